What follows belongs to an exercise in optimizing a design on an open flow for small area and a short achievable clock period; a production flow would make more cautious choices.
Where RTL was checked, it was by simulation tests only, not by an equivalence proof against the original.
Order is by start time. A run may have started before the one above it ended, and the first run may already hold edits.
The series may have gaps, and a smaller design here may also do less where the tests do not look.
No functional check of the RTL was part of runs 2 to 7, 9, 10, 12 to 16, 18, 19, 22 and 24 to 27.
Power and IR drop assume default switching activity.

[flow/config.mk]
export PLATFORM = sky130hd
export DESIGN_NAME = alu_top
export DESIGN_NICKNAME = alu_top
export VERILOG_FILES = /design/flow/design.v
export SDC_FILE = /design/flow/constraint.sdc
export NUM_CORES = 4
export LEC_CHECK = 0
export CAP_MARGIN = 20
export CORE_MARGIN = 2
export CORE_UTILIZATION = 40
export SLEW_MARGIN = 20
[flow/constraint.sdc]
create_clock -name core_clock -period 6.0 [get_ports {clk}]
set_input_delay 1.2000 -clock core_clock [delete_from_list [all_inputs] [get_ports {clk}]]
set_output_delay 1.2000 -clock core_clock [all_outputs]
set_load 0.01 [all_outputs]
[flow/run.sh]
#!/bin/bash
# synth_recipe.tcl (not shown) runs the flow's synth.tcl, then flattens the netlist and writes it again
# the make line also repeats each setting of config.mk as NAME=value (left out here)
make -C /OpenROAD-flow-scripts/flow DESIGN_CONFIG=/design/flow/config.mk WORK_HOME=/design/flow/orfs CLKGATE_MAP_FILE= SYNTH_SCRIPT=/design/flow/synth_recipe.tcl finish
[flow/design.v]
module alu(instruction,regA,regB,result,flags);
input[31:0] instruction,regA,regB;
output[31:0] result;
output[2:0] flags;
reg[2:0] flags;
reg[5:0] opcode,funct;
reg[31:0] rd,rs,rt;
reg[31:0] imm;
reg[5:0] shamt;
always @(*)
begin
    opcode=instruction[31:26];
    funct=instruction[5:0];
    flags=3'b000;
    rd=32'b0;
    imm=32'b0;
    if(instruction[25:21]=={5'b0})
    begin
        rs=regA;
        rt=regB;
    end
    else
    begin
        rs=regB;
        rt=regA;
    end
    shamt=instruction[10:6];
    case(opcode)
    6'b000000:
    begin
        case(funct)
        6'b100000: 
        begin
            rd=rs+rt;
            if(!rs[31]&&!rt[31]&&rd[31]||rs[31]&&rt[31]&&!rd[31])
                flags[0]=1;
            else
                flags[0]=0;
        end
        6'b100001: 
        begin
            rd=rs+rt;
        end
        6'b100010: 
        begin
            rd=rs-rt;
            if(!rs[31]&&rt[31]&&rd[31]||rs[31]&&!rt[31]&&!rd[31])
                flags[0]=1;
            else
                flags[0]=0;
        end
        6'b100011: 
        begin
            rd=rs-rt;
        end
        6'b100100: 
        begin
            rd=rs&rt;
        end
        6'b100111: 
        begin
            rd=~(rs|rt);
        end
        6'b100101: 
        begin
            rd=rs|rt;
        end
        6'b100110: 
        begin
            rd=rs^rt;
        end
        6'b101010: 
        begin
            rd=rs-rt;
            flags[1]=rd[31];
        end
        6'b101011: 
        begin
            rd=rs-rt;
            flags[1]=(rs<rt);
        end
        6'b000000: 
        begin
            rd=rt<<shamt;
        end
        6'b000100: 
        begin
            rd=rt<<rs;
        end
        6'b000010: 
        begin
            rd=rt>>shamt;
        end
        6'b000110: 
        begin
            rd=rt>>rs;
        end
        6'b000011: 
        begin
            rd=rt>>>shamt;
        end
        6'b000111: 
        begin
            rd=rt>>>rs;
        end
        endcase
    end
    6'b001000: 
    begin
        imm=$signed(instruction[15:0]);
        rd=rs+imm;
        if(!rs[31]&&rd[31]||rs[31]&&!rd[31])
            flags[0]=1;
        else
            flags[0]=0;
    end
    6'b001001: 
    begin
        imm=instruction[15:0];
        rd=rs+imm;
    end
    6'b001100: 
    begin
        imm=instruction[15:0];
        rd=rs&imm;
    end
    6'b000100: 
    begin
        rd=rs-rt;
        if(rd=={32'b0})
            flags[2]=1;
        else
            flags[2]=0;
    end
    6'b000101: 
    begin
        rd=rs-rt;
        if(rd=={32'b0})
            flags[2]=1;
        else
            flags[2]=0;
    end
    6'b001101: 
    begin
        imm=instruction[15:0];
        rd=rs|imm;
    end
    6'b001110: 
    begin
        imm=instruction[15:0];
        rd=rs^imm;
    end
    6'b001010: 
    begin
        imm=$signed(instruction[15:0]);
        rd=rs-imm;
        flags[1]=rd[31];
    end
    6'b001011: 
    begin
        imm=instruction[15:0];
        rd=rs-imm;
        flags[1]=(rs<imm);
    end
    6'b100011: 
    begin
        imm=$signed(instruction[15:0]);
        rd=rs+imm;
    end
    6'b101011: 
    begin
        imm=$signed(instruction[15:0]);
        rd=rs+imm;
    end
    endcase
end
assign result=rd[31:0];
endmodule
module alu_top(clk, instruction, regA, regB, result, flags);
input clk;
input [31:0] instruction, regA, regB;
output [31:0] result;
output [2:0] flags;
reg [31:0] instruction_q, regA_q, regB_q;
reg [31:0] result_q;
reg [2:0] flags_q;
wire [31:0] result_d;
wire [2:0] flags_d;
alu u_alu(.instruction(instruction_q), .regA(regA_q), .regB(regB_q),
          .result(result_d), .flags(flags_d));
always @(posedge clk) begin
    instruction_q <= instruction;
    regA_q <= regA;
    regB_q <= regB;
    result_q <= result_d;
    flags_q <= flags_d;
end
assign result = result_q;
assign flags = flags_q;
endmodule
==> results of run 1 <==
[final timing paths]
kind / slack, ns / start / end / cells after the start
max: 0.43 / instruction_q[25]$_DFF_P_ / result_q[30]$_DFF_P_ / 18
min reg2reg: 0.70 / instruction_q[26]$_DFF_P_ / flags_q[0]$_DFF_P_ / 2
max reg2reg: 0.43 / instruction_q[25]$_DFF_P_ / result_q[30]$_DFF_P_ / 18
min: 0.70 / instruction_q[26]$_DFF_P_ / flags_q[0]$_DFF_P_ / 2
[power breakdown]
group / internal (uW) / switching [uW] / leakage [uW]
registers: 890 / 93.6 / 0.00106
logic: 685 / 1320 / 0.00785
clock network: 704 / 386 / 0.000294
total: 2280 / 1800 / 0.00920
[metal layers]
layer / track usage / up-vias
met4: 0.221 / 6
met5: 0 / -
met2: 0.617 / 1967
met3: 0.125 / 341
met1: 0.532 / 12300
li1: - / 11400
[final cells by class]
cell class	instances	area [um2]	area share
antenna	2	5.00	0.000215
clock inverter	10	163	0.00700
clock buffer	22	454	0.0195
timing repair buffer	255	2240	0.0964
multi-input combinational	2544	16500	0.708
sequential	126	2530	0.109
inverter	150	563	0.0242
tap	672	841	0.0362
[through the flow]
stage	setup slack [ns]	cell area, um2	hold WS (ns)	std cells	utilization
2_1_floorplan	0.669	20400	0.594	3027	-
3_3_place_gp	0.692	22600	0.663	3747	0.451
3_5_place_dp	0.601	22600	0.671	3747	0.451
4_1_cts	0.589	23200	0.683	3779	0.463
5_1_grt	0.153	23200	0.744	3779	0.463
6_report	0.434	23300	0.703	3781	0.463
[cell usage after synthesis (9+ instances only)]
master / number
and3_1: 18
a31oi_1: 50
or2_2: 12
dfxtp_1: 126
buf_4: 12
nor3b_1: 15
mux2_2: 30
a21o_1: 41
o221ai_1: 26
o21ai_0: 221
o32ai_1: 9
a31o_2: 9
buf_1: 18
xnor2_1: 65
inv_1: 150
a21oi_1: 291
nand4_1: 36
a211o_1: 9
nand2_1: 289
a211oi_1: 64
nor2_1: 331
a22oi_1: 24
a221o_1: 13
o31ai_1: 31
o22ai_1: 52
nor2b_1: 37
o21bai_1: 14
or3_1: 20
buf_2: 43
nand3_1: 75
and2_1: 16
nand2b_1: 21
nor4_1: 39
a2111oi_0: 20
xor2_1: 19
mux2i_1: 125
clkbuf_1: 127
ha_1: 131
o21a_1: 21
nor3_1: 129
o211ai_1: 62
o2111ai_1: 10
o21ai_1: 16
a221oi_1: 26
[state kept, by name, summed over array words and instances (netlist names)]
signal / count
flags_q: 3
regA_q: 32
result_q: 32
instruction_q: 27
regB_q: 32
[worst max-delay path, stage by stage (launching register included)]
cell and delay, ns:
dfxtp_1 0.33, nor3_4 0.47, nand3_1 0.39, nand2_1 0.29
ha_1 0.27, inv_1 0.08, fa_1 0.44, o21ba_2 0.23
or2_0 0.21, a21oi_1 0.29, o211ai_1 0.25, a2bb2oi_1 0.35
a211oi_1 0.20, o41ai_1 0.65, a2111oi_0 0.22, a41oi_1 0.27
nor2_1 0.10, a2111oi_2 0.23, o31ai_1 0.14
[kinds of logic after synthesis]
logic type                 share of synthesized area
AOI/OAI and AO/OA                              0.361
buffers and inverters                         0.0733
muxes                                         0.0792
xor gates and xnor gates                      0.0361
DFF                                            0.124
adders and majority gates                     0.0835
and+or+nand+nor                                0.243
==> flow_summary.json, run 1 <==
{
  "status": "complete, no violations",
  "fin_tns_setup_ns": 0,
  "path_clk_slew_ns": 0.06,
  "slew_headroom": 0.188,
  "dieArea_um2": 52700,
  "clock_path_buffers": 2,
  "worstMarginPinSlew_ns": 1.19,
  "layout_common_cells": "329 x nor2_1, 288 x a21oi_1, 288 x nand2_1",
  "synth.area.top_cells": "dfxtp_1 12%, ha_1 8.1%, a21oi_1 7.2%, mux2i_1 6.1%, nor2_1 6.1%",
  "drc": 0,
  "die_w_um": 230,
  "final-setup-viol-count": 0,
  "final_common_cell": "nor2_1",
  "wl_met2_um": 47200,
  "num_rows": 82,
  "start_kind": "flop",
  "root_buffer": "clkbuf_16",
  "max_freq_mhz": 180,
  "grt_pass1_vias": 24000,
  "drt_wl_total_um": 113000,
  "top_layer_used": "met5",
  "cts_setup_buffers": 0,
  "wl_met1_um": 44600,
  "power.density_nw_per_um2": 175,
  "slew_viol_final": 0,
  "avgSynthCellArea_um2": 6.73,
  "fin_crit_ns": 5.57,
  "grt.overflow.total": 0,
  "period_share": 0.928,
  "synth_top_flop_cell": "dfxtp_1",
  "core_area_um2": 50200,
  "grt_pass1_wl_um": 163000,
  "cts_buffers": 17,
  "area_growth_pct": 14.2,
  "cp-end-kind": "flop",
  "rsz0062_at_grt": "no",
  "drt-wirelength-per-cell_um": 29.9,
  "yosysSeqAreaShare": 0.124,
  "synth_edf_count": 0,
  "grt_max_degree": 78,
  "vias_per_cell": 6.89,
  "drt_pass1_iterations": 6,
  "hpwlAfterDp_um": 88700,
  "ant_nets": 0,
  "critPathRequiredTime_ns": 6.32,
  "clk_latency_ns": 0.45,
  "finalHoldViolCount": 0,
  "hold_class": "flop to flop",
  "num_io_pins": 132,
  "drt-initial-drc-count": 3855,
  "ctsHoldBuffers": 0,
  "synth_area_leader_cell": "dfxtp_1",
  "synth.distinct_cells": 100,
  "grtUsageTotal": 0.414,
  "crit_fanout": 11,
  "p_leak_uw": 0.00920,
  "drv_cap": 0,
  "cts-resized-gates": 0,
  "synthCells": 3027,
  "initial_core_util": 0.406,
  "yosysTopAreaCellShare": 0.124,
  "fillers": 5173,
  "synthArstFlopShare": 0,
  "cts.sinks": 126,
  "crit_type": "flop to flop",
  "vias": 26000,
  "syn_area_um2": 20400,
  "synth-seq-cells": 126,
  "cts_tree": "built",
  "p_total_uw": 4070,
  "arrival_ns": 5.89,
  "wl_met3_um": 14200,
  "drive_above_1_share": 0.0863,
  "place.gp.congestion": 1.13,
  "antenna_found_initial": 5,
  "fin_skew_ns": 0.0134,
  "htreeDepth": 4,
  "port_buffers": 126,
  "die_h_um": 230,
  "fin_nets": 3325,
  "synth_warnings": 2,
  "ir_drop_mv": 0.250
}
==> run 2: changes to the inputs <==
==> flow/design.v (replaced) <==
module alu_pre(instruction, regA, regB, a, b, cin, sel, fctl, f2);
input  [31:0] instruction, regA, regB;
output [31:0] a, b;        
output        cin;         
output [6:0]  sel;         
output [3:0]  fctl;        
output        f2;          
wire [5:0] op = instruction[31:26];
wire [5:0] fn = instruction[5:0];
wire       rsz = (instruction[25:21] == 5'b0);
wire [31:0] rs = rsz ? regA : regB;
wire [31:0] rt = rsz ? regB : regA;
wire r = (op == 6'b000000);
wire r_add  = r & (fn == 6'b100000);
wire r_addu = r & (fn == 6'b100001);
wire r_sub  = r & (fn == 6'b100010);
wire r_subu = r & (fn == 6'b100011);
wire r_and  = r & (fn == 6'b100100);
wire r_or   = r & (fn == 6'b100101);
wire r_xor  = r & (fn == 6'b100110);
wire r_nor  = r & (fn == 6'b100111);
wire r_slt  = r & (fn == 6'b101010);
wire r_sltu = r & (fn == 6'b101011);
wire r_sll  = r & (fn == 6'b000000);
wire r_srl  = r & (fn == 6'b000010 || fn == 6'b000011);
wire r_sllv = r & (fn == 6'b000100);
wire r_srlv = r & (fn == 6'b000110 || fn == 6'b000111);
wire i_addi  = (op == 6'b001000);
wire i_addiu = (op == 6'b001001);
wire i_andi  = (op == 6'b001100);
wire i_ori   = (op == 6'b001101);
wire i_xori  = (op == 6'b001110);
wire i_beq   = (op == 6'b000100) | (op == 6'b000101);
wire i_slti  = (op == 6'b001010);
wire i_sltiu = (op == 6'b001011);
wire i_mem   = (op == 6'b100011) | (op == 6'b101011);
wire big = |rs[31:5];
wire shconst = r_sll | r_srl;
wire sub = r_sub | r_subu | r_slt | r_sltu | i_beq | i_slti | i_sltiu;
wire add = r_add | r_addu | i_addi | i_addiu | i_mem;
wire simm = i_addi | i_slti | i_mem;
wire zimm = i_addiu | i_andi | i_ori | i_xori | i_sltiu;
wire [31:0] imm = {{16{simm & instruction[15]}}, instruction[15:0]};
wire [31:0] bb = (simm | zimm) ? imm : rt;
assign a   = {rs[31:5], shconst ? instruction[10:6] : rs[4:0]};
assign b   = sub ? ~bb : bb;
assign cin = sub;
assign sel = {add | sub, r_and | i_andi, r_or | i_ori, r_xor | i_xori, r_nor,
              r_sll | (r_sllv & ~big), r_srl | (r_srlv & ~big)};
assign fctl = {r_add | r_sub, i_addi, r_slt | i_slti, r_sltu | i_sltiu};
assign f2 = i_beq & (regA == regB);
endmodule
module alu(a, b, cin, sel, fctl, f2, result, flags);
input  [31:0] a, b;
input         cin;
input  [6:0]  sel;
input  [3:0]  fctl;
input         f2;
output [31:0] result;
output [2:0]  flags;
wire [32:0] sum = {1'b0, a} + {1'b0, b} + {32'b0, cin};
wire [4:0]  amt = a[4:0];
wire [31:0] shl = b << amt;
wire [31:0] shr = b >> amt;
assign result = ({32{sel[6]}} & sum[31:0])
              | ({32{sel[5]}} & (a & b))
              | ({32{sel[4]}} & (a | b))
              | ({32{sel[3]}} & (a ^ b))
              | ({32{sel[2]}} & ~(a | b))
              | ({32{sel[1]}} & shl)
              | ({32{sel[0]}} & shr);
wire ovf = (sum[31] ^ a[31]) & (fctl[2] | (fctl[3] & ~(a[31] ^ b[31])));
assign flags = {f2, (fctl[1] & sum[31]) | (fctl[0] & ~sum[32]), ovf};
endmodule
module alu_top(clk, instruction, regA, regB, result, flags);
input clk;
input [31:0] instruction, regA, regB;
output [31:0] result;
output [2:0] flags;
wire [31:0] a_d, b_d;
wire        cin_d, f2_d;
wire [6:0]  sel_d;
wire [3:0]  fctl_d;
reg  [31:0] a_q, b_q;
reg         cin_q, f2_q;
reg  [6:0]  sel_q;
reg  [3:0]  fctl_q;
reg  [31:0] result_q;
reg  [2:0]  flags_q;
wire [31:0] result_d;
wire [2:0]  flags_d;
alu_pre u_pre(.instruction(instruction), .regA(regA), .regB(regB),
              .a(a_d), .b(b_d), .cin(cin_d), .sel(sel_d), .fctl(fctl_d),
              .f2(f2_d));
alu u_alu(.a(a_q), .b(b_q), .cin(cin_q), .sel(sel_q), .fctl(fctl_q),
          .f2(f2_q), .result(result_d), .flags(flags_d));
always @(posedge clk) begin
    a_q <= a_d;
    b_q <= b_d;
    cin_q <= cin_d;
    sel_q <= sel_d;
    fctl_q <= fctl_d;
    f2_q <= f2_d;
    result_q <= result_d;
    flags_q <= flags_d;
end
assign result = result_q;
assign flags = flags_q;
endmodule
==> run 2 against run 1 <==
Still clean on timing, DRC and antenna; non-clock buffer count is 111 lower; cell count is 52% lower; hold slack worse by 0.37 ns; clock-buffer cell count is 13 lower; combinational power is 42% lower; sequential share of layout area is 7.4 points higher; register-to-register slack better by 1.7 ns; maximum frequency is 44% higher; critical path type unchanged; critical endpoint unchanged.
==> flow_summary.json, run 2 <==
{
  "status": "complete, no violations",
  "die_h_um": 166,
  "fin_nets": 1620,
  "drive_above_1_share": 0.0575,
  "rsz0062_at_grt": "no",
  "cts-resized-gates": 0,
  "max_freq_mhz": 259,
  "critPathRequiredTime_ns": 6.25,
  "num_io_pins": 132,
  "grtUsageTotal": 0.289,
  "synth_area_leader_cell": "dfxtp_1",
  "grt_pass1_vias": 10200,
  "synth_commonest_cells": "233 x nand2_1, 112 x dfxtp_1, 110 x o21ai_0, 104 x mux2i_1, 93 x a21oi_1",
  "grt_pass1_wl_um": 61900,
  "antenna_found_initial": 1,
  "cp-end-kind": "flop",
  "drv_cap": 0,
  "crit_fanout": 17,
  "arrival_ns": 4.12,
  "placement.cell_area_um2": 11900,
  "cts_setup_buffers": 0,
  "synth-seq-cells": 112,
  "avgSynthCellArea_um2": 7.52,
  "r2r-start": "a_q[4]$_DFF_P_",
  "vias": 10900,
  "period_share": 0.645,
  "synth_adder_area_share": 0.0810,
  "drc": 0,
  "die_w_um": 166,
  "yosysMostFrequentCell": "nand2_1",
  "place.gp.congestion": 1.02,
  "fin_crit_ns": 3.87,
  "synth_top_flop_cell": "dfxtp_1",
  "final-setup-viol-count": 0,
  "critPathLaunch": "a_q[4]$_DFF_P_",
  "synthArstFlopShare": 0,
  "grt.overflow.total": 0,
  "cts.sinks": 112,
  "fin_hold_ws_ns": 0.334,
  "grt_max_degree": 60,
  "worstMarginPinSlew_ns": 1.01,
  "path_clk_slew_ns": 0.09,
  "largestRegisters": "a_q (32), b_q (32), result_q (32)",
  "area_growth_pct": 16.4,
  "yosysTopAreaCellShare": 0.213,
  "root_buffer": "clkbuf_16",
  "slew_viol_final": 0,
  "synth.area.mux_share": 0.148,
  "yosys.area_share.simple": 0.171,
  "fin_area_um2": 12300,
  "synth_top_family_by_area": "compound AO/OA/AOI/OAI gates",
  "reg2reg_depth": 12,
  "drt-initial-drc-count": 1149,
  "cts_buffers": 9,
  "htreeDepth": 3,
  "regArea_um2": 2240,
  "syn_area_um2": 10500,
  "clk_latency_ns": 0.38,
  "initial_core_util": 0.405,
  "synth.distinct_cells": 65,
  "ant_nets": 0,
  "vias_per_cell": 6.04,
  "start_kind": "flop",
  "p_total_uw": 2700,
  "synth_xor_area_frac": 0.0723,
  "hold_class": "flop to flop",
  "synth_warnings": 1,
  "drt-wirelength-per-cell_um": 22.7,
  "multi_input_area_um2": 7580,
  "power.density_nw_per_um2": 221,
  "port_buffers": 126,
  "clock_path_buffers": 2,
  "yosysSeqAreaShare": 0.213,
  "crit_type": "flop to flop",
  "min-delay-start": "f2_q$_DFF_P_",
  "finalHoldViolCount": 0,
  "synth.area.top_cells": "dfxtp_1 21%, mux2i_1 9.9%, nand2_1 8.3%, ha_1 7.7%, o21ai_0 5.2%",
  "fin_tns_setup_ns": 0,
  "synthCells": 1400,
  "slew_headroom": 0.324,
  "ir_drop_mv": 0.140,
  "drt_wl_total_um": 40900,
  "core_area_um2": 26000,
  "worst_hold_path.num_cells": 0,
  "synth-compound-area-share": 0.247,
  "dieArea_um2": 27600,
  "hpwlAfterDp_um": 32100,
  "final_common_cell": "nand2_1",
  "ctsHoldBuffers": 0,
  "fin_skew_ns": 0.0214,
  "cts_tree": "built",
  "synth_edf_count": 0,
  "drt_pass1_iterations": 7,
  "layout_common_cells": "232 x nand2_1, 126 x clkdlybuf4s50_1, 111 x dfxtp_1",
  "fillers": 2616,
  "num_rows": 59,
  "p_leak_uw": 0.00530
}
[run 2: layer usage]
metal / wire length, um / GRT usage / vias up
met3: 3640 / 0.0527 / 91
li1: - / - / 5114
met2: 17700 / 0.440 / 592
met4: 1630 / 0.114 / 0
met5: 0 / 0 / -
met1: 17900 / 0.405 / 5065
[run 2: worst paths after layout]
check,end,slack (ns)
setup reg to reg,result_q[30]$_DFF_P_,2.13
hold / removal,flags_q[2]$_DFF_P_,0.33
setup / recovery,result_q[30]$_DFF_P_,2.13
hold reg to reg,flags_q[2]$_DFF_P_,0.33
[run 2: layout make-up]
class | count | share of cell area
Timing Repair Buffer | 144 | 0.114
Antenna cell | 1 | 0.000204
Tap cell | 335 | 0.0342
Sequential cell | 112 | 0.183
Multi-Input combinational cell | 1109 | 0.618
Clock buffer | 9 | 0.0184
Inverter | 80 | 0.0245
Clock inverter | 7 | 0.00776
[run 2: per-stage QoR]
stage                     std cells   util  worst slack, ns
after detailed placement       1780  0.459             1.86
final                          1797  0.472             2.13
after CTS                      1796  0.472             2.23
after global routing           1796  0.472             1.93
after global placement         1780  0.459             1.87
after floorplan                1400      -             2.69
[run 2: power by group]
part / internal, uW / switching [uW] / leakage (uW)
sequential: 810 / 76.2 / 0.000930
clock: 305 / 344 / 0.000151
combinational: 465 / 705 / 0.00422
total: 1580 / 1120 / 0.00530
[run 2: worst max-delay path: stages (launching register included)]
cell,delay (ns)
dfxtp_1,0.31
buf_4,0.25
inv_1,0.34
ha_1,0.52
a21o_1,0.15
a21oi_1,0.08
a211oi_1,0.43
o22ai_2,0.24
o21a_1,0.31
o211ai_1,0.38
a21oi_1,0.18
xnor2_1,0.19
a221o_1,0.35
[run 2: kinds of logic (layout without fill, tap and decap cells)]
kind of cell               after synthesis  in the layout
other                                    0              1
muxes                                  139            139
and+or+nand+nor                        418            418
adders and majority gates               67             67
AOI/OAI and AO/OA                      398            398
DFF                                    112            112
buffers and inverters                  179            240
xor gates and xnor gates                87             87
==> run 3: changes to the inputs <==
==> flow/design.v (replaced) <==
module alu_pre(instruction, regA, regB, p, g, cin, sl, sr, amt, fctl, f2);
input  [31:0] instruction, regA, regB;
output [31:0] p;           
output [31:0] g;           
output        cin;         
output        sl, sr;      
output [2:0]  amt;         
output [3:0]  fctl;        
output        f2;          
wire [5:0] op = instruction[31:26];
wire [5:0] fn = instruction[5:0];
wire       rsz = (instruction[25:21] == 5'b0);
wire [31:0] rs = rsz ? regA : regB;
wire [31:0] rt = rsz ? regB : regA;
wire r = (op == 6'b000000);
wire r_add  = r & (fn == 6'b100000);
wire r_addu = r & (fn == 6'b100001);
wire r_sub  = r & (fn == 6'b100010);
wire r_subu = r & (fn == 6'b100011);
wire r_and  = r & (fn == 6'b100100);
wire r_or   = r & (fn == 6'b100101);
wire r_xor  = r & (fn == 6'b100110);
wire r_nor  = r & (fn == 6'b100111);
wire r_slt  = r & (fn == 6'b101010);
wire r_sltu = r & (fn == 6'b101011);
wire r_sll  = r & (fn == 6'b000000);
wire r_srl  = r & (fn == 6'b000010 || fn == 6'b000011);
wire r_sllv = r & (fn == 6'b000100);
wire r_srlv = r & (fn == 6'b000110 || fn == 6'b000111);
wire i_addi  = (op == 6'b001000);
wire i_addiu = (op == 6'b001001);
wire i_andi  = (op == 6'b001100);
wire i_ori   = (op == 6'b001101);
wire i_xori  = (op == 6'b001110);
wire i_beq   = (op == 6'b000100) | (op == 6'b000101);
wire i_slti  = (op == 6'b001010);
wire i_sltiu = (op == 6'b001011);
wire i_mem   = (op == 6'b100011) | (op == 6'b101011);
wire sub   = r_sub | r_subu | r_slt | r_sltu | i_beq | i_slti | i_sltiu;
wire add   = r_add | r_addu | i_addi | i_addiu | i_mem;
wire simm  = i_addi | i_slti | i_mem;
wire uimm  = i_addiu | i_andi | i_ori | i_xori | i_sltiu;
wire l_and = r_and | i_andi;
wire l_or  = r_or | i_ori;
wire l_xor = r_xor | i_xori;
wire shl   = r_sll | r_sllv;
wire shr   = r_srl | r_srlv;
wire shc   = r_sll | r_srl;
wire big   = (r_sllv | r_srlv) & (|rs[31:5]);
wire [31:0] imm = {{16{simm & instruction[15]}}, instruction[15:0]};
wire [31:0] b  = (simm | uimm) ? imm : rt;
wire [31:0] bs = sub ? ~b : b;
wire [31:0] rtr;
genvar i;
generate for (i = 0; i < 32; i = i + 1) begin : rev
    assign rtr[i] = rt[31-i];
end endgenerate
wire [4:0]  sa = shc ? instruction[10:6] : rs[4:0];
wire [31:0] x0 = shr ? rtr : rt;
wire [31:0] x1 = sa[4] ? {x0[15:0], 16'b0} : x0;
wire [31:0] x2 = sa[3] ? {x1[23:0], 8'b0} : x1;
wire [31:0] arith_p = rs ^ bs;
wire [31:0] arith_g = rs & bs;
wire [31:0] logic_r = ({32{l_and}} & (rs & b)) | ({32{l_or}} & (rs | b))
                    | ({32{l_xor}} & (rs ^ b)) | ({32{r_nor}} & ~(rs | b));
wire        sh = (shl | shr) & ~big;
assign p = ({32{add | sub}} & arith_p) | logic_r | ({32{sh}} & x2);
assign g = {32{add | sub}} & arith_g;
assign cin = sub;
assign sl = shl;
assign sr = shr;
assign amt = sa[2:0];
assign fctl = {((r_add | r_sub) & ~arith_p[31]) | i_addi,
               i_addi ? instruction[15] : rs[31],
               r_slt | i_slti, r_sltu | i_sltiu};
assign f2 = i_beq & (regA == regB);
endmodule
module alu(p, g, cin, sl, sr, amt, fctl, f2, result, flags);
input  [31:0] p, g;
input         cin, sl, sr;
input  [2:0]  amt;
input  [3:0]  fctl;
input         f2;
output [31:0] result;
output [2:0]  flags;
wire [31:0] gg [0:5];
wire [31:0] pp [0:5];
assign gg[0] = {g[31:1], g[0] | (p[0] & cin)};
assign pp[0] = p;
genvar i, l;
generate for (l = 0; l < 5; l = l + 1) begin : lvl
    for (i = 0; i < 32; i = i + 1) begin : bt
        if (i >= (1 << l)) begin : m
            assign gg[l+1][i] = gg[l][i] | (pp[l][i] & gg[l][i - (1 << l)]);
            assign pp[l+1][i] = pp[l][i] & pp[l][i - (1 << l)];
        end else begin : k
            assign gg[l+1][i] = gg[l][i];
            assign pp[l+1][i] = pp[l][i];
        end
    end
end endgenerate
wire [32:0] c = {gg[5], cin};            
wire [31:0] sum = p ^ c[31:0];
wire [31:0] y0 = amt[2] ? {p[27:0], 4'b0} : p;
wire [31:0] y1 = amt[1] ? {y0[29:0], 2'b0} : y0;
wire [31:0] y  = amt[0] ? {y1[30:0], 1'b0} : y1;
wire [31:0] yr;
generate for (i = 0; i < 32; i = i + 1) begin : rev
    assign yr[i] = y[31-i];
end endgenerate
assign result = sl ? y : sr ? yr : sum;
assign flags = {f2, (fctl[1] & sum[31]) | (fctl[0] & ~c[32]),
                fctl[3] & (c[31] ^ fctl[2])};
endmodule
module alu_top(clk, instruction, regA, regB, result, flags);
input clk;
input [31:0] instruction, regA, regB;
output [31:0] result;
output [2:0] flags;
wire [31:0] p_d, g_d;
wire        cin_d, sl_d, sr_d, f2_d;
wire [2:0]  amt_d;
wire [3:0]  fctl_d;
reg  [31:0] p_q, g_q;
reg         cin_q, sl_q, sr_q, f2_q;
reg  [2:0]  amt_q;
reg  [3:0]  fctl_q;
reg  [31:0] result_q;
reg  [2:0]  flags_q;
wire [31:0] result_d;
wire [2:0]  flags_d;
alu_pre u_pre(.instruction(instruction), .regA(regA), .regB(regB),
              .p(p_d), .g(g_d), .cin(cin_d), .sl(sl_d), .sr(sr_d),
              .amt(amt_d), .fctl(fctl_d), .f2(f2_d));
alu u_alu(.p(p_q), .g(g_q), .cin(cin_q), .sl(sl_q), .sr(sr_q), .amt(amt_q),
          .fctl(fctl_q), .f2(f2_q), .result(result_d), .flags(flags_d));
always @(posedge clk) begin
    p_q <= p_d;
    g_q <= g_d;
    cin_q <= cin_d;
    sl_q <= sl_d;
    sr_q <= sr_d;
    amt_q <= amt_d;
    fctl_q <= fctl_d;
    f2_q <= f2_d;
    result_q <= result_d;
    flags_q <= flags_d;
end
assign result = result_q;
assign flags = flags_q;
endmodule
--- a/flow/config.mk
+++ b/flow/config.mk
@@ -10,2 +10,3 @@
 export CORE_UTILIZATION = 40
+export SETUP_SLACK_MARGIN = 2.8
 export SLEW_MARGIN = 20
==> run 3 against run 2 <==
Clock skew is 0.0094 ns lower; non-clock buffer count is 69 higher; register-to-register slack better by 0.79 ns; critical endpoint is now p_q[31]$_DFF_P_; die area is 8.1% higher; setup slack better by 0.36 ns.
==> flow_summary.json, run 3 <==
{
  "status": "complete, no violations",
  "dieArea_um2": 29900,
  "p_leak_uw": 0.00640,
  "top_usage_layer": "met2",
  "synth_area_leader_cell": "dfxtp_1",
  "fillers": 2620,
  "avgSynthCellArea_um2": 7.55,
  "cts_buffers": 9,
  "period_share": 0.584,
  "arrival_ns": 3.74,
  "root_buffer": "clkbuf_16",
  "num_io_pins": 132,
  "vias_per_cell": 6.17,
  "p_total_uw": 2460,
  "multi_input_area_um2": 9340,
  "worstMarginPinSlew_ns": 1.00,
  "cp-end-kind": "flop",
  "fin_skew_ns": 0.0120,
  "cts_tree": "built",
  "fin_crit_ns": 3.50,
  "synth_edf_count": 0,
  "synthCells": 1511,
  "use_met1": 0.375,
  "slew_headroom": 0.333,
  "fin_tns_setup_ns": 0,
  "regArea_um2": 2200,
  "drt-wirelength-per-cell_um": 22.8,
  "final_common_cell": "nand2_1",
  "synth_commonest_cells": "250 x nand2_1, 111 x mux2i_1, 110 x dfxtp_1, 98 x ha_1, 91 x clkbuf_1",
  "synth_warnings": 2,
  "area_growth_pct": 32.2,
  "drive_above_1_share": 0.170,
  "layout_common_cells": "245 x nand2_1, 109 x dfxtp_1, 107 x clkdlybuf4s50_1",
  "critPathRequiredTime_ns": 6.23,
  "yosysMostFrequentCell": "nand2_1",
  "syn_area_um2": 11400,
  "port_buffers": 126,
  "met3_usage": 0.0416,
  "grt_pass1_vias": 11600,
  "clk_latency_ns": 0.36,
  "synth_top_flop_cell": "dfxtp_1",
  "path_clk_slew_ns": 0.08,
  "synth.area.top_cells": "dfxtp_1 19%, ha_1 11%, mux2i_1 9.7%, nand2_1 8.2%, xor2_1 5.2%",
  "htreeDepth": 3,
  "fin_nets": 1821,
  "start_kind": "input pin",
  "drt_pass1_iterations": 7,
  "synth.distinct_cells": 64,
  "drt-initial-drc-count": 1569,
  "place.gp.congestion": 0.954,
  "die_w_um": 173,
  "synth-seq-cells": 110,
  "grt_max_degree": 65,
  "vias": 12400,
  "drt_wl_total_um": 45800,
  "die_h_um": 173,
  "crit_type": "input pin to flop",
  "ir_drop_mv": 0.131,
  "grt.overflow.total": 0,
  "initial_core_util": 0.408,
  "grt_pass1_wl_um": 68100,
  "synthArstFlopShare": 0,
  "use_met2": 0.481,
  "num_rows": 61,
  "drv_cap": 0,
  "slew_viol_final": 0,
  "rsz0062_at_grt": "yes",
  "grtUsageTotal": 0.291,
  "ant_nets": 0,
  "antenna_cells": 0,
  "finalHoldViolCount": 0,
  "final-setup-viol-count": 0,
  "yosysSeqAreaShare": 0.193,
  "max_freq_mhz": 285,
  "clock_path_buffers": 2,
  "core_area_um2": 27900,
  "yosysTopAreaCellShare": 0.193,
  "hpwlAfterDp_um": 31500,
  "hold_class": "flop to flop",
  "cts.sinks": 110,
  "power.density_nw_per_um2": 163,
  "drc": 0,
  "largestRegisters": "g_q (32), p_q (32), result_q (32)",
  "antenna_found_initial": 0,
  "crit_fanout": 32
}
run 3: logic make-up (layout without fill, tap and decap cells):
logic type | Yosys count | after routing | synth area share
AO/OA/AOI/OAI | 333 | 335 | 0.194
flip-flops | 110 | 110 | 0.193
XOR/XNOR | 84 | 84 | 0.0645
adder cells (fa/ha/maj) | 98 | 98 | 0.108
AND/OR/NAND/NOR | 529 | 532 | 0.212
buffers and inverters | 199 | 314 | 0.0697
multiplexers | 158 | 158 | 0.160
run 3: final cells by class:
class,instances,area share
Sequential cell,110,0.146
Clock inverter,5,0.00340
Tap cell,378,0.0314
Timing Repair Buffer,213,0.160
Clock buffer,11,0.0161
Multi-Input combinational cell,1207,0.620
Inverter,85,0.0229
run 3: where the power goes:
group          leakage (uW)  total [uW]  internal [uW]  switching [uW]
combinational       0.00535         943            441             502
sequential         0.000907         910            802             108
clock              0.000144         605            303             302
total               0.00640        2460           1550             912
run 3: critical path, cell delays in order:
cell,delay (ns)
dlygate4sd2_1,0.51
nor4b_4,0.11
a22o_4,0.30
buf_4,0.14
buf_6,0.12
a211o_4,0.36
buf_12,0.20
a222oi_1,0.34
nand2_1,0.16
a221o_1,0.29
run 3: layer usage:
layer | share of wire | vias to the layer above
li1 | - | 5643
met1 | 0.39 | 5886
met2 | 0.46 | 702
met3 | 0.091 | 161
met4 | 0.051 | 0
met5 | 0 | -
run 3: path summary, 6_finish.rpt:
kind	from	endpoint	slack, ns	depth (start not counted)
worst max-delay path	instruction[2]	p_q[31]$_DFF_P_	2.50	10
worst min-delay path	f2_q$_DFF_P_	flags_q[2]$_DFF_P_	0.34	0
worst max register to register	p_q[8]$_DFF_P_	flags_q[1]$_DFF_P_	2.92	8
worst min register to register	f2_q$_DFF_P_	flags_q[2]$_DFF_P_	0.34	0
run 3: per-stage QoR:
stage	instance area (um2)	hold slack (ns)	cells	util	setup slack [ns]
2_1_floorplan	11600	0.310	1511	-	2.43
5_1_grt	15100	0.355	2009	0.540	2.45
3_5_place_dp	12900	0.322	1917	0.461	1.29
3_3_place_gp	12900	0.316	1917	0.461	1.32
4_1_cts	14500	0.341	1981	0.518	2.56
6_report	15100	0.336	2009	0.540	2.50
run 3: timing repair:
| item | CTS | global route |
|---|---|---|
| gates cloned | 11 | 2 |
| buffers inserted | 37 | 26 |
| pin swaps | 30 | 49 |
| setup endpoints to repair | 81 | 69 |
| resized for setup | 168 | 71 |
| hold buffers | 0 | 0 |
==> run 4: changes to the inputs <==
--- a/flow/config.mk
+++ b/flow/config.mk
@@ -10,3 +10,3 @@
 export CORE_UTILIZATION = 40
-export SETUP_SLACK_MARGIN = 2.8
+export SETUP_SLACK_MARGIN = 3.5
 export SLEW_MARGIN = 20
==> run 4 against run 3 <==
Register-to-register slack improved by 0.39 ns; still clean on timing, DRC and antenna; sequential power increased by 0.7%; critical path type unchanged; clock skew increased by 0.0020 ns.
==> flow_summary.json, run 4 <==
{
  "port_buffers": 126,
  "status": "complete, no violations",
  "worstMarginPinSlew_ns": 0.762,
  "synthCells": 1511,
  "path_clk_slew_ns": 0.08,
  "cp-end-kind": "flop",
  "ir_drop_mv": 0.135,
  "critPathLaunch": "instruction[29]",
  "grt_pass1_wl_um": 69900,
  "final-setup-viol-count": 0,
  "final_common_cell": "nand2_1",
  "yosysTopAreaCellShare": 0.193,
  "num_io_pins": 132,
  "area_growth_pct": 35.4,
  "die_h_um": 173,
  "dieArea_um2": 29900,
  "synth_commonest_cells": "250 x nand2_1, 111 x mux2i_1, 110 x dfxtp_1, 98 x ha_1, 91 x clkbuf_1",
  "crit_family": "simple AND/OR/NAND/NOR gates",
  "synth_warnings": 2,
  "yosysMostFrequentCell": "nand2_1",
  "yosysSeqAreaShare": 0.193,
  "p_leak_uw": 0.00659,
  "crit_buf_inv": 3,
  "initial_core_util": 0.408,
  "rsz0062_at_grt": "yes",
  "drt_pass1_iterations": 6,
  "vias_per_cell": 6.11,
  "max_freq_mhz": 286,
  "htreeDepth": 3,
  "power.density_nw_per_um2": 161,
  "fin_crit_ns": 3.50,
  "place.gp.congestion": 0.966,
  "synthArstFlopShare": 0,
  "synth_edf_count": 0,
  "slew_headroom": 0.492,
  "synth_area_leader_cell": "dfxtp_1",
  "hpwlAfterDp_um": 31900,
  "crit_fanout": 6,
  "period_share": 0.583,
  "fin_skew_ns": 0.0140,
  "ant_nets": 0,
  "clock_path_buffers": 2,
  "cts_buffers": 9,
  "drt-wirelength-per-cell_um": 23.1,
  "crit_type": "input pin to flop",
  "grt_max_degree": 49,
  "drv_cap": 0,
  "grt_pass1_vias": 11700,
  "cts_tree": "built",
  "root_buffer": "clkbuf_16",
  "die_w_um": 173,
  "core_area_um2": 27900,
  "utilization": 0.553,
  "fillers": 2589,
  "arrival_ns": 3.76,
  "fin_tns_setup_ns": 0,
  "layout_common_cells": "238 x nand2_1, 97 x mux2i_1, 92 x dfxtp_1, 92 x clkdlybuf4s50_1, 81 x inv_1",
  "drive_above_1_share": 0.227,
  "grtUsageTotal": 0.298,
  "syn_area_um2": 11400,
  "vias": 12400,
  "largestRegisters": "g_q (32), p_q (32), result_q (32)",
  "antenna_cells": 0,
  "antenna_found_initial": 0,
  "start_kind": "input pin",
  "cts.sinks": 110,
  "synth.area.top_cells": "dfxtp_1 19%, ha_1 11%, mux2i_1 9.7%, nand2_1 8.2%, xor2_1 5.2%",
  "crit_slowest_cell": "or4_4",
  "path_cells": "buf_8 -> or4_4 -> or3_4 -> or3_4 -> mux2i_4 -> buf_12 -> buf_12 -> mux2i_2 -> nand2_1 -> nand4_1",
  "clk_latency_ns": 0.36,
  "fin_nets": 1847,
  "max_stage_delay_ns": 0.56,
  "drc": 0,
  "synth-seq-cells": 110,
  "hold_class": "flop to flop",
  "drt-initial-drc-count": 1610,
  "finalHoldViolCount": 0,
  "critPathRequiredTime_ns": 6.26,
  "grt.overflow.total": 0,
  "r2r-start": "p_q[0]$_DFF_P_",
  "avgSynthCellArea_um2": 7.55,
  "drt_wl_total_um": 46900,
  "slew_viol_final": 0,
  "min-delay-start": "f2_q$_DFF_P_",
  "num_rows": 61,
  "synth.distinct_cells": 64,
  "synth_top_flop_cell": "dfxtp_1"
}
## run 4: cell types whose count changed in the layout (fill, tap and decap cells not counted), moves of 8 or more
cell / change
buf_4: +20
mux2_4: -10
ha_1: -22
dfxtp_1: -17
buf_6: +12
xor2_1: +9
xor2_2: -10
mux2_2: +10
ha_2: +20
dfxtp_2: +8
dlygate4sd2_1: +10
dfxtp_4: +9
clkdlybuf4s50_1: -15
## run 4: kinds of logic (layout without fill, tap and decap cells)
kind of cell | after synthesis | in the layout | synth area share
AOI/OAI and AO/OA | 333 | 334 | 0.194
xor gates and xnor gates | 84 | 84 | 0.0645
adders and majority gates | 98 | 98 | 0.108
buffers and inverters | 199 | 340 | 0.0697
DFF | 110 | 110 | 0.193
muxes | 158 | 158 | 0.160
and+or+nand+nor | 529 | 533 | 0.212
## run 4: through the flow
step                      instances  area (um2)  worst slack (ns)  total power, uW  hold WS (ns)
after floorplan                1511       11700              2.43             1390         0.310
after global placement         1920       13000              1.35             1730         0.315
after detailed placement       1920       13000              1.29             1740         0.319
after CTS                      2004       14700              2.53             2430         0.337
after global routing           2035       15400              2.49             2610         0.339
final                          2035       15400              2.50             2480         0.332
## run 4: final timing paths
kind / end / depth (start not counted) / slack, ns
setup / recovery: p_q[29]$_DFF_P_ / 10 / 2.50
hold reg to reg: flags_q[2]$_DFF_P_ / 0 / 0.33
setup reg to reg: result_q[20]$_DFF_P_ / 12 / 3.31
hold / removal: flags_q[2]$_DFF_P_ / 0 / 0.33
## run 4: report_power, final
part	internal (uW)	leakage, uW	switching [uW]
clock network	301	0.000142	297
registers	805	0.000915	111
logic	455	0.00554	515
total	1560	0.00659	924
## run 4: layer usage
layer / share of wire / track usage
met5: 0 / 0
met4: 0.050 / 0.118
met3: 0.090 / 0.0420
met2: 0.46 / 0.500
met1: 0.40 / 0.387
## run 4: what timing repair did
action	in CTS	in global routing
resized for setup	213	108
setup buffers	59	27
endpoints found under the setup margin	96	90
hold buffers	0	0
cloned	9	4
pin swaps	40	49
## run 4: worst reg2reg max path, delay by kind of cell (launching register included)
kind / cells / cell delay [ns]
flops: 1 / 0.36
buf+inv: 1 / 0.16
simple gates: 3 / 0.67
fa+ha+maj: 2 / 0.31
compound gates: 6 / 1.10
## run 4: area by class of cell
class | instances | area (um2) | area share
clock buffers | 10 | 239 | 0.0155
flip-flops and latches | 110 | 2250 | 0.145
well taps | 378 | 473 | 0.0306
clock inverters | 6 | 50.0 | 0.00324
repair buffers | 238 | 2510 | 0.163
inverters | 85 | 333 | 0.0215
repair inverters | 1 | 8.76 | 0.000567
multi-input cells | 1207 | 9580 | 0.620
==> run 5: changes to the inputs <==
--- a/flow/design.v
+++ b/flow/design.v
@@ -1,2 +1,2 @@
-module alu_pre(instruction, regA, regB, p, g, cin, sl, sr, amt, fctl, f2);
+module alu_pre(instruction, regA, regB, p, g, cin, sl, sr, fctl, beq);
 input  [31:0] instruction, regA, regB;
@@ -6,5 +6,4 @@
 output        sl, sr;      
-output [2:0]  amt;         
 output [3:0]  fctl;        
-output        f2;          
+output        beq;         
 wire [5:0] op = instruction[31:26];
@@ -12,4 +11,2 @@
 wire       rsz = (instruction[25:21] == 5'b0);
-wire [31:0] rs = rsz ? regA : regB;
-wire [31:0] rt = rsz ? regB : regA;
 wire r = (op == 6'b000000);
@@ -41,3 +38,2 @@
 wire simm  = i_addi | i_slti | i_mem;
-wire uimm  = i_addiu | i_andi | i_ori | i_xori | i_sltiu;
 wire l_and = r_and | i_andi;
@@ -48,22 +44,28 @@
 wire shc   = r_sll | r_srl;
-wire big   = (r_sllv | r_srlv) & (|rs[31:5]);
 wire [31:0] imm = {{16{simm & instruction[15]}}, instruction[15:0]};
-wire [31:0] b  = (simm | uimm) ? imm : rt;
-wire [31:0] bs = sub ? ~b : b;
-wire [31:0] rtr;
+wire        rr = r | i_beq;                     
+wire [31:0] u = (rr | rsz) ? regA : regB;
+wire [31:0] v = rr ? regB : imm;
+wire [4:0] rs_lo = rsz ? regA[4:0] : regB[4:0];
+wire       big   = rsz ? (|regA[31:5]) : (|regB[31:5]);
+wire [4:0] sa    = shc ? instruction[10:6] : rs_lo;
+wire       shz   = (r_sllv | r_srlv) & big;       
+wire [3:0] fp = ({4{add}}   & 4'b0110) | ({4{sub}}   & 4'b1001)
+              | ({4{l_and}} & 4'b1000) | ({4{l_or}}  & 4'b1110)
+              | ({4{l_xor}} & 4'b0110) | ({4{r_nor}} & 4'b0001)
+              | ({4{(shl | shr) & ~shz}} & 4'b1010);
+wire [3:0] fg = ({4{add}} & 4'b1000) | ({4{sub}} & 4'b0100);
+wire       sw = rr & ~rsz;
+wire [3:0] tp = sw ? {fp[3], fp[1], fp[2], fp[0]} : fp;
+wire [3:0] tg = sw ? {fg[3], fg[1], fg[2], fg[0]} : fg;
+wire [4:0] ra = shl ? sa : (5'd0 - sa);           
 genvar i;
-generate for (i = 0; i < 32; i = i + 1) begin : rev
-    assign rtr[i] = rt[31-i];
+generate for (i = 0; i < 32; i = i + 1) begin : bt
+    assign p[i] = tp[{u[i], v[i]}];
+    if (i < 5) begin : a
+        assign g[i] = (shl | shr) ? ra[i] : tg[{u[i], v[i]}];
+    end else begin : n
+        assign g[i] = tg[{u[i], v[i]}];
+    end
 end endgenerate
-wire [4:0]  sa = shc ? instruction[10:6] : rs[4:0];
-wire [31:0] x0 = shr ? rtr : rt;
-wire [31:0] x1 = sa[4] ? {x0[15:0], 16'b0} : x0;
-wire [31:0] x2 = sa[3] ? {x1[23:0], 8'b0} : x1;
-wire [31:0] arith_p = rs ^ bs;
-wire [31:0] arith_g = rs & bs;
-wire [31:0] logic_r = ({32{l_and}} & (rs & b)) | ({32{l_or}} & (rs | b))
-                    | ({32{l_xor}} & (rs ^ b)) | ({32{r_nor}} & ~(rs | b));
-wire        sh = (shl | shr) & ~big;
-assign p = ({32{add | sub}} & arith_p) | logic_r | ({32{sh}} & x2);
-assign g = {32{add | sub}} & arith_g;
 assign cin = sub;
@@ -71,14 +73,12 @@
 assign sr = shr;
-assign amt = sa[2:0];
-assign fctl = {((r_add | r_sub) & ~arith_p[31]) | i_addi,
-               i_addi ? instruction[15] : rs[31],
+assign fctl = {((r_add | r_sub) & ~p[31]) | i_addi,
+               i_addi ? instruction[15] : (rsz ? regA[31] : regB[31]),
                r_slt | i_slti, r_sltu | i_sltiu};
-assign f2 = i_beq & (regA == regB);
+assign beq = i_beq;
 endmodule
-module alu(p, g, cin, sl, sr, amt, fctl, f2, result, flags);
+module alu(p, g, cin, sl, sr, fctl, beq, result, flags);
 input  [31:0] p, g;
 input         cin, sl, sr;
-input  [2:0]  amt;
 input  [3:0]  fctl;
-input         f2;
+input         beq;
 output [31:0] result;
@@ -103,11 +103,15 @@
 wire [31:0] sum = p ^ c[31:0];
-wire [31:0] y0 = amt[2] ? {p[27:0], 4'b0} : p;
-wire [31:0] y1 = amt[1] ? {y0[29:0], 2'b0} : y0;
-wire [31:0] y  = amt[0] ? {y1[30:0], 1'b0} : y1;
-wire [31:0] yr;
-generate for (i = 0; i < 32; i = i + 1) begin : rev
-    assign yr[i] = y[31-i];
+wire [4:0]  ra = g[4:0];
+wire [31:0] y0 = ra[4] ? {p[15:0], p[31:16]} : p;
+wire [31:0] y1 = ra[3] ? {y0[23:0], y0[31:24]} : y0;
+wire [31:0] y2 = ra[2] ? {y1[27:0], y1[31:28]} : y1;
+wire [31:0] y3 = ra[1] ? {y2[29:0], y2[31:30]} : y2;
+wire [31:0] y  = ra[0] ? {y3[30:0], y3[31]} : y3;
+wire        rz = (ra == 5'd0);
+wire [31:0] keep;
+generate for (i = 0; i < 32; i = i + 1) begin : mk
+    assign keep[i] = sl ? (i >= ra) : (sr & ((i < ra) | rz));
 end endgenerate
-assign result = sl ? y : sr ? yr : sum;
-assign flags = {f2, (fctl[1] & sum[31]) | (fctl[0] & ~c[32]),
+assign result = (sl | sr) ? (y & keep) : sum;
+assign flags = {beq & pp[5][31], (fctl[1] & sum[31]) | (fctl[0] & ~c[32]),
                 fctl[3] & (c[31] ^ fctl[2])};
@@ -120,8 +124,6 @@
 wire [31:0] p_d, g_d;
-wire        cin_d, sl_d, sr_d, f2_d;
-wire [2:0]  amt_d;
+wire        cin_d, sl_d, sr_d, beq_d;
 wire [3:0]  fctl_d;
 reg  [31:0] p_q, g_q;
-reg         cin_q, sl_q, sr_q, f2_q;
-reg  [2:0]  amt_q;
+reg         cin_q, sl_q, sr_q, beq_q;
 reg  [3:0]  fctl_q;
@@ -133,5 +135,5 @@
               .p(p_d), .g(g_d), .cin(cin_d), .sl(sl_d), .sr(sr_d),
-              .amt(amt_d), .fctl(fctl_d), .f2(f2_d));
-alu u_alu(.p(p_q), .g(g_q), .cin(cin_q), .sl(sl_q), .sr(sr_q), .amt(amt_q),
-          .fctl(fctl_q), .f2(f2_q), .result(result_d), .flags(flags_d));
+              .fctl(fctl_d), .beq(beq_d));
+alu u_alu(.p(p_q), .g(g_q), .cin(cin_q), .sl(sl_q), .sr(sr_q),
+          .fctl(fctl_q), .beq(beq_q), .result(result_d), .flags(flags_d));
 always @(posedge clk) begin
@@ -142,5 +144,4 @@
     sr_q <= sr_d;
-    amt_q <= amt_d;
     fctl_q <= fctl_d;
-    f2_q <= f2_d;
+    beq_q <= beq_d;
     result_q <= result_d;
--- a/flow/config.mk
+++ b/flow/config.mk
@@ -10,3 +10,2 @@
 export CORE_UTILIZATION = 40
-export SETUP_SLACK_MARGIN = 3.5
 export SLEW_MARGIN = 20
==> run 5 against run 4 <==
Still clean; maximum frequency is 17% lower; utilization is 7.4 points lower; register-to-register slack lost 0.74 ns; sequential share of layout area grew 4.4 points; non-clock buffer count fell by 94; setup slack worse by 0.70 ns; routed wire length down 32%; first-iteration DRC count decreased by 55%; largest power group is now sequential cells.
==> flow_summary.json, run 5 <==
{
  "synth.distinct_cells": 75,
  "synth_commonest_cells": "184 x mux2i_1, 134 x nand2_1, 107 x dfxtp_1, 79 x clkbuf_1, 77 x nor2_1",
  "path_clk_slew_ns": 0.07,
  "synth_edf_count": 0,
  "vias": 9514,
  "power.density_nw_per_um2": 169,
  "drive_above_1_share": 0.0852,
  "fillers": 2353,
  "period_share": 0.700,
  "crit_type": "input pin to flop",
  "syn_area_um2": 9670,
  "die_w_um": 160,
  "antenna_cells": 0,
  "drt_wl_total_um": 32100,
  "cts_tree": "built",
  "num_io_pins": 132,
  "antenna_found_initial": 0,
  "synthCells": 1215,
  "utilization": 0.479,
  "crit_fanout": 49,
  "fin_tns_setup_ns": 0,
  "layout_common_cells": "184 x mux2i_1, 132 x nand2_1, 126 x clkdlybuf4s50_1",
  "worstMarginPinSlew_ns": 1.21,
  "slew_headroom": 0.190,
  "arrival_ns": 4.46,
  "status": "complete, no violations",
  "cts_buffers": 9,
  "dieArea_um2": 25400,
  "cts.sinks": 107,
  "placement.cell_area_um2": 11000,
  "hpwlAfterDp_um": 24300,
  "clock_path_buffers": 2,
  "synthArstFlopShare": 0,
  "ctsHoldBuffers": 0,
  "critPathRequiredTime_ns": 6.26,
  "grt_pass1_wl_um": 49800,
  "num_rows": 56,
  "use_met2": 0.383,
  "synth-seq-cells": 107,
  "root_buffer": "clkbuf_16",
  "area_growth_pct": 16.8,
  "largestRegisters": "g_q (32), p_q (32), result_q (32)",
  "rsz0062_at_grt": "no",
  "hold_class": "flop to flop",
  "synth_area_leader_cell": "dfxtp_1",
  "p_leak_uw": 0.00440,
  "fin_crit_ns": 4.20,
  "drt-initial-drc-count": 721,
  "finalHoldViolCount": 0,
  "die_h_um": 160,
  "r2r_slack_ns": 2.57,
  "yosysSeqAreaShare": 0.221,
  "synth_warnings": 2,
  "ir_drop_mv": 0.105,
  "ant_nets": 0,
  "fin_nets": 1363,
  "drt-wirelength-per-cell_um": 20.2,
  "core_area_um2": 23600,
  "reg2reg_depth": 12,
  "use_met1": 0.342,
  "port_buffers": 126,
  "yosysMostFrequentCell": "mux2i_1",
  "avgSynthCellArea_um2": 7.96,
  "htreeDepth": 3,
  "max_freq_mhz": 238,
  "vias_per_cell": 6.00,
  "yosysTopAreaCellShare": 0.221,
  "fin_skew_ns": 0.0145,
  "cp-end-kind": "flop",
  "drt_pass1_iterations": 5,
  "synth.area.top_cells": "dfxtp_1 22%, mux2i_1 19%, mux4_2 6.5%, nand2_1 5.2%, o21ai_0 3.1%",
  "clk_latency_ns": 0.36,
  "grt.overflow.total": 0,
  "grt_pass1_vias": 8793,
  "start_kind": "input pin",
  "drc": 0,
  "grtUsageTotal": 0.244,
  "met3_usage": 0.0422,
  "drv_cap": 0,
  "cts_setup_buffers": 0,
  "synth_top_flop_cell": "dfxtp_1",
  "final-setup-viol-count": 0,
  "initial_core_util": 0.410,
  "top_usage_layer": "met2",
  "cts-resized-gates": 0,
  "fin_area_um2": 11300,
  "final_common_cell": "mux2i_1",
  "slew_viol_final": 0,
  "grt_max_degree": 52,
  "place.gp.congestion": 0.942,
  "worst_hold_path.num_cells": 1
}
run 5: changes by cell type in the layout (fill, tap and decap cells not counted), moves of 31 or more:
cell / before / now
a222oi_1: 31 / 0
buf_4: 69 / 18
clkdlybuf4s50_1: 92 / 126
ha_1: 76 / 3
inv_1: 81 / 32
mux2i_1: 97 / 184
nand2_1: 238 / 132
nor3_1: 12 / 43
o21ai_1: 4 / 43
xor2_1: 66 / 19
run 5: metal layers:
metal | share of wire | vias up
met5 | 0 | -
met3 | 0.062 | 49
met1 | 0.46 | 4497
li1 | - | 4624
met4 | 0.027 | 0
met2 | 0.45 | 344
run 5: logic make-up after synthesis:
logic type,Yosys count,synth area share
simple gates,373,0.184
flops,107,0.221
xor+xnor,37,0.0335
buf+inv,140,0.0590
fa+ha+maj,3,0.00388
compound gates,329,0.226
mux,226,0.272
run 5: cell type report:
cell class	instances	area (um2)	area share
Inverter	33	124	0.0110
Timing Repair Buffer	144	1400	0.124
Sequential cell	107	2150	0.190
Clock buffer	10	229	0.0203
Clock inverter	5	37.5	0.00332
Multi-Input combinational cell	968	6970	0.617
Tap cell	319	399	0.0353
run 5: per-stage QoR:
step	total power, uW	setup WS (ns)	std cells	hold slack [ns]
floorplan	1130	2.63	1215	0.406
global placement	1340	1.46	1571	0.515
detailed placement	1350	1.45	1571	0.514
CTS	1910	1.82	1586	0.525
global route	1990	1.59	1586	0.547
finish	1910	1.80	1586	0.519
run 5: worst paths after layout:
path / startpoint / end
max: instruction[28] / p_q[19]$_DFF_P_
min: fctl_q[3]$_DFF_P_ / flags_q[0]$_DFF_P_
max reg2reg: g_q[0]$_DFF_P_ / result_q[24]$_DFF_P_
min reg2reg: fctl_q[3]$_DFF_P_ / flags_q[0]$_DFF_P_
run 5: power breakdown:
group	total, uW	switching (uW)	internal (uW)
clock	565	282	283
sequential	818	63.1	755
combinational	523	275	249
run 5: worst max-delay path: stages:
cell and delay (ns):
clkdlybuf4s50_1 0.55, nand2b_1 0.27, nand2_2 0.11, buf_4 0.53, nor2_1 0.32, o31ai_4 0.73
buf_4 0.37, mux2i_1 0.10, mux2i_1 0.27
==> run 6: changes to the inputs <==
--- a/flow/config.mk
+++ b/flow/config.mk
@@ -10,2 +10,3 @@
 export CORE_UTILIZATION = 40
+export SETUP_SLACK_MARGIN = 3.6
 export SLEW_MARGIN = 20
==> run 6 against run 5 <==
Still clean; clock skew down 0.00089 ns; sequential power about the same; flip-flop and latch count unchanged; maximum frequency up 29%; largest power group unchanged.
==> flow_summary.json, run 6 <==
{
  "finalHoldViolCount": 0,
  "synthCells": 1215,
  "slew_headroom": 0.409,
  "met3_usage": 0.0287,
  "synth.distinct_cells": 75,
  "grt_pass1_vias": 10200,
  "yosysMostFrequentCell": "mux2i_1",
  "num_rows": 56,
  "arrival_ns": 3.54,
  "antenna_cells": 0,
  "clk_latency_ns": 0.37,
  "synth_edf_count": 0,
  "vias_per_cell": 6.35,
  "synthArstFlopShare": 0,
  "fin_crit_ns": 3.25,
  "drc": 0,
  "cts.sinks": 107,
  "hold_class": "flop to flop",
  "power.density_nw_per_um2": 147,
  "yosysSeqAreaShare": 0.221,
  "drive_above_1_share": 0.348,
  "dieArea_um2": 25400,
  "grt_pass1_wl_um": 58800,
  "final_common_cell": "mux2i_1",
  "drt_pass1_iterations": 7,
  "drt_wl_total_um": 41900,
  "p_leak_uw": 0.00605,
  "cp-end-kind": "flop",
  "num_io_pins": 132,
  "use_met2": 0.476,
  "placement.cell_area_um2": 11500,
  "worstMarginPinSlew_ns": 0.886,
  "area_growth_pct": 55.7,
  "period_share": 0.541,
  "top_usage_layer": "met2",
  "antenna_found_initial": 0,
  "ir_drop_mv": 0.122,
  "root_buffer": "clkbuf_16",
  "ctsHoldBuffers": 0,
  "fin_nets": 1524,
  "htreeDepth": 3,
  "clock_path_buffers": 2,
  "core_area_um2": 23600,
  "synth_top_flop_cell": "dfxtp_1",
  "die_w_um": 160,
  "start_kind": "input pin",
  "syn_area_um2": 9670,
  "yosysTopAreaCellShare": 0.221,
  "crit_fanout": 7,
  "cts_tree": "built",
  "critPathRequiredTime_ns": 6.29,
  "avgSynthCellArea_um2": 7.96,
  "final-setup-viol-count": 0,
  "path_clk_slew_ns": 0.08,
  "synth.area.top_cells": "dfxtp_1 22%, mux2i_1 19%, mux4_2 6.5%, nand2_1 5.2%, o21ai_0 3.1%",
  "slew_viol_final": 0,
  "place.gp.congestion": 0.905,
  "ant_nets": 0,
  "fin_skew_ns": 0.0136,
  "drv_cap": 0,
  "grt.overflow.total": 0,
  "initial_core_util": 0.410,
  "grtUsageTotal": 0.292,
  "max_freq_mhz": 308,
  "crit_type": "input pin to flop",
  "port_buffers": 126,
  "drt-initial-drc-count": 1257,
  "hpwlAfterDp_um": 24200,
  "layout_common_cells": "135 x mux2i_1, 128 x nand2_1, 100 x buf_4",
  "synth_commonest_cells": "184 x mux2i_1, 134 x nand2_1, 107 x dfxtp_1, 79 x clkbuf_1, 77 x nor2_1",
  "synth_warnings": 2,
  "fin_tns_setup_ns": 0,
  "synth_area_leader_cell": "dfxtp_1",
  "vias": 11100,
  "synth-seq-cells": 107,
  "largestRegisters": "g_q (32), p_q (32), result_q (32)",
  "cts_buffers": 9,
  "fin_area_um2": 15100,
  "drt-wirelength-per-cell_um": 24.0,
  "die_h_um": 160,
  "rsz0062_at_grt": "yes",
  "use_met1": 0.392,
  "grt_max_degree": 52,
  "status": "complete, no violations"
}
-- run 6: cells by family (layout without fill, tap and decap cells) --
family / Yosys count / count (layout) / synth area share
buffers and inverters: 140 / 351 / 0.0590
adder cells (fa/ha/maj): 3 / 3 / 0.00388
AND/OR/NAND/NOR: 373 / 376 / 0.184
multiplexers: 226 / 226 / 0.272
XOR/XNOR: 37 / 37 / 0.0335
flip-flops: 107 / 107 / 0.221
AO/OA/AOI/OAI: 329 / 329 / 0.226
-- run 6: final cells by class --
type                    instances  area, um2
fillers                      1862       8550
flip-flops and latches        107       2180
repair inverters                1       7.51
clock inverters                 6       77.6
well taps                     319        399
repair buffers                301       3380
inverters                      33        130
clock buffers                  10        239
multi-input cells             971       8650
-- run 6: routing by layer --
metal	wire [um]	vias up
met5	0	-
met4	2150	0
met3	3390	153
met2	19700	711
met1	16700	5259
li1	-	4970
-- run 6: through the flow --
step,total power [uW],instances,hold slack [ns],setup WS (ns),utilization
6_report,2220,1748,0.488,2.75,0.638
5_1_grt,2290,1748,0.504,2.71,0.638
4_1_cts,2120,1700,0.490,3.05,0.595
3_5_place_dp,1380,1570,0.472,1.43,0.485
3_3_place_gp,1370,1570,0.455,1.47,0.485
2_1_floorplan,1160,1215,0.406,2.69,-
-- run 6: path summary, 6_finish.rpt --
kind | start | end | slack, ns | cells past startpoint
worst max-delay path | regA[6] | p_q[27]$_DFF_P_ | 2.75 | 12
worst min-delay path | fctl_q[3]$_DFF_P_ | flags_q[0]$_DFF_P_ | 0.49 | 1
worst min register to register | fctl_q[3]$_DFF_P_ | flags_q[0]$_DFF_P_ | 0.49 | 1
worst max register to register | p_q[0]$_DFF_P_ | result_q[30]$_DFF_P_ | 3.20 | 12
-- run 6: what timing repair did --
item / in CTS / in global routing
pin swaps: 82 / 63
setup buffers: 98 / 42
setup endpoints to repair: 137 / 103
gates resized for setup: 400 / 114
gates cloned: 16 / 6
-- run 6: power by group --
part,internal (uW),switching (uW)
logic,356,388
clock network,345,308
registers,755,64.4
total,1460,760
-- run 6: worst max-delay path, stage by stage --
cell and delay [ns]:
dlygate4sd2_1 0.28, nor4_2 0.27, nand4_1 0.24, nor3_4 0.34, a211oi_4 0.09, o31ai_4 0.32, buf_12 0.16, buf_12 0.11
buf_12 0.12, buf_12 0.11, mux2i_1 0.07, mux2i_1 0.21
==> run 7: changes to the inputs <==
==> flow/flow/run.sh (new file) <==
#!/bin/bash
# Standard ORFS layout, with plain buffers on the ports instead of the
# delay-cell buffers buffer_ports picks by default.
set -euo pipefail
bash standard.sh 'BUFFER_PORTS_ARGS=-buffer_cell sky130_fd_sc_hd__buf_2' finish > standard.log 2>&1
==> flow/standard.sh (new file) <==
#!/bin/bash
# synth_recipe.tcl (not shown) runs the flow's synth.tcl, then flattens the netlist and writes it again
# the make line also repeats each setting of config.mk as NAME=value (left out here)
make -C /OpenROAD-flow-scripts/flow DESIGN_CONFIG=/design/flow/config.mk WORK_HOME=/design/flow/orfs CLKGATE_MAP_FILE= SYNTH_SCRIPT=/design/flow/synth_recipe.tcl "${@:-finish}"
--- a/flow/config.mk
+++ b/flow/config.mk
@@ -10,3 +10,2 @@
 export CORE_UTILIZATION = 40
-export SETUP_SLACK_MARGIN = 3.6
 export SLEW_MARGIN = 20
removed: flow/run.sh
==> run 7 against run 6 <==
Final area shrank 29%; area after synthesis stayed put; first-iteration DRC count fell by 34%; routed wire length down 24%; sequential power fell by 0.5%; power decreased by 12%; critical path type unchanged; largest cell class unchanged; highest routed layer unchanged.
==> flow_summary.json, run 7 <==
{
  "p_int_uw": 1290,
  "fin_nets": 1361,
  "grt_pass1_vias": 8737,
  "rsz0062_at_grt": "no",
  "cts_buffers": 9,
  "synth_edf_count": 0,
  "synth_top_family_by_area": "multiplexers",
  "ctsHoldBuffers": 0,
  "slew_viol_final": 0,
  "drt_pass1_iterations": 5,
  "path_cells": "buf_2 -> or3_1 -> nor3b_2 -> a21oi_1 -> o21a_1 -> buf_4 -> nand2_1 -> mux2i_1 -> a211oi_2 -> o41ai_1",
  "synth_adder_area_share": 0.00388,
  "clock_power_share": 0.338,
  "yosysSeqAreaShare": 0.221,
  "drt-wirelength-per-cell_um": 20.0,
  "grtUsageTotal": 0.243,
  "status": "complete, no violations",
  "path_clk_slew_ns": 0.08,
  "drt-initial-drc-count": 833,
  "yosysTopAreaCellShare": 0.221,
  "drt_wl_total_um": 31700,
  "fin_skew_ns": 0.0183,
  "avgSynthCellArea_um2": 7.96,
  "crit_fanout": 39,
  "start_kind": "input pin",
  "num_rows": 56,
  "synthCells": 1215,
  "p_switching_uw": 654,
  "power_frac_seq": 0.420,
  "place.gp.congestion": 0.938,
  "htreeDepth": 3,
  "arrival_ns": 4.18,
  "synth_commonest_cells": "184 x mux2i_1, 134 x nand2_1, 107 x dfxtp_1, 79 x clkbuf_1, 77 x nor2_1",
  "synth_area_leader_cell": "dfxtp_1",
  "period_share": 0.652,
  "p_leak_uw": 0.00448,
  "synth-compound-area-share": 0.226,
  "slew_headroom": 0.258,
  "fin_hold_ws_ns": 0.511,
  "synth_warnings": 2,
  "final_common_cell": "mux2i_1",
  "max_stage_delay_ns": 0.80,
  "yosys.area_share.simple": 0.184,
  "cts.sinks": 107,
  "drc": 0,
  "synthArstFlopShare": 0,
  "drive_above_1_share": 0.186,
  "grt.overflow.total": 0,
  "clk_latency_ns": 0.38,
  "ant_nets": 0,
  "fin_crit_ns": 3.91,
  "layout_common_cells": "184 x mux2i_1, 132 x nand2_1, 126 x buf_2",
  "max_freq_mhz": 256,
  "cts_setup_buffers": 0,
  "syn_area_um2": 9670,
  "swShare": 0.336,
  "crit_type": "input pin to flop",
  "vias": 9651,
  "finalHoldViolCount": 0,
  "fin_area_um2": 10700,
  "synth.area.top_cells": "dfxtp_1 22%, mux2i_1 19%, mux4_2 6.5%, nand2_1 5.2%, o21ai_0 3.1%",
  "critPathRequiredTime_ns": 6.26,
  "initial_core_util": 0.410,
  "drv_cap": 0,
  "crit_buf_inv": 2,
  "synth_top_flop_cell": "dfxtp_1",
  "final-setup-viol-count": 0,
  "hpwlAfterDp_um": 24000,
  "placement.cell_area_um2": 10400,
  "crit_family": "simple AND/OR/NAND/NOR gates",
  "synth-seq-cells": 107,
  "core_area_um2": 23600,
  "antenna_cells": 0,
  "clock_path_buffers": 2,
  "fin_tns_setup_ns": 0,
  "largestRegisters": "g_q (32), p_q (32), result_q (32)",
  "grt_pass1_wl_um": 49500,
  "cts_tree": "built",
  "ir_drop_mv": 0.112,
  "area_growth_pct": 10.9,
  "die_w_um": 160,
  "synth_xor_area_frac": 0.0335,
  "crit_slowest_cell": "nand2_1",
  "vias_per_cell": 6.09,
  "power.density_nw_per_um2": 181,
  "synth.distinct_cells": 75,
  "port_buffers": 126,
  "cts-resized-gates": 0,
  "root_buffer": "clkbuf_16",
  "worstMarginPinSlew_ns": 1.11,
  "comb_power_share": 0.242,
  "dieArea_um2": 25400,
  "antenna_found_initial": 0,
  "die_h_um": 160,
  "synth.area.mux_share": 0.272,
  "yosysMostFrequentCell": "mux2i_1",
  "hold_class": "flop to flop",
  "num_io_pins": 132,
  "grt_max_degree": 52,
  "cp-end-kind": "flop"
}
run 7: worst reg2reg max path: stages (launching register included):
cell      delay, ns
dfxtp_2        0.32
buf_4          0.45
nor2_1         0.16
inv_1          0.09
ha_1           0.15
o21ai_1        0.10
a22oi_1        0.37
a211oi_2       0.19
o22ai_1        0.33
nor2_1         0.14
a311oi_1       0.65
mux2_2         0.41
nand3_1        0.08
run 7: path summary, 6_finish.rpt:
kind                                         from              endpoint  slack, ns  depth (start not counted)
worst max-delay path              instruction[28]     fctl_q[3]$_DFF_P_       2.09                         10
worst min-delay path            fctl_q[3]$_DFF_P_    flags_q[0]$_DFF_P_       0.51                          1
worst min register to register  fctl_q[3]$_DFF_P_    flags_q[0]$_DFF_P_       0.51                          1
worst max register to register     g_q[0]$_DFF_P_  result_q[24]$_DFF_P_       2.54                         12
run 7: layer usage:
layer | global-route usage | wire length (um) | up-vias
met2 | 0.376 | 14100 | 423
met1 | 0.348 | 14600 | 4573
met5 | 0 | 0 | -
li1 | - | - | 4601
met4 | 0.0810 | 886 | 0
met3 | 0.0294 | 2060 | 54
run 7: cell families (layout without fill, tap and decap cells):
kind of cell             Yosys count  after routing
flip-flops                       107            107
adder cells (fa/ha/maj)            3              3
multiplexers                     226            226
AO/OA/AOI/OAI                    329            329
buffers and inverters            140            191
AND/OR/NAND/NOR                  373            373
XOR/XNOR                          37             37
run 7: stage by stage:
| step | worst slack (ns) | utilization | cells | total power (uW) |
|---|---|---|---|---|
| floorplan | 2.63 | - | 1215 | 1130 |
| global placement | 1.75 | 0.440 | 1569 | 1290 |
| detailed placement | 1.72 | 0.440 | 1569 | 1300 |
| CTS | 2.12 | 0.454 | 1585 | 1950 |
| global route | 1.86 | 0.454 | 1585 | 2030 |
| finish | 2.09 | 0.454 | 1585 | 1950 |
run 7: power by group through the flow:
stage	registers (uW)	clock network, uW	logic [uW]
after global placement	831	0	459
final	816	658	471
after global routing	823	693	514
after detailed placement	832	0	464
after CTS	815	673	466
after floorplan	800	0	330
run 7: cell type report:
| class | instances | area, um2 |
|---|---|---|
| fillers | 2394 | 12900 |
| multi-input cells | 968 | 6980 |
| flip-flops and latches | 107 | 2150 |
| repair buffers | 142 | 751 |
| well taps | 319 | 399 |
| clock buffers | 9 | 225 |
| inverters | 33 | 124 |
| clock inverters | 7 | 103 |
==> run 8: changes to the inputs <==
--- a/flow/design.v
+++ b/flow/design.v
@@ -1,2 +1,2 @@
-module alu_pre(instruction, regA, regB, p, g, cin, sl, sr, fctl, beq);
+module alu_pre(instruction, regA, regB, p, g, cin, sh, sl, sr, fctl, beq);
 input  [31:0] instruction, regA, regB;
@@ -5,2 +5,3 @@
 output        cin;         
+output        sh;          
 output        sl, sr;      
@@ -55,3 +56,3 @@
               | ({4{l_xor}} & 4'b0110) | ({4{r_nor}} & 4'b0001)
-              | ({4{(shl | shr) & ~shz}} & 4'b1010);
+              | ({4{shl | shr}} & 4'b1010);
 wire [3:0] fg = ({4{add}} & 4'b1000) | ({4{sub}} & 4'b0100);
@@ -64,4 +65,4 @@
     assign p[i] = tp[{u[i], v[i]}];
-    if (i < 5) begin : a
-        assign g[i] = (shl | shr) ? ra[i] : tg[{u[i], v[i]}];
+    if (i >= 27) begin : a
+        assign g[i] = (shl | shr) ? ra[i-27] : tg[{u[i], v[i]}];
     end else begin : n
@@ -71,4 +72,5 @@
 assign cin = sub;
-assign sl = shl;
-assign sr = shr;
+assign sh = shl | shr;
+assign sl = shl & ~shz;
+assign sr = shr & ~shz;
 assign fctl = {((r_add | r_sub) & ~p[31]) | i_addi,
@@ -78,5 +80,5 @@
 endmodule
-module alu(p, g, cin, sl, sr, fctl, beq, result, flags);
+module alu(p, g, cin, sh, sl, sr, fctl, beq, result, flags);
 input  [31:0] p, g;
-input         cin, sl, sr;
+input         cin, sh, sl, sr;
 input  [3:0]  fctl;
@@ -103,3 +105,3 @@
 wire [31:0] sum = p ^ c[31:0];
-wire [4:0]  ra = g[4:0];
+wire [4:0]  ra = g[31:27];
 wire [31:0] y0 = ra[4] ? {p[15:0], p[31:16]} : p;
@@ -114,3 +116,3 @@
 end endgenerate
-assign result = (sl | sr) ? (y & keep) : sum;
+assign result = sh ? (y & keep) : sum;
 assign flags = {beq & pp[5][31], (fctl[1] & sum[31]) | (fctl[0] & ~c[32]),
@@ -124,6 +126,6 @@
 wire [31:0] p_d, g_d;
-wire        cin_d, sl_d, sr_d, beq_d;
+wire        cin_d, sh_d, sl_d, sr_d, beq_d;
 wire [3:0]  fctl_d;
 reg  [31:0] p_q, g_q;
-reg         cin_q, sl_q, sr_q, beq_q;
+reg         cin_q, sh_q, sl_q, sr_q, beq_q;
 reg  [3:0]  fctl_q;
@@ -134,5 +136,5 @@
 alu_pre u_pre(.instruction(instruction), .regA(regA), .regB(regB),
-              .p(p_d), .g(g_d), .cin(cin_d), .sl(sl_d), .sr(sr_d),
+              .p(p_d), .g(g_d), .cin(cin_d), .sh(sh_d), .sl(sl_d), .sr(sr_d),
               .fctl(fctl_d), .beq(beq_d));
-alu u_alu(.p(p_q), .g(g_q), .cin(cin_q), .sl(sl_q), .sr(sr_q),
+alu u_alu(.p(p_q), .g(g_q), .cin(cin_q), .sh(sh_q), .sl(sl_q), .sr(sr_q),
           .fctl(fctl_q), .beq(beq_q), .result(result_d), .flags(flags_d));
@@ -142,2 +144,3 @@
     cin_q <= cin_d;
+    sh_q <= sh_d;
     sl_q <= sl_d;
==> run 8 against run 7 <==
Largest cell class unchanged; first-iteration DRC count up 35%; maximum frequency down 3.3%; utilization down 0.60 points; register-to-register slack better by 0.02 ns; sequential power up 3.1%; clock skew down 0.0072 ns.
==> flow_summary.json, run 8 <==
{
  "instances_no_fill": 1608,
  "num_io_pins": 132,
  "synth.distinct_cells": 80,
  "drt-wirelength-per-cell_um": 20.4,
  "status": "complete, no violations",
  "place.gp.congestion": 0.905,
  "synthCells": 1237,
  "initial_core_util": 0.407,
  "dieArea_um2": 26000,
  "fin_area_um2": 10900,
  "r2r-start": "p_q[0]$_DFF_P_",
  "grt_pass1_wl_um": 50700,
  "vias": 9818,
  "yosysSeqAreaShare": 0.219,
  "slew_viol_final": 0,
  "critPathLaunch": "instruction[27]",
  "cp-end-kind": "flop",
  "num_rows": 57,
  "rsz0062_at_grt": "no",
  "synth-seq-cells": 108,
  "crit_slowest_cell": "or2_1",
  "path_clk_slew_ns": 0.08,
  "top_layer_used": "met4",
  "period_share": 0.675,
  "power.density_nw_per_um2": 181,
  "fillers": 2480,
  "max_freq_mhz": 247,
  "synth_commonest_cells": "126 x mux2i_1, 124 x nand2_1, 117 x o21ai_0, 108 x dfxtp_1, 88 x a21oi_1",
  "crit_type": "input pin to flop",
  "drc": 0,
  "avgSynthCellArea_um2": 7.98,
  "dp_cells": 1592,
  "synth_edf_count": 0,
  "antenna_found_initial": 0,
  "root_buffer": "clkbuf_16",
  "grt_pass1_vias": 8924,
  "clk_latency_ns": 0.36,
  "vias_per_cell": 6.11,
  "die_w_um": 161,
  "crit_fanout": 41,
  "grt.overflow.total": 0,
  "regArea_um2": 2170,
  "crit_family": "simple AND/OR/NAND/NOR gates",
  "yosysTopAreaCellShare": 0.219,
  "synth.area.top_cells": "dfxtp_1 22%, mux2i_1 13%, mux4_2 6.8%, o21ai_0 5.9%, nand2_1 4.7%",
  "min-delay-start": "fctl_q[1]$_DFF_P_",
  "synth_area_leader_cell": "dfxtp_1",
  "utilization": 0.448,
  "cts_setup_buffers": 0,
  "cts_tree": "built",
  "start_kind": "input pin",
  "wl_met1_um": 15200,
  "die_h_um": 161,
  "worstMarginPinSlew_ns": 1.18,
  "arrival_ns": 4.29,
  "r2r_slack_ns": 2.56,
  "multi_input_area_um2": 7110,
  "area_growth_pct": 10.1,
  "syn_area_um2": 9870,
  "finalWorstSetupSlack_ns": 1.95,
  "hpwlAfterDp_um": 24900,
  "largestRegisters": "g_q (32), p_q (32), result_q (32)",
  "port_buffers": 126,
  "finalHoldViolCount": 0,
  "critPathRequiredTime_ns": 6.24,
  "drt-initial-drc-count": 1121,
  "drive_above_1_share": 0.200,
  "ant_nets": 0,
  "p_leak_uw": 0.00428,
  "cts-resized-gates": 0,
  "wl_met3_um": 2340,
  "htreeDepth": 3,
  "dp_slack_ns": 1.58,
  "cts.sinks": 108,
  "synth_warnings": 2,
  "core_area_um2": 24200,
  "fin_nets": 1379,
  "synthArstFlopShare": 0,
  "synth_top_flop_cell": "dfxtp_1",
  "hold_class": "flop to flop",
  "grt_max_degree": 55,
  "drt_pass1_iterations": 6,
  "yosysMostFrequentCell": "mux2i_1",
  "path_cells": "buf_2 -> or3_4 -> nor4_4 -> or2_1 -> o21ai_4 -> buf_4 -> o21ai_2 -> buf_4 -> mux2i_1 -> mux2i_1 -> o21ai_1",
  "fin_crit_ns": 4.05,
  "max_stage_delay_ns": 0.61,
  "drt_wl_total_um": 32800,
  "cts_buffers": 9,
  "final-setup-viol-count": 0,
  "ir_drop_mv": 0.144,
  "fin_tns_setup_ns": 0,
  "wl_met2_um": 14400,
  "clock_path_buffers": 2,
  "fin_skew_ns": 0.0111,
  "crit_buf_inv": 3,
  "antenna_cells": 0,
  "grtUsageTotal": 0.247,
  "ctsHoldBuffers": 0,
  "placement.cell_area_um2": 10600,
  "drv_cap": 0,
  "slew_headroom": 0.191,
  "layout_common_cells": "126 x mux2i_1, 126 x buf_2, 124 x nand2_1"
}
## run 8: cell count changes in the layout (fill, tap and decap cells not counted), moves of 15 or more
cell	previous run	this run
a21oi_1	56	88
mux2i_1	184	126
mux2i_4	0	15
nand2b_1	16	34
nor3_1	43	19
o211ai_1	19	37
o21ai_0	60	116
o21ai_1	43	24
## run 8: cell families (layout without fill, tap and decap cells)
| kind of cell | count (synthesis) | after routing | synth area share |
|---|---|---|---|
| XOR/XNOR | 33 | 33 | 0.0293 |
| buffers and inverters | 149 | 196 | 0.0640 |
| flip-flops | 108 | 108 | 0.219 |
| AO/OA/AOI/OAI | 415 | 415 | 0.264 |
| adder cells (fa/ha/maj) | 3 | 3 | 0.00380 |
| AND/OR/NAND/NOR | 349 | 349 | 0.179 |
| multiplexers | 180 | 180 | 0.241 |
## run 8: metrics by stage
| stage | total power, uW | hold slack, ns |
|---|---|---|
| after global routing | 2060 | 0.493 |
| after detailed placement | 1380 | 0.455 |
| after floorplan | 1190 | 0.425 |
| final | 1970 | 0.466 |
| after CTS | 1980 | 0.469 |
| after global placement | 1380 | 0.451 |
## run 8: final timing paths
kind	endpoint	cells after the start
setup / recovery	fctl_q[3]$_DFF_P_	11
hold / removal	flags_q[1]$_DFF_P_	2
setup reg to reg	flags_q[1]$_DFF_P_	12
hold reg to reg	flags_q[1]$_DFF_P_	2
## run 8: layout make-up
cell class / count / share of cell area
clock buffer: 9 / 0.0207
clock inverter: 7 / 0.00656
inverter: 38 / 0.0131
multi-input combinational: 980 / 0.654
sequential: 108 / 0.199
tap: 324 / 0.0373
timing repair buffer: 142 / 0.0691
## run 8: worst reg2reg max path: stages (launching register included)
cell      delay [ns]
dfxtp_1         0.39
ha_1            0.23
or2_2           0.29
ha_1            0.18
nor2_1          0.16
o21ai_1         0.14
a221o_1         0.41
a221o_1         0.44
a31oi_1         0.20
o21ai_0         0.28
a221oi_1        0.42
o211ai_1        0.12
o31ai_1         0.10
## run 8: per-layer routing
| layer | up-vias | global-route usage |
|---|---|---|
| met1 | 4577 | 0.362 |
| li1 | 4730 | - |
| met5 | - | 0 |
| met2 | 470 | 0.379 |
| met4 | 0 | 0.0808 |
| met3 | 41 | 0.0254 |
## run 8: report_power, final
part	internal [uW]	switching, uW	total [uW]
sequential	769	71.8	841
combinational	221	316	537
clock	292	302	595
==> run 9: changes to the inputs <==
--- a/flow/design.v
+++ b/flow/design.v
@@ -1,2 +1,2 @@
-module alu_pre(instruction, regA, regB, p, g, cin, sh, sl, sr, fctl, beq);
+module alu_pre(instruction, regA, regB, p, g, sh, sl, sr, fctl, beq);
 input  [31:0] instruction, regA, regB;
@@ -4,3 +4,2 @@
 output [31:0] g;           
-output        cin;         
 output        sh;          
@@ -9,2 +8,6 @@
 output        beq;         
+function [4:0] neg5(input [4:0] x);   
+    neg5 = {x[4] ^ (|x[3:0]), x[3] ^ (|x[2:0]), x[2] ^ (|x[1:0]),
+            x[1] ^ x[0], x[0]};
+endfunction
 wire [5:0] op = instruction[31:26];
@@ -58,2 +61,4 @@
 wire [3:0] fg = ({4{add}} & 4'b1000) | ({4{sub}} & 4'b0100);
+wire [3:0] fp0 = sub ? 4'b0110 : fp;
+wire [3:0] fg0 = sub ? 4'b1101 : fg;
 wire       sw = rr & ~rsz;
@@ -61,9 +66,17 @@
 wire [3:0] tg = sw ? {fg[3], fg[1], fg[2], fg[0]} : fg;
-wire [4:0] ra = shl ? sa : (5'd0 - sa);           
+wire [3:0] tp0 = sw ? {fp0[3], fp0[1], fp0[2], fp0[0]} : fp0;
+wire [3:0] tg0 = sw ? {fg0[3], fg0[1], fg0[2], fg0[0]} : fg0;
+wire [4:0] nsa = shc ? neg5(instruction[10:6])
+               : rsz ? neg5(regA[4:0]) : neg5(regB[4:0]);
+wire [4:0] ra  = shl ? sa : nsa;
 genvar i;
 generate for (i = 0; i < 32; i = i + 1) begin : bt
-    assign p[i] = tp[{u[i], v[i]}];
-    if (i >= 27) begin : a
+    if (i == 0) begin : z
+        assign p[i] = tp0[{u[i], v[i]}];
+        assign g[i] = tg0[{u[i], v[i]}];
+    end else if (i >= 27) begin : a
+        assign p[i] = tp[{u[i], v[i]}];
         assign g[i] = (shl | shr) ? ra[i-27] : tg[{u[i], v[i]}];
     end else begin : n
+        assign p[i] = tp[{u[i], v[i]}];
         assign g[i] = tg[{u[i], v[i]}];
@@ -71,3 +84,2 @@
 end endgenerate
-assign cin = sub;
 assign sh = shl | shr;
@@ -80,5 +92,5 @@
 endmodule
-module alu(p, g, cin, sh, sl, sr, fctl, beq, result, flags);
+module alu(p, g, sh, sl, sr, fctl, beq, result, flags);
 input  [31:0] p, g;
-input         cin, sh, sl, sr;
+input         sh, sl, sr;
 input  [3:0]  fctl;
@@ -89,3 +101,3 @@
 wire [31:0] pp [0:5];
-assign gg[0] = {g[31:1], g[0] | (p[0] & cin)};
+assign gg[0] = g;
 assign pp[0] = p;
@@ -103,3 +115,3 @@
 end endgenerate
-wire [32:0] c = {gg[5], cin};            
+wire [32:0] c = {gg[5], 1'b0};           
 wire [31:0] sum = p ^ c[31:0];
@@ -117,3 +129,3 @@
 assign result = sh ? (y & keep) : sum;
-assign flags = {beq & pp[5][31], (fctl[1] & sum[31]) | (fctl[0] & ~c[32]),
+assign flags = {beq & (&p[31:1]) & ~p[0], (fctl[1] & sum[31]) | (fctl[0] & ~c[32]),
                 fctl[3] & (c[31] ^ fctl[2])};
@@ -126,6 +138,6 @@
 wire [31:0] p_d, g_d;
-wire        cin_d, sh_d, sl_d, sr_d, beq_d;
+wire        sh_d, sl_d, sr_d, beq_d;
 wire [3:0]  fctl_d;
 reg  [31:0] p_q, g_q;
-reg         cin_q, sh_q, sl_q, sr_q, beq_q;
+reg         sh_q, sl_q, sr_q, beq_q;
 reg  [3:0]  fctl_q;
@@ -136,5 +148,5 @@
 alu_pre u_pre(.instruction(instruction), .regA(regA), .regB(regB),
-              .p(p_d), .g(g_d), .cin(cin_d), .sh(sh_d), .sl(sl_d), .sr(sr_d),
+              .p(p_d), .g(g_d), .sh(sh_d), .sl(sl_d), .sr(sr_d),
               .fctl(fctl_d), .beq(beq_d));
-alu u_alu(.p(p_q), .g(g_q), .cin(cin_q), .sh(sh_q), .sl(sl_q), .sr(sr_q),
+alu u_alu(.p(p_q), .g(g_q), .sh(sh_q), .sl(sl_q), .sr(sr_q),
           .fctl(fctl_q), .beq(beq_q), .result(result_d), .flags(flags_d));
@@ -143,3 +155,2 @@
     g_q <= g_d;
-    cin_q <= cin_d;
     sh_q <= sh_d;
--- a/flow/config.mk
+++ b/flow/config.mk
@@ -10,2 +10,3 @@
 export CORE_UTILIZATION = 40
+export SETUP_SLACK_MARGIN = 3.0
 export SLEW_MARGIN = 20
==> run 9 against run 8 <==
Setup slack better by 0.97 ns; area after synthesis up 0.89%; cell count up 5.8%; sequential power about the same; hold slack worse by 0.025 ns; clock power up 14%; sequential share of layout area down 2.4 points; flip-flop and latch count down 1; register-to-register slack better by 0.46 ns.
==> flow_summary.json, run 9 <==
{
  "synth_area_leader_cell": "dfxtp_1",
  "yosysSeqAreaShare": 0.215,
  "dieArea_um2": 26200,
  "initial_core_util": 0.408,
  "num_rows": 57,
  "fillers": 2358,
  "antenna_cells": 0,
  "critPathRequiredTime_ns": 6.24,
  "max_stage_delay_ns": 0.58,
  "synth_commonest_cells": "112 x mux2i_1, 107 x dfxtp_1, 99 x nand2_1, 93 x a21oi_1, 90 x nor2_1",
  "start_kind": "input pin",
  "port_buffers": 126,
  "worstMarginPinSlew_ns": 1.11,
  "drv_cap": 0,
  "power.density_nw_per_um2": 173,
  "power_frac_seq": 0.397,
  "cts_buffers": 9,
  "fin_skew_ns": 0.0121,
  "period_share": 0.513,
  "num_io_pins": 132,
  "path_clk_slew_ns": 0.07,
  "root_buffer": "clkbuf_16",
  "antenna_found_initial": 0,
  "drt_wl_total_um": 37200,
  "fin_crit_ns": 3.08,
  "max_freq_mhz": 325,
  "final_common_cell": "buf_2",
  "slew_headroom": 0.258,
  "path_cells": "buf_2 -> or4_4 -> nor2_4 -> nor2_4 -> buf_4 -> clkbuf_16 -> mux2i_4 -> buf_4 -> or3_1 -> o211ai_1",
  "synth_warnings": 3,
  "layout_common_cells": "121 x buf_2, 104 x dfxtp_1, 97 x nand2_1",
  "core_area_um2": 24400,
  "clk_latency_ns": 0.36,
  "crit_slowest_cell": "or4_4",
  "rsz0062_at_grt": "yes",
  "vias": 10900,
  "status": "complete, no violations",
  "crit_buf_inv": 4,
  "crit_type": "input pin to flop",
  "p_switching_uw": 688,
  "crit_fanout": 6,
  "dp_slack_ns": 1.88,
  "die_h_um": 162,
  "crit_family": "simple AND/OR/NAND/NOR gates",
  "synth_edf_count": 0,
  "arrival_ns": 3.32,
  "avgSynthCellArea_um2": 7.77,
  "dp_cells": 1634,
  "clock_power_share": 0.320,
  "drt_pass1_iterations": 5,
  "vias_per_cell": 6.37,
  "slew_viol_final": 0,
  "synth_top_flop_cell": "dfxtp_1",
  "finalHoldViolCount": 0,
  "cts_tree": "built",
  "fin_hold_ws_ns": 0.441,
  "synthArstFlopShare": 0,
  "synth.distinct_cells": 71,
  "grtUsageTotal": 0.270,
  "grt_pass1_vias": 9510,
  "cts.sinks": 107,
  "ir_drop_mv": 0.132,
  "p_int_uw": 1430,
  "grt_max_degree": 45,
  "p_leak_uw": 0.00488,
  "htreeDepth": 3,
  "hold_class": "flop to flop",
  "fin_nets": 1477,
  "final-setup-viol-count": 0,
  "drt-initial-drc-count": 1246,
  "swShare": 0.325,
  "ant_nets": 0,
  "finalWorstSetupSlack_ns": 2.92,
  "comb_power_share": 0.283,
  "largestRegisters": "g_q (32), p_q (32), result_q (32)",
  "ctsHoldBuffers": 0,
  "clock_path_buffers": 2,
  "instances_no_fill": 1702,
  "cp-end-kind": "flop",
  "p_total_uw": 2120,
  "yosysMostFrequentCell": "mux2i_1",
  "die_w_um": 162,
  "synth.area.top_cells": "dfxtp_1 22%, mux2i_1 11%, mux4_2 7.2%, a21oi_1 4.7%, o21ai_0 4.1%",
  "drive_above_1_share": 0.275,
  "yosysTopAreaCellShare": 0.215,
  "hpwlAfterDp_um": 26000,
  "place.gp.congestion": 0.949,
  "syn_area_um2": 9960,
  "fin_tns_setup_ns": 0,
  "drc": 0,
  "grt.overflow.total": 0,
  "synth-seq-cells": 107,
  "grt_pass1_wl_um": 55500,
  "drt-wirelength-per-cell_um": 21.9,
  "area_growth_pct": 23.1,
  "synthCells": 1282
}
run 9: cell count changes in the layout (fill, tap and decap cells not counted), moves of 10 or more:
cell	delta
nand2b_1	-30
nand2_1	-27
buf_4	+27
buf_12	+10
inv_1	+27
mux2_2	+20
mux2i_1	-39
inv_2	-11
nor2_1	+26
buf_6	+11
o21ai_0	-40
or2_2	+25
nor4_1	+14
run 9: power by group through the flow:
stage / combinational (uW) / sequential (uW) / clock [uW]
after floorplan: 378 / 810 / 0
after global placement: 518 / 853 / 0
after detailed placement: 523 / 855 / 0
after CTS: 557 / 838 / 695
after global routing: 644 / 847 / 725
final: 600 / 840 / 677
run 9: cell type report:
type	instances	area, um2	share of cell area
clock buffer	11	253	0.0206
clock inverter	5	88.8	0.00724
inverter	53	203	0.0165
multi-input combinational	1005	7660	0.625
sequential	107	2150	0.175
tap	324	405	0.0330
timing repair buffer	197	1510	0.123
run 9: what timing repair did:
action | 4_1_cts | 5_1_grt
endpoints found under the hold margin | 0 | 0
buffers inserted | 26 | 18
setup endpoints to repair | 71 | 75
gates cloned | 4 | 4
pin swaps | 10 | 9
gates resized for setup | 55 | 47
run 9: layer usage:
layer | track usage | routed length [um] | vias to the layer above
met5 | 0 | 0 | -
met4 | 0.101 | 1370 | 0
met3 | 0.0373 | 3220 | 80
met2 | 0.405 | 16400 | 595
met1 | 0.393 | 16200 | 5168
li1 | - | - | 5007
run 9: logic make-up after synthesis:
family | share of synthesized area
buffers and inverters | 0.0666
muxes | 0.232
AOI/OAI and AO/OA | 0.251
xor gates and xnor gates | 0.0317
adders and majority gates | 0.00879
and+or+nand+nor | 0.195
DFF | 0.215
run 9: through the flow:
step / instance area [um2] / utilization
after floorplan: 10200 / -
final: 12300 / 0.503
after CTS: 11800 / 0.484
after global placement: 10900 / 0.447
after global routing: 12300 / 0.503
after detailed placement: 10900 / 0.447
run 9: path summary, 6_finish.rpt:
path	startpoint	end	slack, ns	depth (start not counted)
setup / recovery	instruction[21]	g_q[28]$_DFF_P_	2.92	10
hold / removal	fctl_q[3]$_DFF_P_	flags_q[0]$_DFF_P_	0.44	1
hold reg to reg	fctl_q[3]$_DFF_P_	flags_q[0]$_DFF_P_	0.44	1
setup reg to reg	g_q[31]$_DFF_P_	result_q[16]$_DFF_P_	3.02	7
run 9: worst reg2reg max path, cell delays in order (launching register included):
cell and delay (ns):
dfxtp_2 0.77, buf_4 0.48, mux4_2 0.39, mux2_2 0.30, mux2i_1 0.24, nand2_1 0.09, o2111ai_1 0.19, o311ai_0 0.32
==> run 10: changes to the inputs <==
--- a/flow/config.mk
+++ b/flow/config.mk
@@ -10,3 +10,3 @@
 export CORE_UTILIZATION = 40
-export SETUP_SLACK_MARGIN = 3.0
+export SETUP_SLACK_MARGIN = 3.3
 export SLEW_MARGIN = 20
==> run 10 against run 9 <==
Area after synthesis is the same; hold slack gained 0.018 ns; still clean on timing, DRC and antenna; synthesized cell count is the same; critical endpoint is now fctl_q[3]$_DFF_P_; first-iteration DRC count grew 13%; non-clock buffer count grew 80; utilization grew 7.1 points.
==> flow_summary.json, run 10 <==
{
  "status": "complete, no violations",
  "critPathLaunch": "instruction[30]",
  "cp-end-kind": "flop",
  "crit_family": "buffers and inverters",
  "grt_pass1_vias": 10500,
  "layout_common_cells": "119 x buf_2, 102 x dfxtp_1, 102 x buf_4",
  "dieArea_um2": 26200,
  "finalHoldViolCount": 0,
  "cts_tree": "built",
  "root_buffer": "clkbuf_16",
  "rsz0062_at_grt": "yes",
  "synth_edf_count": 0,
  "clock_power_share": 0.288,
  "htreeDepth": 3,
  "drt-initial-drc-count": 1408,
  "power.density_nw_per_um2": 157,
  "slew_headroom": 0.391,
  "core_area_um2": 24400,
  "critPathRequiredTime_ns": 6.25,
  "slew_viol_final": 0,
  "crit_fanout": 7,
  "crit_type": "input pin to flop",
  "p_leak_uw": 0.00543,
  "synth_area_leader_cell": "dfxtp_1",
  "r2r-start": "p_q[8]$_DFF_P_",
  "synth.area.top_cells": "dfxtp_1 22%, mux2i_1 11%, mux4_2 7.2%, a21oi_1 4.7%, o21ai_0 4.1%",
  "vias_per_cell": 6.57,
  "dp_slack_ns": 1.48,
  "cts_buffers": 9,
  "synthCells": 1282,
  "synth-seq-cells": 107,
  "yosysTopAreaCellShare": 0.215,
  "drt-wirelength-per-cell_um": 24.7,
  "cp_num_cells": 12,
  "die_w_um": 162,
  "yosysSeqAreaShare": 0.215,
  "drive_above_1_share": 0.372,
  "ir_drop_mv": 0.132,
  "synth_top_flop_cell": "dfxtp_1",
  "hold_class": "flop to flop",
  "path_cells": "buf_8 -> or3_4 -> nor4_4 -> buf_6 -> o211ai_1 -> buf_4 -> buf_6 -> buf_4 -> o2111ai_4 -> mux2i_1 -> mux2i_1 -> o21ai_1",
  "endpoint": "fctl_q[3]$_DFF_P_",
  "grt_pass1_wl_um": 62000,
  "initial_core_util": 0.408,
  "finalWorstSetupSlack_ns": 2.84,
  "drt_wl_total_um": 44200,
  "grt.overflow.total": 0,
  "fillers": 2095,
  "worstMarginPinSlew_ns": 0.905,
  "syn_area_um2": 9960,
  "ant_nets": 0,
  "yosysMostFrequentCell": "mux2i_1",
  "dp_cells": 1633,
  "final_common_cell": "buf_2",
  "crit_slowest_cell": "or3_4",
  "final-setup-viol-count": 0,
  "synth_commonest_cells": "112 x mux2i_1, 107 x dfxtp_1, 99 x nand2_1, 93 x a21oi_1, 90 x nor2_1",
  "antenna_found_initial": 1,
  "grt_max_degree": 59,
  "fin_crit_ns": 3.16,
  "avgSynthCellArea_um2": 7.77,
  "num_io_pins": 132,
  "place.gp.congestion": 0.951,
  "fin_area_um2": 14000,
  "reg2reg_depth": 7,
  "path_clk_slew_ns": 0.08,
  "fin_skew_ns": 0.0203,
  "synthArstFlopShare": 0,
  "timing.rr.end": "result_q[29]$_DFF_P_",
  "power_frac_seq": 0.383,
  "drv_cap": 0,
  "port_buffers": 126,
  "r2r_slack_ns": 3.36,
  "num_rows": 57,
  "clock_path_buffers": 2,
  "fin_nets": 1562,
  "clk_latency_ns": 0.38,
  "regArea_um2": 2150,
  "cts.sinks": 107,
  "fin_tns_setup_ns": 0,
  "area_growth_pct": 40.4,
  "swShare": 0.369,
  "instances_no_fill": 1788,
  "start_kind": "input pin",
  "max_stage_delay_ns": 0.40,
  "drc": 0,
  "die_h_um": 162,
  "p_int_uw": 1390,
  "hpwlAfterDp_um": 26900,
  "crit_buf_inv": 5,
  "arrival_ns": 3.40,
  "synth.distinct_cells": 71,
  "vias": 11700,
  "synth_warnings": 3,
  "placement.cell_area_um2": 10900,
  "p_switching_uw": 813,
  "grtUsageTotal": 0.304,
  "largestRegisters": "g_q (32), p_q (32), result_q (32)",
  "multi_input_area_um2": 8590,
  "p_total_uw": 2200,
  "drt_pass1_iterations": 6,
  "period_share": 0.526,
  "max_freq_mhz": 317,
  "comb_power_share": 0.330
}
==> run 10: cell counts after synthesis <==
No cell type changed its count.
==> run 10: how the worst min path moves through the flow <==
stage,startpoint,endpoint,slack (ns),cells after the start
after global routing,fctl_q[3]$_DFF_P_,flags_q[0]$_DFF_P_,0.49,1
after global placement,fctl_q[3]$_DFF_P_,flags_q[0]$_DFF_P_,0.43,1
after CTS,fctl_q[3]$_DFF_P_,flags_q[0]$_DFF_P_,0.45,1
final,fctl_q[3]$_DFF_P_,flags_q[0]$_DFF_P_,0.46,1
after floorplan,fctl_q[3]$_DFF_P_,flags_q[0]$_DFF_P_,0.41,1
after detailed placement,fctl_q[3]$_DFF_P_,flags_q[0]$_DFF_P_,0.43,1
==> run 10: through the flow <==
stage	util	hold WS, ns
global route	0.573	0.486
floorplan	-	0.406
global placement	0.447	0.429
CTS	0.519	0.451
finish	0.574	0.458
detailed placement	0.447	0.432
==> run 10: worst reg2reg max path, stage by stage (launching register included) <==
cell and delay [ns]:
dfxtp_1 0.64, nand2_1 0.17, o21ai_0 0.27, a22oi_1 0.20, a31oi_2 0.46, o21ai_1 0.24
and3_1 0.23, o31a_1 0.30
==> run 10: power groups by stage <==
stage	Sequential, uW	Clock, uW	Combinational [uW]
3_5_place_dp	857	0	526
6_report	842	633	726
3_3_place_gp	856	0	520
2_1_floorplan	810	0	379
5_1_grt	848	672	765
4_1_cts	838	638	612
==> run 10: kinds of logic (layout without fill, tap and decap cells) <==
group / Yosys count / count (layout) / synth area share
AND/OR/NAND/NOR: 390 / 391 / 0.195
AO/OA/AOI/OAI: 389 / 393 / 0.251
multiplexers: 183 / 183 / 0.232
adder cells (fa/ha/maj): 7 / 7 / 0.00879
other: 0 / 1 / 0
buffers and inverters: 170 / 346 / 0.0666
XOR/XNOR: 36 / 36 / 0.0317
flip-flops: 107 / 107 / 0.215
==> run 10: timing repair <==
item | 4_1_cts | 5_1_grt
gates resized for setup | 145 | 142
hold endpoints to repair | 0 | 0
hold buffers | 0 | 0
cloned | 11 | 2
buffers inserted | 61 | 64
pin swaps | 26 | 36
endpoints found under the setup margin | 100 | 80
==> run 10: per-layer routing <==
metal  vias to the layer above  GRT usage  part of all wire
met2                       807      0.480              0.45
met5                         -          0                 0
met4                         0      0.163             0.066
li1                       5201          -                 -
met1                      5533      0.396              0.39
met3                       205     0.0544             0.095
==> run 10: cell type report <==
type                       count  share of cell area
multi-input combinational   1010               0.614
timing repair buffer         277               0.166
sequential                   107               0.154
tap                          324              0.0290
clock buffer                   9              0.0161
inverter                      53              0.0148
clock inverter                 7             0.00599
antenna                        1            0.000179
==> run 11: changes to the inputs <==
==> flow/design.v: back to that of run 8 <==
--- a/flow/config.mk
+++ b/flow/config.mk
@@ -10,3 +10,3 @@
 export CORE_UTILIZATION = 40
-export SETUP_SLACK_MARGIN = 3.3
+export SETUP_SLACK_MARGIN = 2.7
 export SLEW_MARGIN = 20
==> run 11 against run 10 <==
Non-clock buffer count fell by 96; synthesized cell count decreased by 3.5%; clock skew decreased by 0.0077 ns; setup slack worse by 0.14 ns; power decreased by 7.2%; still clean.
==> flow_summary.json, run 11 <==
{
  "synth.area.top_cells": "dfxtp_1 22%, mux2i_1 13%, mux4_2 6.8%, o21ai_0 5.9%, nand2_1 4.7%",
  "yosysTopAreaCellShare": 0.219,
  "grtUsageTotal": 0.251,
  "yosys.area_share.simple": 0.179,
  "p_switching_uw": 698,
  "synth.distinct_cells": 80,
  "vias": 10100,
  "area_growth_pct": 15.6,
  "avgSynthCellArea_um2": 7.98,
  "synthCells": 1237,
  "yosysMostFrequentCell": "mux2i_1",
  "drt-wirelength-per-cell_um": 20.4,
  "synth-compound-area-share": 0.264,
  "num_rows": 57,
  "cts_buffers": 9,
  "p_total_uw": 2040,
  "htreeDepth": 3,
  "syn_area_um2": 9870,
  "cts_tree": "built",
  "synth_commonest_cells": "126 x mux2i_1, 124 x nand2_1, 117 x o21ai_0, 108 x dfxtp_1, 88 x a21oi_1",
  "reg2reg_depth": 12,
  "place.gp.congestion": 0.893,
  "synth_warnings": 2,
  "fin_crit_ns": 3.29,
  "critPathRequiredTime_ns": 6.21,
  "crit_type": "input pin to flop",
  "synth_top_family_by_area": "compound AO/OA/AOI/OAI gates",
  "core_area_um2": 24200,
  "synth_area_leader_cell": "dfxtp_1",
  "power.density_nw_per_um2": 179,
  "die_h_um": 161,
  "synth-seq-cells": 108,
  "ant_nets": 0,
  "clk_latency_ns": 0.37,
  "synth_adder_area_share": 0.00380,
  "synth.area.mux_share": 0.241,
  "yosysSeqAreaShare": 0.219,
  "worstMarginPinSlew_ns": 0.904,
  "dieArea_um2": 26000,
  "ctsHoldBuffers": 0,
  "port_buffers": 126,
  "rsz0062_at_grt": "yes",
  "finalHoldViolCount": 0,
  "max_freq_mhz": 304,
  "grt_pass1_vias": 8916,
  "drt_wl_total_um": 33500,
  "met3_usage": 0.0275,
  "clock_path_buffers": 2,
  "hold_class": "flop to flop",
  "slew_headroom": 0.396,
  "fin_area_um2": 11400,
  "clock_power_share": 0.311,
  "use_met1": 0.364,
  "fin_nets": 1419,
  "slew_viol_final": 0,
  "p_leak_uw": 0.00453,
  "fin_skew_ns": 0.0127,
  "grt_max_degree": 56,
  "grt.overflow.total": 0,
  "final-setup-viol-count": 0,
  "fin_tns_setup_ns": 0,
  "crit_fanout": 9,
  "initial_core_util": 0.407,
  "swShare": 0.341,
  "dp_cells": 1594,
  "path_clk_slew_ns": 0.08,
  "drv_cap": 0,
  "synth_edf_count": 0,
  "largestRegisters": "g_q (32), p_q (32), result_q (32)",
  "top_usage_layer": "met2",
  "vias_per_cell": 6.15,
  "antenna_cells": 0,
  "synth_top_flop_cell": "dfxtp_1",
  "power_frac_seq": 0.412,
  "p_int_uw": 1350,
  "arrival_ns": 3.50,
  "period_share": 0.548,
  "synthArstFlopShare": 0,
  "use_met2": 0.393,
  "num_io_pins": 132,
  "drc": 0,
  "comb_power_share": 0.278,
  "hpwlAfterDp_um": 25000,
  "cp-end-kind": "flop",
  "drt_pass1_iterations": 6,
  "worst_hold_path.num_cells": 2,
  "layout_common_cells": "126 x buf_2, 124 x mux2i_1, 123 x nand2_1",
  "die_w_um": 161,
  "cts.sinks": 108,
  "instances_no_fill": 1648,
  "drive_above_1_share": 0.237,
  "placement.cell_area_um2": 10600,
  "start_kind": "input pin",
  "ir_drop_mv": 0.128,
  "root_buffer": "clkbuf_16",
  "grt_pass1_wl_um": 51400,
  "utilization": 0.471,
  "synth_xor_area_frac": 0.0293,
  "drt-initial-drc-count": 1390,
  "final_common_cell": "buf_2",
  "antenna_found_initial": 1,
  "status": "complete, no violations"
}
run 11: cell types whose count changed in the layout (fill, tap and decap cells not counted), moves of 22 or more:
cell	previous run	this run
nor2_1	84	61
inv_1	42	20
nand2_1	96	123
buf_4	102	46
o21ai_0	65	112
nand2b_1	4	34
or2_2	26	3
mux2i_1	82	124
run 11: power by group through the flow:
stage | combinational [uW] | sequential, uW | clock [uW]
after CTS | 542 | 839 | 648
after global placement | 525 | 855 | 0
after detailed placement | 530 | 856 | 0
after global routing | 612 | 848 | 673
final | 567 | 841 | 635
after floorplan | 372 | 819 | 0
run 11: routing by layer:
layer,part of all wire,routed length [um],vias to the layer above
li1,-,-,4813
met1,0.45,15000,4729
met2,0.44,14800,526
met3,0.080,2680,61
met4,0.030,1020,0
met5,0,0,-
run 11: logic make-up after synthesis:
logic type,Yosys count
adders and majority gates,3
and+or+nand+nor,349
DFF,108
xor gates and xnor gates,33
muxes,180
buffers and inverters,149
AOI/OAI and AO/OA,415
run 11: worst paths after layout:
kind,end,start,slack (ns)
worst max-delay path,p_q[17]$_DFF_P_,instruction[27],2.71
worst min-delay path,flags_q[1]$_DFF_P_,fctl_q[1]$_DFF_P_,0.45
worst max register to register,result_q[26]$_DFF_P_,p_q[0]$_DFF_P_,2.85
worst min register to register,flags_q[1]$_DFF_P_,fctl_q[1]$_DFF_P_,0.45
run 11: critical path, cell delays in order:
cell and delay [ns]:
buf_2 0.14, or3_4 0.40, nor4_4 0.20, buf_4 0.19
or2_4 0.17, buf_4 0.14, nor2_8 0.05, buf_12 0.16
buf_12 0.13, mux2i_4 0.24, buf_4 0.16, mux2i_1 0.20
o21ai_0 0.11
run 11: timing repair:
action,4_1_cts,5_1_grt
pin swaps,8,12
cloned,1,0
endpoints found under the setup margin,69,49
gates resized for setup,15,26
buffers inserted,17,20
run 11: metrics by stage:
| step | worst slack (ns) | hold slack [ns] |
|---|---|---|
| finish | 2.71 | 0.450 |
| global route | 2.66 | 0.483 |
| CTS | 2.61 | 0.454 |
| detailed placement | 1.66 | 0.444 |
| global placement | 1.67 | 0.450 |
| floorplan | 2.71 | 0.425 |
run 11: cell type report:
cell class	instances	area, um2
clock inverter	7	92.6
timing repair buffer	181	1140
fill	2441	12800
clock buffer	9	225
inverter	38	146
tap	324	405
multi-input combinational	981	7240
sequential	108	2170
==> run 12: changes to the inputs <==
--- a/flow/design.v
+++ b/flow/design.v
@@ -1,2 +1,2 @@
-module alu_pre(instruction, regA, regB, p, g, cin, sh, sl, sr, fctl, beq);
+module alu_pre(instruction, regA, regB, p, g, sh, sl, sr, fctl, beq);
 input  [31:0] instruction, regA, regB;
@@ -4,3 +4,2 @@
 output [31:0] g;           
-output        cin;         
 output        sh;          
@@ -9,2 +8,6 @@
 output        beq;         
+function [4:0] neg5(input [4:0] x);   
+    neg5 = {x[4] ^ (|x[3:0]), x[3] ^ (|x[2:0]), x[2] ^ (|x[1:0]),
+            x[1] ^ x[0], x[0]};
+endfunction
 wire [5:0] op = instruction[31:26];
@@ -49,5 +52,3 @@
 wire [31:0] v = rr ? regB : imm;
-wire [4:0] rs_lo = rsz ? regA[4:0] : regB[4:0];
 wire       big   = rsz ? (|regA[31:5]) : (|regB[31:5]);
-wire [4:0] sa    = shc ? instruction[10:6] : rs_lo;
 wire       shz   = (r_sllv | r_srlv) & big;       
@@ -58,2 +59,4 @@
 wire [3:0] fg = ({4{add}} & 4'b1000) | ({4{sub}} & 4'b0100);
+wire [3:0] fp0 = sub ? 4'b0110 : fp;
+wire [3:0] fg0 = sub ? 4'b1101 : fg;
 wire       sw = rr & ~rsz;
@@ -61,9 +64,18 @@
 wire [3:0] tg = sw ? {fg[3], fg[1], fg[2], fg[0]} : fg;
-wire [4:0] ra = shl ? sa : (5'd0 - sa);           
+wire [3:0] tp0 = sw ? {fp0[3], fp0[1], fp0[2], fp0[0]} : fp0;
+wire [3:0] tg0 = sw ? {fg0[3], fg0[1], fg0[2], fg0[0]} : fg0;
+wire [4:0] sh_c = shl ? instruction[10:6] : neg5(instruction[10:6]);
+wire [4:0] sh_a = shc ? sh_c : shl ? regA[4:0] : neg5(regA[4:0]);
+wire [4:0] sh_b = shc ? sh_c : shl ? regB[4:0] : neg5(regB[4:0]);
+wire [4:0] ra   = rsz ? sh_a : sh_b;
 genvar i;
 generate for (i = 0; i < 32; i = i + 1) begin : bt
-    assign p[i] = tp[{u[i], v[i]}];
-    if (i >= 27) begin : a
+    if (i == 0) begin : z
+        assign p[i] = tp0[{u[i], v[i]}];
+        assign g[i] = tg0[{u[i], v[i]}];
+    end else if (i >= 27) begin : a
+        assign p[i] = tp[{u[i], v[i]}];
         assign g[i] = (shl | shr) ? ra[i-27] : tg[{u[i], v[i]}];
     end else begin : n
+        assign p[i] = tp[{u[i], v[i]}];
         assign g[i] = tg[{u[i], v[i]}];
@@ -71,3 +83,2 @@
 end endgenerate
-assign cin = sub;
 assign sh = shl | shr;
@@ -75,3 +86,4 @@
 assign sr = shr & ~shz;
-assign fctl = {((r_add | r_sub) & ~p[31]) | i_addi,
+wire ab31 = regA[31] ^ regB[31];
+assign fctl = {(r_add & ~ab31) | (r_sub & ab31) | i_addi,
                i_addi ? instruction[15] : (rsz ? regA[31] : regB[31]),
@@ -80,5 +92,5 @@
 endmodule
-module alu(p, g, cin, sh, sl, sr, fctl, beq, result, flags);
+module alu(p, g, sh, sl, sr, fctl, beq, result, flags);
 input  [31:0] p, g;
-input         cin, sh, sl, sr;
+input         sh, sl, sr;
 input  [3:0]  fctl;
@@ -89,3 +101,3 @@
 wire [31:0] pp [0:5];
-assign gg[0] = {g[31:1], g[0] | (p[0] & cin)};
+assign gg[0] = g;
 assign pp[0] = p;
@@ -103,3 +115,3 @@
 end endgenerate
-wire [32:0] c = {gg[5], cin};            
+wire [32:0] c = {gg[5], 1'b0};           
 wire [31:0] sum = p ^ c[31:0];
@@ -117,3 +129,3 @@
 assign result = sh ? (y & keep) : sum;
-assign flags = {beq & pp[5][31], (fctl[1] & sum[31]) | (fctl[0] & ~c[32]),
+assign flags = {beq & (&p[31:1]) & ~p[0], (fctl[1] & sum[31]) | (fctl[0] & ~c[32]),
                 fctl[3] & (c[31] ^ fctl[2])};
@@ -126,6 +138,6 @@
 wire [31:0] p_d, g_d;
-wire        cin_d, sh_d, sl_d, sr_d, beq_d;
+wire        sh_d, sl_d, sr_d, beq_d;
 wire [3:0]  fctl_d;
 reg  [31:0] p_q, g_q;
-reg         cin_q, sh_q, sl_q, sr_q, beq_q;
+reg         sh_q, sl_q, sr_q, beq_q;
 reg  [3:0]  fctl_q;
@@ -136,5 +148,5 @@
 alu_pre u_pre(.instruction(instruction), .regA(regA), .regB(regB),
-              .p(p_d), .g(g_d), .cin(cin_d), .sh(sh_d), .sl(sl_d), .sr(sr_d),
+              .p(p_d), .g(g_d), .sh(sh_d), .sl(sl_d), .sr(sr_d),
               .fctl(fctl_d), .beq(beq_d));
-alu u_alu(.p(p_q), .g(g_q), .cin(cin_q), .sh(sh_q), .sl(sl_q), .sr(sr_q),
+alu u_alu(.p(p_q), .g(g_q), .sh(sh_q), .sl(sl_q), .sr(sr_q),
           .fctl(fctl_q), .beq(beq_q), .result(result_d), .flags(flags_d));
@@ -143,3 +155,2 @@
     g_q <= g_d;
-    cin_q <= cin_d;
     sh_q <= sh_d;
--- a/flow/config.mk
+++ b/flow/config.mk
@@ -10,3 +10,3 @@
 export CORE_UTILIZATION = 40
-export SETUP_SLACK_MARGIN = 2.7
+export SETUP_SLACK_MARGIN = 3.0
 export SLEW_MARGIN = 20
==> run 12 against run 11 <==
Still clean on timing, DRC and antenna; non-clock buffer count increased by 27; die area grew 0.79%; routed wire length rose by 7.0%; final area up 8.6%; hold slack lost 0.0089 ns; register-to-register slack improved by 0.27 ns; utilization grew 3.7 points; power fell by 4.5%.
==> flow_summary.json, run 12 <==
{
  "clk_latency_ns": 0.36,
  "dieArea_um2": 26200,
  "clock_path_buffers": 2,
  "synth_area_leader_cell": "dfxtp_1",
  "synth.distinct_cells": 75,
  "r2r_slack_ns": 3.12,
  "avgSynthCellArea_um2": 7.91,
  "max_stage_delay_ns": 0.34,
  "largestRegisters": "g_q (32), p_q (32), result_q (32)",
  "grtUsageTotal": 0.256,
  "die_w_um": 162,
  "fin_tns_setup_ns": 0,
  "drt-wirelength-per-cell_um": 21.3,
  "fin_skew_ns": 0.0134,
  "drt_wl_total_um": 35900,
  "start_kind": "input pin",
  "crit_type": "input pin to flop",
  "grt_max_degree": 62,
  "fin_nets": 1461,
  "initial_core_util": 0.408,
  "power.density_nw_per_um2": 157,
  "ant_nets": 0,
  "timing.rr.end": "flags_q[1]$_DFF_P_",
  "fillers": 2359,
  "worst_hold_path.num_cells": 1,
  "drc": 0,
  "hpwlAfterDp_um": 25200,
  "port_buffers": 126,
  "yosysMostFrequentCell": "mux2i_1",
  "yosysTopAreaCellShare": 0.215,
  "min-delay-start": "fctl_q[3]$_DFF_P_",
  "hold_class": "flop to flop",
  "critPathRequiredTime_ns": 6.26,
  "place.gp.congestion": 0.929,
  "worstMarginPinSlew_ns": 1.06,
  "root_buffer": "clkbuf_16",
  "path_cells": "buf_12 -> nor4_4 -> nand3_1 -> or2_1 -> o31a_1 -> buf_12 -> o211a_4 -> o21ai_4 -> buf_12 -> buf_6 -> buf_6 -> mux2i_1 -> mux2i_1",
  "layout_common_cells": "141 x mux2i_1, 125 x buf_2, 104 x nand2_1",
  "r2r-start": "p_q[18]$_DFF_P_",
  "num_rows": 57,
  "synthArstFlopShare": 0,
  "status": "complete, no violations",
  "drv_cap": 0,
  "htreeDepth": 3,
  "synth_commonest_cells": "182 x mux2i_1, 107 x dfxtp_1, 105 x nand2_1, 95 x a21oi_1, 95 x nor2_1",
  "final-setup-viol-count": 0,
  "synth-seq-cells": 107,
  "drive_above_1_share": 0.275,
  "crit_slowest_cell": "nor4_4",
  "syn_area_um2": 9950,
  "die_h_um": 162,
  "synth.area.top_cells": "dfxtp_1 22%, mux2i_1 18%, mux4_2 7.2%, a21oi_1 4.8%, o21ai_0 4.6%",
  "ctsHoldBuffers": 0,
  "fin_crit_ns": 3.07,
  "synthCells": 1258,
  "core_area_um2": 24400,
  "synth_edf_count": 0,
  "min_to": "flags_q[0]$_DFF_P_",
  "final_common_cell": "mux2i_1",
  "crit_top_cell": "buf_12",
  "grt_pass1_vias": 9142,
  "reg2reg_depth": 8,
  "utilization": 0.508,
  "p_leak_uw": 0.00496,
  "drt_pass1_iterations": 6,
  "cts_tree": "built",
  "path_clk_slew_ns": 0.07,
  "antenna_cells": 0,
  "vias_per_cell": 6.18,
  "cts_buffers": 9,
  "synth_warnings": 3,
  "grt_pass1_wl_um": 52800,
  "num_io_pins": 132,
  "area_growth_pct": 24.5,
  "slew_viol_final": 0,
  "crit_fanout": 5,
  "antenna_found_initial": 1,
  "cp-end-kind": "flop",
  "grt.overflow.total": 0,
  "yosysSeqAreaShare": 0.215,
  "vias": 10400,
  "synth_top_flop_cell": "dfxtp_1",
  "period_share": 0.512,
  "slew_headroom": 0.292,
  "cts.sinks": 107,
  "ir_drop_mv": 0.127,
  "max_freq_mhz": 326,
  "finalHoldViolCount": 0,
  "rsz0062_at_grt": "yes",
  "drt-initial-drc-count": 1185,
  "arrival_ns": 3.33
}
==> run 12: worst max path at each step <==
stage,from,cells after the start,slack [ns],to
detailed placement,instruction[27],11,1.89,p_q[15]$_DFF_P_
floorplan,instruction[31],10,2.96,g_q[9]$_DFF_P_
global placement,instruction[27],11,1.90,p_q[15]$_DFF_P_
finish,instruction[27],13,2.93,p_q[2]$_DFF_P_
CTS,instruction[21],10,2.94,p_q[22]$_DFF_P_
global route,instruction[27],13,2.85,p_q[8]$_DFF_P_
==> run 12: repair_timing <==
item | CTS | global route
gates resized for setup | 38 | 68
buffers inserted | 16 | 40
endpoints found under the setup margin | 80 | 72
pin swaps | 7 | 15
gates cloned | 7 | 4
==> run 12: critical path: cells and delay by family <==
kind	cells	cell delay, ns
AOI/OAI and AO/OA	3	0.51
buffers and inverters	5	0.60
muxes	2	0.27
and+or+nand+nor	3	0.74
==> run 12: cell type report <==
class | count | area, um2 | share of cell area
flip-flops and latches | 107 | 2150 | 0.173
clock buffers | 9 | 225 | 0.0182
repair buffers | 208 | 1590 | 0.129
multi-input cells | 991 | 7780 | 0.628
clock inverters | 7 | 76.3 | 0.00616
inverters | 40 | 156 | 0.0126
well taps | 324 | 405 | 0.0327
==> run 12: stage by stage <==
| step | power (uW) | setup WS (ns) | area (um2) | hold slack (ns) | cells |
|---|---|---|---|---|---|
| global route | 2030 | 2.85 | 12400 | 0.464 | 1686 |
| floorplan | 1110 | 2.96 | 10200 | 0.406 | 1258 |
| detailed placement | 1270 | 1.89 | 10900 | 0.428 | 1603 |
| finish | 1950 | 2.93 | 12400 | 0.441 | 1686 |
| CTS | 1900 | 2.94 | 11700 | 0.445 | 1642 |
| global placement | 1270 | 1.90 | 10900 | 0.413 | 1603 |
==> run 12: power breakdown <==
group	internal (uW)	total, uW	switching [uW]
Combinational	243	542	299
Clock	298	607	310
Sequential	747	802	54.6
Total	1290	1950	663
==> run 12: metal layers <==
metal  GRT usage  routed length [um]  vias up
met3      0.0327                2670       81
met2       0.405               16600      544
met5           0                  13        -
met1       0.355               15400     4920
met4      0.0994                1260        2
li1            -                   -     4876
==> run 12: cell families after synthesis <==
| family | share of synthesized area |
|---|---|
| flops | 0.215 |
| fa+ha+maj | 0.00880 |
| buf+inv | 0.0661 |
| xor+xnor | 0.0370 |
| simple gates | 0.170 |
| mux | 0.272 |
| compound gates | 0.231 |
==> run 13: changes to the inputs <==
==> flow/flow/run.sh (replaced) <==
#!/bin/bash
# Standard ORFS layout, with plain buffers on the ports instead of the
# delay-cell buffers buffer_ports picks by default, and timing repair free
# to change a cell's footprint.
set -euo pipefail
bash standard.sh 'BUFFER_PORTS_ARGS=-buffer_cell sky130_fd_sc_hd__buf_2' MATCH_CELL_FOOTPRINT=0 finish > standard.log 2>&1
==> run 13 against run 12 <==
Still clean; first-iteration DRC count down 0.25%; register-to-register slack improved by 0.03 ns; highest routed layer unchanged; area after synthesis unchanged; setup slack got worse by 0.029 ns; critical endpoint unchanged.
==> flow_summary.json, run 13 <==
{
  "status": "complete, no violations",
  "drt_wl_total_um": 35100,
  "cp-end-kind": "flop",
  "drt-wirelength-per-cell_um": 21.2,
  "place.gp.congestion": 0.941,
  "synth_area_leader_cell": "dfxtp_1",
  "synth_edf_count": 0,
  "grt_pass1_vias": 9090,
  "final-setup-viol-count": 0,
  "power.density_nw_per_um2": 160,
  "die_w_um": 162,
  "fin_crit_ns": 3.10,
  "synth.area.top_cells": "dfxtp_1 22%, mux2i_1 18%, mux4_2 7.2%, a21oi_1 4.8%, o21ai_0 4.6%",
  "largestRegisters": "g_q (32), p_q (32), result_q (32)",
  "synth_warnings": 3,
  "fin_tns_setup_ns": 0,
  "cts_tree": "built",
  "final_common_cell": "mux2i_1",
  "yosysTopAreaCellShare": 0.215,
  "root_buffer": "clkbuf_16",
  "max_freq_mhz": 323,
  "slew_headroom": 0.295,
  "synth-compound-area-share": 0.231,
  "grt.overflow.total": 0,
  "hpwlAfterDp_um": 25200,
  "ir_drop_mv": 0.125,
  "worstMarginPinSlew_ns": 1.06,
  "core_area_um2": 24400,
  "num_io_pins": 132,
  "synth_top_family_by_area": "multiplexers",
  "finalHoldViolCount": 0,
  "synth.area.mux_share": 0.272,
  "period_share": 0.516,
  "synthCells": 1258,
  "slew_viol_final": 0,
  "drt-initial-drc-count": 1182,
  "fin_skew_ns": 0.0136,
  "area_growth_pct": 20.1,
  "grt_max_degree": 62,
  "dieArea_um2": 26200,
  "clock_path_buffers": 2,
  "synth_commonest_cells": "182 x mux2i_1, 107 x dfxtp_1, 105 x nand2_1, 95 x a21oi_1, 95 x nor2_1",
  "antenna_found_initial": 1,
  "yosysSeqAreaShare": 0.215,
  "vias_per_cell": 6.19,
  "grtUsageTotal": 0.256,
  "cts_buffers": 9,
  "critPathRequiredTime_ns": 6.25,
  "clk_latency_ns": 0.37,
  "port_buffers": 126,
  "die_h_um": 162,
  "drt_pass1_iterations": 6,
  "synthArstFlopShare": 0,
  "p_leak_uw": 0.00478,
  "arrival_ns": 3.35,
  "antenna_cells": 0,
  "ant_nets": 0,
  "start_kind": "input pin",
  "fin_nets": 1435,
  "grt_pass1_wl_um": 52600,
  "fin_area_um2": 12000,
  "synth.distinct_cells": 75,
  "yosys.area_share.simple": 0.170,
  "layout_common_cells": "142 x mux2i_1, 123 x buf_2, 105 x nand2_1",
  "avgSynthCellArea_um2": 7.91,
  "fillers": 2461,
  "num_rows": 57,
  "drive_above_1_share": 0.251,
  "htreeDepth": 3,
  "path_clk_slew_ns": 0.07,
  "placement.cell_area_um2": 10900,
  "synth_adder_area_share": 0.00880,
  "synth_xor_area_frac": 0.0370,
  "rsz0062_at_grt": "yes",
  "drc": 0,
  "hold_class": "flop to flop",
  "synth-seq-cells": 107,
  "cts.sinks": 107,
  "crit_type": "input pin to flop",
  "initial_core_util": 0.408,
  "syn_area_um2": 9950,
  "drv_cap": 0,
  "synth_top_flop_cell": "dfxtp_1",
  "crit_fanout": 7,
  "yosysMostFrequentCell": "mux2i_1",
  "vias": 10300
}
==> run 13: cell families after synthesis <==
group           count (synthesis)
compound gates                359
mux                           229
flops                         107
simple gates                  352
fa+ha+maj                       7
xor+xnor                       42
buf+inv                       162
==> run 13: layout make-up <==
| type | instances | area, um2 | area share |
|---|---|---|---|
| Multi-Input combinational cell | 992 | 7640 | 0.639 |
| Sequential cell | 107 | 2150 | 0.180 |
| Timing Repair Buffer | 181 | 1290 | 0.108 |
| Tap cell | 324 | 405 | 0.0339 |
| Clock buffer | 9 | 225 | 0.0188 |
| Inverter | 40 | 154 | 0.0129 |
| Clock inverter | 7 | 83.8 | 0.00701 |
==> run 13: worst max-delay path, stage by stage <==
cell and delay [ns]:
buf_8 0.10, nor4_4 0.28, buf_4 0.18, nand3_2 0.07, or2_1 0.23, o31a_1 0.29
buf_12 0.14, o211a_4 0.15, o21ai_4 0.07, buf_12 0.15, buf_12 0.13, mux2i_1 0.07
mux2i_1 0.27
==> run 13: path summary, 6_finish.rpt <==
| path | start | end | slack (ns) | cells past startpoint |
|---|---|---|---|---|
| worst max-delay path | instruction[30] | p_q[2]$_DFF_P_ | 2.90 | 13 |
| worst min-delay path | fctl_q[3]$_DFF_P_ | flags_q[0]$_DFF_P_ | 0.43 | 1 |
| worst max register to register | p_q[1]$_DFF_P_ | result_q[28]$_DFF_P_ | 3.15 | 9 |
| worst min register to register | fctl_q[3]$_DFF_P_ | flags_q[0]$_DFF_P_ | 0.43 | 1 |
==> run 13: where the power goes <==
group	leakage, uW	internal [uW]	switching (uW)
combinational	0.00376	225	286
clock	0.000149	297	303
sequential	0.000875	747	58.5
==> run 13: layer usage <==
metal / part of all wire / wire length [um] / vias to the layer above / GRT usage
li1: - / - / 4826 / -
met1: 0.44 / 15400 / 4852 / 0.362
met2: 0.46 / 16300 / 529 / 0.414
met3: 0.069 / 2420 / 66 / 0.0207
met4: 0.030 / 1060 / 2 / 0.0825
met5: 0.00040 / 14 / - / 0
==> run 13: stage by stage <==
| stage | cells | hold slack (ns) | util | worst slack, ns | power (uW) |
|---|---|---|---|---|---|
| final | 1660 | 0.432 | 0.490 | 2.90 | 1920 |
| after global routing | 1660 | 0.456 | 0.490 | 2.84 | 2000 |
| after CTS | 1644 | 0.438 | 0.478 | 2.95 | 1900 |
| after detailed placement | 1602 | 0.420 | 0.446 | 1.86 | 1270 |
| after global placement | 1602 | 0.411 | 0.446 | 1.88 | 1270 |
| after floorplan | 1258 | 0.406 | - | 2.96 | 1110 |
==> run 13: what timing repair did <==
action | in CTS | in global routing
gates cloned | 9 | 3
setup buffers | 17 | 13
pin swaps | 6 | 10
hold buffers | 0 | 0
gates resized for setup | 43 | 41
endpoints found under the setup margin | 74 | 73
==> run 14: changes to the inputs <==
--- a/flow/config.mk
+++ b/flow/config.mk
@@ -9,3 +9,3 @@
 export CORE_MARGIN = 2
-export CORE_UTILIZATION = 40
+export CORE_UTILIZATION = 60
 export SETUP_SLACK_MARGIN = 3.0
==> run 14 against run 13 <==
Non-clock buffer count grew 47; combinational power grew 13%; maximum frequency shrank 3.7%; sequential share of layout area shrank 1.1 points; clock power grew 12%; area after synthesis is the same.
==> flow_summary.json, run 14 <==
{
  "hpwlAfterDp_um": 24200,
  "max_freq_mhz": 311,
  "synth-seq-cells": 107,
  "final_common_cell": "mux2i_1",
  "avgSynthCellArea_um2": 7.91,
  "synth_commonest_cells": "182 x mux2i_1, 107 x dfxtp_1, 105 x nand2_1, 95 x a21oi_1, 95 x nor2_1",
  "synth_top_flop_cell": "dfxtp_1",
  "r2r_slack_ns": 3.10,
  "slew_headroom": 0.334,
  "cts_tree": "built",
  "grt_max_degree": 62,
  "crit_type": "input pin to flop",
  "r2r-start": "p_q[3]$_DFF_P_",
  "ant_nets": 0,
  "synth_area_leader_cell": "dfxtp_1",
  "min_to": "flags_q[0]$_DFF_P_",
  "clock_power_share": 0.327,
  "yosysMostFrequentCell": "mux2i_1",
  "ir_drop_mv": 0.118,
  "p_int_uw": 1400,
  "grt_pass1_wl_um": 52900,
  "cp-end-kind": "flop",
  "root_buffer": "clkbuf_16",
  "crit_buf_inv": 4,
  "placement.cell_area_um2": 10800,
  "hold_class": "flop to flop",
  "synth.area.top_cells": "dfxtp_1 22%, mux2i_1 18%, mux4_2 7.2%, a21oi_1 4.8%, o21ai_0 4.6%",
  "synth.distinct_cells": 75,
  "timing.rr.end": "flags_q[1]$_DFF_P_",
  "synth_edf_count": 0,
  "cts_buffers": 9,
  "die_w_um": 133,
  "grt_pass1_vias": 9402,
  "fin_nets": 1484,
  "dieArea_um2": 17600,
  "antenna_found_initial": 1,
  "swShare": 0.320,
  "rsz0062_at_grt": "yes",
  "die_h_um": 133,
  "largestRegisters": "g_q (32), p_q (32), result_q (32)",
  "path_cells": "buf_12 -> nor4_4 -> buf_4 -> nand3b_1 -> a21o_4 -> inv_4 -> a31oi_1 -> o21ai_2 -> or2_4 -> buf_4 -> mux2i_1 -> mux2i_1",
  "synthArstFlopShare": 0,
  "num_io_pins": 132,
  "place.gp.congestion": 0.965,
  "fin_tns_setup_ns": 0,
  "syn_area_um2": 9950,
  "drc": 0,
  "num_rows": 47,
  "grt.overflow.total": 0,
  "drt_pass1_iterations": 8,
  "layout_common_cells": "140 x mux2i_1, 123 x buf_2, 105 x nand2_1",
  "drive_above_1_share": 0.297,
  "start_kind": "input pin",
  "status": "complete, no violations",
  "critPathRequiredTime_ns": 6.27,
  "power_frac_seq": 0.391,
  "fin_skew_ns": 0.0148,
  "power.density_nw_per_um2": 161,
  "antenna_cells": 0,
  "clock_path_buffers": 2,
  "yosysSeqAreaShare": 0.215,
  "fin_crit_ns": 3.22,
  "area_growth_pct": 27.8,
  "initial_core_util": 0.607,
  "reg2reg_depth": 8,
  "vias": 11400,
  "clk_latency_ns": 0.36,
  "vias_per_cell": 7.09,
  "period_share": 0.536,
  "crit_slowest_cell": "nor4_4",
  "finalHoldViolCount": 0,
  "yosysTopAreaCellShare": 0.215,
  "htreeDepth": 3,
  "worstMarginPinSlew_ns": 0.999,
  "synthCells": 1258,
  "p_leak_uw": 0.00512,
  "slew_viol_final": 0,
  "cts.sinks": 107,
  "worst_hold_path.num_cells": 1,
  "crit_fanout": 8,
  "core_area_um2": 16400,
  "fin_area_um2": 12700,
  "comb_power_share": 0.281,
  "drt-wirelength-per-cell_um": 24.7,
  "max_stage_delay_ns": 0.41,
  "crit_family": "simple AND/OR/NAND/NOR gates",
  "grtUsageTotal": 0.381,
  "p_switching_uw": 656,
  "arrival_ns": 3.48,
  "drv_cap": 0,
  "min-delay-start": "fctl_q[3]$_DFF_P_",
  "drt_wl_total_um": 39700,
  "drt-initial-drc-count": 1563,
  "synth_warnings": 3,
  "path_clk_slew_ns": 0.08,
  "fin_hold_ws_ns": 0.434,
  "port_buffers": 126,
  "final-setup-viol-count": 0
}
==> run 14: cell counts after synthesis <==
Identical to the previous run, type by type.
==> run 14: cell families after synthesis <==
kind of cell	Yosys count	synth area share
buffers and inverters	162	0.0661
AO/OA/AOI/OAI	359	0.231
adder cells (fa/ha/maj)	7	0.00880
XOR/XNOR	42	0.0370
AND/OR/NAND/NOR	352	0.170
multiplexers	229	0.272
flip-flops	107	0.215
==> run 14: worst max-delay path by stage <==
stage	start	to	slack, ns	cells past startpoint
2_1_floorplan	instruction[31]	g_q[9]$_DFF_P_	2.96	10
3_3_place_gp	instruction[27]	g_q[12]$_DFF_P_	1.88	9
3_5_place_dp	instruction[27]	p_q[12]$_DFF_P_	1.87	11
4_1_cts	instruction[31]	p_q[12]$_DFF_P_	2.94	12
5_1_grt	instruction[27]	p_q[16]$_DFF_P_	2.76	11
6_report	instruction[27]	p_q[12]$_DFF_P_	2.78	12
==> run 14: power by group through the flow <==
stage,sequential (uW),combinational (uW),clock (uW)
6_report,803,578,672
5_1_grt,807,604,703
4_1_cts,800,486,677
3_5_place_dp,817,448,0
3_3_place_gp,814,440,0
2_1_floorplan,787,323,0
==> run 14: final cells by class <==
class                           count  area, um2
Fill cell                        1102       3680
Inverter                           40        156
Sequential cell                   107       2150
Tap cell                          220        275
Multi-Input combinational cell    994       8010
Clock inverter                      5       93.8
Clock buffer                       11        253
Timing Repair Buffer              228       1780
==> run 14: metal layers <==
layer	GRT usage	up-vias	part of all wire
met1	0.516	5304	0.38
met5	0	-	0
li1	-	4939	-
met4	0.186	0	0.070
met2	0.607	919	0.45
met3	0.0452	219	0.10
==> run 14: repair_timing <==
| action | in CTS | in global routing |
|---|---|---|
| setup endpoints to repair | 69 | 68 |
| gates resized for setup | 55 | 92 |
| setup buffers | 22 | 50 |
| hold buffers | 0 | 0 |
| pin swaps | 10 | 27 |
| cloned | 8 | 7 |
==> run 14: stage by stage <==
step | util | instances | worst slack, ns | total power, uW
finish | 0.775 | 1605 | 2.78 | 2050
global placement | 0.658 | 1502 | 1.88 | 1250
floorplan | - | 1258 | 2.96 | 1110
global route | 0.775 | 1605 | 2.76 | 2110
CTS | 0.713 | 1548 | 2.94 | 1960
detailed placement | 0.658 | 1502 | 1.87 | 1260
==> run 15: changes to the inputs <==
--- a/flow/config.mk
+++ b/flow/config.mk
@@ -9,4 +9,5 @@
 export CORE_MARGIN = 2
-export CORE_UTILIZATION = 60
+export CORE_UTILIZATION = 40
 export SETUP_SLACK_MARGIN = 3.0
 export SLEW_MARGIN = 20
+export TNS_END_PERCENT = 5
==> run 15 against run 14 <==
Area after synthesis unchanged; setup slack better by 0.088 ns; critical path depth is the same; register-to-register slack worse by 0.12 ns; final area down 7.7%; synthesized cell count stayed put; via count fell by 11%; maximum frequency is 2.8% higher; first-iteration DRC count is 32% lower; largest cell class unchanged; critical endpoint is now p_q[22]$_DFF_P_; sequential share of layout area rose by 1.4 points; combinational power decreased by 14%; clock-buffer cell count down 2.
==> flow_summary.json, run 15 <==
{
  "p_total_uw": 1910,
  "instances_no_fill": 1650,
  "port_buffers": 126,
  "synth_commonest_cells": "182 x mux2i_1, 107 x dfxtp_1, 105 x nand2_1, 95 x a21oi_1, 95 x nor2_1",
  "drt-initial-drc-count": 1059,
  "cts.sinks": 107,
  "synth_area_leader_cell": "dfxtp_1",
  "start_kind": "input pin",
  "dp_cells": 1602,
  "yosys.area_share.simple": 0.170,
  "htreeDepth": 3,
  "critPathRequiredTime_ns": 6.28,
  "syn_area_um2": 9950,
  "synthCells": 1258,
  "synth.distinct_cells": 75,
  "ctsHoldBuffers": 0,
  "slew_headroom": 0.300,
  "synth_top_family_by_area": "multiplexers",
  "period_share": 0.522,
  "path_clk_slew_ns": 0.08,
  "root_buffer": "clkbuf_16",
  "arrival_ns": 3.41,
  "drive_above_1_share": 0.233,
  "vias_per_cell": 6.14,
  "grt_max_degree": 62,
  "place.gp.congestion": 0.912,
  "synth_warnings": 3,
  "crit_fanout": 15,
  "grt.overflow.total": 0,
  "vias": 10100,
  "multi_input_area_um2": 7590,
  "synth-compound-area-share": 0.231,
  "dieArea_um2": 26200,
  "yosysMostFrequentCell": "mux2i_1",
  "grt_pass1_vias": 8797,
  "crit_family": "buffers and inverters",
  "synthArstFlopShare": 0,
  "cts_tree": "built",
  "initial_core_util": 0.408,
  "max_stage_delay_ns": 0.33,
  "clk_latency_ns": 0.37,
  "die_w_um": 162,
  "drt-wirelength-per-cell_um": 20.9,
  "ir_drop_mv": 0.135,
  "drt_pass1_iterations": 5,
  "num_rows": 57,
  "rsz0062_at_grt": "yes",
  "dp_slack_ns": 1.78,
  "drv_cap": 0,
  "final_common_cell": "mux2i_1",
  "fin_tns_setup_ns": 0,
  "status": "complete, no violations",
  "max_freq_mhz": 320,
  "area_growth_pct": 18.0,
  "worstMarginPinSlew_ns": 1.05,
  "num_io_pins": 132,
  "hpwlAfterDp_um": 25100,
  "hold_class": "flop to flop",
  "drt_wl_total_um": 34500,
  "antenna_cells": 0,
  "path_cells": "buf_8 -> nor4_4 -> buf_4 -> nand3_2 -> or2_1 -> o31a_1 -> buf_12 -> o211a_4 -> o21ai_4 -> clkbuf_16 -> mux2i_1 -> mux2i_1",
  "synth.area.mux_share": 0.272,
  "synth-seq-cells": 107,
  "slew_viol_final": 0,
  "finalHoldViolCount": 0,
  "final-setup-viol-count": 0,
  "power.density_nw_per_um2": 163,
  "finalWorstSetupSlack_ns": 2.87,
  "largestRegisters": "g_q (32), p_q (32), result_q (32)",
  "layout_common_cells": "150 x mux2i_1, 124 x buf_2, 105 x nand2_1",
  "crit_type": "input pin to flop",
  "crit_slowest_cell": "o31a_1",
  "core_area_um2": 24400,
  "cp-end-kind": "flop",
  "regArea_um2": 2150,
  "antenna_found_initial": 0,
  "fin_skew_ns": 0.0121,
  "crit_buf_inv": 4,
  "synth_xor_area_frac": 0.0370,
  "grt_pass1_wl_um": 51000,
  "die_h_um": 162,
  "fillers": 2422,
  "cts_buffers": 9,
  "yosysSeqAreaShare": 0.215,
  "yosysTopAreaCellShare": 0.215,
  "synth_edf_count": 0,
  "fin_nets": 1425,
  "ant_nets": 0,
  "drc": 0,
  "synth_adder_area_share": 0.00880,
  "p_leak_uw": 0.00468,
  "synth_top_flop_cell": "dfxtp_1",
  "avgSynthCellArea_um2": 7.91,
  "grtUsageTotal": 0.248,
  "crit_top_cell": "mux2i_1",
  "fin_crit_ns": 3.13,
  "synth.area.top_cells": "dfxtp_1 22%, mux2i_1 18%, mux4_2 7.2%, a21oi_1 4.8%, o21ai_0 4.6%",
  "clock_path_buffers": 2
}
[run 15: cell count changes in the layout (fill, tap and decap cells not counted), sizes merged]
| cell | previous run | this run |
|---|---|---|
| buf | 219 | 167 |
| clkbuf | 20 | 13 |
| inv | 40 | 44 |
| bufinv | 2 | 0 |
| o21ai | 113 | 111 |
| clkinv | 2 | 1 |
| clkinvlp | 1 | 2 |
[run 15: timing repair]
| item | CTS | global route |
|---|---|---|
| endpoints found under the hold margin | 0 | 0 |
| cloned | 1 | 6 |
| gates resized for setup | 20 | 38 |
| pin swaps | 2 | 8 |
| buffers inserted | 7 | 18 |
| setup endpoints to repair | 79 | 74 |
[run 15: layout make-up]
| type | count | area share |
|---|---|---|
| repair buffers | 171 | 0.0975 |
| well taps | 324 | 0.0345 |
| clock buffers | 9 | 0.0192 |
| flip-flops and latches | 107 | 0.183 |
| inverters | 40 | 0.0131 |
| multi-input cells | 992 | 0.646 |
| clock inverters | 7 | 0.00661 |
[run 15: worst paths after layout]
kind                     startpoint                   end  slack, ns  cells past startpoint
setup / recovery    instruction[31]       p_q[22]$_DFF_P_       2.87                     12
hold / removal    fctl_q[3]$_DFF_P_    flags_q[0]$_DFF_P_       0.43                      1
setup reg to reg     p_q[7]$_DFF_P_  result_q[25]$_DFF_P_       2.98                      8
hold reg to reg   fctl_q[3]$_DFF_P_    flags_q[0]$_DFF_P_       0.43                      1
[run 15: cells by family after synthesis]
group / Yosys count
compound gates: 359
simple gates: 352
buf+inv: 162
xor+xnor: 42
fa+ha+maj: 7
mux: 229
flops: 107
[run 15: per-layer routing]
metal	wire length, um	global-route usage
met1	15600	0.357
met2	15900	0.395
met3	2200	0.0271
met5	0	0
met4	835	0.0668
[run 15: per-stage QoR]
stage	utilization	hold slack, ns	instance area [um2]
detailed placement	0.446	0.414	10900
CTS	0.465	0.431	11300
global route	0.481	0.458	11700
floorplan	-	0.406	10200
finish	0.481	0.430	11700
global placement	0.446	0.414	10900
[run 15: power breakdown]
part	switching (uW)	leakage [uW]	internal, uW
combinational	282	0.00366	217
clock	310	0.000145	299
sequential	55.6	0.000874	747
==> run 16: changes to the inputs <==
--- a/flow/config.mk
+++ b/flow/config.mk
@@ -9,5 +9,4 @@
 export CORE_MARGIN = 2
-export CORE_UTILIZATION = 40
+export CORE_UTILIZATION = 30
 export SETUP_SLACK_MARGIN = 3.0
 export SLEW_MARGIN = 20
-export TNS_END_PERCENT = 5
==> run 16 against run 15 <==
Sequential share of layout area decreased by 0.66 points; hold slack improved by 0.0068 ns; maximum frequency increased by 2.4%; routed wire length increased by 6.0%; first-iteration DRC count increased by 21%; clock skew about the same; clock power about the same; synthesized cell count unchanged; utilization decreased by 11 points; area after synthesis unchanged; power increased by 1.3%; sequential power about the same; critical endpoint is now p_q[29]$_DFF_P_.
==> flow_summary.json, run 16 <==
{
  "synthArstFlopShare": 0,
  "avgSynthCellArea_um2": 7.91,
  "synth_area_leader_cell": "dfxtp_1",
  "layout_common_cells": "145 x mux2i_1, 123 x buf_2, 105 x nand2_1",
  "place.gp.congestion": 0.906,
  "timing.rr.end": "flags_q[1]$_DFF_P_",
  "r2r_slack_ns": 3.17,
  "final-setup-viol-count": 0,
  "grt_max_degree": 62,
  "fin_tns_setup_ns": 0,
  "synth_adder_area_share": 0.00880,
  "crit_type": "input pin to flop",
  "start_kind": "input pin",
  "synth_xor_area_frac": 0.0370,
  "dp_slack_ns": 1.75,
  "die_h_um": 186,
  "core_area_um2": 32600,
  "synth_top_family_by_area": "multiplexers",
  "slew_viol_final": 0,
  "synth_warnings": 3,
  "drt_wl_total_um": 36500,
  "min_to": "flags_q[0]$_DFF_P_",
  "grtUsageTotal": 0.205,
  "fin_skew_ns": 0.0120,
  "antenna_cells": 0,
  "drt-initial-drc-count": 1278,
  "crit_fanout": 7,
  "placement.cell_area_um2": 11000,
  "worstMarginPinSlew_ns": 1.07,
  "grt.overflow.total": 0,
  "synth-compound-area-share": 0.231,
  "syn_area_um2": 9950,
  "area_growth_pct": 22.6,
  "min-delay-start": "fctl_q[3]$_DFF_P_",
  "multi_input_area_um2": 7680,
  "clk_latency_ns": 0.37,
  "fin_crit_ns": 3.05,
  "drt_pass1_iterations": 6,
  "antenna_found_initial": 0,
  "p_leak_uw": 0.00480,
  "synth_commonest_cells": "182 x mux2i_1, 107 x dfxtp_1, 105 x nand2_1, 95 x a21oi_1, 95 x nor2_1",
  "regArea_um2": 2150,
  "cp-end-kind": "flop",
  "ant_nets": 0,
  "synthCells": 1258,
  "drv_cap": 0,
  "fin_area_um2": 12200,
  "cts.sinks": 107,
  "hold_class": "flop to flop",
  "synth.distinct_cells": 75,
  "drc": 0,
  "fin_nets": 1438,
  "port_buffers": 126,
  "grt_pass1_wl_um": 54800,
  "max_freq_mhz": 327,
  "rsz0062_at_grt": "yes",
  "synth.area.top_cells": "dfxtp_1 22%, mux2i_1 18%, mux4_2 7.2%, a21oi_1 4.8%, o21ai_0 4.6%",
  "synth_edf_count": 0,
  "yosysSeqAreaShare": 0.215,
  "num_io_pins": 132,
  "yosysMostFrequentCell": "mux2i_1",
  "finalHoldViolCount": 0,
  "synth_top_flop_cell": "dfxtp_1",
  "grt_pass1_vias": 9361,
  "drive_above_1_share": 0.251,
  "initial_core_util": 0.305,
  "die_w_um": 186,
  "fillers": 3298,
  "critPathLaunch": "instruction[31]",
  "status": "complete, no violations",
  "arrival_ns": 3.32,
  "root_buffer": "clkbuf_16",
  "power.density_nw_per_um2": 159,
  "clock_path_buffers": 2,
  "num_rows": 66,
  "final_common_cell": "mux2i_1",
  "vias_per_cell": 5.84,
  "synth.area.mux_share": 0.272,
  "cts_tree": "built",
  "ir_drop_mv": 0.150,
  "cts_buffers": 9,
  "hpwlAfterDp_um": 26300,
  "yosysTopAreaCellShare": 0.215,
  "period_share": 0.509,
  "slew_headroom": 0.285,
  "vias": 10400,
  "critPathRequiredTime_ns": 6.27,
  "yosys.area_share.simple": 0.170,
  "reg2reg_depth": 8,
  "drt-wirelength-per-cell_um": 20.5,
  "htreeDepth": 3,
  "finalWorstSetupSlack_ns": 2.95,
  "synth-seq-cells": 107,
  "path_clk_slew_ns": 0.08,
  "largestRegisters": "g_q (32), p_q (32), result_q (32)",
  "worst_hold_path.num_cells": 1,
  "r2r-start": "p_q[8]$_DFF_P_",
  "dieArea_um2": 34700
}
run 16: logic make-up after synthesis:
kind of cell,Yosys count
AO/OA/AOI/OAI,359
AND/OR/NAND/NOR,352
multiplexers,229
buffers and inverters,162
flip-flops,107
XOR/XNOR,42
adder cells (fa/ha/maj),7
run 16: cell type report:
class,count,share of cell area
Clock buffer,9,0.0185
Clock inverter,7,0.00687
Inverter,40,0.0128
Multi-Input combinational cell,992,0.630
Sequential cell,107,0.176
Tap cell,442,0.0453
Timing Repair Buffer,184,0.110
run 16: power breakdown:
| group | switching [uW] | internal, uW | leakage (uW) |
|---|---|---|---|
| Combinational | 298 | 227 | 0.00377 |
| Clock | 307 | 301 | 0.000152 |
| Sequential | 54.4 | 747 | 0.000875 |
run 16: worst max-delay path, stage by stage:
cell	delay [ns]
buf_8	0.10
nor4_4	0.27
buf_6	0.17
nand3_2	0.08
or2_1	0.26
o31a_1	0.30
buf_12	0.14
o211a_4	0.15
o21ai_4	0.13
buf_12	0.18
mux2i_1	0.08
mux2i_1	0.26
run 16: through the flow:
stage / hold WS (ns) / std cells / power, uW / utilization
finish: 0.437 / 1781 / 1930 / 0.374
global route: 0.470 / 1781 / 2020 / 0.374
CTS: 0.440 / 1760 / 1910 / 0.360
detailed placement: 0.417 / 1721 / 1280 / 0.339
global placement: 0.411 / 1721 / 1270 / 0.339
floorplan: 0.406 / 1258 / 1110 / -
run 16: how the worst max path moves through the flow:
| stage | slack [ns] | cells past startpoint | end |
|---|---|---|---|
| CTS | 2.91 | 9 | g_q[14]$_DFF_P_ |
| finish | 2.95 | 12 | p_q[29]$_DFF_P_ |
| global placement | 1.80 | 8 | g_q[23]$_DFF_P_ |
| global route | 2.88 | 10 | g_q[14]$_DFF_P_ |
| detailed placement | 1.75 | 8 | g_q[23]$_DFF_P_ |
| floorplan | 2.96 | 10 | g_q[9]$_DFF_P_ |
run 16: layer usage:
metal  track usage  wire (um)
met5             0          0
met3        0.0389       3070
met4        0.0548        968
met2         0.317      15900
met1         0.290      16500
run 16: repair_timing:
item | in CTS | in global routing
pin swaps | 7 | 6
hold buffers | 0 | 0
gates cloned | 7 | 2
setup buffers | 16 | 19
endpoints found under the setup margin | 83 | 74
resized for setup | 39 | 40
==> run 17: changes to the inputs <==
--- a/flow/design.v
+++ b/flow/design.v
@@ -52,4 +52,2 @@
 wire [31:0] v = rr ? regB : imm;
-wire       big   = rsz ? (|regA[31:5]) : (|regB[31:5]);
-wire       shz   = (r_sllv | r_srlv) & big;       
 wire [3:0] fp = ({4{add}}   & 4'b0110) | ({4{sub}}   & 4'b1001)
@@ -84,4 +82,13 @@
 assign sh = shl | shr;
-assign sl = shl & ~shz;
-assign sr = shr & ~shz;
+wire       szc = (instruction[10:6] == 5'd0);
+wire       sza = shc ? szc : (regA[4:0] == 5'd0);
+wire       szb = shc ? szc : (regB[4:0] == 5'd0);
+wire       zva = (r_sllv | r_srlv) & (|regA[31:5]);
+wire       zvb = (r_sllv | r_srlv) & (|regB[31:5]);
+wire       sla = (shl | (shr & sza)) & ~zva;
+wire       slb = (shl | (shr & szb)) & ~zvb;
+wire       sra = shr & ~sza & ~zva;
+wire       srb = shr & ~szb & ~zvb;
+assign sl = rsz ? sla : slb;
+assign sr = rsz ? sra : srb;
 wire ab31 = regA[31] ^ regB[31];
@@ -118,13 +125,9 @@
 wire [4:0]  ra = g[31:27];
-wire [31:0] y0 = ra[4] ? {p[15:0], p[31:16]} : p;
-wire [31:0] y1 = ra[3] ? {y0[23:0], y0[31:24]} : y0;
-wire [31:0] y2 = ra[2] ? {y1[27:0], y1[31:28]} : y1;
-wire [31:0] y3 = ra[1] ? {y2[29:0], y2[31:30]} : y2;
-wire [31:0] y  = ra[0] ? {y3[30:0], y3[31]} : y3;
-wire        rz = (ra == 5'd0);
-wire [31:0] keep;
-generate for (i = 0; i < 32; i = i + 1) begin : mk
-    assign keep[i] = sl ? (i >= ra) : (sr & ((i < ra) | rz));
-end endgenerate
-assign result = sh ? (y & keep) : sum;
+wire [63:0] w0 = {p & {32{sl}}, p & {32{sr}}};
+wire [63:0] w1 = ra[4] ? {w0[47:0], 16'b0} : w0;
+wire [63:0] w2 = ra[3] ? {w1[55:0], 8'b0} : w1;
+wire [63:0] w3 = ra[2] ? {w2[59:0], 4'b0} : w2;
+wire [63:0] w4 = ra[1] ? {w3[61:0], 2'b0} : w3;
+wire [63:0] w5 = ra[0] ? {w4[62:0], 1'b0} : w4;
+assign result = sh ? w5[63:32] : sum;
 assign flags = {beq & (&p[31:1]) & ~p[0], (fctl[1] & sum[31]) | (fctl[0] & ~c[32]),
--- a/flow/flow/run.sh
+++ b/flow/flow/run.sh
@@ -5,2 +5,2 @@
 set -euo pipefail
-bash standard.sh 'BUFFER_PORTS_ARGS=-buffer_cell sky130_fd_sc_hd__buf_2' MATCH_CELL_FOOTPRINT=0 finish > standard.log 2>&1
+bash standard.sh 'BUFFER_PORTS_ARGS=-buffer_cell sky130_fd_sc_hd__buf_1' MATCH_CELL_FOOTPRINT=0 finish > standard.log 2>&1
--- a/flow/config.mk
+++ b/flow/config.mk
@@ -9,4 +9,5 @@
 export CORE_MARGIN = 2
-export CORE_UTILIZATION = 30
+export CORE_UTILIZATION = 40
 export SETUP_SLACK_MARGIN = 3.0
 export SLEW_MARGIN = 20
+export TNS_END_PERCENT = 5
==> run 17 against run 16 <==
Still clean; combinational power shrank about 20%; area after synthesis shrank 7.1%; clock power grew 9.7%; utilization grew 11 points; clock-buffer cell count grew 1; sequential power is essentially flat; non-clock buffer count shrank 10; sequential share of layout area grew 2.0 points; final area shrank 11%; setup slack lost 0.18 ns; register-to-register slack lost 0.10 ns; clock skew grew 0.0041 ns.
==> flow_summary.json, run 17 <==
{
  "swShare": 0.311,
  "yosysMostFrequentCell": "mux2i_1",
  "synthArstFlopShare": 0,
  "synth_top_flop_cell": "dfxtp_1",
  "drt_pass1_iterations": 5,
  "slew_viol_final": 0,
  "path_clk_slew_ns": 0.08,
  "die_h_um": 156,
  "status": "complete, no violations",
  "synth_area_leader_cell": "dfxtp_1",
  "initial_core_util": 0.409,
  "hpwlAfterDp_um": 23800,
  "synth.area.top_cells": "dfxtp_1 23%, mux2i_1 17%, a21oi_1 4.2%, nand2_1 3.9%, nor2_1 3.2%",
  "cts_buffers": 9,
  "grt_max_degree": 71,
  "dieArea_um2": 24400,
  "antenna_cells": 0,
  "period_share": 0.539,
  "syn_area_um2": 9250,
  "grt_pass1_vias": 8473,
  "synth_warnings": 3,
  "ant_nets": 0,
  "fin_nets": 1362,
  "critPathRequiredTime_ns": 6.27,
  "htreeDepth": 3,
  "synth_commonest_cells": "155 x mux2i_1, 107 x dfxtp_1, 95 x nand2_1, 80 x nor2_1, 78 x a21oi_1",
  "antenna_found_initial": 0,
  "drive_above_1_share": 0.137,
  "die_w_um": 156,
  "fin_crit_ns": 3.24,
  "finalHoldViolCount": 0,
  "hold_class": "flop to flop",
  "final-setup-viol-count": 0,
  "drt-wirelength-per-cell_um": 21.2,
  "slew_headroom": 0.336,
  "ctsHoldBuffers": 0,
  "fin_area_um2": 10900,
  "drt-initial-drc-count": 1045,
  "grt_pass1_wl_um": 49300,
  "dp_cells": 1495,
  "clock_path_buffers": 2,
  "num_rows": 55,
  "max_freq_mhz": 309,
  "place.gp.congestion": 0.940,
  "utilization": 0.482,
  "area_growth_pct": 18.0,
  "grtUsageTotal": 0.261,
  "synth_edf_count": 0,
  "crit_type": "input pin to flop",
  "synth.distinct_cells": 82,
  "grt.overflow.total": 0,
  "rsz0062_at_grt": "yes",
  "cts.sinks": 107,
  "cp-end-kind": "flop",
  "arrival_ns": 3.51,
  "worstMarginPinSlew_ns": 0.986,
  "power.density_nw_per_um2": 173,
  "drt_wl_total_um": 32800,
  "power_frac_seq": 0.425,
  "synth-seq-cells": 107,
  "p_int_uw": 1300,
  "num_io_pins": 132,
  "yosysSeqAreaShare": 0.232,
  "fillers": 2199,
  "comb_power_share": 0.222,
  "root_buffer": "clkbuf_16",
  "final_common_cell": "mux2i_1",
  "layout_common_cells": "137 x mux2i_1, 120 x buf_1, 104 x dfxtp_1",
  "clk_latency_ns": 0.37,
  "fin_tns_setup_ns": 0,
  "avgSynthCellArea_um2": 7.92,
  "port_buffers": 126,
  "vias": 9572,
  "largestRegisters": "g_q (32), p_q (32), result_q (32)",
  "ir_drop_mv": 0.117,
  "p_leak_uw": 0.00405,
  "drv_cap": 0,
  "crit_fanout": 7,
  "core_area_um2": 22600,
  "placement.cell_area_um2": 9920,
  "clock_power_share": 0.353,
  "yosysTopAreaCellShare": 0.232,
  "vias_per_cell": 6.20,
  "start_kind": "input pin",
  "drc": 0,
  "synthCells": 1168,
  "instances_no_fill": 1545,
  "p_switching_uw": 588,
  "fin_skew_ns": 0.0161,
  "cts_tree": "built"
}
[run 17: changes by cell type after synthesis, sizes merged, moves of 10 or more]
| cell | before | now |
|---|---|---|
| a21oi | 95 | 79 |
| a22oi | 1 | 12 |
| clkbuf | 84 | 63 |
| mux2 | 15 | 34 |
| mux2i | 182 | 165 |
| mux4 | 32 | 5 |
| nand3 | 30 | 20 |
| nor2 | 95 | 82 |
| o21ai | 110 | 98 |
[run 17: cells by family (layout without fill, tap and decap cells)]
group / after synthesis / in the layout / share of synthesized area
AO/OA/AOI/OAI: 360 / 360 / 0.256
XOR/XNOR: 32 / 32 / 0.0303
adder cells (fa/ha/maj): 10 / 10 / 0.0135
buffers and inverters: 145 / 237 / 0.0663
flip-flops: 107 / 107 / 0.232
multiplexers: 204 / 204 / 0.236
AND/OR/NAND/NOR: 310 / 310 / 0.166
[run 17: metrics by stage]
| step | total power, uW | worst slack (ns) | hold slack (ns) |
|---|---|---|---|
| after floorplan | 1060 | 2.83 | 0.440 |
| after global placement | 1190 | 1.79 | 0.452 |
| after detailed placement | 1190 | 1.79 | 0.454 |
| after CTS | 1880 | 2.76 | 0.470 |
| after global routing | 1970 | 2.73 | 0.477 |
| final | 1890 | 2.76 | 0.469 |
[run 17: path summary, 6_finish.rpt]
kind	start	endpoint	slack [ns]	depth (start not counted)
min reg2reg	fctl_q[3]$_DFF_P_	flags_q[0]$_DFF_P_	0.47	1
max	instruction[31]	p_q[3]$_DFF_P_	2.76	11
min	fctl_q[3]$_DFF_P_	flags_q[0]$_DFF_P_	0.47	1
max reg2reg	sr_q$_DFF_P_	result_q[24]$_DFF_P_	3.07	8
[run 17: cell type report]
class,instances,area (um2),area share
flip-flops and latches,107,2150,0.197
well taps,285,357,0.0327
repair buffers,174,1040,0.0952
inverters,47,176,0.0162
clock buffers,10,239,0.0219
clock inverters,6,91.3,0.00836
multi-input cells,916,6870,0.629
[run 17: power groups by stage]
stage	registers, uW	logic (uW)	clock network [uW]
CTS	803	394	683
floorplan	793	264	0
detailed placement	820	370	0
global route	809	452	706
finish	804	419	667
global placement	820	366	0
[run 17: routing by layer]
| metal | global-route usage | up-vias | routed length [um] |
|---|---|---|---|
| met2 | 0.405 | 446 | 14800 |
| met4 | 0.0869 | 0 | 962 |
| met1 | 0.373 | 4513 | 14800 |
| met3 | 0.0328 | 65 | 2230 |
| li1 | - | 4548 | - |
| met5 | 0 | - | 0 |
[run 17: what timing repair did]
action                     4_1_cts  5_1_grt
resized for setup               48       34
pin swaps                        7       10
setup endpoints to repair       66       96
setup buffers                   13       13
gates cloned                     5        3
[run 17: critical path: stages]
cell and delay, ns:
buf_8 0.10, or4_4 0.59, or3_4 0.36, o31a_1 0.29, buf_12 0.14, o211a_4 0.15
o21ai_4 0.07, buf_12 0.16, buf_8 0.14, mux2i_1 0.07, mux2i_1 0.23
==> run 18: changes to the inputs <==
--- a/flow/design.v
+++ b/flow/design.v
@@ -52,2 +52,4 @@
 wire [31:0] v = rr ? regB : imm;
+wire       big   = rsz ? (|regA[31:5]) : (|regB[31:5]);
+wire       shz   = (r_sllv | r_srlv) & big;       
 wire [3:0] fp = ({4{add}}   & 4'b0110) | ({4{sub}}   & 4'b1001)
@@ -82,13 +84,5 @@
 assign sh = shl | shr;
-wire       szc = (instruction[10:6] == 5'd0);
-wire       sza = shc ? szc : (regA[4:0] == 5'd0);
-wire       szb = shc ? szc : (regB[4:0] == 5'd0);
-wire       zva = (r_sllv | r_srlv) & (|regA[31:5]);
-wire       zvb = (r_sllv | r_srlv) & (|regB[31:5]);
-wire       sla = (shl | (shr & sza)) & ~zva;
-wire       slb = (shl | (shr & szb)) & ~zvb;
-wire       sra = shr & ~sza & ~zva;
-wire       srb = shr & ~szb & ~zvb;
-assign sl = rsz ? sla : slb;
-assign sr = rsz ? sra : srb;
+wire       sz = (ra == 5'd0);
+assign sl = (shl | (shr & sz)) & ~shz;
+assign sr = shr & ~sz & ~shz;
 wire ab31 = regA[31] ^ regB[31];
==> run 18 against run 17 <==
Clock power decreased by 4.8%; register-to-register slack got worse by 0.20 ns; combinational power increased by 7.6%; final area decreased by 2.8%; die area decreased by 3.2%; largest power group unchanged.
==> flow_summary.json, run 18 <==
{
  "status": "complete, no violations",
  "cts_buffers": 9,
  "drc": 0,
  "crit_buf_inv": 3,
  "yosysTopAreaCellShare": 0.239,
  "hpwlAfterDp_um": 22700,
  "path_clk_slew_ns": 0.07,
  "die_w_um": 154,
  "grt_pass1_vias": 8314,
  "synth_area_leader_cell": "dfxtp_1",
  "min-delay-start": "fctl_q[3]$_DFF_P_",
  "core_area_um2": 21900,
  "fin_tns_setup_ns": 0,
  "drt_pass1_iterations": 6,
  "placement.cell_area_um2": 9560,
  "layout_common_cells": "125 x mux2i_1, 118 x nand2_1, 116 x buf_1",
  "syn_area_um2": 8950,
  "drt_wl_total_um": 31700,
  "htreeDepth": 3,
  "start_kind": "input pin",
  "fin_crit_ns": 3.41,
  "avgSynthCellArea_um2": 7.49,
  "clock_path_buffers": 2,
  "grt.overflow.total": 0,
  "yosysMostFrequentCell": "mux2i_1",
  "ctsHoldBuffers": 0,
  "synth_top_flop_cell": "dfxtp_1",
  "area_growth_pct": 18.6,
  "swShare": 0.332,
  "cp-end-kind": "flop",
  "dieArea_um2": 23600,
  "drv_cap": 0,
  "place.gp.congestion": 0.919,
  "antenna_found_initial": 0,
  "dp_cells": 1515,
  "critPathRequiredTime_ns": 6.26,
  "vias_per_cell": 6.20,
  "fin_nets": 1387,
  "clock_power_share": 0.330,
  "arrival_ns": 3.66,
  "crit_fanout": 11,
  "final-setup-viol-count": 0,
  "num_rows": 54,
  "clk_latency_ns": 0.36,
  "ant_nets": 0,
  "cts.sinks": 107,
  "period_share": 0.568,
  "antenna_cells": 0,
  "finalHoldViolCount": 0,
  "largestRegisters": "g_q (32), p_q (32), result_q (32)",
  "ir_drop_mv": 0.151,
  "slew_viol_final": 0,
  "die_h_um": 154,
  "power.density_nw_per_um2": 181,
  "synth_warnings": 3,
  "fin_area_um2": 10600,
  "crit_slowest_cell": "or4_4",
  "root_buffer": "clkbuf_16",
  "p_int_uw": 1290,
  "crit_family": "simple AND/OR/NAND/NOR gates",
  "p_leak_uw": 0.00387,
  "p_total_uw": 1920,
  "drive_above_1_share": 0.118,
  "num_io_pins": 132,
  "initial_core_util": 0.409,
  "drt-wirelength-per-cell_um": 20.2,
  "synth.distinct_cells": 68,
  "synthArstFlopShare": 0,
  "comb_power_share": 0.234,
  "instances_no_fill": 1568,
  "final_common_cell": "mux2i_1",
  "synth_edf_count": 0,
  "drt-initial-drc-count": 984,
  "max_stage_delay_ns": 0.57,
  "synthCells": 1195,
  "cts_tree": "built",
  "grt_max_degree": 56,
  "path_cells": "buf_8 -> or4_4 -> buf_4 -> a2111oi_2 -> buf_4 -> nand2b_2 -> a21oi_2 -> o2111ai_2 -> or4_4 -> nor2b_4",
  "yosysSeqAreaShare": 0.239,
  "hold_class": "flop to flop",
  "synth.area.top_cells": "dfxtp_1 24%, mux2i_1 16%, o21ai_0 6.5%, nand2_1 5.0%, a21oi_1 4.2%",
  "worstMarginPinSlew_ns": 1.04,
  "power_frac_seq": 0.436,
  "synth_commonest_cells": "146 x mux2i_1, 119 x nand2_1, 117 x o21ai_0, 107 x dfxtp_1, 99 x nor2_1",
  "port_buffers": 126,
  "grt_pass1_wl_um": 48000,
  "critPathLaunch": "instruction[27]",
  "grtUsageTotal": 0.254,
  "fin_skew_ns": 0.00962,
  "max_freq_mhz": 293,
  "rsz0062_at_grt": "yes",
  "r2r-start": "sl_q$_DFF_P_",
  "slew_headroom": 0.308,
  "synth-seq-cells": 107,
  "p_switching_uw": 639,
  "crit_type": "input pin to flop",
  "vias": 9716,
  "fin_hold_ws_ns": 0.436
}
==> run 18: layer usage <==
layer  share of wire  GRT usage
met1            0.45      0.375
met2            0.44      0.383
met3           0.085     0.0330
met4           0.026     0.0830
met5               0          0
==> run 18: kinds of logic (layout without fill, tap and decap cells) <==
kind of cell / Yosys count / in the layout / synth area share
flip-flops: 107 / 107 / 0.239
adder cells (fa/ha/maj): 7 / 7 / 0.00979
AO/OA/AOI/OAI: 404 / 407 / 0.293
AND/OR/NAND/NOR: 340 / 341 / 0.175
multiplexers: 162 / 162 / 0.187
XOR/XNOR: 35 / 35 / 0.0343
buffers and inverters: 140 / 229 / 0.0608
==> run 18: layout make-up <==
| cell class | instances | area [um2] |
|---|---|---|
| clock buffer | 10 | 239 |
| clock inverter | 6 | 81.3 |
| fill | 2236 | 11300 |
| inverter | 41 | 154 |
| multi-input combinational | 952 | 6670 |
| sequential | 107 | 2140 |
| tap | 280 | 350 |
| timing repair buffer | 172 | 980 |
==> run 18: what timing repair did <==
item	CTS	global route
setup buffers	14	17
cloned	3	3
pin swaps	11	8
resized for setup	65	30
endpoints found under the setup margin	67	86
==> run 18: worst paths after layout <==
| kind | endpoint | cells after the start | slack (ns) |
|---|---|---|---|
| hold reg to reg | flags_q[0]$_DFF_P_ | 1 | 0.44 |
| setup reg to reg | result_q[29]$_DFF_P_ | 7 | 2.87 |
| setup / recovery | sr_q$_DFF_P_ | 10 | 2.59 |
| hold / removal | flags_q[0]$_DFF_P_ | 1 | 0.44 |
==> run 18: metrics by stage <==
stage                     setup WS, ns  utilization
after floorplan                   2.48            -
after global placement            1.50        0.437
after detailed placement          1.41        0.437
after CTS                         2.63        0.471
after global routing              2.55        0.485
final                             2.59        0.485
==> run 18: worst register-to-register path, delay by kind of cell (launching register included) <==
kind,cells,cell delay [ns]
compound gates,5,1.21
simple gates,2,1.15
flops,1,0.67
==> run 18: power by group through the flow <==
stage               registers, uW  clock network (uW)  logic (uW)
floorplan                     815                   0         280
global placement              852                   0         390
detailed placement            853                   0         395
CTS                           836                 648         421
global route                  845                 676         490
finish                        839                 635         451
==> run 19: changes to the inputs <==
--- a/flow/config.mk
+++ b/flow/config.mk
@@ -7,2 +7,3 @@
 export LEC_CHECK = 0
+export ABC_AREA = 1
 export CAP_MARGIN = 20
@@ -10,3 +11,3 @@
 export CORE_UTILIZATION = 40
-export SETUP_SLACK_MARGIN = 3.0
+export SETUP_SLACK_MARGIN = 3.3
 export SLEW_MARGIN = 20
==> run 19 against run 18 <==
Clock-buffer cell count fell by 1; sequential power rose by 2%; critical path depth rose by 4; sequential share of layout area fell by 1.5 points; register-to-register slack improved by 0.52 ns; critical path type unchanged; largest cell class unchanged.
==> flow_summary.json, run 19 <==
{
  "arrival_ns": 3.03,
  "htreeDepth": 3,
  "path_clk_slew_ns": 0.07,
  "drc": 0,
  "synth_commonest_cells": "519 x nand2_1, 284 x nand3_1, 178 x inv_1, 115 x nor2_1, 107 x dfxtp_1",
  "critPathLaunch": "instruction[26]",
  "wl_met3_um": 2700,
  "synth.area.mux_share": 0,
  "dp_cells": 2159,
  "ant_nets": 0,
  "crit_buf_inv": 4,
  "core_area_um2": 24400,
  "vias": 12500,
  "critPathRequiredTime_ns": 6.30,
  "period_share": 0.454,
  "r2r_slack_ns": 3.39,
  "slew_headroom": 0.364,
  "slew_viol_final": 0,
  "port_buffers": 126,
  "crit_slowest_cell": "nor2_4",
  "rsz0062_at_grt": "yes",
  "yosysTopAreaCellShare": 0.214,
  "area_growth_pct": 14.7,
  "num_io_pins": 132,
  "path_cells": "clkbuf_2 -> nor2_4 -> nand2_1 -> nor2_4 -> buf_6 -> nand4_1 -> nand3b_4 -> nor2_4 -> buf_12 -> nand2_8 -> inv_6 -> nand2_1 -> nand3_1 -> nand2_1",
  "ir_drop_mv": 0.123,
  "grt.overflow.total": 0,
  "hpwlAfterDp_um": 30800,
  "drive_above_1_share": 0.0836,
  "avgSynthCellArea_um2": 5.60,
  "root_buffer": "clkbuf_16",
  "yosysMostFrequentCell": "nand2_1",
  "instances_no_fill": 2214,
  "drv_cap": 0,
  "clk_latency_ns": 0.38,
  "synth.area.top_cells": "dfxtp_1 21%, nand2_1 19%, nand3_1 14%, inv_1 6.7%, o21ai_0 5.2%",
  "initial_core_util": 0.410,
  "layout_common_cells": "514 x nand2_1, 279 x nand3_1, 177 x inv_1",
  "wl_met1_um": 17500,
  "reg2reg_depth": 10,
  "grtUsageTotal": 0.302,
  "cp_num_cells": 14,
  "synth-compound-area-share": 0.216,
  "vias_per_cell": 5.66,
  "synth_xor_area_frac": 0.00438,
  "largestRegisters": "g_q (32), p_q (32), result_q (32)",
  "antenna_found_initial": 0,
  "status": "complete, no violations",
  "final-setup-viol-count": 0,
  "yosys.area_share.simple": 0.441,
  "yosysSeqAreaShare": 0.214,
  "drt-initial-drc-count": 1236,
  "die_h_um": 162,
  "crit_family": "simple AND/OR/NAND/NOR gates",
  "max_freq_mhz": 367,
  "synthArstFlopShare": 0,
  "final_common_cell": "nand2_1",
  "drt_wl_total_um": 41100,
  "grt_max_degree": 48,
  "fin_tns_setup_ns": 0,
  "synthCells": 1785,
  "cts_buffers": 9,
  "max_stage_delay_ns": 0.25,
  "syn_area_um2": 9990,
  "grt_pass1_wl_um": 61700,
  "endpoint": "p_q[21]$_DFF_P_",
  "synth_top_family_by_area": "simple AND/OR/NAND/NOR gates",
  "fin_nets": 1990,
  "timing.rr.end": "result_q[31]$_DFF_P_",
  "fin_skew_ns": 0.0190,
  "synth-seq-cells": 107,
  "synth_edf_count": 0,
  "finalHoldViolCount": 0,
  "cts.sinks": 107,
  "wl_met2_um": 18500,
  "crit_fanout": 16,
  "dieArea_um2": 26300,
  "clock_path_buffers": 2,
  "synth.distinct_cells": 48,
  "grt_pass1_vias": 11100,
  "num_rows": 57,
  "fin_crit_ns": 2.73,
  "crit_type": "input pin to flop",
  "start_kind": "input pin",
  "top_layer_used": "met4",
  "cts_tree": "built",
  "drt_pass1_iterations": 8,
  "cp-end-kind": "flop",
  "synth_area_leader_cell": "dfxtp_1",
  "p_leak_uw": 0.00525,
  "antenna_cells": 0,
  "hold_class": "flop to flop",
  "synth_warnings": 3,
  "worst_hold_path.num_cells": 2,
  "worstMarginPinSlew_ns": 0.943,
  "drt-wirelength-per-cell_um": 18.6,
  "r2r-start": "sl_q$_DFF_P_",
  "die_w_um": 162,
  "place.gp.congestion": 0.975,
  "power.density_nw_per_um2": 180,
  "synth_adder_area_share": 0.00877,
  "synth_top_flop_cell": "dfxtp_1"
}
[run 19: cell count changes after synthesis, moves of 16 or more]
cell / previous run / this run
nand2_1: 119 / 519
a31oi_1: 23 / 3
inv_1: 40 / 178
o32ai_1: 25 / 0
nand3_1: 22 / 284
xnor2_1: 20 / 1
nor2_1: 99 / 115
or2_2: 2 / 18
mux2i_1: 146 / 0
o21ai_1: 2 / 89
clkbuf_1: 81 / 46
nor3_1: 26 / 5
[run 19: logic make-up after synthesis]
| group | count (synthesis) |
|---|---|
| compound gates | 381 |
| xor+xnor | 5 |
| fa+ha+maj | 7 |
| buf+inv | 281 |
| flops | 107 |
| simple gates | 1004 |
[run 19: per-layer routing]
layer | up-vias | global-route usage
met2 | 623 | 0.492
met4 | 0 | 0.160
met5 | - | 0
met1 | 5606 | 0.399
li1 | 6177 | -
met3 | 119 | 0.0235
[run 19: power breakdown]
| group | internal [uW] | total [uW] | switching, uW |
|---|---|---|---|
| combinational | 196 | 605 | 409 |
| sequential | 783 | 856 | 73.2 |
| clock | 290 | 599 | 309 |
[run 19: cell type report]
type,instances,area (um2)
fill,2706,12900
tap,324,405
timing repair buffer,171,867
sequential,107,2140
multi-input combinational,1404,7010
clock buffer,9,225
inverter,193,752
clock inverter,6,57.6
[run 19: worst reg2reg max path, cell delays in order (launching register included)]
cell	delay, ns
dfxtp_1	0.71
inv_1	0.12
nor2_2	0.47
nand2_1	0.10
o21ai_0	0.27
o22ai_1	0.25
o211ai_1	0.22
nand2_1	0.10
nand2_1	0.08
nand3_1	0.15
nand2_1	0.10
[run 19: what timing repair did]
action	in CTS	in global routing
gates resized for setup	27	43
hold buffers	0	0
setup endpoints to repair	67	98
gates cloned	4	3
pin swaps	11	11
setup buffers	13	20
[run 19: how the worst min path moves through the flow]
stage / startpoint / to
finish: fctl_q[3]$_DFF_P_ / flags_q[0]$_DFF_P_
global route: fctl_q[3]$_DFF_P_ / flags_q[0]$_DFF_P_
CTS: fctl_q[3]$_DFF_P_ / flags_q[0]$_DFF_P_
detailed placement: fctl_q[3]$_DFF_P_ / flags_q[0]$_DFF_P_
global placement: fctl_q[3]$_DFF_P_ / flags_q[0]$_DFF_P_
floorplan: fctl_q[3]$_DFF_P_ / flags_q[0]$_DFF_P_
[run 19: per-stage QoR]
stage / utilization / total power (uW) / hold WS [ns] / cell area (um2) / setup slack [ns]
final: 0.470 / 2060 / 0.416 / 11500 / 3.27
after global routing: 0.470 / 2170 / 0.474 / 11500 / 3.17
after CTS: 0.455 / 2040 / 0.417 / 11100 / 3.20
after detailed placement: 0.432 / 1430 / 0.406 / 10500 / 2.01
after global placement: 0.432 / 1430 / 0.415 / 10500 / 2.14
after floorplan: - / 1230 / 0.402 / 9990 / 3.41
==> run 20: changes to the inputs <==
--- a/flow/design.v
+++ b/flow/design.v
@@ -52,4 +52,2 @@
 wire [31:0] v = rr ? regB : imm;
-wire       big   = rsz ? (|regA[31:5]) : (|regB[31:5]);
-wire       shz   = (r_sllv | r_srlv) & big;       
 wire [3:0] fp = ({4{add}}   & 4'b0110) | ({4{sub}}   & 4'b1001)
@@ -84,5 +82,13 @@
 assign sh = shl | shr;
-wire       sz = (ra == 5'd0);
-assign sl = (shl | (shr & sz)) & ~shz;
-assign sr = shr & ~sz & ~shz;
+wire       szc = (instruction[10:6] == 5'd0);
+wire       sza = shc ? szc : (regA[4:0] == 5'd0);
+wire       szb = shc ? szc : (regB[4:0] == 5'd0);
+wire       zva = (r_sllv | r_srlv) & (|regA[31:5]);
+wire       zvb = (r_sllv | r_srlv) & (|regB[31:5]);
+wire       sla = (shl | (shr & sza)) & ~zva;
+wire       slb = (shl | (shr & szb)) & ~zvb;
+wire       sra = shr & ~sza & ~zva;
+wire       srb = shr & ~szb & ~zvb;
+assign sl = rsz ? sla : slb;
+assign sr = rsz ? sra : srb;
 wire ab31 = regA[31] ^ regB[31];
==> run 20 against run 19 <==
Still clean on timing, DRC and antenna; area after synthesis grew 4.6%; clock-buffer cell count is the same; hold slack gained 0.011 ns; clock power grew 13%; global-route usage shrank 0.95 points; critical path depth shrank 3; power grew 5.4%; register-to-register slack is essentially flat; critical endpoint is now g_q[0]$_DFF_P_.
==> flow_summary.json, run 20 <==
{
  "use_met2": 0.459,
  "synthCells": 1910,
  "vias_per_cell": 5.74,
  "start_kind": "input pin",
  "die_w_um": 166,
  "layout_common_cells": "560 x nand2_1, 451 x nand3_1, 197 x inv_1",
  "antenna_cells": 0,
  "status": "complete, no violations",
  "hpwlAfterDp_um": 31500,
  "max_freq_mhz": 368,
  "port_buffers": 126,
  "htreeDepth": 3,
  "synth.area.top_cells": "nand3_1 22%, dfxtp_1 21%, nand2_1 20%, inv_1 7.1%, o211ai_1 4.7%",
  "drive_above_1_share": 0.0591,
  "cp-end-kind": "flop",
  "synth_top_flop_cell": "dfxtp_1",
  "crit_top_cell": "nand2_1",
  "drv_cap": 0,
  "syn_area_um2": 10400,
  "final-setup-viol-count": 0,
  "hold_class": "flop to flop",
  "yosysSeqAreaShare": 0.205,
  "drt_wl_total_um": 42500,
  "dp_slack_ns": 2.18,
  "drc": 0,
  "crit_family": "simple AND/OR/NAND/NOR gates",
  "fin_tns_setup_ns": 0,
  "crit_slowest_cell": "o21ai_0",
  "top_usage_layer": "met2",
  "fillers": 2892,
  "period_share": 0.452,
  "placement.cell_area_um2": 11000,
  "clock_path_buffers": 2,
  "grt.overflow.total": 0,
  "ant_nets": 0,
  "synth_warnings": 3,
  "synth_area_leader_cell": "nand3_1",
  "num_io_pins": 132,
  "power.density_nw_per_um2": 183,
  "path_cells": "clkbuf_2 -> nor2_4 -> nand2_1 -> nor2_4 -> nand2_1 -> nand2_1 -> nor2_4 -> buf_4 -> nand2_1 -> o21ai_0 -> o21ai_0",
  "finalHoldViolCount": 0,
  "grt_pass1_vias": 12000,
  "use_met1": 0.393,
  "met3_usage": 0.0406,
  "slew_headroom": 0.531,
  "grt_pass1_wl_um": 64600,
  "drt-wirelength-per-cell_um": 18.2,
  "worstMarginPinSlew_ns": 0.703,
  "synthArstFlopShare": 0,
  "path_clk_slew_ns": 0.07,
  "dieArea_um2": 27400,
  "synth.distinct_cells": 37,
  "crit_fanout": 6,
  "fin_crit_ns": 2.71,
  "core_area_um2": 25800,
  "place.gp.congestion": 1.01,
  "crit_type": "input pin to flop",
  "largestRegisters": "g_q (32), p_q (32), result_q (32)",
  "cts_tree": "built",
  "dp_cells": 2292,
  "antenna_found_initial": 0,
  "cts.sinks": 107,
  "yosysTopAreaCellShare": 0.217,
  "arrival_ns": 2.96,
  "root_buffer": "clkbuf_16",
  "fin_nets": 2098,
  "grt_max_degree": 59,
  "synth-seq-cells": 107,
  "fin_area_um2": 11900,
  "p_leak_uw": 0.00564,
  "finalWorstSetupSlack_ns": 3.29,
  "drt_pass1_iterations": 6,
  "cts_buffers": 9,
  "area_growth_pct": 13.5,
  "final_common_cell": "nand2_1",
  "initial_core_util": 0.404,
  "vias": 13400,
  "avgSynthCellArea_um2": 5.47,
  "ir_drop_mv": 0.123,
  "fin_skew_ns": 0.0162,
  "rsz0062_at_grt": "yes",
  "die_h_um": 166,
  "synth_commonest_cells": "565 x nand2_1, 453 x nand3_1, 198 x inv_1, 111 x nor2_1, 107 x dfxtp_1",
  "yosysMostFrequentCell": "nand2_1",
  "synth_edf_count": 0,
  "num_rows": 59,
  "crit_buf_inv": 2,
  "grtUsageTotal": 0.292,
  "drt-initial-drc-count": 1654,
  "critPathRequiredTime_ns": 6.24,
  "slew_viol_final": 0,
  "clk_latency_ns": 0.37,
  "instances_no_fill": 2330,
  "max_stage_delay_ns": 0.29
}
-- run 20: changes by cell type after synthesis, moves of 10 or more --
cell	delta
nand3_1	+169
o211ai_1	+25
or2_2	-14
nor4_1	-10
buf_2	+15
clkbuf_1	-12
o21ai_0	-47
nand2_1	+46
a21oi_1	-13
inv_1	+20
-- run 20: final timing paths --
kind,depth (start not counted),slack [ns],to,start
setup / recovery,11,3.29,g_q[0]$_DFF_P_,instruction[28]
setup reg to reg,10,3.38,result_q[19]$_DFF_P_,g_q[31]$_DFF_P_
hold reg to reg,2,0.43,flags_q[0]$_DFF_P_,fctl_q[3]$_DFF_P_
hold / removal,2,0.43,flags_q[0]$_DFF_P_,fctl_q[3]$_DFF_P_
-- run 20: cell families after synthesis --
family / count (synthesis) / synth area share
AO/OA/AOI/OAI: 289 / 0.157
XOR/XNOR: 3 / 0.00252
adder cells (fa/ha/maj): 10 / 0.0120
buffers and inverters: 307 / 0.119
flip-flops: 107 / 0.205
AND/OR/NAND/NOR: 1194 / 0.504
-- run 20: cell type report --
class / instances / area, um2 / share of cell area
clock buffer: 9 / 225 / 0.0190
clock inverter: 6 / 98.8 / 0.00834
inverter: 214 / 821 / 0.0692
multi-input combinational: 1500 / 7330 / 0.618
sequential: 107 / 2140 / 0.181
tap: 335 / 419 / 0.0353
timing repair buffer: 159 / 822 / 0.0693
-- run 20: stage by stage --
step	hold slack, ns	utilization	power, uW
after floorplan	0.402	-	1240
after global placement	0.406	0.426	1460
after detailed placement	0.428	0.426	1470
after CTS	0.437	0.444	2140
after global routing	0.453	0.459	2280
final	0.427	0.459	2170
-- run 20: routing by layer --
metal | share of wire | wire length (um)
met4 | 0.055 | 2340
met1 | 0.43 | 18200
met3 | 0.078 | 3310
met2 | 0.44 | 18600
met5 | 0 | 0
-- run 20: worst register-to-register path, stage by stage (launching register included) --
cell and delay, ns:
dfxtp_1 0.31, buf_4 0.30, clkinv_1 0.56, nand2_4 0.44, o211ai_1 0.19, nand3_1 0.15
nand3_1 0.08, nand2_1 0.13, nand2_1 0.06, nand3_1 0.15, nand2_1 0.11
-- run 20: what timing repair did --
action / CTS / global route
pin swaps: 3 / 10
endpoints found under the setup margin: 96 / 98
resized for setup: 21 / 48
endpoints found under the hold margin: 0 / 0
hold buffers: 0 / 0
gates cloned: 2 / 4
buffers inserted: 3 / 14
-- run 20: report_power, final --
part	switching [uW]	internal [uW]	total [uW]
sequential	79.7	783	862
combinational	435	199	634
clock	305	371	675
==> run 21: changes to the inputs <==
--- a/flow/config.mk
+++ b/flow/config.mk
@@ -11,3 +11,3 @@
 export CORE_UTILIZATION = 40
-export SETUP_SLACK_MARGIN = 3.3
+export SETUP_SLACK_MARGIN = 3.5
 export SLEW_MARGIN = 20
==> run 21 against run 20 <==
Synthesized cell count stayed put; die area stayed put; critical path depth is 1 higher; clock-buffer cell count stayed put; area after synthesis stayed put.
==> flow_summary.json, run 21 <==
{
  "arrival_ns": 2.87,
  "largestRegisters": "g_q (32), p_q (32), result_q (32)",
  "core_area_um2": 25800,
  "crit_top_cell": "nand3_1",
  "p_leak_uw": 0.00582,
  "num_rows": 59,
  "worst_hold_path.num_cells": 2,
  "drt_wl_total_um": 45300,
  "drt_pass1_iterations": 6,
  "timing.rr.end": "result_q[31]$_DFF_P_",
  "antenna_cells": 0,
  "grt_pass1_vias": 12500,
  "area_growth_pct": 17.8,
  "r2r-start": "g_q[29]$_DFF_P_",
  "hold_class": "flop to flop",
  "slew_viol_final": 0,
  "fin_nets": 2117,
  "yosysMostFrequentCell": "nand2_1",
  "drt-initial-drc-count": 1553,
  "yosysSeqAreaShare": 0.205,
  "synth.area.top_cells": "nand3_1 22%, dfxtp_1 21%, nand2_1 20%, inv_1 7.1%, o211ai_1 4.7%",
  "synth-seq-cells": 107,
  "hpwlAfterDp_um": 32800,
  "avgSynthCellArea_um2": 5.47,
  "syn_area_um2": 10400,
  "fin_hold_ws_ns": 0.420,
  "synth.distinct_cells": 37,
  "path_clk_slew_ns": 0.08,
  "initial_core_util": 0.404,
  "instances_no_fill": 2350,
  "utilization": 0.476,
  "placement.cell_area_um2": 11000,
  "grt_pass1_wl_um": 69000,
  "grt.overflow.total": 0,
  "synth_top_flop_cell": "dfxtp_1",
  "drt-wirelength-per-cell_um": 19.3,
  "period_share": 0.435,
  "synthCells": 1910,
  "rsz0062_at_grt": "yes",
  "port_buffers": 126,
  "antenna_found_initial": 1,
  "fin_area_um2": 12300,
  "path_cells": "clkbuf_2 -> nor2_4 -> buf_4 -> nand3_1 -> nor2_1 -> nor2_4 -> nand2_4 -> o21ai_1 -> inv_2 -> nand3_1 -> nand3_1 -> nand2_1",
  "grt_max_degree": 42,
  "crit_slowest_cell": "nor2_1",
  "crit_type": "input pin to flop",
  "crit_fanout": 8,
  "grtUsageTotal": 0.317,
  "synth_area_leader_cell": "nand3_1",
  "drc": 0,
  "root_buffer": "clkbuf_16",
  "min_to": "flags_q[0]$_DFF_P_",
  "ir_drop_mv": 0.136,
  "drive_above_1_share": 0.0893,
  "htreeDepth": 3,
  "synth_commonest_cells": "565 x nand2_1, 453 x nand3_1, 198 x inv_1, 111 x nor2_1, 107 x dfxtp_1",
  "reg2reg_depth": 9,
  "synth_edf_count": 0,
  "clk_latency_ns": 0.37,
  "synth_warnings": 3,
  "vias_per_cell": 5.86,
  "ctsHoldBuffers": 0,
  "fin_crit_ns": 2.61,
  "power.density_nw_per_um2": 177,
  "max_freq_mhz": 383,
  "cp-end-kind": "flop",
  "die_h_um": 166,
  "status": "complete, no violations",
  "yosysTopAreaCellShare": 0.217,
  "synthArstFlopShare": 0,
  "die_w_um": 166,
  "slew_headroom": 0.510,
  "ant_nets": 0,
  "drv_cap": 0,
  "cts_buffers": 9,
  "dp_cells": 2292,
  "dieArea_um2": 27400,
  "final_common_cell": "nand2_1",
  "finalHoldViolCount": 0,
  "final-setup-viol-count": 0,
  "layout_common_cells": "555 x nand2_1, 450 x nand3_1, 196 x inv_1",
  "num_io_pins": 132,
  "r2r_slack_ns": 3.59,
  "fin_tns_setup_ns": 0,
  "place.gp.congestion": 0.964,
  "critPathRequiredTime_ns": 6.26,
  "worstMarginPinSlew_ns": 0.727,
  "max_stage_delay_ns": 0.23,
  "cts_tree": "built",
  "fin_skew_ns": 0.0131,
  "vias": 13800,
  "start_kind": "input pin",
  "clock_path_buffers": 2,
  "min-delay-start": "fctl_q[3]$_DFF_P_",
  "cts.sinks": 107
}
-- run 21: per-stage QoR --
stage               setup WS, ns  total power (uW)
floorplan                   3.51              1240
global placement            2.35              1470
detailed placement          2.27              1480
CTS                         3.49              2160
global route                3.30              2290
finish                      3.39              2170
-- run 21: what timing repair did --
action,CTS,global route
setup buffers,23,7
cloned,11,1
resized for setup,80,36
pin swaps,20,3
endpoints found under the setup margin,97,99
-- run 21: cell families after synthesis --
group,count (synthesis),synth area share
DFF,107,0.205
xor gates and xnor gates,3,0.00252
AOI/OAI and AO/OA,289,0.157
and+or+nand+nor,1194,0.504
adders and majority gates,10,0.0120
buffers and inverters,307,0.119
-- run 21: worst max-delay path by stage --
stage                    start         endpoint  slack [ns]  depth (start not counted)
3_5_place_dp   instruction[27]   g_q[7]$_DFF_P_        2.27                         10
4_1_cts        instruction[28]   g_q[6]$_DFF_P_        3.49                         13
5_1_grt         instruction[5]  p_q[31]$_DFF_P_        3.30                         13
2_1_floorplan  instruction[31]  p_q[10]$_DFF_P_        3.51                         11
6_report       instruction[30]  p_q[20]$_DFF_P_        3.39                         12
3_3_place_gp   instruction[27]   g_q[7]$_DFF_P_        2.35                         10
-- run 21: layout make-up --
class | count | area (um2)
clock buffers | 9 | 225
clock inverters | 7 | 96.3
fillers | 2823 | 13500
inverters | 214 | 840
multi-input cells | 1503 | 7500
flip-flops and latches | 107 | 2150
well taps | 335 | 419
repair buffers | 175 | 1080
-- run 21: critical path: cells and delay by family --
family          cells  cell delay [ns]
simple gates        8             1.08
buf+inv             3             0.39
compound gates      1             0.19
-- run 21: layer usage --
metal	share of wire	global-route usage	vias to the layer above	wire (um)
met5	0.00035	0	-	16
met2	0.45	0.518	776	20400
met1	0.41	0.410	6243	18500
li1	-	-	6581	-
met3	0.079	0.0363	159	3580
met4	0.060	0.167	2	2710
-- run 21: power breakdown --
| part | internal, uW | switching [uW] | total [uW] |
|---|---|---|---|
| registers | 782 | 84.2 | 866 |
| logic | 211 | 448 | 659 |
| clock network | 335 | 314 | 650 |
==> run 22: changes to the inputs <==
--- a/flow/design.v
+++ b/flow/design.v
@@ -52,2 +52,4 @@
 wire [31:0] v = rr ? regB : imm;
+wire       big   = rsz ? (|regA[31:5]) : (|regB[31:5]);
+wire       shz   = (r_sllv | r_srlv) & big;       
 wire [3:0] fp = ({4{add}}   & 4'b0110) | ({4{sub}}   & 4'b1001)
@@ -82,13 +84,5 @@
 assign sh = shl | shr;
-wire       szc = (instruction[10:6] == 5'd0);
-wire       sza = shc ? szc : (regA[4:0] == 5'd0);
-wire       szb = shc ? szc : (regB[4:0] == 5'd0);
-wire       zva = (r_sllv | r_srlv) & (|regA[31:5]);
-wire       zvb = (r_sllv | r_srlv) & (|regB[31:5]);
-wire       sla = (shl | (shr & sza)) & ~zva;
-wire       slb = (shl | (shr & szb)) & ~zvb;
-wire       sra = shr & ~sza & ~zva;
-wire       srb = shr & ~szb & ~zvb;
-assign sl = rsz ? sla : slb;
-assign sr = rsz ? sra : srb;
+wire       sz = (ra == 5'd0);
+assign sl = (shl | (shr & sz)) & ~shz;
+assign sr = shr & ~sz & ~shz;
 wire ab31 = regA[31] ^ regB[31];
--- a/flow/config.mk
+++ b/flow/config.mk
@@ -10,4 +10,4 @@
 export CORE_MARGIN = 2
-export CORE_UTILIZATION = 40
-export SETUP_SLACK_MARGIN = 3.5
+export CORE_UTILIZATION = 50
+export SETUP_SLACK_MARGIN = 3.3
 export SLEW_MARGIN = 20
==> run 22 against run 21 <==
Hold slack improved by 0.0035 ns; critical path depth rose by 1; critical path type unchanged; still clean on timing, DRC and antenna; register-to-register slack got worse by 0.19 ns; via count fell by 6.3%; clock skew fell by 0.0032 ns.
==> flow_summary.json, run 22 <==
{
  "synthArstFlopShare": 0,
  "drc": 0,
  "critPathRequiredTime_ns": 6.26,
  "hpwlAfterDp_um": 29400,
  "root_buffer": "clkbuf_16",
  "ctsHoldBuffers": 0,
  "synthCells": 1785,
  "core_area_um2": 19500,
  "multi_input_area_um2": 7030,
  "slew_viol_final": 0,
  "antenna_cells": 0,
  "yosysSeqAreaShare": 0.214,
  "grt_pass1_wl_um": 60200,
  "crit_type": "input pin to flop",
  "path_cells": "clkbuf_4 -> nor2_4 -> inv_2 -> nor2_4 -> buf_6 -> nand4_1 -> nand3b_4 -> nor2_4 -> buf_12 -> buf_4 -> nand2_4 -> o21ai_0 -> o21ai_1",
  "path_clk_slew_ns": 0.07,
  "power.density_nw_per_um2": 178,
  "area_growth_pct": 15.4,
  "fin_skew_ns": 0.00999,
  "synth_top_flop_cell": "dfxtp_1",
  "start_kind": "input pin",
  "grtUsageTotal": 0.357,
  "fin_hold_ws_ns": 0.424,
  "fin_area_um2": 11500,
  "synth_edf_count": 0,
  "max_freq_mhz": 367,
  "yosysMostFrequentCell": "nand2_1",
  "drv_cap": 0,
  "clk_latency_ns": 0.36,
  "num_rows": 51,
  "drive_above_1_share": 0.0936,
  "die_w_um": 145,
  "dieArea_um2": 21100,
  "ir_drop_mv": 0.178,
  "cp-end-kind": "flop",
  "place.gp.congestion": 0.987,
  "avgSynthCellArea_um2": 5.60,
  "grt_max_degree": 48,
  "dp_cells": 2098,
  "crit_top_cell": "nor2_4",
  "instances_no_fill": 2167,
  "fin_tns_setup_ns": 0,
  "drt-initial-drc-count": 1495,
  "antenna_found_initial": 0,
  "grt.overflow.total": 0,
  "port_buffers": 126,
  "synth.distinct_cells": 48,
  "p_leak_uw": 0.00530,
  "drt-wirelength-per-cell_um": 18.6,
  "cts.sinks": 107,
  "p_total_uw": 2050,
  "final_common_cell": "nand2_1",
  "layout_common_cells": "511 x nand2_1, 279 x nand3_1, 174 x inv_1",
  "fin_crit_ns": 2.72,
  "period_share": 0.454,
  "synth_area_leader_cell": "dfxtp_1",
  "synth.area.top_cells": "dfxtp_1 21%, nand2_1 19%, nand3_1 14%, inv_1 6.7%, o21ai_0 5.2%",
  "initial_core_util": 0.512,
  "cts_buffers": 9,
  "synth_warnings": 3,
  "clock_path_buffers": 2,
  "slew_headroom": 0.251,
  "synth-seq-cells": 107,
  "max_stage_delay_ns": 0.26,
  "die_h_um": 145,
  "synth_commonest_cells": "519 x nand2_1, 284 x nand3_1, 178 x inv_1, 115 x nor2_1, 107 x dfxtp_1",
  "fillers": 2050,
  "rsz0062_at_grt": "yes",
  "drt_pass1_iterations": 6,
  "fin_nets": 2001,
  "final-setup-viol-count": 0,
  "regArea_um2": 2140,
  "ant_nets": 0,
  "largestRegisters": "g_q (32), p_q (32), result_q (32)",
  "crit_fanout": 7,
  "crit_slowest_cell": "nor2_4",
  "finalHoldViolCount": 0,
  "grt_pass1_vias": 11300,
  "vias": 12900,
  "hold_class": "flop to flop",
  "worstMarginPinSlew_ns": 1.12,
  "yosysTopAreaCellShare": 0.214,
  "status": "complete, no violations",
  "vias_per_cell": 5.95,
  "placement.cell_area_um2": 10500,
  "arrival_ns": 2.99,
  "num_io_pins": 132,
  "htreeDepth": 3,
  "syn_area_um2": 9990,
  "cts_tree": "built",
  "drt_wl_total_um": 40200
}
## run 22: power by group
group / switching, uW / total, uW / internal (uW)
combinational: 420 / 620 / 200
sequential: 71.2 / 854 / 783
clock: 285 / 578 / 293
## run 22: layout make-up
class	count	share of cell area
Timing Repair inverter	3	0.00184
Timing Repair Buffer	178	0.0817
Tap cell	265	0.0288
Clock inverter	7	0.00586
Clock buffer	9	0.0195
Multi-Input combinational cell	1405	0.610
Sequential cell	107	0.186
Inverter	193	0.0667
## run 22: timing repair
item,4_1_cts,5_1_grt
resized for setup,29,61
cloned,5,6
pin swaps,13,12
setup buffers,21,21
setup endpoints to repair,69,100
## run 22: cell families after synthesis
logic type	synth area share
AND/OR/NAND/NOR	0.441
AO/OA/AOI/OAI	0.216
buffers and inverters	0.115
flip-flops	0.214
adder cells (fa/ha/maj)	0.00877
XOR/XNOR	0.00438
## run 22: layer usage
metal,GRT usage,wire (um),vias up
met2,0.589,18100,762
met5,0,0,-
met4,0.195,2650,0
met3,0.0348,3340,147
met1,0.460,16100,5772
li1,-,-,6208
## run 22: stage by stage
step / setup slack (ns) / util
4_1_cts: 3.25 / 0.569
3_3_place_gp: 2.06 / 0.535
6_report: 3.28 / 0.590
2_1_floorplan: 3.41 / -
3_5_place_dp: 2.04 / 0.535
5_1_grt: 3.18 / 0.590
## run 22: worst paths after layout
check / to / cells past startpoint / slack, ns / from
worst min register to register: flags_q[0]$_DFF_P_ / 2 / 0.42 / fctl_q[3]$_DFF_P_
worst max register to register: result_q[31]$_DFF_P_ / 11 / 3.40 / sl_q$_DFF_P_
worst max-delay path: p_q[28]$_DFF_P_ / 13 / 3.28 / instruction[28]
worst min-delay path: flags_q[0]$_DFF_P_ / 2 / 0.42 / fctl_q[3]$_DFF_P_
## run 22: worst max-delay path: cells and delay by family
family	cells	cell delay (ns)
AOI/OAI and AO/OA	2	0.23
buffers and inverters	5	0.65
and+or+nand+nor	6	0.88
==> run 23: changes to the inputs <==
--- a/flow/design.v
+++ b/flow/design.v
@@ -52,4 +52,2 @@
 wire [31:0] v = rr ? regB : imm;
-wire       big   = rsz ? (|regA[31:5]) : (|regB[31:5]);
-wire       shz   = (r_sllv | r_srlv) & big;       
 wire [3:0] fp = ({4{add}}   & 4'b0110) | ({4{sub}}   & 4'b1001)
@@ -84,5 +82,13 @@
 assign sh = shl | shr;
-wire       sz = (ra == 5'd0);
-assign sl = (shl | (shr & sz)) & ~shz;
-assign sr = shr & ~sz & ~shz;
+wire       szc = (instruction[10:6] == 5'd0);
+wire       sza = shc ? szc : (regA[4:0] == 5'd0);
+wire       szb = shc ? szc : (regB[4:0] == 5'd0);
+wire       zva = (r_sllv | r_srlv) & (|regA[31:5]);
+wire       zvb = (r_sllv | r_srlv) & (|regB[31:5]);
+wire       sla = (shl | (shr & sza)) & ~zva;
+wire       slb = (shl | (shr & szb)) & ~zvb;
+wire       sra = shr & ~sza & ~zva;
+wire       srb = shr & ~szb & ~zvb;
+assign sl = rsz ? sla : slb;
+assign sr = rsz ? sra : srb;
 wire ab31 = regA[31] ^ regB[31];
--- a/flow/config.mk
+++ b/flow/config.mk
@@ -10,4 +10,4 @@
 export CORE_MARGIN = 2
-export CORE_UTILIZATION = 50
-export SETUP_SLACK_MARGIN = 3.3
+export CORE_UTILIZATION = 40
+export SETUP_SLACK_MARGIN = 2.8
 export SLEW_MARGIN = 20
==> run 23 against run 22 <==
Cell count rose by 6.6%; first-iteration DRC count rose by 5.2%; register-to-register slack got worse by 0.42 ns; still clean; sequential power rose by 0.9%; flip-flop and latch count did not move; combinational power fell by 2%; clock power rose by 16%; global-route usage fell by 6.8 points.
==> flow_summary.json, run 23 <==
{
  "status": "complete, no violations",
  "fin_skew_ns": 0.0171,
  "grt.overflow.total": 0,
  "grt_max_degree": 65,
  "synth_commonest_cells": "565 x nand2_1, 453 x nand3_1, 198 x inv_1, 111 x nor2_1, 107 x dfxtp_1",
  "avgSynthCellArea_um2": 5.47,
  "rsz0062_at_grt": "yes",
  "finalHoldViolCount": 0,
  "synth_warnings": 3,
  "grt_pass1_wl_um": 63700,
  "slew_headroom": 0.455,
  "hpwlAfterDp_um": 31500,
  "cts.sinks": 107,
  "drv_cap": 0,
  "syn_area_um2": 10400,
  "fin_hold_ws_ns": 0.429,
  "drt-wirelength-per-cell_um": 17.6,
  "antenna_found_initial": 0,
  "period_share": 0.526,
  "layout_common_cells": "565 x nand2_1, 453 x nand3_1, 198 x inv_1",
  "die_h_um": 166,
  "yosysMostFrequentCell": "nand2_1",
  "synth.distinct_cells": 37,
  "drt_wl_total_um": 40500,
  "vias_per_cell": 5.65,
  "path_clk_slew_ns": 0.07,
  "drc": 0,
  "max_freq_mhz": 317,
  "root_buffer": "clkbuf_16",
  "area_growth_pct": 8.95,
  "initial_core_util": 0.404,
  "ir_drop_mv": 0.122,
  "synth_area_leader_cell": "nand3_1",
  "drive_above_1_share": 0.0370,
  "finalWorstSetupSlack_ns": 2.85,
  "final_common_cell": "nand2_1",
  "dp_slack_ns": 2.18,
  "die_w_um": 166,
  "crit_fanout": 31,
  "arrival_ns": 3.46,
  "clock_path_buffers": 2,
  "fin_nets": 2078,
  "cts_buffers": 9,
  "htreeDepth": 3,
  "port_buffers": 126,
  "synth-seq-cells": 107,
  "fin_crit_ns": 3.15,
  "grtUsageTotal": 0.288,
  "crit_type": "input pin to flop",
  "synth.area.top_cells": "nand3_1 22%, dfxtp_1 21%, nand2_1 20%, inv_1 7.1%, o211ai_1 4.7%",
  "worstMarginPinSlew_ns": 0.815,
  "start_kind": "input pin",
  "critPathRequiredTime_ns": 6.31,
  "power.density_nw_per_um2": 188,
  "clk_latency_ns": 0.37,
  "yosysSeqAreaShare": 0.205,
  "yosysTopAreaCellShare": 0.217,
  "p_leak_uw": 0.00543,
  "largestRegisters": "g_q (32), p_q (32), result_q (32)",
  "fillers": 2944,
  "cp-end-kind": "flop",
  "drt-initial-drc-count": 1572,
  "synthCells": 1910,
  "grt_pass1_vias": 11900,
  "synthArstFlopShare": 0,
  "final-setup-viol-count": 0,
  "synth_edf_count": 0,
  "cts_tree": "built",
  "drt_pass1_iterations": 8,
  "ant_nets": 0,
  "num_rows": 59,
  "place.gp.congestion": 1.01,
  "fin_tns_setup_ns": 0,
  "slew_viol_final": 0,
  "num_io_pins": 132,
  "core_area_um2": 25800,
  "synth_top_flop_cell": "dfxtp_1",
  "dieArea_um2": 27400,
  "vias": 13100,
  "hold_class": "flop to flop",
  "antenna_cells": 0
}
[run 23: cell types whose count changed in the layout (fill, tap and decap cells not counted), moves of 7 or more]
cell	before	now
a21oi_1	81	68
buf_4	46	17
inv_1	174	198
nand2_1	511	565
nand3_1	279	453
nand4_1	22	15
nor3_1	5	13
nor4_1	14	4
o211ai_1	40	65
o21a_1	13	4
o21ai_0	98	56
o21ai_2	17	1
o22ai_1	18	10
or2_2	18	4
[run 23: layout make-up]
cell class / count / area [um2] / area share
Inverter: 214 / 806 / 0.0708
Timing Repair Buffer: 143 / 601 / 0.0528
Clock buffer: 9 / 225 / 0.0198
Tap cell: 335 / 419 / 0.0368
Sequential cell: 107 / 2140 / 0.188
Multi-Input combinational cell: 1496 / 7090 / 0.623
Clock inverter: 6 / 98.8 / 0.00868
[run 23: layer usage]
metal  routed length [um]  vias up  global-route usage  share of wire
met5                    0        -                   0              0
met4                 2330        0               0.154          0.057
met3                 3120      125              0.0416          0.077
met2                17300      628               0.445           0.43
met1                17800     5819               0.389           0.44
li1                     -     6481                   -              -
[run 23: worst paths after layout]
check        slack [ns]  cells past startpoint              start                    to
min reg2reg        0.43                      2  fctl_q[3]$_DFF_P_    flags_q[0]$_DFF_P_
min                0.43                      2  fctl_q[3]$_DFF_P_    flags_q[0]$_DFF_P_
max reg2reg        2.98                     10    g_q[31]$_DFF_P_  result_q[19]$_DFF_P_
max                2.85                     12    instruction[26]        p_q[1]$_DFF_P_
[run 23: worst max-delay path, cell delays in order]
cell and delay (ns):
buf_1 0.11, nor2_1 0.20, nand2_1 0.10, nor2_2 0.37, nand2_2 0.24, nand3_2 0.35, inv_2 0.34, nand3b_1 0.28
nand2_1 0.08, nand2_1 0.08, nand2_1 0.04, nand2_1 0.06
[run 23: cell families (layout without fill, tap and decap cells)]
| group | count (synthesis) | in the layout | share of synthesized area |
|---|---|---|---|
| buffers and inverters | 307 | 372 | 0.119 |
| adder cells (fa/ha/maj) | 10 | 10 | 0.0120 |
| AO/OA/AOI/OAI | 289 | 289 | 0.157 |
| flip-flops | 107 | 107 | 0.205 |
| XOR/XNOR | 3 | 3 | 0.00252 |
| AND/OR/NAND/NOR | 1194 | 1194 | 0.504 |
[run 23: what timing repair did]
| action | in CTS | in global routing |
|---|---|---|
| hold buffers | 0 | 0 |
| endpoints found under the setup margin | 19 | 65 |
| buffers inserted | 0 | 3 |
| resized for setup | 2 | 3 |
| pin swaps | 0 | 1 |
[run 23: stage by stage]
step                       util  instance area (um2)  cells  total power [uW]
after floorplan               -                10400   1910              1240
after global placement    0.426                11000   2292              1460
after detailed placement  0.426                11000   2292              1470
after CTS                 0.439                11300   2307              2140
after global routing      0.441                11400   2310              2250
final                     0.441                11400   2310              2140
[run 23: power by group]
| group | switching [uW] | internal [uW] | total [uW] |
|---|---|---|---|
| registers | 79.2 | 783 | 862 |
| logic | 421 | 187 | 608 |
| clock network | 302 | 371 | 673 |
| total | 802 | 1340 | 2140 |
==> run 24: changes to the inputs <==
--- a/flow/design.v
+++ b/flow/design.v
@@ -52,2 +52,4 @@
 wire [31:0] v = rr ? regB : imm;
+wire       big   = rsz ? (|regA[31:5]) : (|regB[31:5]);
+wire       shz   = (r_sllv | r_srlv) & big;       
 wire [3:0] fp = ({4{add}}   & 4'b0110) | ({4{sub}}   & 4'b1001)
@@ -82,13 +84,5 @@
 assign sh = shl | shr;
-wire       szc = (instruction[10:6] == 5'd0);
-wire       sza = shc ? szc : (regA[4:0] == 5'd0);
-wire       szb = shc ? szc : (regB[4:0] == 5'd0);
-wire       zva = (r_sllv | r_srlv) & (|regA[31:5]);
-wire       zvb = (r_sllv | r_srlv) & (|regB[31:5]);
-wire       sla = (shl | (shr & sza)) & ~zva;
-wire       slb = (shl | (shr & szb)) & ~zvb;
-wire       sra = shr & ~sza & ~zva;
-wire       srb = shr & ~szb & ~zvb;
-assign sl = rsz ? sla : slb;
-assign sr = rsz ? sra : srb;
+wire       sz = (ra == 5'd0);
+assign sl = (shl | (shr & sz)) & ~shz;
+assign sr = shr & ~sz & ~shz;
 wire ab31 = regA[31] ^ regB[31];
--- a/flow/config.mk
+++ b/flow/config.mk
@@ -11,4 +11,4 @@
 export CORE_UTILIZATION = 40
-export SETUP_SLACK_MARGIN = 2.8
+export SETUP_SLACK_MARGIN = 3.3
 export SLEW_MARGIN = 20
-export TNS_END_PERCENT = 5
+export TNS_END_PERCENT = 0
==> run 24 against run 23 <==
Hold slack got worse by 0.014 ns; register-to-register slack improved by 0.44 ns; clock-buffer cell count did not move; clock power fell by 11%; power fell by 3.8%; sequential power fell by 0.7%; synthesized cell count fell by 6.5%; clock skew fell by 0.0024 ns; largest cell class unchanged; highest routed layer unchanged.
==> flow_summary.json, run 24 <==
{
  "drt_wl_total_um": 41200,
  "hold_class": "flop to flop",
  "critPathRequiredTime_ns": 6.27,
  "synthCells": 1785,
  "drt-wirelength-per-cell_um": 18.6,
  "power.density_nw_per_um2": 180,
  "synth_top_flop_cell": "dfxtp_1",
  "slew_headroom": 0.356,
  "synth.distinct_cells": 48,
  "fin_crit_ns": 2.76,
  "synthArstFlopShare": 0,
  "drv_cap": 0,
  "fin_skew_ns": 0.0147,
  "yosysTopAreaCellShare": 0.214,
  "yosysSeqAreaShare": 0.214,
  "num_io_pins": 132,
  "max_freq_mhz": 362,
  "synth.area.top_cells": "dfxtp_1 21%, nand2_1 19%, nand3_1 14%, inv_1 6.7%, o21ai_0 5.2%",
  "grt_pass1_wl_um": 61300,
  "slew_viol_final": 0,
  "vias_per_cell": 5.68,
  "dieArea_um2": 26300,
  "yosysMostFrequentCell": "nand2_1",
  "hpwlAfterDp_um": 30800,
  "period_share": 0.460,
  "arrival_ns": 3.03,
  "cp-end-kind": "flop",
  "start_kind": "input pin",
  "root_buffer": "clkbuf_16",
  "htreeDepth": 3,
  "ant_nets": 0,
  "instances_no_fill": 2215,
  "place.gp.congestion": 0.975,
  "fin_nets": 1991,
  "dp_cells": 2159,
  "grt_pass1_vias": 11000,
  "port_buffers": 126,
  "num_rows": 57,
  "grtUsageTotal": 0.300,
  "path_clk_slew_ns": 0.07,
  "syn_area_um2": 9990,
  "initial_core_util": 0.410,
  "die_w_um": 162,
  "synth_edf_count": 0,
  "final_common_cell": "nand2_1",
  "clock_path_buffers": 2,
  "cts_buffers": 9,
  "finalHoldViolCount": 0,
  "avgSynthCellArea_um2": 5.60,
  "drt_pass1_iterations": 6,
  "area_growth_pct": 14.6,
  "synth-seq-cells": 107,
  "status": "complete, no violations",
  "synth_warnings": 3,
  "grt_max_degree": 48,
  "ir_drop_mv": 0.122,
  "fillers": 2714,
  "largestRegisters": "g_q (32), p_q (32), result_q (32)",
  "final-setup-viol-count": 0,
  "fin_tns_setup_ns": 0,
  "p_leak_uw": 0.00525,
  "clk_latency_ns": 0.37,
  "antenna_cells": 0,
  "layout_common_cells": "514 x nand2_1, 281 x nand3_1, 177 x inv_1",
  "die_h_um": 162,
  "drc": 0,
  "core_area_um2": 24400,
  "synth_area_leader_cell": "dfxtp_1",
  "vias": 12600,
  "rsz0062_at_grt": "yes",
  "crit_fanout": 6,
  "crit_type": "input pin to flop",
  "utilization": 0.469,
  "grt.overflow.total": 0,
  "drt-initial-drc-count": 1265,
  "worstMarginPinSlew_ns": 0.956,
  "antenna_found_initial": 0,
  "drive_above_1_share": 0.0830,
  "cts_tree": "built",
  "cts.sinks": 107,
  "synth_commonest_cells": "519 x nand2_1, 284 x nand3_1, 178 x inv_1, 115 x nor2_1, 107 x dfxtp_1"
}
-- run 24: cell types whose count changed in the layout (fill, tap and decap cells not counted), sizes merged, moves of 12 or more --
cell and delta:
nand3 -169, inv -19, a21oi +12, o211ai -25, o21ai +62, nand2 -42, buf +25, or2 +14
-- run 24: power by group --
part	switching, uW	leakage [uW]	internal, uW
Sequential	72.9	0.000883	783
Clock	309	0.000140	290
Combinational	411	0.00423	196
Total	792	0.00525	1270
-- run 24: cell families (layout without fill, tap and decap cells) --
| kind of cell | Yosys count | count (layout) | share of synthesized area |
|---|---|---|---|
| and+or+nand+nor | 1004 | 1011 | 0.441 |
| AOI/OAI and AO/OA | 381 | 381 | 0.216 |
| buffers and inverters | 281 | 380 | 0.115 |
| DFF | 107 | 107 | 0.214 |
| adders and majority gates | 7 | 7 | 0.00877 |
| xor gates and xnor gates | 5 | 5 | 0.00438 |
-- run 24: routing by layer --
layer	track usage	up-vias	wire, um	part of all wire
met3	0.0232	122	2620	0.064
met2	0.490	636	18700	0.45
li1	-	6187	-	-
met4	0.152	0	2160	0.052
met5	0	-	0	0
met1	0.398	5629	17800	0.43
-- run 24: area by class of cell --
type | instances | area (um2) | area share
flip-flops and latches | 107 | 2140 | 0.187
multi-input cells | 1404 | 6980 | 0.610
well taps | 324 | 405 | 0.0354
clock inverters | 6 | 57.6 | 0.00503
inverters | 193 | 752 | 0.0657
repair buffers | 172 | 885 | 0.0773
clock buffers | 9 | 225 | 0.0197
-- run 24: metrics by stage --
stage	total power [uW]	setup WS (ns)	hold WS (ns)	instance area [um2]
after floorplan	1230	3.41	0.402	9990
after global placement	1430	2.14	0.415	10500
after detailed placement	1430	2.01	0.406	10500
after CTS	2030	3.20	0.417	11100
after global routing	2170	3.17	0.474	11400
final	2060	3.24	0.416	11400
-- run 24: timing repair --
item	in CTS	in global routing
buffers inserted	11	23
endpoints found under the setup margin	67	98
cloned	3	4
gates resized for setup	22	47
hold buffers	0	0
pin swaps	10	13
-- run 24: worst paths after layout --
kind | start | endpoint | slack, ns | depth (start not counted)
max reg2reg | sl_q$_DFF_P_ | result_q[31]$_DFF_P_ | 3.42 | 11
min reg2reg | fctl_q[3]$_DFF_P_ | flags_q[0]$_DFF_P_ | 0.42 | 2
max | instruction[1] | sr_q$_DFF_P_ | 3.24 | 11
min | fctl_q[3]$_DFF_P_ | flags_q[0]$_DFF_P_ | 0.42 | 2
-- run 24: worst max-delay path, stage by stage --
cell and delay (ns):
buf_1 0.24, inv_1 0.17, nand2_1 0.15, nand4_1 0.21
nor2_4 0.26, clkbuf_2 0.20, nand2_1 0.06, nor2_1 0.14
nor2_1 0.07, nand3_1 0.10, nor2b_1 0.22
==> run 25: changes to the inputs <==
--- a/flow/config.mk
+++ b/flow/config.mk
@@ -11,4 +11,4 @@
 export CORE_UTILIZATION = 40
-export SETUP_SLACK_MARGIN = 3.3
+export SETUP_SLACK_MARGIN = 3.4
 export SLEW_MARGIN = 20
-export TNS_END_PERCENT = 0
+export TNS_END_PERCENT = 5
==> run 25 against run 24 <==
Still clean on timing, DRC and antenna; synthesized cell count unchanged; via count is 0.45% higher; clock skew up 0.0030 ns; area after synthesis unchanged; global-route usage increased by 0.32 points; cell count grew 0.54%; clock-buffer cell count unchanged; final area up 2.4%; critical path type unchanged.
==> flow_summary.json, run 25 <==
{
  "status": "complete, no violations",
  "hold_class": "flop to flop",
  "synth-seq-cells": 107,
  "num_rows": 57,
  "crit_family": "simple AND/OR/NAND/NOR gates",
  "vias_per_cell": 5.67,
  "final-setup-viol-count": 0,
  "final_common_cell": "nand2_1",
  "antenna_cells": 0,
  "synthCells": 1785,
  "vias": 12600,
  "ant_nets": 0,
  "synth-compound-area-share": 0.216,
  "crit_type": "input pin to flop",
  "synth.area.top_cells": "dfxtp_1 21%, nand2_1 19%, nand3_1 14%, inv_1 6.7%, o21ai_0 5.2%",
  "cts_buffers": 9,
  "path_clk_slew_ns": 0.07,
  "synth_edf_count": 0,
  "yosysSeqAreaShare": 0.214,
  "port_buffers": 126,
  "dp_slack_ns": 2.01,
  "power_frac_seq": 0.412,
  "max_freq_mhz": 365,
  "synth_commonest_cells": "519 x nand2_1, 284 x nand3_1, 178 x inv_1, 115 x nor2_1, 107 x dfxtp_1",
  "die_w_um": 162,
  "power.density_nw_per_um2": 177,
  "drt_wl_total_um": 41600,
  "placement.cell_area_um2": 10500,
  "drive_above_1_share": 0.105,
  "p_leak_uw": 0.00536,
  "antenna_found_initial": 0,
  "fin_hold_ws_ns": 0.415,
  "grt_pass1_vias": 11100,
  "drt-wirelength-per-cell_um": 18.7,
  "p_total_uw": 2080,
  "cts.sinks": 107,
  "synth_xor_area_frac": 0.00438,
  "yosysMostFrequentCell": "nand2_1",
  "cp-end-kind": "flop",
  "period_share": 0.457,
  "yosysTopAreaCellShare": 0.214,
  "synth.distinct_cells": 48,
  "slew_viol_final": 0,
  "p_switching_uw": 800,
  "clock_power_share": 0.288,
  "dieArea_um2": 26300,
  "crit_slowest_cell": "nor2_4",
  "max_stage_delay_ns": 0.27,
  "drv_cap": 0,
  "layout_common_cells": "512 x nand2_1, 279 x nand3_1, 177 x inv_1",
  "yosys.area_share.simple": 0.441,
  "clk_latency_ns": 0.38,
  "use_met2": 0.495,
  "initial_core_util": 0.410,
  "syn_area_um2": 9990,
  "crit_buf_inv": 4,
  "synthArstFlopShare": 0,
  "crit_fanout": 6,
  "met3_usage": 0.0235,
  "die_h_um": 162,
  "num_io_pins": 132,
  "area_growth_pct": 17.3,
  "path_cells": "clkbuf_2 -> nor2_4 -> buf_4 -> buf_4 -> nand4_1 -> nor2_4 -> clkbuf_2 -> nand2_1 -> nor2_1 -> nor2_1 -> nand3_1 -> nor2b_2",
  "synth_adder_area_share": 0.00877,
  "worstMarginPinSlew_ns": 0.978,
  "comb_power_share": 0.299,
  "finalWorstSetupSlack_ns": 3.26,
  "place.gp.congestion": 0.975,
  "core_area_um2": 24400,
  "ctsHoldBuffers": 0,
  "use_met1": 0.399,
  "drc": 0,
  "root_buffer": "clkbuf_16",
  "swShare": 0.385,
  "synth_top_family_by_area": "simple AND/OR/NAND/NOR gates",
  "fin_nets": 2003,
  "fin_area_um2": 11700,
  "clock_path_buffers": 2,
  "cts_tree": "built",
  "top_usage_layer": "met2",
  "ir_drop_mv": 0.121,
  "slew_headroom": 0.341,
  "hpwlAfterDp_um": 30800,
  "drt-initial-drc-count": 1292,
  "synth_warnings": 3,
  "arrival_ns": 3.03,
  "synth.area.mux_share": 0,
  "drt_pass1_iterations": 6,
  "p_int_uw": 1280,
  "synth_top_flop_cell": "dfxtp_1",
  "grt_max_degree": 48,
  "fin_skew_ns": 0.0177,
  "synth_area_leader_cell": "dfxtp_1",
  "start_kind": "input pin",
  "largestRegisters": "g_q (32), p_q (32), result_q (32)",
  "htreeDepth": 3,
  "grt_pass1_wl_um": 62000,
  "grt.overflow.total": 0,
  "fin_tns_setup_ns": 0,
  "rsz0062_at_grt": "yes",
  "fin_crit_ns": 2.74,
  "avgSynthCellArea_um2": 5.60,
  "critPathRequiredTime_ns": 6.28,
  "grtUsageTotal": 0.303,
  "finalHoldViolCount": 0
}
==> run 25: cell types whose count changed in the layout (fill, tap and decap cells not counted), sizes merged <==
cell / previous run / this run
nand2: 532 / 534
clkbuf: 13 / 15
clkinv: 4 / 5
buf: 168 / 175
==> run 25: final timing paths <==
| path | from | cells past startpoint | slack, ns | end |
|---|---|---|---|---|
| worst max-delay path | instruction[27] | 12 | 3.26 | sr_q$_DFF_P_ |
| worst min register to register | fctl_q[3]$_DFF_P_ | 2 | 0.42 | flags_q[0]$_DFF_P_ |
| worst max register to register | g_q[31]$_DFF_P_ | 11 | 3.45 | result_q[15]$_DFF_P_ |
| worst min-delay path | fctl_q[3]$_DFF_P_ | 2 | 0.42 | flags_q[0]$_DFF_P_ |
==> run 25: per-stage QoR <==
step,utilization,instances
global placement,0.432,2159
finish,0.481,2227
detailed placement,0.432,2159
global route,0.481,2227
CTS,0.459,2197
floorplan,-,1785
==> run 25: final cells by class <==
| class | instances | area (um2) |
|---|---|---|
| Sequential cell | 107 | 2140 |
| Timing Repair Buffer | 181 | 980 |
| Tap cell | 324 | 405 |
| Fill cell | 2651 | 12700 |
| Timing Repair inverter | 1 | 8.76 |
| Clock buffer | 9 | 225 |
| Multi-Input combinational cell | 1406 | 7140 |
| Clock inverter | 6 | 57.6 |
| Inverter | 193 | 764 |
==> run 25: metal layers <==
layer	wire length, um	up-vias
met3	2460	130
met1	17900	5685
met2	18700	605
met4	2510	0
li1	-	6210
met5	0	-
==> run 25: repair_timing <==
item,CTS,global route
buffers inserted,19,24
cloned,4,6
resized for setup,33,76
endpoints found under the setup margin,72,99
pin swaps,15,17
==> run 25: power by group through the flow <==
stage	clock (uW)	sequential, uW	combinational (uW)
floorplan	0	852	375
global placement	0	870	556
detailed placement	0	871	562
CTS	604	854	582
global route	636	863	685
finish	598	856	622
==> run 25: logic make-up after synthesis <==
family | after synthesis
buffers and inverters | 281
XOR/XNOR | 5
AND/OR/NAND/NOR | 1004
adder cells (fa/ha/maj) | 7
flip-flops | 107
AO/OA/AOI/OAI | 381
==> run 25: worst min-delay path, stage by stage (launching register included) <==
cell and delay, ns:
dfxtp_1 0.30, nand2_1 0.05, nor2_1 0.03
==> run 26: changes to the inputs <==
--- a/flow/design.v
+++ b/flow/design.v
@@ -54,14 +54,25 @@
 wire       shz   = (r_sllv | r_srlv) & big;       
-wire [3:0] fp = ({4{add}}   & 4'b0110) | ({4{sub}}   & 4'b1001)
-              | ({4{l_and}} & 4'b1000) | ({4{l_or}}  & 4'b1110)
-              | ({4{l_xor}} & 4'b0110) | ({4{r_nor}} & 4'b0001)
-              | ({4{shl | shr}} & 4'b1010);
-wire [3:0] fg = ({4{add}} & 4'b1000) | ({4{sub}} & 4'b0100);
-wire [3:0] fp0 = sub ? 4'b0110 : fp;
-wire [3:0] fg0 = sub ? 4'b1101 : fg;
-wire       sw = rr & ~rsz;
-wire [3:0] tp = sw ? {fp[3], fp[1], fp[2], fp[0]} : fp;
-wire [3:0] tg = sw ? {fg[3], fg[1], fg[2], fg[0]} : fg;
-wire [3:0] tp0 = sw ? {fp0[3], fp0[1], fp0[2], fp0[0]} : fp0;
-wire [3:0] tg0 = sw ? {fg0[3], fg0[1], fg0[2], fg0[0]} : fg0;
+wire c_addR = (fn[5:1] == 5'b10000);
+wire c_subR = fn[5] & ~fn[4] & ~fn[2] & fn[1];
+wire c_shR  = (fn[5:3] == 3'b000) & (fn[1] | ~fn[0]);
+wire c_addI = (op == 6'b001000) | (op == 6'b001001) | i_mem;
+wire c_subI = (op[5:2] == 4'b0001 & ~op[1]) | (op[5:1] == 5'b00101);
+wire c_add  = r ? c_addR : c_addI;
+wire c_sub  = r ? c_subR : c_subI;
+wire c_ox   = r ? (fn == 6'b100101 | fn == 6'b100110)            
+                : (op == 6'b001101 | op == 6'b001110);
+wire c_ao   = r ? (fn[5:1] == 5'b10010) : (op[5:1] == 5'b00110);   
+wire c_sh   = r & c_shR;
+wire c_nor  = r & (fn == 6'b100111);
+wire c_swsub = c_sub & rr & ~rsz;            
+wire [3:0] tp  = {c_sub | c_ao | c_sh,
+                  c_add | c_ox | (c_sh & ~rsz),
+                  c_add | c_ox | (c_sh & rsz),
+                  c_sub | c_nor};
+wire [3:0] tg  = {c_add, c_sub & ~c_swsub, c_swsub, 1'b0};
+wire [3:0] tp0 = {c_ao | c_sh,
+                  c_sub | c_add | c_ox | (c_sh & ~rsz),
+                  c_sub | c_add | c_ox | (c_sh & rsz),
+                  c_nor};
+wire [3:0] tg0 = {c_add | c_sub, c_sub & ~c_swsub, c_swsub, c_sub};
 wire [4:0] sh_c = shl ? instruction[10:6] : neg5(instruction[10:6]);
--- a/flow/config.mk
+++ b/flow/config.mk
@@ -11,3 +11,3 @@
 export CORE_UTILIZATION = 40
-export SETUP_SLACK_MARGIN = 3.4
+export SETUP_SLACK_MARGIN = 3.2
 export SLEW_MARGIN = 20
==> run 26 against run 25 <==
Power fell by 1.6%; non-clock buffer count fell by 33; flip-flop and latch count did not move; hold slack improved by 0.0053 ns; setup slack got worse by 0.017 ns; sequential power fell by 0.5%; first-iteration DRC count fell by 6.4%; final area fell by 6.1%; critical path depth did not move; combinational power fell by about 10%; largest cell class unchanged; highest routed layer unchanged.
==> flow_summary.json, run 26 <==
{
  "ant_nets": 0,
  "port_buffers": 126,
  "cts.sinks": 107,
  "syn_area_um2": 9850,
  "die_w_um": 161,
  "crit_fanout": 33,
  "hold_class": "flop to flop",
  "synthCells": 1738,
  "slew_viol_final": 0,
  "swShare": 0.384,
  "grt_pass1_wl_um": 59300,
  "dp_cells": 2117,
  "place.gp.congestion": 0.946,
  "synth.distinct_cells": 51,
  "rsz0062_at_grt": "yes",
  "final-setup-viol-count": 0,
  "fin_skew_ns": 0.0201,
  "yosysTopAreaCellShare": 0.217,
  "fin_nets": 1922,
  "grtUsageTotal": 0.290,
  "cts_buffers": 9,
  "synth_commonest_cells": "487 x nand2_1, 235 x nand3_1, 164 x inv_1, 128 x o21ai_0, 124 x nor2_1",
  "clock_power_share": 0.310,
  "fin_area_um2": 11000,
  "num_rows": 57,
  "synth_top_flop_cell": "dfxtp_1",
  "ir_drop_mv": 0.125,
  "slew_headroom": 0.331,
  "drt-wirelength-per-cell_um": 17.9,
  "antenna_found_initial": 0,
  "fin_crit_ns": 2.76,
  "power.density_nw_per_um2": 185,
  "path_clk_slew_ns": 0.08,
  "htreeDepth": 3,
  "instances_no_fill": 2147,
  "drt_pass1_iterations": 5,
  "root_buffer": "clkbuf_16",
  "synth_area_leader_cell": "dfxtp_1",
  "final_common_cell": "nand2_1",
  "path_cells": "buf_1 -> nor2_2 -> nand2_2 -> nor2_8 -> nand3_1 -> o211ai_2 -> buf_12 -> nor2_4 -> buf_4 -> nand2_4 -> o21ai_0 -> o21ai_1",
  "drt_wl_total_um": 38500,
  "drt-initial-drc-count": 1209,
  "grt.overflow.total": 0,
  "dieArea_um2": 25900,
  "clk_latency_ns": 0.37,
  "drc": 0,
  "worstMarginPinSlew_ns": 1.00,
  "drv_cap": 0,
  "hpwlAfterDp_um": 29400,
  "num_io_pins": 132,
  "clock_path_buffers": 2,
  "crit_type": "input pin to flop",
  "p_int_uw": 1260,
  "p_switching_uw": 785,
  "synthArstFlopShare": 0,
  "critPathRequiredTime_ns": 6.24,
  "finalHoldViolCount": 0,
  "start_kind": "input pin",
  "die_h_um": 161,
  "max_freq_mhz": 362,
  "max_stage_delay_ns": 0.25,
  "synth-seq-cells": 107,
  "yosysSeqAreaShare": 0.217,
  "status": "complete, no violations",
  "layout_common_cells": "487 x nand2_1, 235 x nand3_1, 163 x inv_1",
  "largestRegisters": "g_q (32), p_q (32), result_q (32)",
  "synth.area.top_cells": "dfxtp_1 22%, nand2_1 19%, nand3_1 12%, o21ai_0 6.5%, inv_1 6.2%",
  "initial_core_util": 0.406,
  "core_area_um2": 24200,
  "finalWorstSetupSlack_ns": 3.24,
  "synth_warnings": 3,
  "dp_slack_ns": 1.69,
  "crit_slowest_cell": "nor2_4",
  "cp-end-kind": "flop",
  "placement.cell_area_um2": 10400,
  "vias": 12000,
  "p_leak_uw": 0.00488,
  "vias_per_cell": 5.61,
  "antenna_cells": 0,
  "yosysMostFrequentCell": "nand2_1",
  "avgSynthCellArea_um2": 5.67,
  "period_share": 0.460,
  "drive_above_1_share": 0.0631,
  "cts_tree": "built",
  "grt_pass1_vias": 10800,
  "arrival_ns": 3.00,
  "area_growth_pct": 11.8,
  "utilization": 0.454,
  "grt_max_degree": 46,
  "power_frac_seq": 0.417,
  "fin_tns_setup_ns": 0,
  "comb_power_share": 0.273,
  "synth_edf_count": 0
}
==> run 26: logic make-up (layout without fill, tap and decap cells) <==
family / after synthesis / count (layout) / synth area share
AND/OR/NAND/NOR: 933 / 939 / 0.415
AO/OA/AOI/OAI: 428 / 428 / 0.247
buffers and inverters: 258 / 337 / 0.108
flip-flops: 107 / 107 / 0.217
adder cells (fa/ha/maj): 7 / 7 / 0.00889
XOR/XNOR: 5 / 5 / 0.00444
==> run 26: layout make-up <==
class                      count  area [um2]
clock inverter                 7        83.8
clock buffer                   9         225
multi-input combinational   1379        6830
tap                          324         405
fill                        2762       13200
inverter                     173         669
timing repair buffer         148         662
sequential                   107        2140
==> run 26: worst paths after layout <==
path                           from                    to  slack [ns]  depth (start not counted)
hold / removal    fctl_q[3]$_DFF_P_    flags_q[0]$_DFF_P_        0.42                          2
setup / recovery    instruction[29]       p_q[22]$_DFF_P_        3.24                         12
hold reg to reg   fctl_q[3]$_DFF_P_    flags_q[0]$_DFF_P_        0.42                          2
setup reg to reg       sl_q$_DFF_P_  result_q[31]$_DFF_P_        3.29                         10
==> run 26: worst max-delay path, delay by kind of cell <==
family,cells,cell delay [ns]
AND/OR/NAND/NOR,6,0.78
buffers and inverters,3,0.59
AO/OA/AOI/OAI,3,0.41
==> run 26: timing repair <==
action / in CTS / in global routing
gates cloned: 3 / 3
hold buffers: 0 / 0
buffers inserted: 3 / 5
endpoints found under the setup margin: 64 / 84
pin swaps: 5 / 4
resized for setup: 37 / 13
==> run 26: power groups by stage <==
stage / registers, uW / clock network [uW] / logic [uW]
6_report: 852 / 633 / 557
3_5_place_dp: 867 / 0 / 531
5_1_grt: 859 / 670 / 621
3_3_place_gp: 866 / 0 / 525
2_1_floorplan: 846 / 0 / 354
4_1_cts: 851 / 642 / 542
==> run 26: through the flow <==
step | power [uW] | hold slack (ns)
3_3_place_gp | 1390 | 0.410
2_1_floorplan | 1200 | 0.402
3_5_place_dp | 1400 | 0.414
6_report | 2040 | 0.421
5_1_grt | 2150 | 0.475
4_1_cts | 2030 | 0.424
==> run 26: per-layer routing <==
layer | track usage | up-vias | share of wire
li1 | - | 6007 | -
met1 | 0.397 | 5394 | 0.45
met2 | 0.470 | 558 | 0.45
met3 | 0.0269 | 78 | 0.064
met4 | 0.114 | 0 | 0.038
met5 | 0 | - | 0
==> run 27: changes to the inputs <==
--- a/flow/config.mk
+++ b/flow/config.mk
@@ -11,3 +11,3 @@
 export CORE_UTILIZATION = 40
-export SETUP_SLACK_MARGIN = 3.2
+export SETUP_SLACK_MARGIN = 3.3
 export SLEW_MARGIN = 20
==> run 27 against run 26 <==
First-iteration DRC count is 1.8% lower; utilization is 0.22 points higher; sequential share of layout area is 0.095 points lower; final area is 0.49% higher; still clean; largest power group unchanged; critical path type unchanged; hold slack better by 0.00057 ns; synthesized cell count stayed put; largest cell class unchanged; clock skew is 0.0021 ns lower; non-clock buffer count is 4 higher; global-route usage hardly changed.
==> flow_summary.json, run 27 <==
{
  "status": "complete, no violations",
  "slew_viol_final": 0,
  "finalHoldViolCount": 0,
  "start_kind": "input pin",
  "final-setup-viol-count": 0,
  "r2r_slack_ns": 3.36,
  "die_h_um": 161,
  "grtUsageTotal": 0.290,
  "clock_path_buffers": 2,
  "fin_nets": 1926,
  "yosysTopAreaCellShare": 0.217,
  "crit_fanout": 33,
  "core_area_um2": 24200,
  "p_leak_uw": 0.00491,
  "worst_hold_path.num_cells": 2,
  "critPathRequiredTime_ns": 6.27,
  "root_buffer": "clkbuf_16",
  "synth_edf_count": 0,
  "num_io_pins": 132,
  "synth-seq-cells": 107,
  "period_share": 0.455,
  "initial_core_util": 0.406,
  "drt_pass1_iterations": 6,
  "cp_num_cells": 12,
  "clk_latency_ns": 0.38,
  "crit_type": "input pin to flop",
  "grt_pass1_vias": 10800,
  "max_stage_delay_ns": 0.23,
  "final_common_cell": "nand2_1",
  "vias": 12100,
  "drt_wl_total_um": 38600,
  "ir_drop_mv": 0.128,
  "htreeDepth": 3,
  "drt-wirelength-per-cell_um": 18.0,
  "drv_cap": 0,
  "syn_area_um2": 9850,
  "cts_buffers": 9,
  "reg2reg_depth": 10,
  "utilization": 0.456,
  "crit_family": "simple AND/OR/NAND/NOR gates",
  "rsz0062_at_grt": "yes",
  "cp-end-kind": "flop",
  "crit_buf_inv": 3,
  "synth.distinct_cells": 51,
  "layout_common_cells": "486 x nand2_1, 234 x nand3_1, 163 x inv_1",
  "grt_pass1_wl_um": 59300,
  "max_freq_mhz": 366,
  "num_rows": 57,
  "largestRegisters": "g_q (32), p_q (32), result_q (32)",
  "r2r-start": "sr_q$_DFF_P_",
  "cts.sinks": 107,
  "arrival_ns": 3.00,
  "place.gp.congestion": 0.946,
  "fin_crit_ns": 2.73,
  "drive_above_1_share": 0.0662,
  "antenna_cells": 0,
  "drt-initial-drc-count": 1187,
  "antenna_found_initial": 0,
  "synth_warnings": 3,
  "timing.rr.end": "result_q[1]$_DFF_P_",
  "cts_tree": "built",
  "yosysSeqAreaShare": 0.217,
  "synth.area.top_cells": "dfxtp_1 22%, nand2_1 19%, nand3_1 12%, o21ai_0 6.5%, inv_1 6.2%",
  "vias_per_cell": 5.63,
  "p_total_uw": 2040,
  "grt_max_degree": 46,
  "slew_headroom": 0.329,
  "min-delay-start": "fctl_q[3]$_DFF_P_",
  "synthArstFlopShare": 0,
  "synth_commonest_cells": "487 x nand2_1, 235 x nand3_1, 164 x inv_1, 128 x o21ai_0, 124 x nor2_1",
  "fin_skew_ns": 0.0179,
  "min_to": "flags_q[0]$_DFF_P_",
  "hpwlAfterDp_um": 29400,
  "hold_class": "flop to flop",
  "power.density_nw_per_um2": 185,
  "path_clk_slew_ns": 0.07,
  "port_buffers": 126,
  "synth_top_flop_cell": "dfxtp_1",
  "avgSynthCellArea_um2": 5.67,
  "die_w_um": 161,
  "grt.overflow.total": 0,
  "path_cells": "buf_1 -> nor2_2 -> nand2_2 -> nor2_8 -> nand3_1 -> o211ai_2 -> buf_12 -> nor2_4 -> buf_4 -> nand2_8 -> nand2_1 -> a21oi_1",
  "area_growth_pct": 12.3,
  "yosysMostFrequentCell": "nand2_1",
  "synth_area_leader_cell": "dfxtp_1",
  "synthCells": 1738,
  "fin_hold_ws_ns": 0.421,
  "worstMarginPinSlew_ns": 1.00,
  "dieArea_um2": 25900,
  "drc": 0,
  "crit_slowest_cell": "buf_12",
  "fin_tns_setup_ns": 0,
  "ant_nets": 0
}
run 27: cell count changes in the layout (fill, tap and decap cells not counted), sizes merged:
cell and change:
buf +4, clkinv -1, inv +1
run 27: final cells by class:
cell class,instances,area (um2)
sequential,107,2140
tap,324,405
clock inverter,7,83.8
inverter,173,669
timing repair buffer,152,708
fill,2753,13200
multi-input combinational,1379,6830
clock buffer,9,225
run 27: repair_timing:
item,CTS,global route
resized for setup,43,10
cloned,3,3
endpoints found under the setup margin,66,97
hold buffers,0,0
buffers inserted,6,6
pin swaps,6,7
endpoints found under the hold margin,0,0
run 27: cell families after synthesis:
| logic type | count (synthesis) | synth area share |
|---|---|---|
| AND/OR/NAND/NOR | 933 | 0.415 |
| AO/OA/AOI/OAI | 428 | 0.247 |
| buffers and inverters | 258 | 0.108 |
| flip-flops | 107 | 0.217 |
| adder cells (fa/ha/maj) | 7 | 0.00889 |
| XOR/XNOR | 5 | 0.00444 |
run 27: how the worst max path moves through the flow:
stage / slack [ns] / endpoint / from
after floorplan: 3.45 / p_q[31]$_DFF_P_ / instruction[31]
after global placement: 1.78 / p_q[1]$_DFF_P_ / instruction[27]
after detailed placement: 1.69 / p_q[1]$_DFF_P_ / instruction[27]
after CTS: 3.27 / p_q[8]$_DFF_P_ / instruction[2]
after global routing: 3.13 / p_q[16]$_DFF_P_ / instruction[31]
final: 3.27 / p_q[13]$_DFF_P_ / instruction[29]
run 27: where the power goes:
group / internal (uW) / switching, uW / total, uW / leakage, uW
combinational: 177 / 382 / 558 / 0.00387
clock: 303 / 331 / 634 / 0.000152
sequential: 779 / 74.1 / 853 / 0.000883
total: 1260 / 787 / 2040 / 0.00491
run 27: through the flow:
stage                     instance area (um2)  instances  worst slack, ns
after global placement                  10400       2117             1.78
after global routing                    11100       2151             3.13
after floorplan                          9850       1738             3.45
after CTS                               10900       2142             3.27
final                                   11100       2151             3.27
after detailed placement                10400       2117             1.69
run 27: worst register-to-register path, cell delays in order (launching register included):
cell and delay (ns):
dfxtp_1 0.66, nand2_1 0.43, o21ai_0 0.69, nand2_1 0.10
o21ai_0 0.12, inv_1 0.10, o21ai_0 0.16, nand2_1 0.09
nand3_1 0.10, nand3_1 0.08, nand2_1 0.07
run 27: layer usage:
| layer | part of all wire | vias up | global-route usage |
|---|---|---|---|
| met5 | 0 | - | 0 |
| met4 | 0.037 | 0 | 0.117 |
| met3 | 0.072 | 73 | 0.0271 |
| met2 | 0.45 | 569 | 0.468 |
| met1 | 0.44 | 5458 | 0.397 |
| li1 | - | 6012 | - |
==> run 28: changes to the inputs <==
--- a/flow/design.v
+++ b/flow/design.v
@@ -118,5 +118,5 @@
     for (i = 0; i < 32; i = i + 1) begin : bt
-        if (i >= (1 << l)) begin : m
-            assign gg[l+1][i] = gg[l][i] | (pp[l][i] & gg[l][i - (1 << l)]);
-            assign pp[l+1][i] = pp[l][i] & pp[l][i - (1 << l)];
+        if (i & (1 << l)) begin : m
+            assign gg[l+1][i] = gg[l][i] | (pp[l][i] & gg[l][((i >> l) << l) - 1]);
+            assign pp[l+1][i] = pp[l][i] & pp[l][((i >> l) << l) - 1];
         end else begin : k
==> run 28 against run 27 <==
Via count down 7.0%; critical path depth down 1; setup slack worse by 0.033 ns; synthesized cell count down 10%; final area down 1.6%; cell count down 8.6%; register-to-register slack better by 0.09 ns; clock-buffer cell count unchanged; combinational power up 9.0%; first-iteration DRC count down 6.7%; die area down 6.5%; global-route usage down 1.2 points.
==> flow_summary.json, run 28 <==
{
  "final-setup-viol-count": 0,
  "yosysSeqAreaShare": 0.233,
  "r2r_slack_ns": 3.45,
  "crit_slowest_cell": "a21oi_4",
  "arrival_ns": 2.99,
  "cp-end-kind": "flop",
  "root_buffer": "clkbuf_16",
  "dieArea_um2": 24200,
  "fin_nets": 1785,
  "min_to": "result_q[0]$_DFF_P_",
  "slew_viol_final": 0,
  "drc": 0,
  "grtUsageTotal": 0.278,
  "cts_buffers": 9,
  "drt_wl_total_um": 36400,
  "synth-seq-cells": 107,
  "synth.distinct_cells": 52,
  "drt_pass1_iterations": 6,
  "final_common_cell": "nand2_1",
  "vias_per_cell": 5.73,
  "cts.sinks": 107,
  "cts_tree": "built",
  "grt_pass1_vias": 9636,
  "p_leak_uw": 0.00491,
  "critPathRequiredTime_ns": 6.23,
  "max_freq_mhz": 362,
  "antenna_cells": 0,
  "layout_common_cells": "431 x nand2_1, 187 x nand3_1, 151 x inv_1",
  "min-delay-start": "p_q[0]$_DFF_P_",
  "worst_hold_path.num_cells": 2,
  "max_stage_delay_ns": 0.26,
  "finalHoldViolCount": 0,
  "start_kind": "input pin",
  "clock_path_buffers": 2,
  "worstMarginPinSlew_ns": 0.974,
  "area_growth_pct": 18.4,
  "synth.area.top_cells": "dfxtp_1 23%, nand2_1 18%, nand3_1 10%, inv_1 6.2%, o21ai_1 5.4%",
  "antenna_found_initial": 0,
  "rsz0062_at_grt": "yes",
  "placement.cell_area_um2": 9720,
  "crit_type": "input pin to flop",
  "yosysMostFrequentCell": "nand2_1",
  "synthArstFlopShare": 0,
  "period_share": 0.460,
  "port_buffers": 126,
  "power.density_nw_per_um2": 187,
  "fin_area_um2": 10900,
  "synth_commonest_cells": "439 x nand2_1, 189 x nand3_1, 153 x inv_1, 107 x dfxtp_1, 100 x o21ai_1",
  "path_cells": "clkbuf_2 -> nor2_4 -> nand3_4 -> nor2_2 -> a21oi_4 -> inv_8 -> nor3_4 -> buf_12 -> nand2_8 -> nor3_1 -> o21ai_1",
  "initial_core_util": 0.406,
  "htreeDepth": 3,
  "syn_area_um2": 9200,
  "reg2reg_depth": 12,
  "fin_tns_setup_ns": 0,
  "core_area_um2": 22600,
  "timing.rr.end": "result_q[6]$_DFF_P_",
  "num_io_pins": 132,
  "hold_class": "flop to flop",
  "ir_drop_mv": 0.178,
  "yosysTopAreaCellShare": 0.233,
  "largestRegisters": "g_q (32), p_q (32), result_q (32)",
  "grt_max_degree": 51,
  "synth_area_leader_cell": "dfxtp_1",
  "crit_fanout": 24,
  "vias": 11300,
  "synth_warnings": 3,
  "ant_nets": 0,
  "place.gp.congestion": 0.972,
  "r2r-start": "g_q[31]$_DFF_P_",
  "synth_top_flop_cell": "dfxtp_1",
  "drt-wirelength-per-cell_um": 18.5,
  "slew_headroom": 0.350,
  "synth_edf_count": 0,
  "die_w_um": 156,
  "hpwlAfterDp_um": 25800,
  "status": "complete, no violations",
  "num_rows": 55,
  "die_h_um": 156,
  "avgSynthCellArea_um2": 5.89,
  "clk_latency_ns": 0.37,
  "fin_crit_ns": 2.76,
  "drv_cap": 0,
  "drt-initial-drc-count": 1108,
  "synthCells": 1563,
  "fin_skew_ns": 0.00988,
  "path_clk_slew_ns": 0.07,
  "grt_pass1_wl_um": 52900,
  "grt.overflow.total": 0,
  "drive_above_1_share": 0.106,
  "ctsHoldBuffers": 0
}
## run 28: cell count changes in the layout (fill, tap and decap cells not counted), moves of 15 or more
| cell | delta |
|---|---|
| a21oi_1 | -32 |
| nand2_1 | -55 |
| nand3_1 | -47 |
| nor2_1 | -48 |
| o21ai_0 | -32 |
| o21ai_1 | +15 |
| o21ai_2 | +18 |
## run 28: worst max path at each step
stage | start | to | slack, ns | depth (start not counted)
3_5_place_dp | instruction[27] | g_q[9]$_DFF_P_ | 1.48 | 11
4_1_cts | instruction[31] | g_q[8]$_DFF_P_ | 3.25 | 10
6_report | instruction[26] | p_q[0]$_DFF_P_ | 3.24 | 11
3_3_place_gp | instruction[27] | p_q[0]$_DFF_P_ | 1.51 | 9
5_1_grt | instruction[26] | p_q[0]$_DFF_P_ | 3.21 | 12
2_1_floorplan | instruction[31] | g_q[16]$_DFF_P_ | 3.42 | 10
## run 28: cell families (layout without fill, tap and decap cells)
logic type / count (synthesis) / count (layout) / share of synthesized area
xor gates and xnor gates: 3 / 3 / 0.00286
and+or+nand+nor: 770 / 779 / 0.365
muxes: 1 / 1 / 0.00109
buffers and inverters: 241 / 351 / 0.107
adders and majority gates: 11 / 11 / 0.0150
AOI/OAI and AO/OA: 430 / 430 / 0.276
DFF: 107 / 107 / 0.233
## run 28: through the flow
stage                util  power [uW]  hold slack, ns  std cells  worst slack (ns)
CTS                 0.458        2000           0.471       1940              3.25
finish              0.481        2040           0.464       1967              3.24
global route        0.481        2150           0.500       1967              3.21
floorplan               -        1210           0.402       1563              3.42
global placement    0.430        1400           0.452       1904              1.51
detailed placement  0.430        1400           0.456       1904              1.48
## run 28: routing by layer
metal | vias up | global-route usage | share of wire
li1 | 5560 | - | -
met1 | 5140 | 0.388 | 0.44
met2 | 489 | 0.440 | 0.45
met3 | 78 | 0.0333 | 0.072
met4 | 0 | 0.101 | 0.040
met5 | - | 0 | 0
## run 28: final cells by class
| cell class | instances | area (um2) |
|---|---|---|
| fillers | 2403 | 11700 |
| multi-input cells | 1224 | 6440 |
| flip-flops and latches | 107 | 2140 |
| repair buffers | 171 | 972 |
| inverters | 162 | 666 |
| well taps | 285 | 357 |
| clock buffers | 9 | 225 |
| clock inverters | 7 | 62.6 |
| repair inverters | 2 | 22.5 |
## run 28: critical path: cells and delay by family
kind	cells	cell delay, ns
AOI/OAI and AO/OA	2	0.40
buffers and inverters	3	0.44
and+or+nand+nor	6	0.93
## run 28: report_power, final
group / total [uW] / leakage (uW) / switching (uW) / internal, uW
logic: 608 / 0.00389 / 408 / 201
clock network: 587 / 0.000140 / 298 / 289
registers: 845 / 0.000885 / 57.0 / 788
total: 2040 / 0.00491 / 762 / 1280
## run 28: repair_timing
action | 4_1_cts | 5_1_grt
pin swaps | 9 | 20
gates resized for setup | 34 | 84
gates cloned | 4 | 10
buffers inserted | 16 | 16
endpoints found under the setup margin | 65 | 97
==> run 29: changes to the inputs <==
--- a/flow/config.mk
+++ b/flow/config.mk
@@ -11,3 +11,3 @@
 export CORE_UTILIZATION = 40
-export SETUP_SLACK_MARGIN = 3.3
+export SETUP_SLACK_MARGIN = 3.2
 export SLEW_MARGIN = 20
==> run 29 against run 28 <==
Still clean; clock-buffer cell count unchanged; synthesized cell count did not move; utilization shrank 1.9 points; global-route usage down 0.24 points; cell count fell by 1.1%; first-iteration DRC count decreased by 10%; highest routed layer unchanged.
==> flow_summary.json, run 29 <==
{
  "status": "complete, no violations",
  "synth_edf_count": 0,
  "synthArstFlopShare": 0,
  "yosys.area_share.simple": 0.365,
  "drive_above_1_share": 0.0741,
  "instances_no_fill": 1945,
  "fin_crit_ns": 2.82,
  "wl_met1_um": 15500,
  "yosysSeqAreaShare": 0.233,
  "die_h_um": 156,
  "fin_tns_setup_ns": 0,
  "port_buffers": 126,
  "fin_area_um2": 10500,
  "syn_area_um2": 9200,
  "antenna_found_initial": 0,
  "final-setup-viol-count": 0,
  "root_buffer": "clkbuf_16",
  "ctsHoldBuffers": 0,
  "finalHoldViolCount": 0,
  "synth_adder_area_share": 0.0150,
  "synth.area.mux_share": 0.00109,
  "drv_cap": 0,
  "fin_skew_ns": 0.00890,
  "dieArea_um2": 24200,
  "drt-initial-drc-count": 992,
  "synth.area.top_cells": "dfxtp_1 23%, nand2_1 18%, nand3_1 10%, inv_1 6.2%, o21ai_1 5.4%",
  "vias": 11100,
  "drt_pass1_iterations": 6,
  "synth_commonest_cells": "439 x nand2_1, 189 x nand3_1, 153 x inv_1, 107 x dfxtp_1, 100 x o21ai_1",
  "die_w_um": 156,
  "clock_path_buffers": 2,
  "ant_nets": 0,
  "synth_xor_area_frac": 0.00286,
  "drc": 0,
  "cts.sinks": 107,
  "synth.distinct_cells": 52,
  "yosysMostFrequentCell": "nand2_1",
  "place.gp.congestion": 0.972,
  "initial_core_util": 0.406,
  "clk_latency_ns": 0.36,
  "grtUsageTotal": 0.275,
  "synth-seq-cells": 107,
  "critPathRequiredTime_ns": 6.29,
  "p_total_uw": 2010,
  "antenna_cells": 0,
  "slew_viol_final": 0,
  "ir_drop_mv": 0.177,
  "final_common_cell": "nand2_1",
  "r2r_slack_ns": 3.32,
  "num_rows": 55,
  "crit_fanout": 16,
  "wl_met3_um": 2690,
  "grt.overflow.total": 0,
  "layout_common_cells": "434 x nand2_1, 189 x nand3_1, 152 x inv_1",
  "cts_tree": "built",
  "grt_max_degree": 51,
  "hpwlAfterDp_um": 25800,
  "yosysTopAreaCellShare": 0.233,
  "slew_headroom": 0.351,
  "wl_met2_um": 15800,
  "cp-end-kind": "flop",
  "cts_buffers": 9,
  "fin_nets": 1763,
  "drt_wl_total_um": 34800,
  "top_layer_used": "met4",
  "dp_cells": 1904,
  "utilization": 0.462,
  "synth_top_family_by_area": "simple AND/OR/NAND/NOR gates",
  "synthCells": 1563,
  "synth_warnings": 3,
  "placement.cell_area_um2": 9720,
  "htreeDepth": 3,
  "vias_per_cell": 5.72,
  "synth-compound-area-share": 0.276,
  "p_leak_uw": 0.00471,
  "hold_class": "flop to flop",
  "power.density_nw_per_um2": 192,
  "arrival_ns": 3.11,
  "drt-wirelength-per-cell_um": 17.9,
  "grt_pass1_vias": 9545,
  "rsz0062_at_grt": "yes",
  "synth_area_leader_cell": "dfxtp_1",
  "period_share": 0.470,
  "max_freq_mhz": 355,
  "crit_type": "input pin to flop",
  "avgSynthCellArea_um2": 5.89,
  "synth_top_flop_cell": "dfxtp_1",
  "area_growth_pct": 13.8,
  "core_area_um2": 22600,
  "grt_pass1_wl_um": 52500,
  "path_clk_slew_ns": 0.07,
  "largestRegisters": "g_q (32), p_q (32), result_q (32)",
  "start_kind": "input pin",
  "worstMarginPinSlew_ns": 0.973,
  "num_io_pins": 132
}
==> run 29: cell count changes in the layout (fill, tap and decap cells not counted), sizes merged <==
cell,delta
clkinv,-1
buf,-9
nand2,-4
clkbuf,-7
inv,-1
==> run 29: per-stage QoR <==
step / worst slack, ns / hold WS, ns
floorplan: 3.42 / 0.402
global placement: 1.51 / 0.452
detailed placement: 1.48 / 0.456
CTS: 3.21 / 0.471
global route: 3.10 / 0.500
finish: 3.18 / 0.464
==> run 29: worst max-delay path, cell delays in order <==
cell	delay, ns
clkbuf_2	0.16
nor2_4	0.19
nand3_4	0.23
nor2_2	0.31
nor2_8	0.10
nand2_8	0.11
nand2_1	0.24
nand2_4	0.32
a21oi_1	0.11
nor2_1	0.14
==> run 29: final timing paths <==
path                          endpoint             from  cells after the start
hold / removal     result_q[0]$_DFF_P_   p_q[0]$_DFF_P_                      2
setup / recovery        p_q[5]$_DFF_P_  instruction[27]                     10
setup reg to reg  result_q[17]$_DFF_P_  p_q[10]$_DFF_P_                      8
hold reg to reg    result_q[0]$_DFF_P_   p_q[0]$_DFF_P_                      2
==> run 29: logic make-up after synthesis <==
| family | count (synthesis) |
|---|---|
| simple gates | 770 |
| buf+inv | 241 |
| compound gates | 430 |
| mux | 1 |
| fa+ha+maj | 11 |
| xor+xnor | 3 |
| flops | 107 |
==> run 29: final cells by class <==
class                   instances  area, um2
clock inverters                 7       62.6
fillers                      2427      12200
well taps                     285        357
inverters                     162        642
clock buffers                   9        225
repair buffers                155        782
multi-input cells            1220       6260
flip-flops and latches        107       2140
==> run 29: layer usage <==
metal | global-route usage | up-vias
met5 | 0 | -
met4 | 0.0878 | 0
met3 | 0.0308 | 59
met2 | 0.440 | 475
met1 | 0.388 | 5077
li1 | - | 5514
==> run 29: power breakdown <==
group / switching (uW) / total, uW / leakage (uW) / internal, uW
sequential: 56.8 / 845 / 0.000885 / 788
clock: 294 / 583 / 0.000140 / 289
combinational: 394 / 583 / 0.00369 / 189
==> run 29: timing repair <==
item | in CTS | in global routing
gates cloned | 3 | 2
endpoints found under the hold margin | 0 | 0
endpoints found under the setup margin | 64 | 89
pin swaps | 8 | 7
resized for setup | 26 | 35
setup buffers | 12 | 7
==> run 30: changes to the inputs <==
--- a/flow/config.mk
+++ b/flow/config.mk
@@ -11,3 +11,3 @@
 export CORE_UTILIZATION = 40
-export SETUP_SLACK_MARGIN = 3.2
+export SETUP_SLACK_MARGIN = 3.1
 export SLEW_MARGIN = 20
==> run 30 against run 29 <==
Routed wire length down 1.7%; critical path depth is 1 higher; flip-flop and latch count unchanged; highest routed layer unchanged; largest power group unchanged; sequential power hardly changed; via count down 0.81%; utilization fell by 0.34 points; cell count decreased by 0.10%; clock-buffer cell count unchanged; maximum frequency down 3.2%; largest cell class unchanged; first-iteration DRC count up 11%; hold slack better by 0.00062 ns.
==> flow_summary.json, run 30 <==
{
  "root_buffer": "clkbuf_16",
  "cts_buffers": 9,
  "start_kind": "input pin",
  "synthCells": 1563,
  "slew_viol_final": 0,
  "initial_core_util": 0.406,
  "num_rows": 55,
  "fin_nets": 1760,
  "synth_commonest_cells": "439 x nand2_1, 189 x nand3_1, 153 x inv_1, 107 x dfxtp_1, 100 x o21ai_1",
  "drt_pass1_iterations": 6,
  "synth_warnings": 3,
  "die_w_um": 156,
  "grt_max_degree": 64,
  "die_h_um": 156,
  "drt-initial-drc-count": 1104,
  "grtUsageTotal": 0.272,
  "yosys.area_share.simple": 0.365,
  "status": "complete, no violations",
  "grt.overflow.total": 0,
  "htreeDepth": 3,
  "arrival_ns": 3.13,
  "crit_buf_inv": 3,
  "drc": 0,
  "drt-wirelength-per-cell_um": 17.6,
  "synth_area_leader_cell": "dfxtp_1",
  "hold_class": "flop to flop",
  "crit_family": "simple AND/OR/NAND/NOR gates",
  "slew_headroom": 0.352,
  "clk_latency_ns": 0.36,
  "synth_top_family_by_area": "simple AND/OR/NAND/NOR gates",
  "port_buffers": 126,
  "cts.sinks": 107,
  "vias": 11000,
  "crit_top_cell": "nor2_2",
  "syn_area_um2": 9200,
  "swShare": 0.369,
  "synth_edf_count": 0,
  "num_io_pins": 132,
  "p_leak_uw": 0.00467,
  "crit_slowest_cell": "nor3_4",
  "max_stage_delay_ns": 0.25,
  "path_clk_slew_ns": 0.07,
  "max_freq_mhz": 344,
  "yosysSeqAreaShare": 0.233,
  "grt_pass1_wl_um": 52000,
  "synth.area.mux_share": 0.00109,
  "grt_pass1_vias": 9482,
  "dieArea_um2": 24200,
  "fin_skew_ns": 0.0104,
  "power_frac_seq": 0.422,
  "drive_above_1_share": 0.0670,
  "yosysTopAreaCellShare": 0.233,
  "synth.distinct_cells": 52,
  "synth.area.top_cells": "dfxtp_1 23%, nand2_1 18%, nand3_1 10%, inv_1 6.2%, o21ai_1 5.4%",
  "synth_xor_area_frac": 0.00286,
  "drt_wl_total_um": 34300,
  "path_cells": "buf_1 -> nor2_2 -> nand3_4 -> nor2_2 -> a21oi_4 -> inv_4 -> nor3_4 -> buf_12 -> nand2_8 -> nor3_1 -> o21ai_1",
  "clock_path_buffers": 2,
  "p_switching_uw": 739,
  "finalHoldViolCount": 0,
  "ant_nets": 0,
  "worstMarginPinSlew_ns": 0.972,
  "synth-compound-area-share": 0.276,
  "utilization": 0.459,
  "area_growth_pct": 12.9,
  "ctsHoldBuffers": 0,
  "fin_crit_ns": 2.91,
  "p_int_uw": 1260,
  "synth_adder_area_share": 0.0150,
  "layout_common_cells": "438 x nand2_1, 189 x nand3_1, 152 x inv_1",
  "synthArstFlopShare": 0,
  "antenna_found_initial": 0,
  "fin_tns_setup_ns": 0,
  "critPathRequiredTime_ns": 6.22,
  "cp-end-kind": "flop",
  "hpwlAfterDp_um": 25800,
  "place.gp.congestion": 0.972,
  "cts_tree": "built",
  "ir_drop_mv": 0.176,
  "drv_cap": 0,
  "largestRegisters": "g_q (32), p_q (32), result_q (32)",
  "synth_top_flop_cell": "dfxtp_1",
  "clock_power_share": 0.291,
  "final_common_cell": "nand2_1",
  "crit_type": "input pin to flop",
  "final-setup-viol-count": 0,
  "synth-seq-cells": 107,
  "rsz0062_at_grt": "yes",
  "yosysMostFrequentCell": "nand2_1",
  "crit_fanout": 32,
  "period_share": 0.485,
  "avgSynthCellArea_um2": 5.89,
  "core_area_um2": 22600,
  "comb_power_share": 0.287,
  "power.density_nw_per_um2": 193,
  "vias_per_cell": 5.68
}
run 30: cell types whose count changed in the layout (fill, tap and decap cells not counted), moves of 2 or more:
cell | previous run | this run
nand2_4 | 5 | 3
o21ai_0 | 86 | 94
clkbuf_2 | 4 | 1
buf_1 | 122 | 125
nand2_1 | 434 | 438
o21ai_2 | 14 | 12
nand2_2 | 5 | 2
o21ai_1 | 105 | 99
run 30: layout make-up:
type | count | area [um2]
Sequential cell | 107 | 2140
Multi-Input combinational cell | 1218 | 6200
Tap cell | 285 | 357
Fill cell | 2438 | 12300
Timing Repair Buffer | 154 | 766
Inverter | 162 | 637
Antenna cell | 1 | 2.50
Clock buffer | 9 | 225
Clock inverter | 7 | 62.6
run 30: worst paths after layout:
path                                      start              endpoint  slack (ns)  cells past startpoint
worst max-delay path            instruction[28]        p_q[0]$_DFF_P_        3.09                     11
worst min register to register   p_q[0]$_DFF_P_   result_q[0]$_DFF_P_        0.47                      2
worst min-delay path             p_q[0]$_DFF_P_   result_q[0]$_DFF_P_        0.47                      2
worst max register to register  p_q[10]$_DFF_P_  result_q[17]$_DFF_P_        3.30                      8
run 30: cell families (layout without fill, tap and decap cells):
group | after synthesis | after routing
AND/OR/NAND/NOR | 770 | 773
flip-flops | 107 | 107
adder cells (fa/ha/maj) | 11 | 11
AO/OA/AOI/OAI | 430 | 430
XOR/XNOR | 3 | 3
multiplexers | 1 | 1
other | 0 | 1
buffers and inverters | 241 | 332
run 30: per-layer routing:
| metal | up-vias | global-route usage | part of all wire |
|---|---|---|---|
| li1 | 5507 | - | - |
| met1 | 5023 | 0.385 | 0.46 |
| met2 | 452 | 0.433 | 0.45 |
| met3 | 53 | 0.0311 | 0.066 |
| met4 | 0 | 0.0878 | 0.027 |
| met5 | - | 0 | 0 |
run 30: power groups by stage:
| stage | Clock, uW | Combinational, uW | Sequential, uW |
|---|---|---|---|
| finish | 582 | 575 | 845 |
| global route | 625 | 641 | 852 |
| CTS | 596 | 557 | 844 |
| detailed placement | 0 | 542 | 861 |
| global placement | 0 | 537 | 861 |
| floorplan | 0 | 353 | 859 |
run 30: what timing repair did:
action	CTS	global route
pin swaps	7	5
setup endpoints to repair	64	84
cloned	2	1
setup buffers	10	8
gates resized for setup	22	14
run 30: worst register-to-register path, delay by kind of cell, from the launching register on:
kind,cells,cell delay (ns)
simple gates,5,1.32
flops,1,0.42
compound gates,1,0.40
fa+ha+maj,1,0.26
buf+inv,1,0.17
run 30: per-stage QoR:
stage	worst slack, ns	hold WS [ns]	instance area, um2	power, uW	instances
after floorplan	3.42	0.402	9200	1210	1563
after global placement	1.51	0.452	9720	1400	1904
after detailed placement	1.48	0.456	9720	1400	1904
after CTS	3.08	0.471	10200	2000	1932
after global routing	3.01	0.500	10400	2120	1942
final	3.09	0.465	10400	2000	1943
==> run 31: changes to the inputs <==
--- a/flow/config.mk
+++ b/flow/config.mk
@@ -10,4 +10,4 @@
 export CORE_MARGIN = 2
-export CORE_UTILIZATION = 40
-export SETUP_SLACK_MARGIN = 3.1
+export CORE_UTILIZATION = 45
+export SETUP_SLACK_MARGIN = 3.2
 export SLEW_MARGIN = 20
==> run 31 against run 30 <==
Still clean; final area grew 0.87%; synthesized cell count is the same; setup slack gained 0.073 ns; hold slack gained 0.023 ns; routed wire length shrank 0.73%; die area shrank 11%; combinational power is essentially flat; utilization grew 6.1 points; clock power grew 7.2%; first-iteration DRC count shrank 17%; maximum frequency grew 2.6%; sequential share of layout area shrank 0.19 points; largest cell class unchanged; largest power group unchanged.
==> flow_summary.json, run 31 <==
{
  "area_growth_pct": 13.9,
  "yosysSeqAreaShare": 0.233,
  "drt-initial-drc-count": 920,
  "slew_viol_final": 0,
  "synth_warnings": 3,
  "drt_wl_total_um": 34000,
  "yosysMostFrequentCell": "nand2_1",
  "hpwlAfterDp_um": 25100,
  "fin_tns_setup_ns": 0,
  "crit_type": "input pin to flop",
  "slew_headroom": 0.346,
  "fin_nets": 1765,
  "cp-end-kind": "flop",
  "die_w_um": 147,
  "grt_pass1_wl_um": 50500,
  "fin_skew_ns": 0.0122,
  "critPathRequiredTime_ns": 6.28,
  "endpoint": "p_q[9]$_DFF_P_",
  "htreeDepth": 3,
  "finalHoldViolCount": 0,
  "core_area_um2": 20200,
  "grt_pass1_vias": 9372,
  "status": "complete, no violations",
  "start_kind": "input pin",
  "p_total_uw": 2050,
  "arrival_ns": 3.12,
  "drive_above_1_share": 0.0704,
  "die_h_um": 147,
  "drt-wirelength-per-cell_um": 17.6,
  "cts_tree": "built",
  "r2r-start": "sr_q$_DFF_P_",
  "power.density_nw_per_um2": 195,
  "synth_commonest_cells": "439 x nand2_1, 189 x nand3_1, 153 x inv_1, 107 x dfxtp_1, 100 x o21ai_1",
  "clock_path_buffers": 2,
  "path_clk_slew_ns": 0.07,
  "synthArstFlopShare": 0,
  "worstMarginPinSlew_ns": 0.980,
  "crit_fanout": 23,
  "fin_hold_ws_ns": 0.488,
  "drv_cap": 0,
  "initial_core_util": 0.456,
  "synthCells": 1563,
  "grt.overflow.total": 0,
  "synth.distinct_cells": 52,
  "layout_common_cells": "437 x nand2_1, 189 x nand3_1, 152 x inv_1",
  "antenna_cells": 0,
  "root_buffer": "clkbuf_16",
  "synth_top_flop_cell": "dfxtp_1",
  "avgSynthCellArea_um2": 5.89,
  "grtUsageTotal": 0.295,
  "yosysTopAreaCellShare": 0.233,
  "grt_max_degree": 64,
  "antenna_found_initial": 0,
  "vias": 11000,
  "fin_crit_ns": 2.84,
  "synth_edf_count": 0,
  "port_buffers": 126,
  "synth-seq-cells": 107,
  "drt_pass1_iterations": 5,
  "place.gp.congestion": 1.03,
  "cts.sinks": 107,
  "hold_class": "flop to flop",
  "num_rows": 52,
  "r2r_slack_ns": 3.30,
  "rsz0062_at_grt": "yes",
  "ctsHoldBuffers": 0,
  "critPathLaunch": "instruction[30]",
  "largestRegisters": "g_q (32), p_q (32), result_q (32)",
  "reg2reg_depth": 11,
  "utilization": 0.520,
  "synth.area.top_cells": "dfxtp_1 23%, nand2_1 18%, nand3_1 10%, inv_1 6.2%, o21ai_1 5.4%",
  "final-setup-viol-count": 0,
  "p_leak_uw": 0.00473,
  "period_share": 0.473,
  "dp_slack_ns": 1.49,
  "clk_latency_ns": 0.36,
  "ant_nets": 0,
  "final_common_cell": "nand2_1",
  "drc": 0,
  "vias_per_cell": 5.71,
  "finalWorstSetupSlack_ns": 3.16,
  "timing.rr.end": "result_q[11]$_DFF_P_",
  "syn_area_um2": 9200,
  "num_io_pins": 132,
  "synth_area_leader_cell": "dfxtp_1",
  "dieArea_um2": 21600,
  "max_freq_mhz": 352,
  "cts_buffers": 9,
  "ir_drop_mv": 0.122
}
## run 31: changes by cell type in the layout (fill, tap and decap cells not counted), moves of 2 or more
cell / change
o21ai_0: -2
buf_4: +4
clkbuf_16: +2
inv_8: +3
o21ai_1: +3
nor2_2: -2
## run 31: stage by stage
step | std cells | instance area, um2
after global routing | 1932 | 10500
after detailed placement | 1889 | 9710
final | 1932 | 10500
after CTS | 1916 | 10200
after global placement | 1889 | 9710
after floorplan | 1563 | 9200
## run 31: layout make-up
type                    count  area, um2
clock buffers               9        225
clock inverters             7       93.8
fillers                  2191       9690
flip-flops and latches    107       2140
multi-input cells        1219       6220
repair buffers            158        812
well taps                 270        338
inverters                 162        646
## run 31: how the worst min path moves through the flow
stage                            startpoint             endpoint  depth (start not counted)
after floorplan           fctl_q[3]$_DFF_P_   flags_q[0]$_DFF_P_                          2
after global placement       p_q[0]$_DFF_P_  result_q[0]$_DFF_P_                          2
after detailed placement     p_q[0]$_DFF_P_  result_q[0]$_DFF_P_                          2
after CTS                    p_q[0]$_DFF_P_  result_q[0]$_DFF_P_                          2
after global routing         p_q[0]$_DFF_P_  result_q[0]$_DFF_P_                          2
final                        p_q[0]$_DFF_P_  result_q[0]$_DFF_P_                          2
## run 31: cell families (layout without fill, tap and decap cells)
| kind of cell | count (synthesis) | count (layout) | share of synthesized area |
|---|---|---|---|
| adders and majority gates | 11 | 11 | 0.0150 |
| and+or+nand+nor | 770 | 774 | 0.365 |
| AOI/OAI and AO/OA | 430 | 430 | 0.276 |
| muxes | 1 | 1 | 0.00109 |
| xor gates and xnor gates | 3 | 3 | 0.00286 |
| buffers and inverters | 241 | 336 | 0.107 |
| DFF | 107 | 107 | 0.233 |
## run 31: layer usage
metal,vias up,GRT usage,part of all wire
met5,-,0,0
met4,0,0.0798,0.025
met3,46,0.0388,0.071
met2,480,0.472,0.46
met1,4995,0.418,0.45
li1,5504,-,-
## run 31: repair_timing
item / in CTS / in global routing
pin swaps: 7 / 8
cloned: 2 / 5
setup endpoints to repair: 64 / 98
buffers inserted: 9 / 11
gates resized for setup: 26 / 19
## run 31: worst max-delay path, cell delays in order
cell and delay [ns]:
buf_1 0.11, nor2_4 0.19, nand4_1 0.27, nand2_8 0.20, inv_16 0.08, nand2_1 0.10, nand2_2 0.09, clkinv_4 0.13
nor2_4 0.05, buf_4 0.18, clkbuf_16 0.17, o21ai_1 0.12, a21oi_1 0.05, nor2_1 0.16
## run 31: report_power, final
group          switching, uW  internal [uW]
logic                    388            188
clock network            288            336
registers               57.6            788
total                    734           1310
==> run 32: changes to the inputs <==
==> flow/flow/run.sh (replaced) <==
#!/bin/bash
# Standard ORFS layout, with plain buffers on the ports instead of the
# delay-cell buffers buffer_ports picks by default, and timing repair free
# to change a cell's footprint; the buffers ABC added are removed
# before timing repair.
set -euo pipefail
bash standard.sh 'BUFFER_PORTS_ARGS=-buffer_cell sky130_fd_sc_hd__buf_1' MATCH_CELL_FOOTPRINT=0 REMOVE_ABC_BUFFERS=1 finish > standard.log 2>&1
--- a/flow/config.mk
+++ b/flow/config.mk
@@ -10,3 +10,3 @@
 export CORE_MARGIN = 2
-export CORE_UTILIZATION = 45
+export CORE_UTILIZATION = 40
 export SETUP_SLACK_MARGIN = 3.2
==> run 32 against run 31 <==
First-iteration DRC count is 2.5% higher; final area is 1.1% lower; largest power group unchanged; clock-buffer cell count unchanged; setup slack better by 0.042 ns; area after synthesis unchanged; synthesized cell count is the same; via count down 1.2%; utilization decreased by 6.2 points; flip-flop and latch count unchanged; sequential power hardly changed; largest cell class unchanged.
==> flow_summary.json, run 32 <==
{
  "yosysMostFrequentCell": "nand2_1",
  "crit_type": "input pin to flop",
  "num_io_pins": 132,
  "cp-end-kind": "flop",
  "synth.area.top_cells": "dfxtp_1 23%, nand2_1 18%, nand3_1 10%, inv_1 6.2%, o21ai_1 5.4%",
  "synthCells": 1563,
  "layout_common_cells": "438 x nand2_1, 189 x nand3_1, 151 x inv_1",
  "start_kind": "input pin",
  "port_buffers": 126,
  "power_frac_seq": 0.419,
  "avgSynthCellArea_um2": 5.89,
  "ir_drop_mv": 0.116,
  "power.density_nw_per_um2": 195,
  "slew_headroom": 0.340,
  "drive_above_1_share": 0.0670,
  "vias": 10900,
  "synth_commonest_cells": "439 x nand2_1, 189 x nand3_1, 153 x inv_1, 107 x dfxtp_1, 100 x o21ai_1",
  "synth_warnings": 3,
  "fin_crit_ns": 2.80,
  "hold_class": "flop to flop",
  "cts_tree": "built",
  "largestRegisters": "g_q (32), p_q (32), result_q (32)",
  "die_h_um": 156,
  "drt-wirelength-per-cell_um": 17.3,
  "cts.sinks": 107,
  "grtUsageTotal": 0.275,
  "yosysTopAreaCellShare": 0.233,
  "rsz0062_at_grt": "yes",
  "grt_pass1_vias": 9625,
  "worstMarginPinSlew_ns": 0.989,
  "p_total_uw": 2020,
  "p_switching_uw": 749,
  "fillers": 2512,
  "hpwlAfterDp_um": 25200,
  "crit_fanout": 32,
  "grt_max_degree": 64,
  "grt_pass1_wl_um": 52300,
  "drt_pass1_iterations": 7,
  "fin_tns_setup_ns": 0,
  "synth.distinct_cells": 52,
  "status": "complete, no violations",
  "period_share": 0.466,
  "drt_wl_total_um": 33700,
  "clock_path_buffers": 2,
  "clk_latency_ns": 0.37,
  "slew_viol_final": 0,
  "final_common_cell": "nand2_1",
  "synth_edf_count": 0,
  "htreeDepth": 3,
  "drv_cap": 0,
  "antenna_cells": 0,
  "die_w_um": 156,
  "p_int_uw": 1270,
  "drt-initial-drc-count": 943,
  "antenna_found_initial": 0,
  "grt.overflow.total": 0,
  "dieArea_um2": 24200,
  "area_growth_pct": 12.7,
  "critPathRequiredTime_ns": 6.31,
  "synth_area_leader_cell": "dfxtp_1",
  "max_freq_mhz": 358,
  "place.gp.congestion": 0.949,
  "num_rows": 55,
  "fin_nets": 1760,
  "root_buffer": "clkbuf_16",
  "path_clk_slew_ns": 0.09,
  "ctsHoldBuffers": 0,
  "synth_top_flop_cell": "dfxtp_1",
  "yosysSeqAreaShare": 0.233,
  "synthArstFlopShare": 0,
  "comb_power_share": 0.278,
  "arrival_ns": 3.10,
  "p_leak_uw": 0.00467,
  "clock_power_share": 0.303,
  "vias_per_cell": 5.61,
  "final-setup-viol-count": 0,
  "syn_area_um2": 9200,
  "drc": 0,
  "swShare": 0.371,
  "fin_skew_ns": 0.0202,
  "cts_buffers": 9,
  "finalHoldViolCount": 0,
  "initial_core_util": 0.406,
  "core_area_um2": 22600,
  "ant_nets": 0,
  "synth-seq-cells": 107
}
==> run 32: cell counts after synthesis <==
No cell type changed its count.
==> run 32: final timing paths <==
kind                           from                   end  slack, ns  cells after the start
setup / recovery    instruction[29]       p_q[22]$_DFF_P_       3.20                     14
hold / removal    fctl_q[3]$_DFF_P_    flags_q[0]$_DFF_P_       0.42                      2
setup reg to reg    p_q[10]$_DFF_P_  result_q[17]$_DFF_P_       3.22                      8
hold reg to reg   fctl_q[3]$_DFF_P_    flags_q[0]$_DFF_P_       0.42                      2
==> run 32: critical path, cell delays in order <==
cell and delay [ns]:
buf_1 0.15, inv_1 0.08, nor2_1 0.14, nand2_1 0.13, o21ai_1 0.30, a21oi_4 0.09, inv_6 0.20, nor3_4 0.08
buf_12 0.16, nand2_8 0.22, nand2_1 0.08, o21ai_1 0.08, nand2_1 0.06, nand2_1 0.12
==> run 32: power groups by stage <==
stage | combinational [uW] | sequential, uW | clock (uW)
global route | 633 | 853 | 654
CTS | 551 | 844 | 626
floorplan | 325 | 871 | 0
global placement | 534 | 860 | 0
finish | 561 | 845 | 612
detailed placement | 537 | 861 | 0
==> run 32: layer usage <==
layer,share of wire,global-route usage
met1,0.46,0.387
met2,0.45,0.438
met3,0.058,0.0325
met4,0.025,0.0848
met5,0,0
==> run 32: cells by family after synthesis <==
logic type               Yosys count  share of synthesized area
adder cells (fa/ha/maj)           11                     0.0150
AND/OR/NAND/NOR                  770                      0.365
multiplexers                       1                    0.00109
buffers and inverters            241                      0.107
XOR/XNOR                           3                    0.00286
AO/OA/AOI/OAI                    430                      0.276
flip-flops                       107                      0.233
==> run 32: metrics by stage <==
stage / cells / hold slack [ns] / setup slack, ns / cell area (um2) / util
finish: 1942 / 0.418 / 3.20 / 10400 / 0.458
global route: 1942 / 0.430 / 3.07 / 10400 / 0.458
CTS: 1934 / 0.423 / 3.20 / 10300 / 0.453
detailed placement: 1905 / 0.416 / 1.43 / 9730 / 0.430
global placement: 1905 / 0.420 / 1.47 / 9730 / 0.430
floorplan: 1484 / 0.402 / 2.31 / 8820 / -
==> run 32: timing repair <==
action / 4_1_cts / 5_1_grt
endpoints found under the setup margin: 66 / 94
pin swaps: 7 / 6
resized for setup: 24 / 12
cloned: 2 / 1
buffers inserted: 11 / 7
==> run 32: cell type report <==
cell class / count / area [um2] / share of cell area
Multi-Input combinational cell: 1218 / 6180 / 0.597
Sequential cell: 107 / 2140 / 0.207
Timing Repair Buffer: 154 / 744 / 0.0718
Inverter: 162 / 636 / 0.0613
Tap cell: 285 / 357 / 0.0344
Clock buffer: 9 / 225 / 0.0217
Clock inverter: 7 / 76.3 / 0.00736
==> run 33: changes to the inputs <==
--- a/flow/config.mk
+++ b/flow/config.mk
@@ -13,2 +13,2 @@
 export SLEW_MARGIN = 20
-export TNS_END_PERCENT = 5
+export TNS_END_PERCENT = 20
==> run 33 against run 32 <==
Setup slack got worse by 0.0035 ns; global-route usage stayed put; utilization grew 0.46 points; routed wire length is 1.7% higher; combinational power increased by 1%; sequential share of layout area decreased by 0.21 points; critical path type unchanged; final area grew 1.0%; still clean; via count is 0.84% higher.
==> flow_summary.json, run 33 <==
{
  "fin_nets": 1764,
  "drt_wl_total_um": 34300,
  "crit_fanout": 31,
  "final-setup-viol-count": 0,
  "fin_hold_ws_ns": 0.417,
  "hold_class": "flop to flop",
  "power_frac_seq": 0.418,
  "cts.sinks": 107,
  "timing.rr.end": "result_q[17]$_DFF_P_",
  "met3_usage": 0.0325,
  "clk_latency_ns": 0.37,
  "r2r_slack_ns": 3.23,
  "vias": 11000,
  "placement.cell_area_um2": 9730,
  "slew_viol_final": 0,
  "root_buffer": "clkbuf_16",
  "yosysMostFrequentCell": "nand2_1",
  "layout_common_cells": "433 x nand2_1, 189 x nand3_1, 151 x inv_1",
  "use_met1": 0.387,
  "yosysSeqAreaShare": 0.233,
  "start_kind": "input pin",
  "r2r-start": "p_q[10]$_DFF_P_",
  "num_io_pins": 132,
  "swShare": 0.371,
  "drive_above_1_share": 0.0795,
  "reg2reg_depth": 8,
  "grtUsageTotal": 0.275,
  "antenna_found_initial": 0,
  "dp_slack_ns": 1.43,
  "final_common_cell": "nand2_1",
  "grt_pass1_wl_um": 52300,
  "core_area_um2": 22600,
  "synth_edf_count": 0,
  "finalHoldViolCount": 0,
  "arrival_ns": 3.03,
  "avgSynthCellArea_um2": 5.89,
  "use_met2": 0.438,
  "synth-seq-cells": 107,
  "clock_power_share": 0.302,
  "slew_headroom": 0.342,
  "die_h_um": 156,
  "critPathRequiredTime_ns": 6.23,
  "hpwlAfterDp_um": 25200,
  "drt-wirelength-per-cell_um": 17.6,
  "worstMarginPinSlew_ns": 0.986,
  "cp-end-kind": "flop",
  "cts_tree": "built",
  "fin_tns_setup_ns": 0,
  "power.density_nw_per_um2": 193,
  "largestRegisters": "g_q (32), p_q (32), result_q (32)",
  "drt-initial-drc-count": 974,
  "p_total_uw": 2020,
  "fin_crit_ns": 2.80,
  "antenna_cells": 0,
  "dieArea_um2": 24200,
  "p_leak_uw": 0.00472,
  "top_usage_layer": "met2",
  "num_rows": 55,
  "min_to": "flags_q[0]$_DFF_P_",
  "rsz0062_at_grt": "yes",
  "max_freq_mhz": 357,
  "area_growth_pct": 13.8,
  "fin_area_um2": 10500,
  "comb_power_share": 0.281,
  "drt_pass1_iterations": 5,
  "synth.area.top_cells": "dfxtp_1 23%, nand2_1 18%, nand3_1 10%, inv_1 6.2%, o21ai_1 5.4%",
  "synth.distinct_cells": 52,
  "grt_max_degree": 64,
  "grt_pass1_vias": 9625,
  "clock_path_buffers": 2,
  "vias_per_cell": 5.65,
  "status": "complete, no violations",
  "path_clk_slew_ns": 0.09,
  "drv_cap": 0,
  "die_w_um": 156,
  "crit_type": "input pin to flop",
  "synthCells": 1563,
  "htreeDepth": 3,
  "yosysTopAreaCellShare": 0.233,
  "grt.overflow.total": 0,
  "drc": 0,
  "worst_hold_path.num_cells": 2,
  "min-delay-start": "fctl_q[3]$_DFF_P_",
  "period_share": 0.466,
  "synthArstFlopShare": 0,
  "cts_buffers": 9,
  "ant_nets": 0,
  "synth_area_leader_cell": "dfxtp_1",
  "p_switching_uw": 752,
  "synth_commonest_cells": "439 x nand2_1, 189 x nand3_1, 153 x inv_1, 107 x dfxtp_1, 100 x o21ai_1",
  "fin_skew_ns": 0.0194,
  "synth_top_flop_cell": "dfxtp_1",
  "port_buffers": 126,
  "ctsHoldBuffers": 0,
  "synth_warnings": 3,
  "place.gp.congestion": 0.949,
  "ir_drop_mv": 0.114,
  "syn_area_um2": 9200,
  "finalWorstSetupSlack_ns": 3.20,
  "initial_core_util": 0.406,
  "p_int_uw": 1270
}
-- run 33: changes by cell type in the layout (fill, tap and decap cells not counted), sizes merged --
| cell | delta |
|---|---|
| clkbuf | +4 |
| nand2 | +3 |
| buf | -3 |
-- run 33: routing by layer --
layer  wire [um]  share of wire
met2       15500           0.45
met4         935          0.027
met3        2130          0.062
met5           0              0
met1       15700           0.46
-- run 33: worst max-delay path: stages --
cell and delay [ns]:
clkbuf_2 0.18, inv_1 0.08, nand4_1 0.12, buf_4 0.15
nand2_8 0.07, inv_8 0.20, nand2_4 0.29, o21ai_1 0.38
o21ai_1 0.13, o32ai_1 0.22
-- run 33: worst max-delay path by stage --
stage	from	end	slack (ns)	depth (start not counted)
global route	p_q[1]$_DFF_P_	result_q[17]$_DFF_P_	3.09	12
global placement	instruction[27]	p_q[22]$_DFF_P_	1.47	10
CTS	g_q[31]$_DFF_P_	result_q[1]$_DFF_P_	3.20	10
finish	instruction[27]	g_q[8]$_DFF_P_	3.20	10
detailed placement	instruction[27]	p_q[22]$_DFF_P_	1.43	10
floorplan	instruction[29]	p_q[5]$_DFF_P_	2.31	11
-- run 33: logic make-up (layout without fill, tap and decap cells) --
group	count (synthesis)	after routing	share of synthesized area
adder cells (fa/ha/maj)	11	11	0.0150
XOR/XNOR	3	3	0.00286
buffers and inverters	241	333	0.107
flip-flops	107	107	0.233
multiplexers	1	1	0.00109
AND/OR/NAND/NOR	770	776	0.365
AO/OA/AOI/OAI	430	430	0.276
-- run 33: stage by stage --
stage          std cells   util
2_1_floorplan       1484      -
3_3_place_gp        1905  0.430
3_5_place_dp        1905  0.430
4_1_cts             1934  0.453
5_1_grt             1946  0.462
6_report            1946  0.462
-- run 33: cell type report --
type                       instances  area [um2]
tap                              285         357
timing repair buffer             155         764
clock buffer                       9         225
multi-input combinational       1221        6270
sequential                       107        2140
clock inverter                     7        76.3
inverter                         162         636
fill                            2503       12200
-- run 33: timing repair --
item	4_1_cts	5_1_grt
pin swaps	7	7
gates cloned	2	4
buffers inserted	11	8
gates resized for setup	24	32
setup endpoints to repair	66	94
-- run 33: power groups by stage --
stage                     logic (uW)  registers (uW)  clock network, uW
after floorplan                  325             871                  0
after global placement           534             860                  0
after detailed placement         537             861                  0
after CTS                        551             844                626
after global routing             639             853                654
final                            568             846                610

[static timing again, ports no longer ideal]
The results above use ideal ports. As a check the final layouts listed here were re-extracted and re-timed, cells and wires unchanged. Step 1, drivers: a clkbuf_16 drives clk and a buf_2 each remaining input, both assumed. Step 2 adds t to the input delays and takes it off the output delays; t is the mean of the earliest and latest rising clock arrival at the registers after step 1. Input paths then give back, and output paths get back, about the clock's delay inside the block. Three values: no drivers, after step 1, after step 2; two values: the first two.
| run | t, ns | setup slack, ns | hold slack, ns | latest minus earliest clock arrival (ns) | pins driven straight from the clock port |
|---|---|---|---|---|---|
| run 1 | 0.507 | 0.434 / 0.434 / 0.434 | 0.703 / 0.703 / 0.703 | 0.014 / 0.014 | 1 |
| run 2 | 0.416 | 2.132 / 2.132 / 1.765 | 0.334 / 0.334 / 0.334 | 0.024 / 0.023 | 1 |
| run 3 | 0.399 | 2.496 / 2.521 / 2.122 | 0.336 / 0.336 / 0.336 | 0.012 / 0.012 | 1 |
| run 4 | 0.402 | 2.501 / 2.504 / 2.102 | 0.332 / 0.332 / 0.332 | 0.018 / 0.018 | 1 |
| run 5 | 0.409 | 1.797 / 1.827 / 1.418 | 0.519 / 0.519 / 0.519 | 0.014 / 0.014 | 1 |
| run 6 | 0.412 | 2.751 / 2.775 / 2.362 | 0.488 / 0.488 / 0.488 | 0.015 / 0.015 | 1 |
| run 7 | 0.419 | 2.087 / 2.120 / 1.701 | 0.511 / 0.511 / 0.511 | 0.018 / 0.018 | 1 |
| run 8 | 0.401 | 1.951 / 1.977 / 1.575 | 0.466 / 0.466 / 0.466 | 0.012 / 0.011 | 1 |
| run 9 | 0.401 | 2.923 / 2.944 / 2.543 | 0.441 / 0.441 / 0.441 | 0.012 / 0.013 | 1 |
| run 10 | 0.416 | 2.844 / 2.833 / 2.416 | 0.458 / 0.458 / 0.458 | 0.021 / 0.021 | 1 |
| run 11 | 0.405 | 2.709 / 2.734 / 2.329 | 0.450 / 0.450 / 0.450 | 0.012 / 0.012 | 1 |
| run 12 | 0.400 | 2.931 / 2.928 / 2.527 | 0.441 / 0.441 / 0.441 | 0.013 / 0.013 | 1 |
| run 13 | 0.401 | 2.902 / 2.905 / 2.504 | 0.432 / 0.432 / 0.432 | 0.014 / 0.013 | 1 |
| run 14 | 0.391 | 2.783 / 2.776 / 2.385 | 0.434 / 0.434 / 0.434 | 0.014 / 0.015 | 1 |
| run 15 | 0.406 | 2.870 / 2.878 / 2.472 | 0.430 / 0.430 / 0.430 | 0.013 / 0.012 | 1 |
| run 16 | 0.408 | 2.945 / 2.948 / 2.540 | 0.437 / 0.437 / 0.437 | 0.012 / 0.012 | 1 |
| run 17 | 0.403 | 2.764 / 2.770 / 2.367 | 0.469 / 0.469 / 0.469 | 0.016 / 0.016 | 1 |
| run 18 | 0.402 | 2.591 / 2.598 / 2.196 | 0.436 / 0.436 / 0.436 | 0.010 / 0.010 | 1 |
| run 19 | 0.414 | 3.275 / 3.293 / 2.879 | 0.416 / 0.416 / 0.416 | 0.020 / 0.020 | 1 |
| run 20 | 0.412 | 3.286 / 3.311 / 2.899 | 0.427 / 0.427 / 0.427 | 0.017 / 0.016 | 1 |
| run 21 | 0.411 | 3.392 / 3.422 / 3.011 | 0.420 / 0.420 / 0.420 | 0.013 / 0.013 | 1 |
| run 22 | 0.394 | 3.277 / 3.296 / 2.902 | 0.424 / 0.424 / 0.424 | 0.010 / 0.010 | 1 |
| run 23 | 0.408 | 2.846 / 2.870 / 2.461 | 0.429 / 0.429 / 0.429 | 0.017 / 0.017 | 1 |
| run 24 | 0.414 | 3.240 / 3.263 / 2.849 | 0.416 / 0.416 / 0.416 | 0.016 / 0.016 | 1 |
| run 25 | 0.413 | 3.257 / 3.278 / 2.865 | 0.415 / 0.415 / 0.415 | 0.018 / 0.018 | 1 |
| run 26 | 0.409 | 3.241 / 3.262 / 2.853 | 0.421 / 0.421 / 0.421 | 0.020 / 0.020 | 1 |
| run 27 | 0.414 | 3.270 / 3.294 / 2.880 | 0.421 / 0.421 / 0.421 | 0.018 / 0.018 | 1 |
| run 28 | 0.402 | 3.238 / 3.250 / 2.848 | 0.464 / 0.464 / 0.464 | 0.010 / 0.010 | 1 |
| run 29 | 0.401 | 3.182 / 3.198 / 2.798 | 0.464 / 0.464 / 0.464 | 0.009 / 0.009 | 1 |
| run 30 | 0.400 | 3.090 / 3.108 / 2.708 | 0.465 / 0.465 / 0.465 | 0.010 / 0.011 | 1 |
| run 31 | 0.392 | 3.163 / 3.182 / 2.791 | 0.488 / 0.488 / 0.488 | 0.012 / 0.013 | 1 |
| run 32 | 0.410 | 3.205 / 3.224 / 2.821 | 0.418 / 0.418 / 0.418 | 0.020 / 0.021 | 1 |
| run 33 | 0.411 | 3.201 / 3.226 / 2.815 | 0.417 / 0.417 / 0.417 | 0.020 / 0.019 | 1 |
After both steps every run listed still meets setup and hold. For run 10, which loses most, drivers alone change the setup slack by -0.011 ns; drivers and shift together by -0.428 ns.
